This is an optimization exercise on Yosys and OpenROAD, whose aim is small area, not a production implementation. RTL that was checked went through simulation tests only; none was proved equivalent to the original. Order is by start time. A run may have started before the one above it ended, and the first run may already hold edits. Some runs may be left out. An edit can pass the tests and still lose a function that they never use. The RTL of runs 8 to 11 was laid out without a check of its function. No driver is modelled on the clock port, so clocking that relies on it looks cheaper here than on a real chip.

File: flow/design.v
module ALUcntrl
(
input [3:0] Opcode,
input [3:0] OpcodeExt_ImmHi,
input [15:0] Reg2Data,
input [3:0] Rsrc_ImmLo,
output reg [3:0] ALUctrl,
output reg [15:0] Rsrc_Imm
);
reg [15:0] signExt, zeroExt, shiftExt;
reg [7:0] Imm;
parameter ADDI = 4'b0101;
parameter SUBI = 4'b1001;
parameter CMPI = 4'b1011;
parameter ANDI = 4'b0001;
parameter ORI = 4'b0010;
parameter XORI = 4'b0011;
parameter MOVI = 4'b1101;
parameter LSH= 4'b1000;
parameter LUI = 4'b1111;
parameter ADD = 4'b0101;
parameter SUB = 4'b1001;
parameter CMP = 4'b1011;
parameter AND = 4'b0001;
parameter OR = 4'b0010;
parameter XOR = 4'b0011;
parameter MOV = 4'b1101;
always@(*) begin
	Rsrc_Imm <= 16'b0;
	Imm <= {OpcodeExt_ImmHi[3:0], Rsrc_ImmLo[3:0]};  
	zeroExt <= {8'b00000000, Imm[7:0]};  
	signExt <= {{8{Imm[7]}}, Imm[7:0]};  
	shiftExt <= {{12{Rsrc_ImmLo[3]}}, Imm[3:0]};  
	case(Opcode) 
		ADDI: begin ALUctrl <= 4'b0101; Rsrc_Imm <= signExt; end
		SUBI: begin ALUctrl <= 4'b1001; Rsrc_Imm <= signExt; end
		CMPI: begin ALUctrl <= 4'b1011; Rsrc_Imm <= signExt; end
		ANDI: begin ALUctrl <= 4'b0001; Rsrc_Imm <= zeroExt; end
		ORI: begin ALUctrl <= 4'b0010; Rsrc_Imm <= zeroExt; end
		XORI: begin ALUctrl <= 4'b0011; Rsrc_Imm <= zeroExt; end
		MOVI: begin ALUctrl <= 4'b1101; Rsrc_Imm <= zeroExt; end
		LSH:
			if(OpcodeExt_ImmHi[2])  
			begin
				ALUctrl <= 4'b0100;
			end
		else if (OpcodeExt_ImmHi[0])
			begin
				ALUctrl <= 4'b0111;  
				Rsrc_Imm <= shiftExt;
			end
		else 
			begin
				ALUctrl <= 4'b0000;  
				Rsrc_Imm <= shiftExt;
			end
		LUI:
		begin
			ALUctrl <= 4'b1111; 
			Rsrc_Imm <= {8'b0, Imm[7:0]};
		end
		default: case(OpcodeExt_ImmHi)  
			ADD: begin ALUctrl <= 4'b0101; Rsrc_Imm <= Reg2Data; end
			SUB: begin ALUctrl <= 4'b1001; Rsrc_Imm <= Reg2Data; end
			CMP: begin ALUctrl <= 4'b1011; Rsrc_Imm <= Reg2Data; end
			AND: begin ALUctrl <= 4'b0001; Rsrc_Imm <= Reg2Data; end
			OR: begin ALUctrl <= 4'b0010; Rsrc_Imm <= Reg2Data; end
			XOR: begin ALUctrl <= 4'b0011; Rsrc_Imm <= Reg2Data; end
			MOV: begin ALUctrl <= 4'b1101; Rsrc_Imm <= Reg2Data; end
			default: begin ALUctrl <= 4'b0000; Rsrc_Imm <= Reg2Data; end 
			endcase
		endcase
	end
endmodule
module ALU (
	input clk,
	input Reset,
	input ALUen,
	input [15:0] Rdest,
	input [15:0] Rsrc,
	input [3:0] alucont,
	output reg [15:0] result,
	output reg [15:0] PSR
);
parameter ADD = 4'b0101;
parameter SUB = 4'b1001;
parameter AND = 4'b0001;
parameter OR = 4'b0010;
parameter XOR = 4'b0011;
parameter LSH = 4'b0100;
parameter LSHI = 4'b0000;
parameter RSHI = 4'b0111;
parameter CMP = 4'b1011;
parameter MOV = 4'b1101;
parameter LUI = 4'b1111;
reg [16:0] temp;   
reg [15:0] PSR_next;  
always @(posedge clk) begin
	if (~Reset) PSR <= 16'b0;
	else PSR <= PSR_next & 16'h00E5;
end
always @(*) begin
	result = 16'b0;
	temp = 17'b0;
	PSR_next = PSR;
	if (ALUen) begin
	case (alucont)
		AND: result = Rdest & Rsrc;  
		OR: result = Rdest | Rsrc;   
		XOR: result = Rdest ^ Rsrc;  
		MOV: result = Rsrc; 		 
		ADD: begin
			temp = Rdest + Rsrc;  
			result = temp[15:0];  
			PSR_next[0] = temp[16];  
			PSR_next[5] = (Rdest[15] == Rsrc[15]) && (result[15] != Rdest[15]);  
		end
		SUB: begin
			temp = Rdest + (~Rsrc + 1);  
			result = temp[15:0];  
			PSR_next[0] = temp[16];  
			PSR_next[5] = (Rdest[15] != Rsrc[15]) && (result[15] != Rdest[15]);  
		end
		LSH: begin
			if (Rsrc == 16'b1111111111111111) begin       
				 result = Rdest >> 1;          				 
			end else if (Rsrc == 16'h0001) begin			 
				 result = Rdest << 1;          				 
			end else begin
				 result = Rdest;               				 
			end
      end
		LSHI:begin
			result = Rdest << Rsrc;  
		end
		RSHI:begin
			result = Rdest >> Rsrc;  
		end
		CMP: begin
			temp = Rdest - Rsrc;	 
		   result = 16'b0;
			PSR_next[6] = (temp[15:0] == 16'b0);    
			PSR_next[7] = temp[16];                 
			PSR_next[2] = (temp[15] == 1'b1);       
		end
		LUI:
			result = (Rsrc << 8) | Rdest[7:0];  
		default: result = 16'b0;  
	endcase
	end
end
endmodule
module mux(
input [15:0] data1, data2,
input select,
output [15:0] dataout
);
assign dataout = select ? data1 : data2;
endmodule
module Controller(
input clk,
input Reset,
input [3:0] OpCode,
input [3:0] OpCodeExt_ImmHi,
input [3:0] RSource_ImmLo,     
output reg AluEn,
output reg MemMuxEn,
output reg RegFileEn,
output reg MemWriteEn,
output reg PCEn,
output reg InstrEn,
output reg PCRead,
output reg PCWrite
);
reg [3:0] state;
reg [3:0] NS;
parameter FETCH = 4'b0000;
parameter DECODE = 4'b0001;
parameter MEMEX = 4'b0010;  
parameter ALUEX = 4'b0011;  
parameter REGWB = 4'b0111;
parameter MEMWB = 4'b0100;
parameter JEX = 4'b0101;
parameter JEXWB = 4'b1000;
parameter PCUPDATE = 4'b1111;
parameter MEMTYPE = 4'b0100;
parameter BranchTYPE = 4'b1100;
always @(posedge clk) begin
	if(~Reset)
	begin
	state <= FETCH;
	end
	else state <= NS;
end
always @(*) begin
	NS <= FETCH;
	case(state)
		FETCH:NS<= DECODE;
		DECODE:begin
			case(OpCode)
				MEMTYPE:begin
					if(OpCodeExt_ImmHi == 4'b0000 || OpCodeExt_ImmHi == 4'b0100)begin
					NS <= MEMEX;  
					end
					if(OpCodeExt_ImmHi == 4'b1100 || OpCodeExt_ImmHi == 4'b1000 || OpCodeExt_ImmHi == 4'b1111)begin
					NS <= JEX;  
					end
				end
				BranchTYPE: NS <= JEX;
				default: NS <= ALUEX;
				endcase
		end
		MEMEX:NS <= MEMWB;
		ALUEX:NS <= REGWB;
		REGWB: NS <= JEX;
		MEMWB: NS <= JEX;
		JEX: NS <= JEXWB;
		JEXWB: NS <= PCUPDATE;
		PCUPDATE: NS <= FETCH;
		default:NS <= FETCH;
	endcase
		if(~Reset)
		begin
			NS <= FETCH;
		end
end
always @(*) begin
	AluEn <= 0;
	MemMuxEn <= 0;
	RegFileEn <= 0;
	PCEn <= 0;
	MemWriteEn <= 0;
	InstrEn <= 0;
	PCRead <= 0;
	PCWrite <= 0;
	case(state)
		FETCH:begin
			AluEn <= 0;
			MemMuxEn <= 0;
			RegFileEn <= 0;
			PCEn <= 0;
			MemWriteEn <= 0;
			InstrEn <= 1;
			PCRead <= 1;
			PCWrite <= 0;
		end
		DECODE:begin
		end
		MEMEX: begin
		MemMuxEn <= 1;
		end
		ALUEX:AluEn <= 1;
		MEMWB:begin
			if(OpCode == 4'b0100 && OpCodeExt_ImmHi == 4'b0100) begin
				MemWriteEn <=1;
				RegFileEn <= 0;
			end
			else if(OpCode == 4'b0100 && OpCodeExt_ImmHi == 4'b0000)begin
				MemMuxEn <= 1;
				RegFileEn <= 1;
			end
			else
			RegFileEn <=1;
		end
		REGWB: begin
		if((OpCode == 4'b0000 && OpCodeExt_ImmHi == 4'b1011)||(OpCode == 4'b1011 || (OpCode == 4'b0100 && OpCodeExt_ImmHi == 4'b0100))) RegFileEn <=0;
		else RegFileEn <=1;
		AluEn <= 1;
		end
		JEX: begin
			PCEn <= 1;
		end
		JEXWB: begin
			PCWrite <=1;
			MemWriteEn <= 1;
		end
		PCUPDATE: begin
			PCRead <= 1;
		end
		default: RegFileEn <=0;
		endcase
end
endmodule
module InstrReg(
input clk,
input En,
input [15:0] instruction,
output reg[3:0] opcode,
output reg[3:0] opcodeExt_ImmHi,
output reg[3:0] Rdest,
output reg[3:0] Rsrc_ImmLo
);
always @(posedge clk)
	if(En)begin
		opcode <= instruction[15:12];  
		Rdest <= instruction[11:8];	 
		opcodeExt_ImmHi <= instruction[7:4];	 
		Rsrc_ImmLo <= instruction[3:0];  
	end
endmodule
module PCControl(
input clk, PCen, Reset,
input [15:0] PSR,             
input [15:0] RegData,
input [3:0] dispLo,           
input [3:0] OpcodeExt_dispHi,
input [3:0] CondRlink,        
input [3:0] Opcode,           
output reg [15:0]PC           
);
reg [3:0] RlinkIndex;
reg [15:0] Rlink [7:0];
parameter JUMP = 4'b0100;
parameter BCOND = 4'b1100;
parameter EQ = 4'b0000;  
parameter NE = 4'b0001;  
parameter GE = 4'b1101;  
parameter CS = 4'b0010;  
parameter CC = 4'b0011;  
parameter HI = 4'b0100;  
parameter LS = 4'b0101;  
parameter LO = 4'b1010;  
parameter HS = 4'b1011;  
parameter GT = 4'b0110;  
parameter LE = 4'b0111;  
parameter FS = 4'b1000;  
parameter FC = 4'b1001;  
parameter LT = 4'b1100;  
parameter UC = 4'b1110;  
parameter JAL = 4'b1000;  
parameter JCOND = 4'b1100;  
parameter RET = 4'b1111;  
always @(posedge clk) begin
if(~Reset) begin
	PC <= 16'h0;
	RlinkIndex <= 4'd0;
end
else if(PCen)begin
    case (Opcode)
        JUMP: begin
            case (OpcodeExt_dispHi)
                JAL: begin
						  if (RlinkIndex < 8) begin
								Rlink[RlinkIndex] <= PC + 1'b1;
								RlinkIndex <= RlinkIndex + 1'b1;
							end
                    PC <= RegData;
                end
                JCOND: begin
                    case (CondRlink)
                        EQ: PC <= PSR[6] ? RegData : PC + 1'b1;   
                        NE: PC <= ~PSR[6] ? RegData : PC + 1'b1;  
                        GE: PC <= (PSR[7] | PSR[6]) ? RegData : PC + 1'b1;  
                        CS: PC <= PSR[0] ? RegData : PC + 1'b1;  
                        CC: PC <= ~PSR[0] ? RegData : PC + 1'b1;  
                        HI: PC <= PSR[2] ? RegData : PC + 1'b1;  
                        LS: PC <= ~PSR[2] ? RegData : PC + 1'b1;  
                        LO: PC <= (~PSR[2] & ~PSR[6]) ? RegData : PC + 1'b1;  
                        HS: PC <= (PSR[2] | PSR[6]) ? RegData : PC + 1'b1;  
                        GT: PC <= PSR[7] ? RegData : PC + 1'b1;  
                        LE: PC <= ~PSR[7] ? RegData : PC + 1'b1;  
                        FS: PC <= PSR[5] ? RegData : PC + 1'b1;  
                        FC: PC <= ~PSR[5] ? RegData : PC + 1'b1;  
                        LT: PC <= (~PSR[7] & ~PSR[6]) ? RegData : PC + 1'b1;  
                        UC: PC <= RegData;  
                        default: PC <= PC + 1'b1;  
                    endcase
                end
                RET: begin
					 if(RlinkIndex >0) begin
							RlinkIndex <= RlinkIndex - 1;
                    PC <= Rlink[RlinkIndex - 1];
                end else begin
						 PC <= PC +1;
						 end
					 end
                default: PC <= PC + 1'b1;  
            endcase
        end
        BCOND: begin
            case (CondRlink)
                EQ: PC <= PSR[6] ? PC + {{8{OpcodeExt_dispHi[3]}},OpcodeExt_dispHi[3:0], dispLo[3:0]} : PC + 1'b1;   
                NE: PC <= ~PSR[6] ? PC + {{8{OpcodeExt_dispHi[3]}},OpcodeExt_dispHi[3:0], dispLo[3:0]} : PC + 1'b1;  
                GE: PC <= (PSR[7] | PSR[6]) ? PC + {{8{OpcodeExt_dispHi[3]}},OpcodeExt_dispHi[3:0], dispLo[3:0]} : PC + 1'b1;  
                CS: PC <= PSR[0] ? PC + {{8{OpcodeExt_dispHi[3]}},OpcodeExt_dispHi[3:0], dispLo[3:0]} : PC + 1'b1;  
                CC: PC <= ~PSR[0] ? PC + {{8{OpcodeExt_dispHi[3]}},OpcodeExt_dispHi[3:0], dispLo[3:0]} : PC + 1'b1;  
                HI: PC <= PSR[2] ? PC + {{8{OpcodeExt_dispHi[3]}},OpcodeExt_dispHi[3:0], dispLo[3:0]} : PC + 1'b1;  
                LS: PC <= ~PSR[2] ? PC + {{8{OpcodeExt_dispHi[3]}},OpcodeExt_dispHi[3:0], dispLo[3:0]} : PC + 1'b1;  
                LO: PC <= (~PSR[2] & ~PSR[6]) ? PC + {{8{OpcodeExt_dispHi[3]}},OpcodeExt_dispHi[3:0], dispLo[3:0]} : PC + 1'b1;  
                HS: PC <= (PSR[2] | PSR[6]) ? PC + {{8{OpcodeExt_dispHi[3]}},OpcodeExt_dispHi[3:0], dispLo[3:0]} : PC + 1'b1;  
                GT: PC <= PSR[7] ? PC + {{8{OpcodeExt_dispHi[3]}},OpcodeExt_dispHi[3:0], dispLo[3:0]} : PC + 1'b1;  
                LE: PC <= ~PSR[7] ? PC + {{8{OpcodeExt_dispHi[3]}},OpcodeExt_dispHi[3:0], dispLo[3:0]} : PC + 1'b1;  
                FS: PC <= PSR[5] ? PC + {{8{OpcodeExt_dispHi[3]}},OpcodeExt_dispHi[3:0], dispLo[3:0]} : PC + 1'b1;  
                FC: PC <= ~PSR[5] ? PC + {{8{OpcodeExt_dispHi[3]}},OpcodeExt_dispHi[3:0], dispLo[3:0]} : PC + 1'b1;  
                LT: PC <= (~PSR[7] & ~PSR[6]) ? PC + {{8{OpcodeExt_dispHi[3]}},OpcodeExt_dispHi[3:0], dispLo[3:0]} : PC + 1'b1;  
                UC: PC <= PC + {{8{OpcodeExt_dispHi[3]}},OpcodeExt_dispHi[3:0], dispLo[3:0]};  
                default: PC <= PC + 1'b1;  
            endcase
        end
        default: PC <= PC + 1'b1;  
    endcase
	 end
end
endmodule
module RegFile (
	 input Reset,
    input clk,                     
    input En,                      
    input [3:0] read_addr,         
    input [3:0] readwrite_addr,    
    input [15:0] write_data,       
    output [15:0] read_data1,      
    output [15:0] read_data2       
);
	reg [15:0] registers [15:0];
	integer i;  
always @(posedge clk) begin
        if (!Reset) begin
            for (i = 0; i < 16; i = i + 1) begin
		    registers[i] <= 16'h0000;  
            end
        end 
	else if (En) begin  
            registers[readwrite_addr] <= write_data;  
        end
		  end
 assign read_data2 = registers[read_addr];  
 assign read_data1 = registers[readwrite_addr];  
endmodule
module CPUCore(
input clk,
input Reset,
output wire [15:0] mem_addr,
output wire        mem_we,
output wire [15:0] mem_wdata,
input  wire [15:0] mem_rdata
);
wire[3:0] OpCodeExt_ImmHi;
wire[3:0] OpCode;
wire[3:0] Rdest;
wire[3:0] Rsrc_ImmLo;
wire AluEn;
wire MemMuxEn;
wire RegFileEn;
wire MemWriteEn;
wire PCEn;
wire InstrEn;
wire PCRead;
wire PCWrite;
wire [15:0] PC;
wire[15:0] read_data1;  
wire[15:0] read_data2;
wire [15:0] MemData;
wire [15:0] Rsrc_ImmData;
wire [15:0] ALUResult;
wire [15:0] PSR;
wire [3:0]alucont;
wire [15:0] Mem_a1;
wire [15:0] MemAddr;
wire [15:0] AluMuxOut;
wire [15:0] MemDataFromMux;
assign MemData   = mem_rdata;
assign mem_addr  = MemAddr;
assign mem_we    = MemWriteEn;
assign mem_wdata = MemDataFromMux;
InstrReg InstrReg(
.clk(clk),
.En(InstrEn),
.instruction(MemData),
.opcode(OpCode),
.opcodeExt_ImmHi(OpCodeExt_ImmHi),
.Rdest(Rdest),
.Rsrc_ImmLo(Rsrc_ImmLo)
);
Controller Controller(
	.clk(clk),
	.Reset(Reset),
	.OpCode(OpCode),
	.OpCodeExt_ImmHi(OpCodeExt_ImmHi),
	.RSource_ImmLo(Rsrc_ImmLo),
	.AluEn(AluEn),
	.MemMuxEn(MemMuxEn),
	.RegFileEn(RegFileEn),
	.PCEn(PCEn),
	.PCRead(PCRead),
	.PCWrite(PCWrite),
	.MemWriteEn(MemWriteEn),
	.InstrEn(InstrEn)
);
PCControl PCControl(
	.Reset(Reset),
	.clk(clk),
	.PSR(PSR),
	.PCen(PCEn),
	.RegData(read_data2),
	.dispLo(Rsrc_ImmLo),   
	.OpcodeExt_dispHi(OpCodeExt_ImmHi),
	.CondRlink(Rdest),
	.Opcode(OpCode),  
	.PC(PC)  
);
RegFile RegFile (
	 .Reset(Reset),
    .clk(clk),                 
    .En(RegFileEn),                  
    .read_addr(Rsrc_ImmLo),  
    .readwrite_addr(Rdest),    
    .write_data(AluMuxOut),   
    .read_data1(read_data1),  
    .read_data2(read_data2)   
);
ALUcntrl ALUcntrl
(
	.Opcode(OpCode),
	.OpcodeExt_ImmHi(OpCodeExt_ImmHi),
	.Reg2Data(read_data2),
	.Rsrc_ImmLo(Rsrc_ImmLo),
	.ALUctrl(alucont),
	.Rsrc_Imm(Rsrc_ImmData)
);
ALU ALU (
	.clk(clk),
	.Reset(Reset),
	.ALUen(AluEn),
	.Rdest(read_data1),
	.Rsrc(Rsrc_ImmData),
	.alucont(alucont),
	.result(ALUResult),
	.PSR(PSR)
);
mux muxALu(
.select(MemMuxEn),
.data1(MemData),
.data2(ALUResult),
.dataout(AluMuxOut)
);
mux muxMEM1(
.select(PCWrite),
.data1(16'h8000),
.data2(read_data2),  
.dataout(Mem_a1)
);
mux muxMEM2(
.select(PCRead),
.data1(PC),
.data2(Mem_a1),
.dataout(MemAddr)
);
mux muxMEMdata(
.select(PCWrite),
.data1(PC),
.data2(read_data1),
.dataout(MemDataFromMux)
);
endmodule
File: flow/run.sh
#!/bin/bash
# synth_recipe.tcl (not shown) runs the flow's synth.tcl, then flattens the netlist and writes it again
# the make line also repeats each setting of config.mk as NAME=value (left out here)
make -C /OpenROAD-flow-scripts/flow DESIGN_CONFIG=/design/flow/config.mk WORK_HOME=/design/flow/orfs CLKGATE_MAP_FILE= SYNTH_SCRIPT=/design/flow/synth_recipe.tcl finish
File: flow/config.mk
export PLATFORM = sky130hd
export DESIGN_NAME = CPUCore
export DESIGN_NICKNAME = CPUCore
export VERILOG_FILES = /design/flow/design.v
export SDC_FILE = /design/flow/constraint.sdc
export NUM_CORES = 4
export LEC_CHECK = 0
export CAP_MARGIN = 20
export CORE_MARGIN = 2
export CORE_UTILIZATION = 40
export PLACE_DENSITY = 0.6
export SLEW_MARGIN = 20
File: flow/constraint.sdc
create_clock -name core_clock -period 10.0 [get_ports {clk}]
set_input_delay 2.0000 -clock core_clock [delete_from_list [all_inputs] [get_ports {clk}]]
set_output_delay 2.0000 -clock core_clock [all_outputs]
set_load 0.01 [all_outputs]
==> results of run 1 <==
-- cell families after synthesis --
logic type,share of synthesized area
simple gates,0.170
compound gates,0.181
flops,0.414
buf+inv,0.0456
mux,0.152
fa+ha+maj,0.0241
xor+xnor,0.0137
-- critical path: stages (launching register included) --
cell and delay (ns):
sky130_fd_sc_hd__dfxtp_4 0.78, sky130_fd_sc_hd__buf_4 0.57, sky130_fd_sc_hd__mux4_2 0.39, sky130_fd_sc_hd__mux2_2 0.32, sky130_fd_sc_hd__a32oi_1 0.53, sky130_fd_sc_hd__and2_1 0.52, sky130_fd_sc_hd__inv_1 0.39, sky130_fd_sc_hd__ha_1 0.45
sky130_fd_sc_hd__inv_1 0.09, sky130_fd_sc_hd__o21bai_1 0.16, sky130_fd_sc_hd__a2111o_1 0.45, sky130_fd_sc_hd__a31oi_1 0.29, sky130_fd_sc_hd__o21bai_1 0.13, sky130_fd_sc_hd__a21oi_1 0.40, sky130_fd_sc_hd__o2bb2ai_1 0.22, sky130_fd_sc_hd__o31ai_1 0.14
sky130_fd_sc_hd__xor2_1 0.19, sky130_fd_sc_hd__a211o_1 0.31, sky130_fd_sc_hd__o21ba_2 0.50, sky130_fd_sc_hd__nor3_1 0.11
-- routing by layer --
metal  part of all wire  track usage  vias to the layer above  wire length (µm)
li1                   -            -                    11900                 -
met1               0.39        0.488                    14300             55100
met2               0.42        0.510                     2302             59200
met3               0.13       0.0904                      445             18700
met4              0.053        0.158                        2              7450
met5           0.000093            0                        -                13
-- stage by stage --
step / utilization / setup slack [ns] / std cells / hold slack [ns] / instance area [µm²]
6_report: 0.449 / 2.73 / 4172 / 0.606 / 34100
5_1_grt: 0.449 / 2.44 / 4171 / 0.620 / 34100
4_1_cts: 0.448 / 2.88 / 4171 / 0.596 / 34100
3_5_place_dp: 0.427 / 2.91 / 4083 / 0.586 / 32500
3_3_place_gp: 0.426 / 2.98 / 4080 / 0.575 / 32400
2_1_floorplan: - / 4.08 / 3130 / 0.505 / 30800
-- placed cells by master (no fill, tap or decap), types with 16 or more instances in the layout --
cell and n:
sky130_fd_sc_hd__dfxtp_1 31, sky130_fd_sc_hd__o22ai_1 29, sky130_fd_sc_hd__nor2_1 458, sky130_fd_sc_hd__nand4_1 36, sky130_fd_sc_hd__mux2i_1 72, sky130_fd_sc_hd__clkbuf_16 48
sky130_fd_sc_hd__o211ai_1 22, sky130_fd_sc_hd__a221oi_1 41, sky130_fd_sc_hd__a22oi_1 24, sky130_fd_sc_hd__a31oi_1 41, sky130_fd_sc_hd__a211oi_1 27, sky130_fd_sc_hd__mux4_2 162
sky130_fd_sc_hd__clkdlybuf4s50_1 49, sky130_fd_sc_hd__ha_1 56, sky130_fd_sc_hd__a21oi_1 195, sky130_fd_sc_hd__mux2_2 25, sky130_fd_sc_hd__a22o_1 18, sky130_fd_sc_hd__nor4_1 24
sky130_fd_sc_hd__edfxtp_1 400, sky130_fd_sc_hd__o221ai_1 25, sky130_fd_sc_hd__o21ai_0 216, sky130_fd_sc_hd__nor2b_1 16, sky130_fd_sc_hd__buf_4 117, sky130_fd_sc_hd__nor3_1 84
sky130_fd_sc_hd__nand2b_1 27, sky130_fd_sc_hd__and3_1 23, sky130_fd_sc_hd__nand2_1 328, sky130_fd_sc_hd__nand3_1 68, sky130_fd_sc_hd__xnor2_1 34, sky130_fd_sc_hd__a21o_1 20
sky130_fd_sc_hd__and2_1 23, sky130_fd_sc_hd__inv_1 66
-- state kept, by name (all words and copies together), names as in the netlist, named ones only --
register / flops
ALU.PSR: 5
Controller.state: 4
InstrReg.Rdest: 4
InstrReg.Rsrc_ImmLo: 4
InstrReg.opcode: 4
InstrReg.opcodeExt_ImmHi: 4
PCControl.PC: 16
PCControl.Rlink: 128
PCControl.RlinkIndex: 4
RegFile.registers: 256
-- how the worst min path moves through the flow --
| stage | start | end | cells past startpoint |
|---|---|---|---|
| floorplan | InstrReg.Rsrc_ImmLo[2] | register | 1 |
| global placement | Controller.state[2] | Controller.state[1] | 1 |
| detailed placement | Controller.state[2] | Controller.state[1] | 1 |
| CTS | Controller.state[2] | Controller.state[1] | 1 |
| global route | Controller.state[2] | Controller.state[1] | 1 |
| finish | Controller.state[2] | Controller.state[1] | 1 |
-- final cells by class --
| cell class | count | area share |
|---|---|---|
| repair buffers | 170 | 0.0418 |
| flip-flops and latches | 437 | 0.374 |
| diodes | 1 | 0.0000733 |
| multi-input cells | 2373 | 0.491 |
| well taps | 1030 | 0.0378 |
| clock buffers | 60 | 0.0365 |
| inverters | 73 | 0.00803 |
| clock inverters | 28 | 0.0111 |
==> summary.md, run 1 <==
| Metric | Value |
|---|---|
| Status | `no timing/DRC/antenna violations` |
| Total iterations of the first detailed-routing run | `8` |
| Post-detailed-route via-to-cell ratio | `~7.0` |
| Hold Path Class | `reg2reg` |
| Final critical-path share of the clock period | `0.727` |
| Portion of the post-synthesis area used by sequential elements | `0.414` |
| Most used flip-flop cell after synthesis | `sky130_fd_sc_hd__edfxtp_1` |
| Final ANT Viol Nets | `0` |
| Clk buf depth | `3` |
| Maximum level of the CTS H-tree | `2` |
| Total track usage | `0.350` |
| Maximum clock frequency | `approximately 0.14 GHz` |
| Type of destination of the critical path | `register` |
| Total area of sequential cells | `between 10,000 and 15,000 µm²` |
| Worst Reg2Reg Path Length in Cells | `19` |
| Leading cell types by total area after synthesis | `sky130_fd_sc_hd__edfxtp_1, sky130_fd_sc_hd__mux4_2, sky130_fd_sc_hd__nor2_1, sky130_fd_sc_hd__nand2_1, sky130_fd_sc_hd__o21ai_0` |
| Most common cell in the netlist | `sky130_fd_sc_hd__nor2_1` |
| Fin nets | `approximately 3,200` |
| Total of endpoints with negative setup slack in the final report | `0` |
| Tightest slew margin relative to the limit | `0.213` |
| Global-route wire length before repair | `roughly 200 mm` |
| Critical R2R Capture | `RegFile.registers[1][14]` |
| Last weighted congestion value of the routability-driven placer | `about 1` |
| Routed wire length per instance | `33.7 µm` |
| Standard-cell row count | `around 100` |
| Maximum fanout along the worst path | `39` |
| Max-slew violation total from the final report | `0` |
| Clock insertion delay at the later pin of the skew report | `0.64 ns` |
| Hold Buf Count CTS | `0` |
| Reg-to-reg setup timing slack | `between 2 and 3 ns` |
| Largest net degree at the start of global routing | `~50` |
| Total of max-cap violations | `0` |
| Distinct cells, synth | `94` |
| Number of antenna violations at the first check in global routing | `5` |
| Area inside the core boundary | `approximately 76,000 µm²` |
| Sink count of the clock tree | `437` |
| Number of global-route vias before repair | `between 20,000 and 30,000` |
| CTS resizes | `0` |
| Area of the mapped netlist | `around 31,000 µm²` |
| Filler cell count in the final layout | `approximately 7,200` |
| Setup TNS | `0 ns` |
| Number of cells produced by synthesis | `around 3,100` |
| Capture point of the worst path | `RegFile.registers[1][14]` |
| Number of buffer cells added on primary ports | `50` |
| Cell type with the largest total area after synthesis | `sky130_fd_sc_hd__edfxtp_1` |
| Transition time at the pin with the least slew margin | `1.18 ns` |
| Flip-flop and latch count after synthesis | `between 400 and 500` |
| Number of flops mapped to enable cells by yosys | `400` |
| Via total after detailed routing | `around 29,000` |
| Number of buffers added by the clock tree synthesis step | `48` |
| Hold Violations, Final | `0` |
| # IOs | `between 50 and 60` |
| Final WL | `~140 mm` |
| Effective utilization at floorplan | `0.405` |
| Clock root buffer | `sky130_fd_sc_hd__clkbuf_16` |
| Detailed-route DRC error count | `0` |
| Type of element launching the critical path | `register` |
| Vertical extent of the die | `roughly 280 µm` |
| Proportion of layout cells with a drive suffix above 1 | `0.141` |
| Post-Syn Area per Cell | `approximately 10 µm²` |
| Area Growth Syn to Fin | `10.9%` |
| Post-synthesis net count | `3,206` |
| Yosys warns | `6` |
| Proportion of netlist area held by the largest area contributor | `0.390` |
| Overflow left after global routing | `0` |
| Period minus WS final | `approximately 7.3 ns` |
| Clk_skew | `0.0574 ns` |
| Area of the multi-input gates | `about 17,000 µm²` |
| Share of synthesized registers carrying an async set or reset | `0` |
| Iteration-0 DRC Markers | `approximately 4,600` |
| List of most frequent post-synthesis cells | `sky130_fd_sc_hd__nor2_1, sky130_fd_sc_hd__edfxtp_1, sky130_fd_sc_hd__nand2_1` |
| TritonCTS clock tree | `built` |
| Worst-path clk slew | `0.06 ns` |
| RSZ-0062 raised after global routing | `false` |
| Die extent in x | `roughly 280 µm` |
| Signal arrival time at the worst endpoint | `7.58 ns` |
| Area of the die | `about 80,000 µm²` |
| Detailed-placement wirelength estimate | `approximately 99 mm` |
| Number of buffers inserted to repair setup after CTS | `0` |
| Crit Path Class | `reg2reg` |
| Required time at the worst-slack endpoint | `just over 10 ns` |
Power of run 1 is not shown: the default activity estimate is doubtful for this run.
==> run 2: changes to the inputs <==
==> flow/design.v (replaced) <==
module CPUCore(
input clk,
input Reset,
output wire [15:0] mem_addr,
output wire        mem_we,
output wire [15:0] mem_wdata,
input  wire [15:0] mem_rdata
);
localparam S_INIT = 4'd0,   
           S_FTCH = 4'd1,   
           S_EXEC = 4'd2,   
           S_SH1  = 4'd3,   
           S_SH2  = 4'd4,   
           S_RSH  = 4'd5,   
           S_MSET = 4'd6,   
           S_CAP  = 4'd7,   
           S_REST = 4'd8;   
reg [3:0]   ph;
reg [3:0]   st;
reg         first;
reg [255:0] rf;
reg [127:0] sk;
reg [15:0]  A, D, IR;
reg [3:0]   idx;
reg         c, cp;
reg         fC, fL, fF, fZ, fN;
wire [3:0] op  = IR[15:12];
wire [3:0] rdi = IR[11:8];
wire [3:0] ext = IR[7:4];
wire [3:0] rsi = IR[3:0];
wire [15:0] rtap;
wire [7:0]  stap;
genvar g;
generate
  for (g = 0; g < 16; g = g + 1) begin : gr
    assign rtap[g] = rf[16*g];
  end
  for (g = 0; g < 8; g = g + 1) begin : gs
    assign stap[g] = sk[16*g];
  end
endgenerate
wire [2:0] idxm1 = idx[2:0] - 3'd1;
wire rd_t = rtap[rdi];
wire rs_t = rtap[rsi];
wire st_t = stap[idxm1];
wire isR    = (op == 4'h0) | (op == 4'h6) | (op == 4'h7) | (op == 4'hA) | (op == 4'hE);
wire [3:0] f = isR ? ext : op;
wire fADD = (f == 4'h5), fSUB = (f == 4'h9), fCMP = (f == 4'hB), fAND = (f == 4'h1),
     fOR  = (f == 4'h2), fXOR = (f == 4'h3), fMOV = (f == 4'hD), fLUI = (f == 4'hF) & ~isR;
wire knownf = fADD | fSUB | fCMP | fAND | fOR | fXOR | fMOV | fLUI;
wire isALU  = knownf & (isR | (op != 4'h4 && op != 4'h8 && op != 4'hC));
wire isSHLR = isR & ~knownf;
wire isSH   = (op == 4'h8);
wire isMEM  = (op == 4'h4);
wire isB    = (op == 4'hC);
wire iLOAD  = isMEM & (ext == 4'h0);
wire iSTOR  = isMEM & (ext == 4'h4);
wire iJAL   = isMEM & (ext == 4'h8);
wire iJC    = isMEM & (ext == 4'hC);
wire iRET   = isMEM & (ext == 4'hF);
wire alu_we = isALU & ~((op == 4'h0 && ext == 4'hB) || op == 4'hB);
reg cond;
always @(*) begin
  case (rdi)
    4'h0: cond = fZ;
    4'h1: cond = ~fZ;
    4'hD: cond = fN | fZ;
    4'h2: cond = fC;
    4'h3: cond = ~fC;
    4'h4: cond = fL;
    4'h5: cond = ~fL;
    4'hA: cond = ~fL & ~fZ;
    4'hB: cond = fL | fZ;
    4'h6: cond = fN;
    4'h7: cond = ~fN;
    4'h8: cond = fF;
    4'h9: cond = ~fF;
    4'hC: cond = ~fN & ~fZ;
    4'hE: cond = 1'b1;
    default: cond = 1'b0;
  endcase
end
wire sExec = (st == S_EXEC);
wire ph0 = (ph == 4'd0);
wire ph15 = (ph == 4'd15);
wire immraw = IR[ph[2:0]];
wire sext   = ~isR & (fADD | fSUB | fCMP);
wire immb   = ph[3] ? (sext & IR[7]) : immraw;
wire a    = rd_t;
wire b    = isR ? rs_t : immb;
wire bb   = b ^ (fSUB | fCMP);
wire cin  = ph0 ? (fSUB | fCMP) : c;
wire sum  = a ^ bb ^ cin;
wire cout = (a & bb) | (cin & (a ^ bb));
reg alu_out;
always @(*) begin
  if (fADD | fSUB)      alu_out = sum;
  else if (fAND)        alu_out = a & b;
  else if (fOR)         alu_out = a | b;
  else if (fXOR)        alu_out = a ^ b;
  else if (fMOV)        alu_out = b;
  else if (fLUI)        alu_out = ph[3] ? immraw : a;
  else                  alu_out = 1'b0;
end
wire takenB = isB & cond;
wire pb     = sExec & takenB & (ph[3] ? IR[7] : immraw);
wire pcin   = ph0 ? ~(sExec & takenB) : cp;
wire pcsum  = A[0] ^ pb ^ pcin;
wire pcout  = (A[0] & pb) | (pcin & (A[0] ^ pb));
wire [3:0] m    = IR[3:0];
wire       shr  = isSH & ext[0];
wire [3:0] sel  = shr ? m : (4'd0 - m);
wire       dsel = D[sel];
wire [4:0] phs  = {1'b0, ph} + {1'b0, sel};
wire       zero = isSHLR ? c : IR[3];
wire       mask = zero | (shr ? phs[4] : ~phs[4]);
wire       shout = ~mask & dsel;
wire       shwe  = (m != 4'd0) | zero;
reg wen, wbit;
always @(*) begin
  wen = 1'b0; wbit = 1'b0;
  case (st)
    S_EXEC: begin wen = alu_we; wbit = alu_out; end
    S_SH1:  begin wen = ~shr & shwe; wbit = shout; end
    S_SH2:  begin wen = shr & shwe; wbit = shout; end
    S_MSET: begin wen = 1'b1; wbit = pcsum; end
    S_REST: begin wen = 1'b1; wbit = D[0]; end
    default: ;
  endcase
end
wire init = (st == S_INIT);
reg a_in;
always @(*) begin
  case (st)
    S_INIT: a_in = 1'b0;
    S_EXEC: begin
      if (iJAL | (iJC & cond)) a_in = rs_t;
      else if (iRET & (idx != 4'd0)) a_in = st_t;
      else a_in = pcsum;
    end
    S_SH2:  a_in = pcsum;
    S_MSET: a_in = rs_t;
    S_REST: a_in = rd_t;
    default: a_in = A[0];
  endcase
end
reg d_in;
always @(*) begin
  case (st)
    S_SH1, S_MSET: d_in = rd_t;
    S_RSH:         d_in = rs_t;
    S_CAP:         d_in = D[0];
    default:       d_in = A[15];
  endcase
end
integer r;
always @(posedge clk) begin
  for (r = 0; r < 16; r = r + 1)
    rf[16*r +: 16] <= {(init | (wen & (rdi == r))) ? (wbit & ~init) : rf[16*r], rf[16*r+1 +: 15]};
  for (r = 0; r < 8; r = r + 1)
    sk[16*r +: 16] <= {(sExec & iJAL & ~idx[3] & (idx[2:0] == r)) ? pcsum : sk[16*r], sk[16*r+1 +: 15]};
  A <= {a_in, A[15:1]};
  if (st == S_CAP && ph == 4'd1)
    D <= {mem_rdata[1:0], mem_rdata[15:2]};
  else
    D <= {d_in, D[15:1]};
  cp <= pcout;
  if (st == S_FTCH && ph == 4'd1) IR <= mem_rdata;
  if (st == S_RSH && ph15) IR[3:0] <= D[4:1];
  if (sExec) c <= cout;
  else if (st == S_RSH) c <= (ph[3:2] != 2'b00) & (c | rs_t);
end
always @(posedge clk) begin
  if (~Reset) begin
    ph <= 4'd0; st <= S_INIT; first <= 1'b1; idx <= 4'd0;
    fC <= 1'b0; fL <= 1'b0; fF <= 1'b0; fZ <= 1'b0; fN <= 1'b0;
  end else begin
    ph <= ph + 4'd1;
    if (sExec & isALU) begin
      if (fCMP) begin
        fZ <= (ph0 | fZ) & ~sum;
        if (ph15) begin fN <= ~cout; fL <= sum; end
      end
      if ((fADD | fSUB) & ph15) begin
        fC <= fADD ? cout : ~cout;
        fF <= cin ^ cout;
      end
    end
    if (ph15) begin
      if (sExec & iJAL & ~idx[3]) idx <= idx + 4'd1;
      if (sExec & iRET & (idx != 4'd0)) idx <= idx - 4'd1;
      if (st == S_FTCH) first <= 1'b0;
      case (st)
        S_INIT: st <= S_FTCH;
        S_FTCH: begin
          if (isSHLR) st <= S_RSH;
          else if (isSH & ~ext[2]) st <= S_SH1;
          else if (iLOAD | iSTOR) st <= S_MSET;
          else st <= S_EXEC;
        end
        S_SH1:  st <= S_SH2;
        S_RSH:  st <= S_SH1;
        S_MSET: st <= iLOAD ? S_CAP : S_REST;
        S_CAP:  st <= S_REST;
        default: st <= S_FTCH;
      endcase
    end
  end
end
assign mem_we    = ((st == S_FTCH) & (ph == 4'd1) & ~first) | ((st == S_REST) & ph0 & iSTOR);
assign mem_addr  = ((st == S_FTCH) & (ph == 4'd1)) ? 16'h8000 : A;
assign mem_wdata = D;
endmodule
==> run 2 against run 1 <==
Against the previous run: still clean; first-iteration DRC count is 91% lower; synthesized area is 58% lower; critical endpoint is now mem_we; non-clock buffer count is 119 lower.
==> summary.md, run 2 <==
| Metric | Value |
|---|---|
| Final ANT Viol Nets | `0 (unchanged)` |
| TritonCTS clock tree | `built` |
| Standard-cell row count | `65 (-36%)` |
| Via total after detailed routing | `7,010 (-76%)` |
| Detailed-route DRC error count | `0 (unchanged)` |
| Beginning of the worst register-to-register path | `IR[10]` |
| Start point of the critical path | `st[0]` |
| Share of synthesized registers carrying an async set or reset | `0 (unchanged)` |
| Util after Layout | `0.482 (+0.0331)` |
| Delay-heaviest family, CP | `simple AND/OR/NAND/NOR gates` |
| Transition time at the pin with the least slew margin | `1.05 ns (-0.125 ns)` |
| Placed cell areas | `13,700 µm² (-58%)` |
| Largest net degree at the start of global routing | `22 (-55%)` |
| Post-detailed-route via-to-cell ratio | `4.77 (-31%)` |
| Biggest register | `rf` |
| Worst Reg2Reg Path Length in Cells | `13 (-6)` |
| Area of the die | `33,700 µm² (-57%)` |
| Most common library cell in the layout ignoring fill and taps | `sky130_fd_sc_hd__dfxtp_1` |
| Distinct cells, synth | `77 (-18%)` |
| Flip-flop and latch count after synthesis | `452 (+3.4%)` |
| ANT cells | `0 (-1)` |
| Last weighted congestion value of the routability-driven placer | `0.878 (-10%)` |
| # IOs | `51 (unchanged)` |
| Cell type with the largest total area after synthesis | `sky130_fd_sc_hd__dfxtp_1` |
| Largest register FFs | `256 (unchanged)` |
| Hold Buf Count CTS | `0 (unchanged)` |
| Required time at the worst-slack endpoint | `8.00 ns (-2.31 ns)` |
| Cell with the largest stage delay on the worst path | `sky130_fd_sc_hd__dfxtp_1` |
| Signal arrival time at the worst endpoint | `2.93 ns (-4.65 ns)` |
| Iteration-0 DRC Markers | `428 (-91%)` |
| Most used cells in the layout excluding fill and tap cells | `sky130_fd_sc_hd__dfxtp_1, sky130_fd_sc_hd__nand2_1, sky130_fd_sc_hd__clkdlybuf4s50_1` |
| Status | `no timing/DRC/antenna violations` |
| Final critical-path share of the clock period | `0.493 (-0.233)` |
| Routed wire length per instance | `15.2 µm (-55%)` |
| Largest registers ranked by flip-flop count | `rf: 256 flops, sk: 128 flops` |
| Leading cell types by total area after synthesis | `sky130_fd_sc_hd__dfxtp_1, sky130_fd_sc_hd__edfxtp_1, sky130_fd_sc_hd__mux2_2, sky130_fd_sc_hd__mux2i_1, sky130_fd_sc_hd__nand2_1` |
| Number of flops mapped to enable cells by yosys | `17 (-96%)` |
| Type of destination of the critical path | `output port` |
| Most common cell in the netlist | `sky130_fd_sc_hd__dfxtp_1` |
| Filler cell count in the final layout | `2,746 (-62%)` |
| Hold Violations, Final | `0 (unchanged)` |
| Number of antenna violations at the first check in global routing | `0 (-5)` |
| Total of max-cap violations | `0 (unchanged)` |
| Number of cells produced by synthesis | `982 (-69%)` |
| Area of all placed cells without fillers | `15,200 µm² (-55%)` |
| Area inside the core boundary | `31,600 µm² (-58%)` |
| Maximum fanout along the worst path | `19 (-51%)` |
| Overflow left after global routing | `0 (unchanged)` |
| Crit Path Class | `reg2out` |
| Clk_skew | `0.0225 ns (-0.0349 ns)` |
| Number of buffers added by the clock tree synthesis step | `41 (-15%)` |
| Min-Delay Startpoint | `rf[104]` |
| Number of global-route vias before repair | `6,534 (-76%)` |
| Area Growth Syn to Fin | `18.0%` |
| Period minus WS final | `4.93 ns (-2.33 ns)` |
| Worst-path clk slew | `0.06 ns (about the same)` |
| Detailed-placement wirelength estimate | `14.5 mm (-85%)` |
| Critical path, cell by cell | `nor2b_1 > nand4_1 > o22ai_1 > clkdlybuf4s50_1` |
| Area of the mapped netlist | `12,900 µm² (-58%)` |
| Tightest slew margin relative to the limit | `0.294 (+0.0811)` |
| Max-slew violation total from the final report | `0 (unchanged)` |
| Die extent in x | `184 µm (-35%)` |
| Maximum level of the CTS H-tree | `2 (unchanged)` |
| Total track usage | `0.132 (-0.218)` |
| Vertical extent of the die | `184 µm (-35%)` |
| Post-synthesis net count | `1,019 (-68%)` |
| Worst Hold Depth | `0 (-1)` |
| Setup TNS | `0 ns (unchanged)` |
| Portion of the post-synthesis area used by sequential elements | `0.714 (+0.300)` |
| Sink count of the clock tree | `452 (+3.4%)` |
| Hold Path Class | `reg2reg` |
| Effective utilization at floorplan | `0.408 (+0.00348)` |
| List of most frequent post-synthesis cells | `sky130_fd_sc_hd__dfxtp_1, sky130_fd_sc_hd__nand2_1, sky130_fd_sc_hd__nor2_1` |
| Proportion of layout cells with a drive suffix above 1 | `0.125 (-0.0168)` |
| CTS resizes | `0 (unchanged)` |
| Total of endpoints with negative setup slack in the final report | `0 (unchanged)` |
| Fin nets | `1,072 (-66%)` |
| Most used flip-flop cell after synthesis | `sky130_fd_sc_hd__dfxtp_1` |
| Levels on crit path | `4 (-15)` |
| Global-route wire length before repair | `34.9 mm (-82%)` |
| Number of buffers inserted to repair setup after CTS | `0 (unchanged)` |
| Clock root buffer | `sky130_fd_sc_hd__clkbuf_16` |
| Total iterations of the first detailed-routing run | `5 (-3)` |
| Yosys warns | `1 (-5)` |
| Worst path buffer plus inverter count | `1 (-2)` |
| Type of element launching the critical path | `register` |
| Proportion of netlist area held by the largest area contributor | `0.675 (+0.284)` |
| Biggest cell delay along the critical path | `0.61 ns (-0.17 ns)` |
| RSZ-0062 raised after global routing | `false` |
| Maximum clock frequency | `0.203 GHz (+47%)` |
| Clock insertion delay at the later pin of the skew report | `0.54 ns (-0.10 ns)` |
| Number of buffer cells added on primary ports | `50 (unchanged)` |
| Final WL | `22.3 mm (-84%)` |
| Post-Syn Area per Cell | `13.1 µm² (+34%)` |
| Clk buf depth | `3 (unchanged)` |
==> run 2: logic make-up after synthesis <==
| group | share of synthesized area |
|---|---|
| flops | 0.714 |
| simple gates | 0.100 |
| compound gates | 0.0656 |
| mux | 0.0674 |
| buf+inv | 0.0234 |
| fa+ha+maj | 0.0202 |
| xor+xnor | 0.00930 |
==> run 2: cell type report <==
cell class              count  area (µm²)  area share
repair buffers             51         508      0.0333
well taps                 402         503      0.0330
flip-flops and latches    452        9220       0.605
inverters                  28         105     0.00690
clock buffers              60        1270      0.0834
clock inverters            16         235      0.0154
multi-input cells         461        3390       0.223
==> run 2: worst reg2reg max path: stages, from the launching register on <==
cell and delay (ns):
sky130_fd_sc_hd__edfxtp_1 0.64, sky130_fd_sc_hd__nor2b_1 0.41, sky130_fd_sc_hd__a22o_1 0.21, sky130_fd_sc_hd__a221o_1 0.13
sky130_fd_sc_hd__o21ai_0 0.07, sky130_fd_sc_hd__o211a_1 0.20, sky130_fd_sc_hd__or4_1 0.56, sky130_fd_sc_hd__mux2_2 0.29
sky130_fd_sc_hd__fa_1 0.60, sky130_fd_sc_hd__nor3b_1 0.21, sky130_fd_sc_hd__a31oi_1 0.17, sky130_fd_sc_hd__nor2_1 0.07
sky130_fd_sc_hd__nor3_2 0.81, sky130_fd_sc_hd__mux2i_1 0.19
==> run 2: path summary, 6_finish.rpt <==
check / to / slack [ns]
setup / recovery: mem_we / 5.07
hold / removal: rf[103] / 0.32
setup reg to reg: rf[191] / 5.26
hold reg to reg: rf[103] / 0.32
==> run 2: through the flow <==
stage	hold slack (ns)	std cells	setup WS, ns
final	0.318	1470	5.07
after global routing	0.320	1470	4.75
after CTS	0.317	1470	4.96
after detailed placement	0.312	1394	5.22
after global placement	0.310	1394	5.42
after floorplan	0.310	982	6.36
==> run 2: routing by layer <==
| layer | wire (µm) | up-vias | share of wire | track usage |
|---|---|---|---|---|
| li1 | - | 3461 | - | - |
| met1 | 11200 | 3327 | 0.50 | 0.190 |
| met2 | 9230 | 175 | 0.41 | 0.192 |
| met3 | 1240 | 47 | 0.056 | 0.0307 |
| met4 | 644 | 0 | 0.029 | 0.0493 |
| met5 | 0 | - | 0 | 0 |
Power of run 2 is not shown: the default activity estimate is doubtful for this run.
==> run 3: changes to the inputs <==
--- a/flow/config.mk
+++ b/flow/config.mk
@@ -7,2 +7,3 @@
 export LEC_CHECK = 0
+export ABC_AREA = 1
 export CAP_MARGIN = 20
@@ -10,2 +11,3 @@
 export CORE_UTILIZATION = 40
+export CTS_BUF_LIST = sky130_fd_sc_hd__clkbuf_4
 export PLACE_DENSITY = 0.6
==> run 3 against run 2 <==
Against the previous run: still clean; flip-flop and latch count stayed put; critical path depth is 4 higher; setup slack worse by 0.13 ns; clock-buffer cell count is 98 higher; clock skew is 0.018 ns higher; design area is 2.7% lower; die area is 2.9% lower; first-iteration DRC count is 0.47% higher; utilization hardly changed; wire length is 3.6% higher; synthesized area is 3.0% lower; critical path type unchanged.
==> summary.md, run 3 <==
| Metric | Value |
|---|---|
| Status | `no timing/DRC/antenna violations` |
| Worst path buffer plus inverter count | `4 (+3)` |
| Largest register FFs | `256 (unchanged)` |
| Max-slew violation total from the final report | `0 (unchanged)` |
| # IOs | `51 (unchanged)` |
| Maximum fanout along the worst path | `20 (+1)` |
| Detailed-placement wirelength estimate | `15.5 mm (+6.9%)` |
| Clock root buffer | `sky130_fd_sc_hd__clkbuf_4` |
| Hold Violations, Final | `0 (unchanged)` |
| Proportion of layout cells with a drive suffix above 1 | `0.154 (+0.0290)` |
| Clock insertion delay at the later pin of the skew report | `0.74 ns (+0.20 ns)` |
| Tightest slew margin relative to the limit | `0.345 (+0.0504)` |
| Hold Buf Count CTS | `0 (unchanged)` |
| Proportion of netlist area held by the largest area contributor | `0.695 (+0.0207)` |
| Most common cell in the netlist | `sky130_fd_sc_hd__dfxtp_1` |
| Biggest cell delay along the critical path | `0.56 ns (-0.05 ns)` |
| Number of flops mapped to enable cells by yosys | `17 (unchanged)` |
| Maximum level of the CTS H-tree | `3 (+1)` |
| Period minus WS final | `5.06 ns (+0.134 ns)` |
| Most common library cell in the layout ignoring fill and taps | `sky130_fd_sc_hd__dfxtp_1` |
| Filler cell count in the final layout | `2,868 (+4.4%)` |
| Crit Path Class | `reg2out` |
| Detailed-route DRC error count | `0 (unchanged)` |
| Biggest register | `rf` |
| Multiplexer share of the synthesized area | `0.00619 (-0.0612)` |
| Number of buffer cells added on primary ports | `50 (unchanged)` |
| Complex-gate fraction of the synthesized area | `0.0579 (-0.00768)` |
| Final critical-path share of the clock period | `0.506 (+0.0134)` |
| Distinct cells, synth | `48 (-38%)` |
| Yosys warns | `1 (unchanged)` |
| Cell with the largest stage delay on the worst path | `sky130_fd_sc_hd__dfxtp_1` |
| Post-Syn Area per Cell | `11.1 µm² (-15%)` |
| Post-synthesis net count | `1,162 (+14%)` |
| Routed wire length per instance | `13.2 µm (-13%)` |
| Clk buf depth | `3 (unchanged)` |
| Final ANT Viol Nets | `0 (unchanged)` |
| Hold Path Class | `reg2reg` |
| RSZ-0062 raised after global routing | `false` |
| Flip-flop and latch count after synthesis | `452 (unchanged)` |
| Final WL | `23.1 mm (+3.6%)` |
| Required time at the worst-slack endpoint | `8.00 ns (about the same)` |
| Util after Layout | `0.482 (about the same)` |
| Standard-cell row count | `64 (-1.5%)` |
| Largest net degree at the start of global routing | `34 (+55%)` |
| Die extent in x | `181 µm (-1.5%)` |
| Placed cell areas | `13,500 µm² (-1.9%)` |
| Largest registers ranked by flip-flop count | `rf: 256 flops, sk: 128 flops` |
| Global-route wire length before repair | `38.1 mm (+9.1%)` |
| Largest family of logic cells by synthesized area | `simple AND/OR/NAND/NOR gates` |
| Type of element launching the critical path | `register` |
| Worst-path clk slew | `0.06 ns (about the same)` |
| Last weighted congestion value of the routability-driven placer | `0.884 (+0.68%)` |
| Share of synthesized registers carrying an async set or reset | `0 (unchanged)` |
| Number of buffers inserted to repair setup after CTS | `0 (unchanged)` |
| Fraction of the mapped netlist area in adder cells | `0.0208 (+0.000618)` |
| Post-synthesis xor/xnor area fraction | `0.00629 (-0.00301)` |
| Post-detailed-route via-to-cell ratio | `4.47 (-6.2%)` |
| Iteration-0 DRC Markers | `430 (+0.47%)` |
| Number of buffers added by the clock tree synthesis step | `105 (+160%)` |
| Overflow left after global routing | `0 (unchanged)` |
| Portion of the post-synthesis area used by sequential elements | `0.736 (+0.0219)` |
| Vertical extent of the die | `181 µm (-1.5%)` |
| Effective utilization at floorplan | `0.407 (-0.000719)` |
| Maximum clock frequency | `0.197 GHz (-2.6%)` |
| Number of cells produced by synthesis | `1,125 (+15%)` |
| Area Growth Syn to Fin | `18.3%` |
| List of most frequent post-synthesis cells | `sky130_fd_sc_hd__dfxtp_1, sky130_fd_sc_hd__nand2_1, sky130_fd_sc_hd__inv_1` |
| Simple logic cell fraction of the synthesized area | `0.132 (+0.0320)` |
| TritonCTS clock tree | `built` |
| Clk_skew | `0.0401 ns (+0.0176 ns)` |
| Leading cell types by total area after synthesis | `sky130_fd_sc_hd__dfxtp_1, sky130_fd_sc_hd__nand2_1, sky130_fd_sc_hd__edfxtp_1, sky130_fd_sc_hd__inv_1, sky130_fd_sc_hd__nor2_1` |
| Most used cells in the layout excluding fill and tap cells | `sky130_fd_sc_hd__dfxtp_1, sky130_fd_sc_hd__nand2_1, sky130_fd_sc_hd__clkbuf_4` |
| Type of destination of the critical path | `output port` |
| Area of the mapped netlist | `12,500 µm² (-3.0%)` |
| Critical path, cell by cell | `ha_1 > inv_1 > nor2_1 > nand2_1 > inv_1 > buf_4 > nor2_1 > clkdlybuf4s50_1` |
| Total track usage | `0.146 (+0.0141)` |
| Total of max-cap violations | `0 (unchanged)` |
| Sink count of the clock tree | `452 (unchanged)` |
| Cell type with the largest total area after synthesis | `sky130_fd_sc_hd__dfxtp_1` |
| Area of all placed cells without fillers | `14,800 µm² (-2.7%)` |
| Total of endpoints with negative setup slack in the final report | `0 (unchanged)` |
| Transition time at the pin with the least slew margin | `0.982 ns (-0.0710 ns)` |
| Most used flip-flop cell after synthesis | `sky130_fd_sc_hd__dfxtp_1` |
| Fin nets | `1,306 (+22%)` |
| Number of global-route vias before repair | `7,841 (+20%)` |
| Signal arrival time at the worst endpoint | `3.06 ns (+0.13 ns)` |
| Setup TNS | `0 ns (unchanged)` |
| Total iterations of the first detailed-routing run | `5 (unchanged)` |
| Via total after detailed routing | `7,812 (+11%)` |
| Delay-heaviest family, CP | `buffers and inverters` |
| Area of the die | `32,700 µm² (-2.9%)` |
| CTS resizes | `0 (unchanged)` |
| Number of antenna violations at the first check in global routing | `2 (+2)` |
| Area inside the core boundary | `30,700 µm² (-2.8%)` |
[run 3: worst paths after layout]
kind / startpoint / end / slack, ns / cells after the start
worst max register to register: IR[0] / rf[111] / 6.36 / 13
worst min-delay path: sk[83] / sk[82] / 0.29 / 0
worst max-delay path: ph[0] / mem_addr[9] / 4.94 / 8
worst min register to register: sk[83] / sk[82] / 0.29 / 0
[run 3: worst register-to-register path: stages, from the launching register on]
cell and delay, ns:
sky130_fd_sc_hd__edfxtp_1 0.90, sky130_fd_sc_hd__clkinv_1 0.46, sky130_fd_sc_hd__o21ai_0 0.26, sky130_fd_sc_hd__nand3b_1 0.13, sky130_fd_sc_hd__nand3_1 0.09, sky130_fd_sc_hd__nand2_1 0.08
sky130_fd_sc_hd__nor2_1 0.16, sky130_fd_sc_hd__fa_1 0.48, sky130_fd_sc_hd__clkinv_1 0.21, sky130_fd_sc_hd__o22ai_1 0.17, sky130_fd_sc_hd__a21oi_2 0.17, sky130_fd_sc_hd__nand2_2 0.23
sky130_fd_sc_hd__nand2_1 0.13, sky130_fd_sc_hd__nand2_1 0.05
[run 3: final cells by class]
type | instances | area, µm² | area share
Clock buffer | 158 | 1190 | 0.0800
Sequential cell | 452 | 9220 | 0.622
Multi-Input combinational cell | 542 | 2800 | 0.189
Antenna cell | 2 | 5.00 | 0.000338
Tap cell | 396 | 495 | 0.0334
Clock inverter | 28 | 166 | 0.0112
Inverter | 116 | 435 | 0.0294
Timing Repair Buffer | 52 | 515 | 0.0348
[run 3: logic make-up after synthesis]
| group | Yosys count |
|---|---|
| adder cells (fa/ha/maj) | 19 |
| XOR/XNOR | 9 |
| AO/OA/AOI/OAI | 124 |
| buffers and inverters | 131 |
| AND/OR/NAND/NOR | 383 |
| flip-flops | 452 |
| multiplexers | 7 |
[run 3: metrics by stage]
step | std cells | setup WS [ns] | hold WS, ns
after floorplan | 1125 | 6.17 | 0.310
after global placement | 1558 | 5.80 | 0.310
after detailed placement | 1558 | 5.73 | 0.312
after CTS | 1744 | 4.87 | 0.282
after global routing | 1746 | 4.67 | 0.290
final | 1746 | 4.94 | 0.294
[run 3: routing by layer]
layer | share of wire | vias to the layer above | global-route usage
met5 | 0 | - | 0
met4 | 0.020 | 0 | 0.0660
met3 | 0.068 | 32 | 0.0490
met2 | 0.44 | 230 | 0.222
met1 | 0.48 | 3586 | 0.188
li1 | - | 3964 | -
Power of run 3 is not shown: the default activity estimate is doubtful for this run.
==> run 4: changes to the inputs <==
--- a/flow/design.v
+++ b/flow/design.v
@@ -8,14 +8,12 @@
 );
-localparam S_INIT = 4'd0,   
-           S_FTCH = 4'd1,   
-           S_EXEC = 4'd2,   
-           S_SH1  = 4'd3,   
-           S_SH2  = 4'd4,   
-           S_RSH  = 4'd5,   
-           S_MSET = 4'd6,   
-           S_CAP  = 4'd7,   
-           S_REST = 4'd8;   
+localparam S_INIT = 3'd0,   
+           S_FTCH = 3'd1,   
+           S_PRE  = 3'd2,   
+           S_EXEC = 3'd3,   
+           S_SHF  = 3'd4,   
+           S_MSET = 3'd5,   
+           S_CAP  = 3'd6,   
+           S_REST = 3'd7;   
 reg [3:0]   ph;
-reg [3:0]   st;
-reg         first;
+reg [2:0]   st;
 reg [255:0] rf;
@@ -30,17 +28,13 @@
 wire [3:0] rsi = IR[3:0];
-wire [15:0] rtap;
-wire [7:0]  stap;
-genvar g;
-generate
-  for (g = 0; g < 16; g = g + 1) begin : gr
-    assign rtap[g] = rf[16*g];
-  end
-  for (g = 0; g < 8; g = g + 1) begin : gs
-    assign stap[g] = sk[16*g];
-  end
-endgenerate
-wire [2:0] idxm1 = idx[2:0] - 3'd1;
-wire rd_t = rtap[rdi];
-wire rs_t = rtap[rsi];
-wire st_t = stap[idxm1];
+wire sInit = (st == S_INIT);
+wire sFtch = (st == S_FTCH);
+wire sPre  = (st == S_PRE);
+wire sExec = (st == S_EXEC);
+wire sShf  = (st == S_SHF);
+wire sMset = (st == S_MSET);
+wire sCap  = (st == S_CAP);
+wire sRest = (st == S_REST);
+wire ph0  = (ph == 4'd0);
+wire ph1  = (ph == 4'd1);
+wire ph15 = (ph == 4'd15);
 wire isR    = (op == 4'h0) | (op == 4'h6) | (op == 4'h7) | (op == 4'hA) | (op == 4'hE);
@@ -61,2 +55,19 @@
 wire alu_we = isALU & ~((op == 4'h0 && ext == 4'hB) || op == 4'hB);
+wire shimm  = isSH & ~ext[2];
+wire shr    = isSH & ext[0];
+wire [15:0] rtap;
+wire [7:0]  stap;
+genvar g;
+generate
+  for (g = 0; g < 16; g = g + 1) begin : gr
+    assign rtap[g] = rf[16*g];
+  end
+  for (g = 0; g < 8; g = g + 1) begin : gs
+    assign stap[g] = sk[16*g];
+  end
+endgenerate
+wire [3:0] pidx = (sPre & ~isSH) ? rsi : rdi;
+wire pt   = rtap[pidx];
+wire [2:0] idxm1 = idx[2:0] - 3'd1;
+wire st_t = stap[idxm1];
 reg cond;
@@ -82,5 +93,2 @@
 end
-wire sExec = (st == S_EXEC);
-wire ph0 = (ph == 4'd0);
-wire ph15 = (ph == 4'd15);
 wire immraw = IR[ph[2:0]];
@@ -88,4 +96,4 @@
 wire immb   = ph[3] ? (sext & IR[7]) : immraw;
-wire a    = rd_t;
-wire b    = isR ? rs_t : immb;
+wire a    = pt;
+wire b    = isR ? D[0] : immb;
 wire bb   = b ^ (fSUB | fCMP);
@@ -104,16 +112,11 @@
 end
-wire takenB = isB & cond;
-wire pb     = sExec & takenB & (ph[3] ? IR[7] : immraw);
-wire pcin   = ph0 ? ~(sExec & takenB) : cp;
+wire takenB = sExec & isB & cond;
+wire pb     = takenB & (ph[3] ? IR[7] : immraw);
+wire pcin   = ph0 ? ~takenB : cp;
 wire pcsum  = A[0] ^ pb ^ pcin;
 wire pcout  = (A[0] & pb) | (pcin & (A[0] ^ pb));
-wire [3:0] m    = IR[3:0];
-wire       shr  = isSH & ext[0];
-wire [3:0] sel  = shr ? m : (4'd0 - m);
-wire       dsel = D[sel];
-wire [4:0] phs  = {1'b0, ph} + {1'b0, sel};
+wire [3:0] cnt  = IR[3:0];
 wire       zero = isSHLR ? c : IR[3];
-wire       mask = zero | (shr ? phs[4] : ~phs[4]);
-wire       shout = ~mask & dsel;
-wire       shwe  = (m != 4'd0) | zero;
+wire       cnz  = (cnt != 4'd0);
+wire       shout = ~zero & (shr ? (~ph15 & D[1]) : (~ph0 & D[15]));
 reg wen, wbit;
@@ -123,4 +126,3 @@
     S_EXEC: begin wen = alu_we; wbit = alu_out; end
-    S_SH1:  begin wen = ~shr & shwe; wbit = shout; end
-    S_SH2:  begin wen = shr & shwe; wbit = shout; end
+    S_SHF:  begin wen = zero | cnz; wbit = shout; end
     S_MSET: begin wen = 1'b1; wbit = pcsum; end
@@ -130,3 +132,2 @@
 end
-wire init = (st == S_INIT);
 reg a_in;
@@ -136,3 +137,3 @@
     S_EXEC: begin
-      if (iJAL | (iJC & cond)) a_in = rs_t;
+      if (iJAL | (iJC & cond)) a_in = D[0];
       else if (iRET & (idx != 4'd0)) a_in = st_t;
@@ -140,5 +141,4 @@
     end
-    S_SH2:  a_in = pcsum;
-    S_MSET: a_in = rs_t;
-    S_REST: a_in = rd_t;
+    S_MSET: a_in = D[0];
+    S_REST: a_in = pt;
     default: a_in = A[0];
@@ -149,4 +149,4 @@
   case (st)
-    S_SH1, S_MSET: d_in = rd_t;
-    S_RSH:         d_in = rs_t;
+    S_PRE, S_MSET: d_in = pt;
+    S_SHF:         d_in = shr ? wbit : pt;
     S_CAP:         d_in = D[0];
@@ -155,2 +155,10 @@
 end
+wire [3:0] dlo, dhi;
+generate
+  for (g = 0; g < 4; g = g + 1) begin : gd
+    assign dlo[g] = sInit | (wen & (rdi[1:0] == g));
+    assign dhi[g] = sInit | (rdi[3:2] == g);
+  end
+endgenerate
+wire wb = wbit & ~sInit;
 integer r;
@@ -158,3 +166,3 @@
   for (r = 0; r < 16; r = r + 1)
-    rf[16*r +: 16] <= {(init | (wen & (rdi == r))) ? (wbit & ~init) : rf[16*r], rf[16*r+1 +: 15]};
+    rf[16*r +: 16] <= {(dlo[r%4] & dhi[r/4]) ? wb : rf[16*r], rf[16*r+1 +: 15]};
   for (r = 0; r < 8; r = r + 1)
@@ -162,3 +170,3 @@
   A <= {a_in, A[15:1]};
-  if (st == S_CAP && ph == 4'd1)
+  if (sCap & ph1)
     D <= {mem_rdata[1:0], mem_rdata[15:2]};
@@ -167,6 +175,7 @@
   cp <= pcout;
-  if (st == S_FTCH && ph == 4'd1) IR <= mem_rdata;
-  if (st == S_RSH && ph15) IR[3:0] <= D[4:1];
+  if ((sFtch | sInit) & ph1) IR <= mem_rdata;
+  if (sPre & isSHLR & ph15) IR[3:0] <= D[4:1];
+  if (sShf & ph15 & cnz) IR[3:0] <= cnt - 4'd1;
   if (sExec) c <= cout;
-  else if (st == S_RSH) c <= (ph[3:2] != 2'b00) & (c | rs_t);
+  else if (sPre) c <= (ph[3:2] != 2'b00) & (c | pt);
 end
@@ -174,3 +183,3 @@
   if (~Reset) begin
-    ph <= 4'd0; st <= S_INIT; first <= 1'b1; idx <= 4'd0;
+    ph <= 4'd0; st <= S_INIT; idx <= 4'd0;
     fC <= 1'b0; fL <= 1'b0; fF <= 1'b0; fZ <= 1'b0; fN <= 1'b0;
@@ -191,8 +200,10 @@
       if (sExec & iRET & (idx != 4'd0)) idx <= idx - 4'd1;
-      if (st == S_FTCH) first <= 1'b0;
       case (st)
-        S_INIT: st <= S_FTCH;
-        S_FTCH: begin
-          if (isSHLR) st <= S_RSH;
-          else if (isSH & ~ext[2]) st <= S_SH1;
+        S_INIT, S_FTCH: begin
+          if (isSHLR | (shimm & shr) | iLOAD | iSTOR | iJAL | iJC | (isR & isALU)) st <= S_PRE;
+          else if (shimm) st <= S_SHF;
+          else st <= S_EXEC;
+        end
+        S_PRE: begin
+          if (isSHLR | shimm) st <= S_SHF;
           else if (iLOAD | iSTOR) st <= S_MSET;
@@ -200,4 +211,3 @@
         end
-        S_SH1:  st <= S_SH2;
-        S_RSH:  st <= S_SH1;
+        S_SHF:  if (zero | (cnt[3:1] == 3'd0)) st <= S_EXEC;
         S_MSET: st <= iLOAD ? S_CAP : S_REST;
@@ -209,4 +219,6 @@
 end
-assign mem_we    = ((st == S_FTCH) & (ph == 4'd1) & ~first) | ((st == S_REST) & ph0 & iSTOR);
-assign mem_addr  = ((st == S_FTCH) & (ph == 4'd1)) ? 16'h8000 : A;
+wire f0 = sInit & ph0;
+wire f8 = sFtch & ph1;
+assign mem_we    = f8 | (sRest & ph0 & iSTOR);
+assign mem_addr  = {f8 | (A[15] & ~f0), A[14:0] & ~{15{f0 | f8}}};
 assign mem_wdata = D;
--- a/flow/config.mk
+++ b/flow/config.mk
@@ -10,5 +10,7 @@
 export CORE_MARGIN = 2
-export CORE_UTILIZATION = 40
-export CTS_BUF_LIST = sky130_fd_sc_hd__clkbuf_4
-export PLACE_DENSITY = 0.6
+export CORE_UTILIZATION = 60
+export CTS_BUF_LIST = sky130_fd_sc_hd__clkbuf_16
+export CTS_CLUSTER_DIAMETER = 60
+export CTS_CLUSTER_SIZE = 32
+export PLACE_DENSITY = 0.7
 export SLEW_MARGIN = 20
==> run 4 against run 3 <==
Against the previous run: clock skew fell by 0.016 ns; flip-flop and latch count down 2; maximum frequency shrank 3.9%; via count shrank 13%; critical path type unchanged; synthesized area decreased by 3.2%; final cell count shrank 20%; largest cell class unchanged; register-to-register slack got worse by 0.07 ns.
==> summary.md, run 4 <==
| Metric | Value |
|---|---|
| Biggest register | `rf` |
| # IOs | `51 (unchanged)` |
| RSZ-0062 raised after global routing | `false` |
| Clk buf depth | `3 (unchanged)` |
| Max-slew violation total from the final report | `0 (unchanged)` |
| List of most frequent post-synthesis cells | `sky130_fd_sc_hd__dfxtp_1, sky130_fd_sc_hd__nand2_1, sky130_fd_sc_hd__inv_1` |
| Beginning of the worst register-to-register path | `IR[13]` |
| Number of antenna violations at the first check in global routing | `0 (-2)` |
| Die extent in x | `146 µm (-19%)` |
| Total track usage | `0.187 (+0.0413)` |
| Number of buffers added by the clock tree synthesis step | `21 (-80%)` |
| Complex-gate fraction of the synthesized area | `0.0566 (-0.00138)` |
| Hold Path Class | `reg2reg` |
| Number of cells produced by synthesis | `1,048 (-6.8%)` |
| Number of global-route vias before repair | `6,457 (-18%)` |
| DP Worst Slack | `4.86 ns (-0.875 ns)` |
| Total iterations of the first detailed-routing run | `5 (unchanged)` |
| Signal arrival time at the worst endpoint | `3.27 ns (+0.21 ns)` |
| Clk_skew | `0.0245 ns (-0.0156 ns)` |
| Number of flops mapped to enable cells by yosys | `17 (unchanged)` |
| Period minus WS final | `5.27 ns (+0.208 ns)` |
| Maximum fanout along the worst path | `15 (-25%)` |
| Via total after detailed routing | `6,761 (-13%)` |
| Maximum clock frequency | `0.190 GHz (-3.9%)` |
| Multiplexer share of the synthesized area | `0.000826 (-0.00537)` |
| Post-synthesis net count | `1,083 (-6.8%)` |
| Number of buffers inserted to repair setup after CTS | `0 (unchanged)` |
| Proportion of layout cells with a drive suffix above 1 | `0.0667 (-0.0869)` |
| Critical R2R Capture | `rf[239]` |
| Distinct cells, synth | `46 (-4.2%)` |
| Portion of the post-synthesis area used by sequential elements | `0.757 (+0.0212)` |
| Fraction of the mapped netlist area in adder cells | `0.0194 (-0.00137)` |
| Area Growth Syn to Fin | `12.4%` |
| Detailed-route DRC error count | `0 (unchanged)` |
| Largest family of logic cells by synthesized area | `simple AND/OR/NAND/NOR gates` |
| Type of destination of the critical path | `output port` |
| Iteration-0 DRC Markers | `391 (-9.1%)` |
| Post-Syn Area per Cell | `11.6 µm² (+3.9%)` |
| Overflow left after global routing | `0 (unchanged)` |
| Effective utilization at floorplan | `0.617 (+0.209)` |
| Area of the die | `21,400 µm² (-35%)` |
| Area of all placed cells without fillers | `13,600 µm² (-8.1%)` |
| Worst-path clk slew | `0.10 ns (+0.04 ns)` |
| Fin nets | `1,150 (-12%)` |
| Maximum level of the CTS H-tree | `1 (-2)` |
| Yosys warns | `1 (unchanged)` |
| Proportion of netlist area held by the largest area contributor | `0.715 (+0.0198)` |
| Total of max-cap violations | `0 (unchanged)` |
| Clock root buffer | `sky130_fd_sc_hd__clkbuf_16` |
| Cell type with the largest total area after synthesis | `sky130_fd_sc_hd__dfxtp_1` |
| Util after Layout | `0.693 (+0.211)` |
| Final critical-path share of the clock period | `0.527 (+0.0208)` |
| Capture point of the worst path | `mem_addr[1]` |
| CTS resizes | `0 (unchanged)` |
| Clock insertion delay at the later pin of the skew report | `0.53 ns (-0.21 ns)` |
| Hold Buf Count CTS | `0 (unchanged)` |
| ANT cells | `0 (-2)` |
| Flip-flop and latch count after synthesis | `450 (-0.44%)` |
| Status | `no timing/DRC/antenna violations` |
| Most common library cell in the layout ignoring fill and taps | `sky130_fd_sc_hd__dfxtp_1` |
| Filler cell count in the final layout | `1,498 (-48%)` |
| Most used cells in the layout excluding fill and tap cells | `sky130_fd_sc_hd__dfxtp_1, sky130_fd_sc_hd__nand2_1, sky130_fd_sc_hd__inv_1` |
| Final WL | `19.7 mm (-14%)` |
| Tightest slew margin relative to the limit | `0.342 (-0.00284)` |
| Post-detailed-route via-to-cell ratio | `4.86 (+8.7%)` |
| Largest register FFs | `256 (unchanged)` |
| Type of element launching the critical path | `register` |
| Required time at the worst-slack endpoint | `8.00 ns (about the same)` |
| Simple logic cell fraction of the synthesized area | `0.133 (+0.000573)` |
| Area of the mapped netlist | `12,100 µm² (-3.2%)` |
| Post-synthesis xor/xnor area fraction | `0.00361 (-0.00268)` |
| Detailed-placement wirelength estimate | `13.9 mm (-11%)` |
| Most used flip-flop cell after synthesis | `sky130_fd_sc_hd__dfxtp_1` |
| Routed wire length per instance | `14.2 µm (+7.4%)` |
| Vertical extent of the die | `146 µm (-19%)` |
| Setup TNS | `0 ns (unchanged)` |
| Reg-to-reg setup timing slack | `6.29 ns (-0.07 ns)` |
| Share of synthesized registers carrying an async set or reset | `0 (unchanged)` |
| Number of buffer cells added on primary ports | `50 (unchanged)` |
| Last weighted congestion value of the routability-driven placer | `0.899 (+1.7%)` |
| Largest net degree at the start of global routing | `34 (unchanged)` |
| Worst Slack Setup Final | `4.73 ns (-0.208 ns)` |
| Hold Violations, Final | `0 (unchanged)` |
| Final ANT Viol Nets | `0 (unchanged)` |
| Transition time at the pin with the least slew margin | `0.981 ns (-0.00124 ns)` |
| Leading cell types by total area after synthesis | `sky130_fd_sc_hd__dfxtp_1, sky130_fd_sc_hd__nand2_1, sky130_fd_sc_hd__edfxtp_1, sky130_fd_sc_hd__inv_1, sky130_fd_sc_hd__nand3_1` |
| Global-route wire length before repair | `32.3 mm (-15%)` |
| TritonCTS clock tree | `built` |
| Sink count of the clock tree | `450 (-0.44%)` |
| Crit Path Class | `reg2out` |
| Area inside the core boundary | `19,700 µm² (-36%)` |
| Total of endpoints with negative setup slack in the final report | `0 (unchanged)` |
| Start point of the critical path | `ph[0]` |
| Largest registers ranked by flip-flop count | `rf: 256 flops, sk: 128 flops` |
| Most common cell in the netlist | `sky130_fd_sc_hd__dfxtp_1` |
| Standard-cell row count | `51 (-20%)` |
| Placed cell areas | `12,900 µm² (-4.0%)` |
| Worst Reg2Reg Path Length in Cells | `17 (+4)` |
[run 4: final cells by class]
| cell class | count | area, µm² | area share |
|---|---|---|---|
| Sequential cell | 450 | 9180 | 0.674 |
| Multi-Input combinational cell | 506 | 2590 | 0.190 |
| Clock buffer | 21 | 526 | 0.0386 |
| Timing Repair Buffer | 51 | 508 | 0.0373 |
| Tap cell | 265 | 332 | 0.0243 |
| Inverter | 85 | 319 | 0.0234 |
| Clock inverter | 12 | 176 | 0.0129 |
[run 4: routing by layer]
layer | wire, µm | up-vias | track usage
met4 | 298 | 0 | 0.0398
met2 | 8010 | 163 | 0.275
li1 | - | 3478 | -
met5 | 0 | - | 0
met1 | 10300 | 3096 | 0.290
met3 | 1120 | 24 | 0.0353
[run 4: logic make-up after synthesis]
family / Yosys count
mux: 1
fa+ha+maj: 17
buf+inv: 92
xor+xnor: 5
simple gates: 372
compound gates: 111
flops: 450
[run 4: how the worst min path moves through the flow]
stage / start / end / slack [ns] / depth (start not counted)
floorplan: rf[1] / rf[0] / 0.31 / 0
global placement: sk[34] / sk[33] / 0.31 / 0
detailed placement: sk[117] / sk[116] / 0.31 / 0
CTS: rf[121] / rf[120] / 0.32 / 0
global route: rf[121] / rf[120] / 0.32 / 0
finish: rf[121] / rf[120] / 0.32 / 0
[run 4: metrics by stage]
| step | hold slack, ns | instances |
|---|---|---|
| after global placement | 0.310 | 1357 |
| after detailed placement | 0.312 | 1357 |
| final | 0.318 | 1390 |
| after floorplan | 0.310 | 1048 |
| after CTS | 0.316 | 1390 |
| after global routing | 0.315 | 1390 |
[run 4: critical path: stages (launching register included)]
cell and delay (ns):
sky130_fd_sc_hd__dfxtp_1 0.50, sky130_fd_sc_hd__ha_1 0.20, sky130_fd_sc_hd__nand2_1 0.07, sky130_fd_sc_hd__nor2_2 0.54
sky130_fd_sc_hd__nand2_1 0.23, sky130_fd_sc_hd__o21ai_1 0.59, sky130_fd_sc_hd__nor2_1 0.10, sky130_fd_sc_hd__clkdlybuf4s50_1 0.53
Power of run 4 is not shown: the default activity estimate is doubtful for this run.
==> run 5: changes to the inputs <==
--- a/flow/config.mk
+++ b/flow/config.mk
@@ -11,5 +11,5 @@
 export CORE_UTILIZATION = 60
-export CTS_BUF_LIST = sky130_fd_sc_hd__clkbuf_16
-export CTS_CLUSTER_DIAMETER = 60
-export CTS_CLUSTER_SIZE = 32
+export CTS_BUF_LIST = sky130_fd_sc_hd__clkbuf_8
+export CTS_CLUSTER_DIAMETER = 50
+export CTS_CLUSTER_SIZE = 20
 export PLACE_DENSITY = 0.7
==> run 5 against run 4 <==
Against the previous run: wire length decreased by 0.49%; global-route usage unchanged; critical path depth unchanged; critical endpoint unchanged; synthesized cell count unchanged; die area unchanged; clock-buffer cell count increased by 10; non-clock buffer count unchanged; register-to-register slack about the same.
==> summary.md, run 5 <==
| Metric | Value |
|---|---|
| Number of buffers added by the clock tree synthesis step | `31 (+48%)` |
| Signal arrival time at the worst endpoint | `3.37 ns (+0.10 ns)` |
| Setup TNS | `0 ns (unchanged)` |
| Cell type with the largest total area after synthesis | `sky130_fd_sc_hd__dfxtp_1` |
| Area of the mapped netlist | `12,100 µm² (unchanged)` |
| Period minus WS final | `5.37 ns (+0.0962 ns)` |
| Final WL | `19.7 mm (-0.49%)` |
| Cell with the largest stage delay on the worst path | `sky130_fd_sc_hd__o21ai_1` |
| Iteration-0 DRC Markers | `407 (+4.1%)` |
| Transition time at the pin with the least slew margin | `0.962 ns (-0.0191 ns)` |
| Number of antenna violations at the first check in global routing | `0 (unchanged)` |
| Flip-flop and latch count after synthesis | `450 (unchanged)` |
| Sink count of the clock tree | `450 (unchanged)` |
| List of most frequent post-synthesis cells | `sky130_fd_sc_hd__dfxtp_1, sky130_fd_sc_hd__nand2_1, sky130_fd_sc_hd__inv_1` |
| Post-detailed-route via-to-cell ratio | `4.86 (-0.18%)` |
| Post-Syn Area per Cell | `11.6 µm² (unchanged)` |
| Worst Slack Setup Final | `4.63 ns (-0.0962 ns)` |
| Tightest slew margin relative to the limit | `0.355 (+0.0128)` |
| Standard-cell row count | `51 (unchanged)` |
| Clock root buffer | `sky130_fd_sc_hd__clkbuf_8` |
| RSZ-0062 raised after global routing | `false` |
| Post-synthesis net count | `1,083 (unchanged)` |
| Via total after detailed routing | `6,812 (+0.75%)` |
| Proportion of layout cells with a drive suffix above 1 | `0.0773 (+0.0107)` |
| Placed cell areas | `12,900 µm² (unchanged)` |
| Largest registers ranked by flip-flop count | `rf: 256 flops, sk: 128 flops` |
| Portion of the post-synthesis area used by sequential elements | `0.757 (unchanged)` |
| Area inside the core boundary | `19,700 µm² (unchanged)` |
| Most used flip-flop cell after synthesis | `sky130_fd_sc_hd__dfxtp_1` |
| ANT cells | `0 (unchanged)` |
| Final ANT Viol Nets | `0 (unchanged)` |
| Detailed-route DRC error count | `0 (unchanged)` |
| Final critical-path share of the clock period | `0.537 (+0.00962)` |
| Clk buf depth | `3 (unchanged)` |
| Effective utilization at floorplan | `0.617 (unchanged)` |
| Most common library cell in the layout ignoring fill and taps | `sky130_fd_sc_hd__dfxtp_1` |
| Last weighted congestion value of the routability-driven placer | `0.899 (unchanged)` |
| Distinct cells, synth | `46 (unchanged)` |
| Number of buffers inserted to repair setup after CTS | `0 (unchanged)` |
| Crit Path Class | `reg2out` |
| Area Growth Syn to Fin | `11.6%` |
| TritonCTS clock tree | `built` |
| Met3 wirelength from detailed routing | `1.12 mm (unchanged)` |
| Most used cells in the layout excluding fill and tap cells | `sky130_fd_sc_hd__dfxtp_1, sky130_fd_sc_hd__nand2_1, sky130_fd_sc_hd__inv_1` |
| DP Worst Slack | `4.86 ns (unchanged)` |
| WHS | `0.323 ns (+0.00450 ns)` |
| Share of synthesized registers carrying an async set or reset | `0 (unchanged)` |
| Detailed-routing wirelength on met1 | `10.3 mm (about the same)` |
| Number of global-route vias before repair | `6,532 (+1.2%)` |
| Area of all placed cells without fillers | `13,500 µm² (-0.74%)` |
| Hold Violations, Final | `0 (unchanged)` |
| Total iterations of the first detailed-routing run | `5 (unchanged)` |
| Type of destination of the critical path | `output port` |
| Number of flops mapped to enable cells by yosys | `17 (unchanged)` |
| Largest register FFs | `256 (unchanged)` |
| Yosys warns | `1 (unchanged)` |
| CTS resizes | `0 (unchanged)` |
| Status | `no timing/DRC/antenna violations` |
| Global-route wire length before repair | `32.4 mm (+0.24%)` |
| Clk_skew | `0.0300 ns (+0.00545 ns)` |
| Biggest register | `rf` |
| Hold Path Class | `reg2reg` |
| Proportion of netlist area held by the largest area contributor | `0.715 (unchanged)` |
| Type of element launching the critical path | `register` |
| Overflow left after global routing | `0 (unchanged)` |
| Number of buffer cells added on primary ports | `50 (unchanged)` |
| Cell with the most instances on the worst path | `sky130_fd_sc_hd__nand2_1` |
| Maximum clock frequency | `0.186 GHz (-1.8%)` |
| Total of max-cap violations | `0 (unchanged)` |
| Detailed-placement wirelength estimate | `13.9 mm (unchanged)` |
| Clock insertion delay at the later pin of the skew report | `0.60 ns (+0.07 ns)` |
| Largest net degree at the start of global routing | `22 (-35%)` |
| Area of the die | `21,400 µm² (unchanged)` |
| Biggest cell delay along the critical path | `0.58 ns (about the same)` |
| Required time at the worst-slack endpoint | `8.00 ns (about the same)` |
| Total length of routed met2 wires | `7.82 mm (-2.4%)` |
| Number of cells produced by synthesis | `1,048 (unchanged)` |
| Total of endpoints with negative setup slack in the final report | `0 (unchanged)` |
| Routed wire length per instance | `14.0 µm (-1.4%)` |
| Most common cell in the netlist | `sky130_fd_sc_hd__dfxtp_1` |
| Maximum fanout along the worst path | `15 (unchanged)` |
| Leading cell types by total area after synthesis | `sky130_fd_sc_hd__dfxtp_1, sky130_fd_sc_hd__nand2_1, sky130_fd_sc_hd__edfxtp_1, sky130_fd_sc_hd__inv_1, sky130_fd_sc_hd__nand3_1` |
| # IOs | `51 (unchanged)` |
| Vertical extent of the die | `146 µm (unchanged)` |
| Worst-path clk slew | `0.11 ns (about the same)` |
| Max-slew violation total from the final report | `0 (unchanged)` |
| Total track usage | `0.187 (unchanged)` |
| Fin nets | `1,160 (+0.87%)` |
| Maximum level of the CTS H-tree | `1 (unchanged)` |
| Filler cell count in the final layout | `1,520 (+1.5%)` |
| Uppermost signal routing layer after detailed routing | `met4` |
| Die extent in x | `146 µm (unchanged)` |
| Hold Buf Count CTS | `0 (unchanged)` |
| Critical path, cell by cell | `ha_1 > nand2_1 > nor2_2 > nand2_1 > o21ai_1 > nor2_1 > clkdlybuf4s50_1` |
==> run 5: area by class of cell <==
class,count,area (µm²),share of cell area
Inverter,85,319,0.0236
Clock inverter,15,174,0.0129
Sequential cell,450,9180,0.679
Multi-Input combinational cell,506,2590,0.191
Tap cell,265,332,0.0245
Clock buffer,31,427,0.0315
Timing Repair Buffer,51,508,0.0376
==> run 5: critical path, delay by kind of cell (launching register included) <==
family	cells	cell delay, ns
AO/OA/AOI/OAI	1	0.58
adder cells (fa/ha/maj)	1	0.20
buffers and inverters	1	0.52
flip-flops	1	0.50
AND/OR/NAND/NOR	4	0.98
==> run 5: cell families (layout without fill, tap and decap cells) <==
kind of cell,count (synthesis),after routing,share of synthesized area
XOR/XNOR,5,5,0.00361
multiplexers,1,1,0.000826
AO/OA/AOI/OAI,111,111,0.0566
AND/OR/NAND/NOR,372,372,0.133
flip-flops,450,450,0.757
buffers and inverters,92,182,0.0297
adder cells (fa/ha/maj),17,17,0.0194
==> run 5: worst paths after layout <==
check,from,endpoint,slack (ns),depth (start not counted)
setup reg to reg,IR[8],rf[239],6.28,16
hold reg to reg,sk[122],sk[121],0.32,0
hold / removal,sk[122],sk[121],0.32,0
setup / recovery,ph[0],mem_addr[1],4.63,7
==> run 5: routing by layer <==
layer / global-route usage / vias to the layer above
met5: 0 / -
li1: - / 3496
met1: 0.291 / 3093
met3: 0.0381 / 36
met4: 0.0422 / 0
met2: 0.271 / 187
==> run 5: stage by stage <==
stage | util | cells
after floorplan | - | 1048
after global placement | 0.657 | 1357
after detailed placement | 0.657 | 1357
after CTS | 0.688 | 1403
after global routing | 0.688 | 1403
final | 0.688 | 1403
Power of run 5 is not shown: the default activity estimate is doubtful for this run.
==> run 6: changes to the inputs <==
--- a/flow/design.v
+++ b/flow/design.v
@@ -40,8 +40,2 @@
 wire isR    = (op == 4'h0) | (op == 4'h6) | (op == 4'h7) | (op == 4'hA) | (op == 4'hE);
-wire [3:0] f = isR ? ext : op;
-wire fADD = (f == 4'h5), fSUB = (f == 4'h9), fCMP = (f == 4'hB), fAND = (f == 4'h1),
-     fOR  = (f == 4'h2), fXOR = (f == 4'h3), fMOV = (f == 4'hD), fLUI = (f == 4'hF) & ~isR;
-wire knownf = fADD | fSUB | fCMP | fAND | fOR | fXOR | fMOV | fLUI;
-wire isALU  = knownf & (isR | (op != 4'h4 && op != 4'h8 && op != 4'hC));
-wire isSHLR = isR & ~knownf;
 wire isSH   = (op == 4'h8);
@@ -49,2 +43,11 @@
 wire isB    = (op == 4'hC);
+wire [3:0] f = isR ? ext : op;
+wire knownR = (f[0] & ~(f[2] & f[1])) | (f == 4'b0010);
+wire isALU  = isR ? knownR : ~(isMEM | isSH | isB);
+wire isSHLR = isR & ~knownR;
+wire fLOG  = (f[3:2] == 2'b00);
+wire fSUBC = f[3] & ~f[2];            
+wire fADDS = fSUBC | (f[3:2] == 2'b01);  
+wire fCMP  = fSUBC & f[1];
+wire fMOV  = f[3] & f[2] & ~f[1];
 wire iLOAD  = isMEM & (ext == 4'h0);
@@ -54,3 +57,3 @@
 wire iRET   = isMEM & (ext == 4'hF);
-wire alu_we = isALU & ~((op == 4'h0 && ext == 4'hB) || op == 4'hB);
+wire alu_we = isALU & ~(fCMP & ~op[2] & (op[3] ? op[0] : ~op[1]));   
 wire shimm  = isSH & ~ext[2];
@@ -72,25 +75,18 @@
 wire st_t = stap[idxm1];
-reg cond;
-always @(*) begin
-  case (rdi)
-    4'h0: cond = fZ;
-    4'h1: cond = ~fZ;
-    4'hD: cond = fN | fZ;
-    4'h2: cond = fC;
-    4'h3: cond = ~fC;
-    4'h4: cond = fL;
-    4'h5: cond = ~fL;
-    4'hA: cond = ~fL & ~fZ;
-    4'hB: cond = fL | fZ;
-    4'h6: cond = fN;
-    4'h7: cond = ~fN;
-    4'h8: cond = fF;
-    4'h9: cond = ~fF;
-    4'hC: cond = ~fN & ~fZ;
-    4'hE: cond = 1'b1;
-    default: cond = 1'b0;
-  endcase
-end
+reg cbase;
+always @(*) begin
+  case (rdi[3:1])
+    3'd0: cbase = fZ;
+    3'd1: cbase = fC;
+    3'd2: cbase = fL;
+    3'd3: cbase = fN;
+    3'd4: cbase = fF;
+    3'd5: cbase = fL | fZ;
+    3'd6: cbase = fN | fZ;
+    default: cbase = 1'b0;
+  endcase
+end
+wire cond = cbase ^ rdi[0] ^ (rdi[3] & (rdi[2] | rdi[1]));
 wire immraw = IR[ph[2:0]];
-wire sext   = ~isR & (fADD | fSUB | fCMP);
+wire sext   = ~isR & fADDS;
 wire immb   = ph[3] ? (sext & IR[7]) : immraw;
@@ -98,16 +94,14 @@
 wire b    = isR ? D[0] : immb;
-wire bb   = b ^ (fSUB | fCMP);
-wire cin  = ph0 ? (fSUB | fCMP) : c;
-wire sum  = a ^ bb ^ cin;
-wire cout = (a & bb) | (cin & (a ^ bb));
-reg alu_out;
-always @(*) begin
-  if (fADD | fSUB)      alu_out = sum;
-  else if (fAND)        alu_out = a & b;
-  else if (fOR)         alu_out = a | b;
-  else if (fXOR)        alu_out = a ^ b;
-  else if (fMOV)        alu_out = b;
-  else if (fLUI)        alu_out = ph[3] ? immraw : a;
-  else                  alu_out = 1'b0;
-end
+wire bb   = b ^ fSUBC;
+wire cin  = ph0 ? fSUBC : c;
+wire axb  = a ^ bb;
+wire sum  = axb ^ cin;
+wire cout = (a & bb) | (cin & axb);
+wire lxor = a ^ b;
+wire land = a & b;
+wire logic_out = f[1] ? (f[0] ? lxor : (lxor | land)) : land;
+wire alu_out = fLOG ? logic_out :
+               fADDS ? (sum & ~fCMP) :
+               fMOV ? b :
+               (ph[3] ? immraw : a);    
 wire takenB = sExec & isB & cond;
@@ -115,4 +109,5 @@
 wire pcin   = ph0 ? ~takenB : cp;
-wire pcsum  = A[0] ^ pb ^ pcin;
-wire pcout  = (A[0] & pb) | (pcin & (A[0] ^ pb));
+wire pxa    = A[0] ^ pb;
+wire pcsum  = pxa ^ pcin;
+wire pcout  = (A[0] & pb) | (pcin & pxa);
 wire [3:0] cnt  = IR[3:0];
@@ -149,3 +144,4 @@
   case (st)
-    S_PRE, S_MSET: d_in = pt;
+    S_PRE:         d_in = pt;
+    S_MSET:        d_in = pt & iSTOR;
     S_SHF:         d_in = shr ? wbit : pt;
@@ -163,2 +159,3 @@
 wire wb = wbit & ~sInit;
+wire push = sExec & iJAL & ~idx[3];
 integer r;
@@ -168,8 +165,5 @@
   for (r = 0; r < 8; r = r + 1)
-    sk[16*r +: 16] <= {(sExec & iJAL & ~idx[3] & (idx[2:0] == r)) ? pcsum : sk[16*r], sk[16*r+1 +: 15]};
+    sk[16*r +: 16] <= {(push & (idx[2:0] == r)) ? pcsum : sk[16*r], sk[16*r+1 +: 15]};
   A <= {a_in, A[15:1]};
-  if (sCap & ph1)
-    D <= {mem_rdata[1:0], mem_rdata[15:2]};
-  else
-    D <= {d_in, D[15:1]};
+  D <= {d_in, D[15:1]} | ({16{sCap & ph1}} & {mem_rdata[1:0], mem_rdata[15:2]});
   cp <= pcout;
@@ -187,3 +181,3 @@
     ph <= ph + 4'd1;
-    if (sExec & isALU) begin
+    if (sExec & isALU & fADDS) begin
       if (fCMP) begin
@@ -191,5 +185,4 @@
         if (ph15) begin fN <= ~cout; fL <= sum; end
-      end
-      if ((fADD | fSUB) & ph15) begin
-        fC <= fADD ? cout : ~cout;
+      end else if (ph15) begin
+        fC <= cout ^ fSUBC;
         fF <= cin ^ cout;
@@ -198,3 +191,3 @@
     if (ph15) begin
-      if (sExec & iJAL & ~idx[3]) idx <= idx + 4'd1;
+      if (push) idx <= idx + 4'd1;
       if (sExec & iRET & (idx != 4'd0)) idx <= idx - 4'd1;
==> flow/flow/run.sh (new file) <==
#!/bin/bash
# Standard layout, with the port buffers made from the smallest buffer cell
# and a clock tree of clkbuf_8 leaf clusters without dummy loads.
export BUFFER_PORTS_ARGS="-buffer_cell sky130_fd_sc_hd__buf_1"
export CTS_ARGS="-sink_clustering_enable -repair_clock_nets -buf_list sky130_fd_sc_hd__clkbuf_8 -sink_clustering_size 24 -sink_clustering_max_diameter 40 -dont_use_dummy_load"
bash standard.sh > standard.log 2>&1
==> flow/standard.sh (new file) <==
#!/bin/bash
# synth_recipe.tcl (not shown) runs the flow's synth.tcl, then flattens the netlist and writes it again
# the make line also repeats each setting of config.mk as NAME=value (left out here)
make -C /OpenROAD-flow-scripts/flow DESIGN_CONFIG=/design/flow/config.mk WORK_HOME=/design/flow/orfs CLKGATE_MAP_FILE= SYNTH_SCRIPT=/design/flow/synth_recipe.tcl "${@:-finish}"
removed: flow/run.sh
==> run 6 against run 5 <==
Against the previous run: still clean; via count down 2.0%; die area fell by 0.87%; clock skew grew 0.047 ns; global-route usage down 0.58 points; final cell count shrank 3.5%; register-to-register slack improved by 0.07 ns; utilization is 2.2 points lower; first-iteration DRC count is 6.1% higher; setup slack improved by 0.46 ns; critical endpoint is now mem_addr[13]; largest cell class unchanged; highest routed layer unchanged.
==> summary.md, run 6 <==
| Metric | Value |
|---|---|
| Status | `no timing/DRC/antenna violations` |
| Number of buffers inserted to repair setup after CTS | `0 (unchanged)` |
| Last weighted congestion value of the routability-driven placer | `0.863 (-4.0%)` |
| Met3 wirelength from detailed routing | `902 µm (-20%)` |
| Global-route wire length before repair | `30.9 mm (-4.4%)` |
| Detailed-route DRC error count | `0 (unchanged)` |
| Hold Violations, Final | `0 (unchanged)` |
| Setup TNS | `0 ns (unchanged)` |
| Critical R2R Capture | `rf[239]` |
| Clock root buffer | `sky130_fd_sc_hd__clkbuf_8` |
| Area of the die | `21,200 µm² (-0.87%)` |
| Period minus WS final | `4.91 ns (-0.459 ns)` |
| Critical path, cell by cell | `ha_1 > nand2_1 > nor2_2 > nand2_1 > o21ai_1 > clkbuf_4 > nor2_1 > buf_1` |
| Fin nets | `1,127 (-2.8%)` |
| Maximum clock frequency | `0.204 GHz (+9.3%)` |
| Clock insertion delay at the later pin of the skew report | `0.55 ns (-0.05 ns)` |
| Largest registers ranked by flip-flop count | `rf: 256 flops, sk: 128 flops` |
| Maximum fanout along the worst path | `14 (-1)` |
| Largest net degree at the start of global routing | `25 (+14%)` |
| Tightest slew margin relative to the limit | `0.545 (+0.190)` |
| Type of destination of the critical path | `output port` |
| Transition time at the pin with the least slew margin | `0.682 ns (-0.280 ns)` |
| Standard-cell row count | `51 (unchanged)` |
| Clk buf depth | `3 (unchanged)` |
| Vertical extent of the die | `146 µm (-0.43%)` |
| Worst path buffer plus inverter count | `2 (+1)` |
| Routed wire length per instance | `14.0 µm (-0.13%)` |
| Leading cell types by total area after synthesis | `sky130_fd_sc_hd__dfxtp_1, sky130_fd_sc_hd__nand2_1, sky130_fd_sc_hd__edfxtp_1, sky130_fd_sc_hd__inv_1, sky130_fd_sc_hd__nand3_1` |
| Effective utilization at floorplan | `0.615 (-0.00148)` |
| Signal arrival time at the worst endpoint | `2.91 ns (-0.46 ns)` |
| Number of antenna violations at the first check in global routing | `0 (unchanged)` |
| Hold Path Class | `reg2reg` |
| Beginning of the worst register-to-register path | `IR[12]` |
| Hold Buf Count CTS | `0 (unchanged)` |
| Post-synthesis net count | `1,046 (-3.4%)` |
| Final critical-path share of the clock period | `0.491 (-0.0459)` |
| Total track usage | `0.181 (-0.00581)` |
| Post-detailed-route via-to-cell ratio | `4.93 (+1.5%)` |
| Yosys warns | `1 (unchanged)` |
| Proportion of layout cells with a drive suffix above 1 | `0.0579 (-0.0194)` |
| Number of buffer cells added on primary ports | `50 (unchanged)` |
| Area inside the core boundary | `19,500 µm² (-0.65%)` |
| Uppermost signal routing layer after detailed routing | `met4` |
| Crit Path Class | `reg2out` |
| Number of buffers added by the clock tree synthesis step | `36 (+16%)` |
| Type of element launching the critical path | `register` |
| Total of max-cap violations | `0 (unchanged)` |
| Final ANT Viol Nets | `0 (unchanged)` |
| Maximum level of the CTS H-tree | `2 (+1)` |
| Total iterations of the first detailed-routing run | `5 (unchanged)` |
| Share of synthesized registers carrying an async set or reset | `0 (unchanged)` |
| Clk_skew | `0.0767 ns (+0.0467 ns)` |
| Number of flops mapped to enable cells by yosys | `17 (unchanged)` |
| Via total after detailed routing | `6,675 (-2.0%)` |
| Reg-to-reg setup timing slack | `6.35 ns (+0.07 ns)` |
| Largest register FFs | `256 (unchanged)` |
| Worst-path clk slew | `0.12 ns (about the same)` |
| Detailed-routing wirelength on met1 | `10.0 mm (-3.1%)` |
| Most used cells in the layout excluding fill and tap cells | `sky130_fd_sc_hd__dfxtp_1, sky130_fd_sc_hd__nand2_1, sky130_fd_sc_hd__inv_1` |
| Biggest register | `rf` |
| Terminating pin of the worst hold path | `sk[76]` |
| Overflow left after global routing | `0 (unchanged)` |
| Max-slew violation total from the final report | `0 (unchanged)` |
| Cell with the largest stage delay on the worst path | `sky130_fd_sc_hd__nor2_2` |
| Total of endpoints with negative setup slack in the final report | `0 (unchanged)` |
| Final WL | `18.9 mm (-3.6%)` |
| Worst Reg2Reg Path Length in Cells | `20 (+4)` |
| Flip-flop and latch count after synthesis | `450 (unchanged)` |
| Area Growth Syn to Fin | `8.18%` |
| # IOs | `51 (unchanged)` |
| Total length of routed met2 wires | `7.54 mm (-3.6%)` |
| Post-Syn Area per Cell | `11.9 µm² (+2.9%)` |
| Most common cell in the netlist | `sky130_fd_sc_hd__dfxtp_1` |
| Biggest cell delay along the critical path | `0.55 ns (-0.03 ns)` |
| CTS resizes | `0 (unchanged)` |
| List of most frequent post-synthesis cells | `sky130_fd_sc_hd__dfxtp_1, sky130_fd_sc_hd__nand2_1, sky130_fd_sc_hd__inv_1` |
| Most used flip-flop cell after synthesis | `sky130_fd_sc_hd__dfxtp_1` |
| Number of global-route vias before repair | `6,277 (-3.9%)` |
| Cell type with the largest total area after synthesis | `sky130_fd_sc_hd__dfxtp_1` |
| Portion of the post-synthesis area used by sequential elements | `0.764 (+0.00678)` |
| RSZ-0062 raised after global routing | `false` |
| Required time at the worst-slack endpoint | `8.00 ns (about the same)` |
| Proportion of netlist area held by the largest area contributor | `0.721 (+0.00640)` |
| Worst Hold Depth | `0 (unchanged)` |
| Detailed-placement wirelength estimate | `13.2 mm (-5.2%)` |
| Die extent in x | `146 µm (-0.43%)` |
| Distinct cells, synth | `43 (-6.5%)` |
| Number of cells produced by synthesis | `1,009 (-3.7%)` |
| Min-Delay Startpoint | `sk[77]` |
| Sink count of the clock tree | `450 (unchanged)` |
| Filler cell count in the final layout | `1,539 (+1.3%)` |
| TritonCTS clock tree | `built` |
| Delay-heaviest family, CP | `simple AND/OR/NAND/NOR gates` |
| Cell with the most instances on the worst path | `sky130_fd_sc_hd__nand2_1` |
| Area of the mapped netlist | `12,000 µm² (-0.89%)` |
| Most common library cell in the layout ignoring fill and taps | `sky130_fd_sc_hd__dfxtp_1` |
| Iteration-0 DRC Markers | `432 (+6.1%)` |
run 6: changes by cell type in the layout (fill, tap and decap cells not counted), moves of 8 or more:
cell / change
sky130_fd_sc_hd__o21ai_2: -13
sky130_fd_sc_hd__nand2_1: -68
sky130_fd_sc_hd__clkdlybuf4s50_1: -50
sky130_fd_sc_hd__a21o_1: +12
sky130_fd_sc_hd__nand3_1: +8
sky130_fd_sc_hd__buf_1: +50
run 6: layout make-up:
class | count | area (µm²) | area share
tap | 265 | 332 | 0.0255
clock buffer | 36 | 495 | 0.0381
timing repair buffer | 51 | 195 | 0.0150
antenna | 1 | 2.50 | 0.000193
multi-input combinational | 460 | 2450 | 0.189
sequential | 450 | 9180 | 0.706
inverter | 91 | 342 | 0.0263
run 6: worst reg2reg max path: cells and delay by family, from the launching register on:
kind	cells	cell delay, ns
and+or+nand+nor	10	0.96
DFF	1	0.43
adders and majority gates	2	0.79
buffers and inverters	3	0.25
xor gates and xnor gates	1	0.23
AOI/OAI and AO/OA	4	0.87
run 6: worst max-delay path by stage:
stage / from / endpoint / slack, ns / depth (start not counted)
floorplan: st[2] / mem_addr[10] / 5.88 / 8
finish: ph[0] / mem_addr[13] / 5.09 / 8
global placement: st[2] / mem_addr[3] / 5.33 / 7
CTS: ph[0] / mem_addr[1] / 4.68 / 7
global route: ph[0] / mem_addr[13] / 4.89 / 8
detailed placement: ph[0] / mem_addr[1] / 5.21 / 7
run 6: cell families (layout without fill, tap and decap cells):
family,count (synthesis),in the layout,synth area share
AO/OA/AOI/OAI,122,122,0.0605
buffers and inverters,99,178,0.0323
AND/OR/NAND/NOR,311,311,0.116
adder cells (fa/ha/maj),19,19,0.0217
flip-flops,450,450,0.764
XOR/XNOR,8,8,0.00583
other,0,1,0
run 6: through the flow:
stage,hold WS (ns),util,area (µm²),setup slack [ns],std cells
global route,0.268,0.666,13000,4.89,1353
floorplan,0.310,-,12000,5.88,1009
detailed placement,0.312,0.640,12500,5.21,1316
finish,0.265,0.666,13000,5.09,1354
global placement,0.310,0.640,12500,5.33,1316
CTS,0.262,0.665,13000,4.68,1352
run 6: routing by layer:
metal / vias to the layer above / GRT usage
met1: 3063 / 0.277
met5: - / 0
met4: 0 / 0.0627
met3: 42 / 0.0329
met2: 182 / 0.261
li1: 3388 / -
Power of run 6 is not shown: the default activity estimate is doubtful for this run.
==> run 7: changes to the inputs <==
==> flow/flow/run.sh (replaced) <==
#!/bin/bash
# Standard layout, with the port buffers made from the smallest buffer cell
# and a clock tree of clkbuf_8 leaf clusters without dummy loads.
export BUFFER_PORTS_ARGS="-buffer_cell sky130_fd_sc_hd__buf_1"
export CTS_ARGS="-sink_clustering_enable -repair_clock_nets -buf_list sky130_fd_sc_hd__clkbuf_8 -sink_clustering_size 20 -sink_clustering_max_diameter 50 -dont_use_dummy_load"
bash standard.sh > standard.log 2>&1
==> run 7 against run 6 <==
Against the previous run: sequential share of layout area increased by 0.19 points; critical path depth is 1 lower; wire length is 0.34% higher; worst hold slack better by 0.017 ns; global-route usage increased by 0.11 points; synthesized area did not move; setup slack lost 0.14 ns; die area did not move; utilization is 0.18 points lower; clock-buffer cell count fell by 2; design area is 0.27% lower; critical endpoint is now mem_addr[5].
==> summary.md, run 7 <==
| Metric | Value |
|---|---|
| Status | `no timing/DRC/antenna violations` |
| Period minus WS final | `5.05 ns (+0.136 ns)` |
| Area inside the core boundary | `19,500 µm² (unchanged)` |
| Number of buffers inserted to repair setup after CTS | `0 (unchanged)` |
| Post-Syn Area per Cell | `11.9 µm² (unchanged)` |
| RSZ-0062 raised after global routing | `false` |
| Via total after detailed routing | `6,662 (-0.19%)` |
| Detailed-route DRC error count | `0 (unchanged)` |
| Distinct cells, synth | `43 (unchanged)` |
| Clk_skew | `0.0719 ns (-0.00482 ns)` |
| Largest register FFs | `256 (unchanged)` |
| Hold Violations, Final | `0 (unchanged)` |
| Critical R2R Capture | `rf[239]` |
| Terminating pin of the worst hold path | `sk[76]` |
| Crit Path Class | `reg2out` |
| Routed wire length per instance | `14.1 µm (+0.56%)` |
| Hold Path Class | `reg2reg` |
| Total iterations of the first detailed-routing run | `5 (unchanged)` |
| Type of element launching the critical path | `register` |
| Cell type with the largest total area after synthesis | `sky130_fd_sc_hd__dfxtp_1` |
| Iteration-0 DRC Markers | `395 (-8.6%)` |
| Worst-path clk slew | `0.11 ns (about the same)` |
| Total area of sequential cells | `9180 µm² (unchanged)` |
| Most used flip-flop cell after synthesis | `sky130_fd_sc_hd__dfxtp_1` |
| Area Growth Syn to Fin | `7.89%` |
| Maximum fanout along the worst path | `15 (+1)` |
| Area of all placed cells without fillers | `13,000 µm² (-0.27%)` |
| List of most frequent post-synthesis cells | `sky130_fd_sc_hd__dfxtp_1, sky130_fd_sc_hd__nand2_1, sky130_fd_sc_hd__inv_1` |
| Largest net degree at the start of global routing | `21 (-16%)` |
| Max-slew violation total from the final report | `0 (unchanged)` |
| Total of max-cap violations | `0 (unchanged)` |
| Share of synthesized registers carrying an async set or reset | `0 (unchanged)` |
| Min-Delay Startpoint | `sk[77]` |
| Post-synthesis net count | `1,046 (unchanged)` |
| Tightest slew margin relative to the limit | `0.307 (-0.238)` |
| Area of the die | `21,200 µm² (unchanged)` |
| Die extent in x | `146 µm (unchanged)` |
| Most common cell in the netlist | `sky130_fd_sc_hd__dfxtp_1` |
| Hold Buf Count CTS | `0 (unchanged)` |
| Type of destination of the critical path | `output port` |
| Reg-to-reg setup timing slack | `6.34 ns (about the same)` |
| Fin nets | `1,124 (-0.27%)` |
| Standard-cell row count | `51 (unchanged)` |
| Leading cell types by total area after synthesis | `sky130_fd_sc_hd__dfxtp_1, sky130_fd_sc_hd__nand2_1, sky130_fd_sc_hd__edfxtp_1, sky130_fd_sc_hd__inv_1, sky130_fd_sc_hd__nand3_1` |
| Sink count of the clock tree | `450 (unchanged)` |
| Portion of the post-synthesis area used by sequential elements | `0.764 (unchanged)` |
| Post-detailed-route via-to-cell ratio | `4.93 (about the same)` |
| Filler cell count in the final layout | `1,542 (+0.19%)` |
| Worst path buffer plus inverter count | `1 (-1)` |
| Final WL | `19.0 mm (+0.34%)` |
| CTS resizes | `0 (unchanged)` |
| Flip-flop and latch count after synthesis | `450 (unchanged)` |
| Transition time at the pin with the least slew margin | `1.03 ns (+0.351 ns)` |
| Beginning of the worst register-to-register path | `IR[12]` |
| Most used cells in the layout excluding fill and tap cells | `sky130_fd_sc_hd__dfxtp_1, sky130_fd_sc_hd__nand2_1, sky130_fd_sc_hd__inv_1` |
| Cell with the largest stage delay on the worst path | `sky130_fd_sc_hd__o21ai_1` |
| Number of global-route vias before repair | `6,263 (-0.22%)` |
| Detailed-placement wirelength estimate | `13.2 mm (unchanged)` |
| Maximum clock frequency | `0.198 GHz (-2.7%)` |
| Vertical extent of the die | `146 µm (unchanged)` |
| # IOs | `51 (unchanged)` |
| Setup TNS | `0 ns (unchanged)` |
| Overflow left after global routing | `0 (unchanged)` |
| Biggest register | `rf` |
| Number of antenna violations at the first check in global routing | `0 (unchanged)` |
| Required time at the worst-slack endpoint | `8.00 ns (about the same)` |
| Delay-heaviest family, CP | `simple AND/OR/NAND/NOR gates` |
| Worst Hold Depth | `0 (unchanged)` |
| Number of flops mapped to enable cells by yosys | `17 (unchanged)` |
| Number of cells produced by synthesis | `1,009 (unchanged)` |
| Area of the multi-input gates | `2450 µm² (unchanged)` |
| Proportion of layout cells with a drive suffix above 1 | `0.0553 (-0.00260)` |
| Yosys warns | `1 (unchanged)` |
| Number of buffer cells added on primary ports | `50 (unchanged)` |
| Cell with the most instances on the worst path | `sky130_fd_sc_hd__nand2_1` |
| Global-route wire length before repair | `31.0 mm (+0.31%)` |
| Most common library cell in the layout ignoring fill and taps | `sky130_fd_sc_hd__dfxtp_1` |
| Signal arrival time at the worst endpoint | `3.05 ns (+0.14 ns)` |
| Final critical-path share of the clock period | `0.505 (+0.0136)` |
| Maximum level of the CTS H-tree | `2 (unchanged)` |
| Area of the mapped netlist | `12,000 µm² (unchanged)` |
| Effective utilization at floorplan | `0.615 (unchanged)` |
| Biggest cell delay along the critical path | `0.61 ns (+0.06 ns)` |
| Placed cell areas | `12,500 µm² (unchanged)` |
| TritonCTS clock tree | `built` |
| Final ANT Viol Nets | `0 (unchanged)` |
| Worst Reg2Reg Path Length in Cells | `20 (unchanged)` |
| Proportion of netlist area held by the largest area contributor | `0.721 (unchanged)` |
| Number of buffers added by the clock tree synthesis step | `34 (-5.6%)` |
| Total of endpoints with negative setup slack in the final report | `0 (unchanged)` |
| Largest registers ranked by flip-flop count | `rf: 256 flops, sk: 128 flops` |
| Total track usage | `0.182 (+0.00113)` |
| Last weighted congestion value of the routability-driven placer | `0.863 (unchanged)` |
| Clock root buffer | `sky130_fd_sc_hd__clkbuf_8` |
| Clk buf depth | `3 (unchanged)` |
| Critical path, cell by cell | `ha_1 > nand2_1 > nor2_2 > nand2_1 > o21ai_1 > nor2_1 > buf_1` |
| Clock insertion delay at the later pin of the skew report | `0.54 ns (about the same)` |
run 7: cell count changes in the layout (fill, tap and decap cells not counted), sizes merged:
cell    delta
clkbuf     -3
run 7: how the worst max path moves through the flow:
stage / from / endpoint / slack (ns) / cells after the start
after global routing: ph[0] / mem_addr[13] / 4.67 / 7
after floorplan: st[2] / mem_addr[10] / 5.88 / 8
after CTS: ph[0] / mem_addr[14] / 4.60 / 7
after global placement: st[2] / mem_addr[3] / 5.33 / 7
final: ph[0] / mem_addr[5] / 4.95 / 7
after detailed placement: ph[0] / mem_addr[1] / 5.21 / 7
run 7: cell type report:
class,count,area share
clock buffer,34,0.0361
antenna,1,0.000193
multi-input combinational,460,0.189
inverter,91,0.0263
sequential,450,0.708
timing repair buffer,50,0.0145
tap,265,0.0256
run 7: kinds of logic (layout without fill, tap and decap cells):
kind of cell | Yosys count | count (layout) | synth area share
fa+ha+maj | 19 | 19 | 0.0217
compound gates | 122 | 122 | 0.0605
flops | 450 | 450 | 0.764
simple gates | 311 | 311 | 0.116
buf+inv | 99 | 175 | 0.0323
xor+xnor | 8 | 8 | 0.00583
other cells | 0 | 1 | 0
run 7: metrics by stage:
stage / cells / utilization / hold WS, ns / worst slack [ns]
floorplan: 1009 / - / 0.310 / 5.88
global placement: 1316 / 0.640 / 0.310 / 5.33
detailed placement: 1316 / 0.640 / 0.312 / 5.21
CTS: 1350 / 0.664 / 0.276 / 4.60
global route: 1350 / 0.664 / 0.284 / 4.67
finish: 1351 / 0.664 / 0.282 / 4.95
run 7: metal layers:
metal | share of wire | global-route usage | up-vias
met3 | 0.052 | 0.0326 | 43
met1 | 0.52 | 0.277 | 3058
li1 | - | - | 3384
met4 | 0.025 | 0.0637 | 0
met2 | 0.40 | 0.264 | 177
met5 | 0 | 0 | -
run 7: worst reg2reg max path, cell delays in order (launching register included):
cell and delay (ns):
sky130_fd_sc_hd__edfxtp_1 0.44, sky130_fd_sc_hd__inv_1 0.10, sky130_fd_sc_hd__nand2_1 0.09, sky130_fd_sc_hd__nand3_1 0.11
sky130_fd_sc_hd__nand2_2 0.12, sky130_fd_sc_hd__nand2_1 0.08, sky130_fd_sc_hd__o21a_1 0.17, sky130_fd_sc_hd__inv_1 0.08
sky130_fd_sc_hd__ha_1 0.30, sky130_fd_sc_hd__inv_1 0.07, sky130_fd_sc_hd__a21oi_1 0.12, sky130_fd_sc_hd__nor2_1 0.06
sky130_fd_sc_hd__a22oi_1 0.38, sky130_fd_sc_hd__xor2_1 0.23, sky130_fd_sc_hd__fa_1 0.50, sky130_fd_sc_hd__a31oi_1 0.20
sky130_fd_sc_hd__nand2_1 0.08, sky130_fd_sc_hd__nand2_2 0.08, sky130_fd_sc_hd__nand2_4 0.13, sky130_fd_sc_hd__nand3_1 0.11
sky130_fd_sc_hd__nand2_1 0.10
Power of run 7 is not shown: the default activity estimate is doubtful for this run.
==> run 8: changes to the inputs <==
--- a/flow/design.v
+++ b/flow/design.v
@@ -73,4 +73,3 @@
 wire pt   = rtap[pidx];
-wire [2:0] idxm1 = idx[2:0] - 3'd1;
-wire st_t = stap[idxm1];
+wire st_t = stap[0];    
 reg cbase;
@@ -160,2 +159,3 @@
 wire push = sExec & iJAL & ~idx[3];
+wire pop  = sExec & iRET & (idx != 4'd0);
 integer r;
@@ -164,4 +164,6 @@
     rf[16*r +: 16] <= {(dlo[r%4] & dhi[r/4]) ? wb : rf[16*r], rf[16*r+1 +: 15]};
-  for (r = 0; r < 8; r = r + 1)
-    sk[16*r +: 16] <= {(push & (idx[2:0] == r)) ? pcsum : sk[16*r], sk[16*r+1 +: 15]};
+  sk[15:0] <= {push ? pcsum : pop ? sk[16] : sk[0], sk[15:1]};
+  for (r = 1; r < 7; r = r + 1)
+    sk[16*r +: 16] <= {push ? sk[16*(r-1)] : pop ? sk[16*(r+1)] : sk[16*r], sk[16*r+1 +: 15]};
+  sk[127:112] <= {push ? sk[96] : sk[112], sk[127:113]};
   A <= {a_in, A[15:1]};
@@ -192,3 +194,3 @@
       if (push) idx <= idx + 4'd1;
-      if (sExec & iRET & (idx != 4'd0)) idx <= idx - 4'd1;
+      if (pop) idx <= idx - 4'd1;
       case (st)
==> flow/flow/run.sh (replaced) <==
#!/bin/bash
# Standard layout, with the port buffers made from the smallest buffer cell
# and a clock tree of clkbuf_8 leaf clusters without dummy loads.
export BUFFER_PORTS_ARGS="-buffer_cell sky130_fd_sc_hd__buf_1"
export CTS_ARGS="-sink_clustering_enable -repair_clock_nets -buf_list sky130_fd_sc_hd__clkbuf_16 -sink_clustering_size 36 -sink_clustering_max_diameter 50 -dont_use_dummy_load"
bash standard.sh > standard.log 2>&1
==> run 8 against run 7 <==
Against the previous run: highest routed layer unchanged; design area is 1.5% higher; non-clock buffer count is 2 higher; critical endpoint is now mem_addr[14]; utilization is 0.98 points higher; critical path depth is 1 higher; synthesized cell count is 1.8% lower; largest cell class unchanged; still clean.
==> summary.md, run 8 <==
| Metric | Value |
|---|---|
| Status | `no timing/DRC/antenna violations` |
| Detailed-placement wirelength estimate | `12.9 mm (-1.9%)` |
| Final WL | `19.2 mm (+0.92%)` |
| Vertical extent of the die | `145 µm (-0.31%)` |
| Biggest register | `rf` |
| Hold Path Class | `reg2reg` |
| Multiplexer share of the synthesized area | `0 (unchanged)` |
| Hold Buf Count CTS | `0 (unchanged)` |
| Routed wire length per instance | `14.4 µm (+2.7%)` |
| Overflow left after global routing | `0 (unchanged)` |
| Delay-heaviest family, CP | `flip-flops` |
| Sink count of the clock tree | `450 (unchanged)` |
| Signal arrival time at the worst endpoint | `2.34 ns (-0.71 ns)` |
| Cell type with the largest total area after synthesis | `sky130_fd_sc_hd__dfxtp_1` |
| Number of buffers inserted to repair setup after CTS | `0 (unchanged)` |
| Final critical-path share of the clock period | `0.434 (-0.0705)` |
| List of most frequent post-synthesis cells | `sky130_fd_sc_hd__dfxtp_1, sky130_fd_sc_hd__nand2_1, sky130_fd_sc_hd__inv_1` |
| Total length of routed met2 wires | `8.02 mm (+5.9%)` |
| Yosys warns | `1 (unchanged)` |
| Total area of sequential cells | `9180 µm² (unchanged)` |
| Proportion of layout cells with a drive suffix above 1 | `0.0602 (+0.00491)` |
| Maximum fanout along the worst path | `15 (unchanged)` |
| Beginning of the worst register-to-register path | `IR[14]` |
| Share of synthesized registers carrying an async set or reset | `0 (unchanged)` |
| Most common cell in the netlist | `sky130_fd_sc_hd__dfxtp_1` |
| Most used cells in the layout excluding fill and tap cells | `sky130_fd_sc_hd__dfxtp_1, sky130_fd_sc_hd__nand2_1, sky130_fd_sc_hd__inv_1` |
| Largest net degree at the start of global routing | `30 (+43%)` |
| Most common library cell in the layout ignoring fill and taps | `sky130_fd_sc_hd__dfxtp_1` |
| Fraction of the mapped netlist area in adder cells | `0.0166 (-0.00510)` |
| Area inside the core boundary | `19,500 µm² (unchanged)` |
| Cell with the largest stage delay on the worst path | `sky130_fd_sc_hd__dfxtp_1` |
| Clk_skew | `0.0562 ns (-0.0157 ns)` |
| Setup TNS | `0 ns (unchanged)` |
| Met3 wirelength from detailed routing | `1.12 mm (+12%)` |
| Uppermost signal routing layer after detailed routing | `met4` |
| Number of buffer cells added on primary ports | `50 (unchanged)` |
| ANT cells | `0 (-1)` |
| Required time at the worst-slack endpoint | `8.00 ns (about the same)` |
| Area of the mapped netlist | `11,900 µm² (-0.64%)` |
| Clock root buffer | `sky130_fd_sc_hd__clkbuf_16` |
| Fin cells | `1,328 (-1.7%)` |
| Area of the multi-input gates | `2360 µm² (-3.7%)` |
| Detailed-route DRC error count | `0 (unchanged)` |
| Number of global-route vias before repair | `6,211 (-0.83%)` |
| Area of the die | `21,000 µm² (-0.62%)` |
| Flip-flop and latch count after synthesis | `450 (unchanged)` |
| Post-Syn Area per Cell | `12.0 µm² (+1.2%)` |
| Worst path buffer plus inverter count | `2 (+1)` |
| Proportion of netlist area held by the largest area contributor | `0.726 (+0.00461)` |
| Most used flip-flop cell after synthesis | `sky130_fd_sc_hd__dfxtp_1` |
| Maximum clock frequency | `0.230 GHz (+16%)` |
| Hold Violations, Final | `0 (unchanged)` |
| Iteration-0 DRC Markers | `489 (+24%)` |
| Global-route wire length before repair | `31.5 mm (+1.6%)` |
| Number of buffers added by the clock tree synthesis step | `29 (-15%)` |
| Clock insertion delay at the later pin of the skew report | `0.56 ns (+0.02 ns)` |
| Final ANT Viol Nets | `0 (unchanged)` |
| Simple logic cell fraction of the synthesized area | `0.117 (+0.000740)` |
| Effective utilization at floorplan | `0.611 (-0.00391)` |
| Largest registers ranked by flip-flop count | `rf: 256 flops, sk: 128 flops` |
| Maximum level of the CTS H-tree | `1 (-1)` |
| Fin nets | `1,097 (-2.4%)` |
| Die extent in x | `145 µm (-0.31%)` |
| Largest family of logic cells by synthesized area | `simple AND/OR/NAND/NOR gates` |
| Total placed cells including tap cells | `1,299 (-1.3%)` |
| Min-Delay Startpoint | `sk[104]` |
| CTS resizes | `0 (unchanged)` |
| Distinct cells, synth | `44 (+2.3%)` |
| Portion of the post-synthesis area used by sequential elements | `0.769 (+0.00488)` |
| Max-slew violation total from the final report | `0 (unchanged)` |
| Total track usage | `0.186 (+0.00359)` |
| Type of element launching the critical path | `register` |
| Post-synthesis net count | `1,023 (-2.2%)` |
| Via total after detailed routing | `6,477 (-2.8%)` |
| Largest register FFs | `256 (unchanged)` |
| Critical path, cell by cell | `ha_1 > nand2_1 > nor2_1 > buf_4 > nand2_1 > o21ai_2 > nor2_1 > buf_1` |
| Number of cells produced by synthesis | `991 (-1.8%)` |
| Post-detailed-route via-to-cell ratio | `4.88 (-1.1%)` |
| Total iterations of the first detailed-routing run | `6 (+1)` |
| Worst-path clk slew | `0.10 ns (about the same)` |
| Standard-cell row count | `51 (unchanged)` |
| Period minus WS final | `4.34 ns (-0.705 ns)` |
| Total of endpoints with negative setup slack in the final report | `0 (unchanged)` |
| Number of antenna violations at the first check in global routing | `0 (unchanged)` |
| Biggest cell delay along the critical path | `0.53 ns (-0.08 ns)` |
| Complex-gate fraction of the synthesized area | `0.0602 (-0.000347)` |
| Area Growth Syn to Fin | `10.2%` |
| Last weighted congestion value of the routability-driven placer | `0.907 (+5.0%)` |
| Total of max-cap violations | `0 (unchanged)` |
| Number of flops mapped to enable cells by yosys | `17 (unchanged)` |
| Type of destination of the critical path | `output port` |
| Transition time at the pin with the least slew margin | `0.724 ns (-0.309 ns)` |
| # IOs | `51 (unchanged)` |
| RSZ-0062 raised after global routing | `false` |
| Tightest slew margin relative to the limit | `0.514 (+0.207)` |
| Crit Path Class | `reg2out` |
| Leading cell types by total area after synthesis | `sky130_fd_sc_hd__dfxtp_1, sky130_fd_sc_hd__nand2_1, sky130_fd_sc_hd__edfxtp_1, sky130_fd_sc_hd__inv_1, sky130_fd_sc_hd__nand3_1` |
| Detailed-routing wirelength on met1 | `9.61 mm (-3.4%)` |
| TritonCTS clock tree | `built` |
| Clk buf depth | `3 (unchanged)` |
| Filler cell count in the final layout | `1,472 (-4.5%)` |
| Post-synthesis xor/xnor area fraction | `0.00440 (-0.00143)` |
| Start point of the critical path | `ph[0]` |
-- run 8: cell count changes after synthesis, moves of 3 or more --
cell / previous run / this run
sky130_fd_sc_hd__ha_1: 16 / 11
sky130_fd_sc_hd__nor2_1: 68 / 57
sky130_fd_sc_hd__a21oi_1: 32 / 18
sky130_fd_sc_hd__nand3_1: 61 / 58
sky130_fd_sc_hd__a211oi_1: 0 / 4
sky130_fd_sc_hd__nor3_1: 9 / 2
sky130_fd_sc_hd__nand3_2: 4 / 7
sky130_fd_sc_hd__a31oi_1: 5 / 2
sky130_fd_sc_hd__nand2_2: 5 / 8
sky130_fd_sc_hd__inv_1: 86 / 90
sky130_fd_sc_hd__nand2_1: 144 / 150
sky130_fd_sc_hd__o211ai_1: 4 / 13
-- run 8: metal layers --
| layer | GRT usage | vias up |
|---|---|---|
| met3 | 0.0340 | 31 |
| met4 | 0.0544 | 0 |
| li1 | - | 3300 |
| met1 | 0.278 | 2978 |
| met2 | 0.280 | 168 |
| met5 | 0 | - |
-- run 8: cell families after synthesis --
family / after synthesis
AO/OA/AOI/OAI: 116
XOR/XNOR: 6
buffers and inverters: 103
flip-flops: 450
adder cells (fa/ha/maj): 14
AND/OR/NAND/NOR: 302
-- run 8: stage by stage --
stage,instance area (µm²),utilization,setup WS (ns),hold WS [ns]
floorplan,11900,-,5.92,0.310
global placement,12400,0.636,6.01,0.309
detailed placement,12400,0.636,5.87,0.312
CTS,13200,0.674,5.33,0.284
global route,13200,0.674,5.38,0.284
finish,13200,0.674,5.66,0.280
-- run 8: worst paths after layout --
kind,depth (start not counted),to,slack [ns]
hold / removal,0,sk[103],0.28
setup / recovery,8,mem_addr[14],5.66
setup reg to reg,17,rf[15],6.39
hold reg to reg,0,sk[103],0.28
-- run 8: final cells by class --
cell class | count | area share
Clock buffer | 29 | 0.0552
Tap cell | 265 | 0.0252
Sequential cell | 450 | 0.698
Multi-Input combinational cell | 438 | 0.180
Timing Repair Buffer | 52 | 0.0154
Inverter | 94 | 0.0268
-- run 8: worst reg2reg max path: cells and delay by family (launching register included) --
family / cells / cell delay [ns]
buffers and inverters: 2 / 0.18
DFF: 1 / 0.46
AOI/OAI and AO/OA: 5 / 1.12
xor gates and xnor gates: 1 / 0.23
and+or+nand+nor: 7 / 0.70
adders and majority gates: 2 / 0.83
Power of run 8 is not shown: the default activity estimate is doubtful for this run.
==> run 9: changes to the inputs <==
==> flow/flow/run.sh (replaced) <==
#!/bin/bash
# Standard layout, with the port buffers made from the smallest buffer cell
# and a clock tree of clkbuf_8 leaf clusters without dummy loads.
export BUFFER_PORTS_ARGS="-buffer_cell sky130_fd_sc_hd__buf_1"
export CTS_ARGS="-sink_clustering_enable -repair_clock_nets -buf_list sky130_fd_sc_hd__clkbuf_16 -sink_clustering_size 36 -sink_clustering_max_diameter 100 -dont_use_dummy_load"
bash standard.sh > standard.log 2>&1
==> run 9 against run 8 <==
Against the previous run: die area unchanged; clock skew down 0.035 ns; global-route usage down 0.44 points; flip-flop and latch count unchanged; via count down 1.9%; critical path type unchanged; highest routed layer unchanged.
==> summary.md, run 9 <==
| Metric | Value |
|---|---|
| Status | `no timing/DRC/antenna violations` |
| Leading cell types by total area after synthesis | `sky130_fd_sc_hd__dfxtp_1, sky130_fd_sc_hd__nand2_1, sky130_fd_sc_hd__edfxtp_1, sky130_fd_sc_hd__inv_1, sky130_fd_sc_hd__nand3_1` |
| Type of destination of the critical path | `output port` |
| Area inside the core boundary | `19,500 µm² (unchanged)` |
| Area of all placed cells without fillers | `12,800 µm² (-2.5%)` |
| Final WL | `18.7 mm (-2.3%)` |
| Most used cells in the layout excluding fill and tap cells | `sky130_fd_sc_hd__dfxtp_1, sky130_fd_sc_hd__nand2_1, sky130_fd_sc_hd__inv_1` |
| Crit Path Class | `reg2out` |
| Number of buffers inserted to repair setup after CTS | `0 (unchanged)` |
| Cell with the largest stage delay on the worst path | `sky130_fd_sc_hd__dfxtp_1` |
| Area of the die | `21,000 µm² (unchanged)` |
| Worst path buffer plus inverter count | `2 (unchanged)` |
| Biggest register | `rf` |
| Proportion of netlist area held by the largest area contributor | `0.726 (unchanged)` |
| Routed wire length per instance | `14.3 µm (-1.3%)` |
| Delay-heaviest family, CP | `flip-flops` |
| Final ANT Viol Nets | `0 (unchanged)` |
| Most used flip-flop cell after synthesis | `sky130_fd_sc_hd__dfxtp_1` |
| Area of the mapped netlist | `11,900 µm² (unchanged)` |
| Number of cells produced by synthesis | `991 (unchanged)` |
| Number of flops mapped to enable cells by yosys | `17 (unchanged)` |
| List of most frequent post-synthesis cells | `sky130_fd_sc_hd__dfxtp_1, sky130_fd_sc_hd__nand2_1, sky130_fd_sc_hd__inv_1` |
| ANT cells | `0 (unchanged)` |
| Sink count of the clock tree | `450 (unchanged)` |
| Detailed-placement wirelength estimate | `12.9 mm (unchanged)` |
| Type of element launching the critical path | `register` |
| Total iterations of the first detailed-routing run | `6 (unchanged)` |
| Distinct cells, synth | `44 (unchanged)` |
| Number of buffers added by the clock tree synthesis step | `16 (-45%)` |
| Worst Reg2Reg Path Length in Cells | `17 (unchanged)` |
| Cell type with the largest total area after synthesis | `sky130_fd_sc_hd__dfxtp_1` |
| Number of antenna violations at the first check in global routing | `0 (unchanged)` |
| Fin nets | `1,084 (-1.2%)` |
| Placed cell areas | `12,400 µm² (unchanged)` |
| Share of synthesized registers carrying an async set or reset | `0 (unchanged)` |
| TritonCTS clock tree | `built` |
| Proportion of layout cells with a drive suffix above 1 | `0.0486 (-0.0116)` |
| Total of endpoints with negative setup slack in the final report | `0 (unchanged)` |
| Number of global-route vias before repair | `6,046 (-2.7%)` |
| Number of buffer cells added on primary ports | `50 (unchanged)` |
| Largest register FFs | `256 (unchanged)` |
| Maximum clock frequency | `0.230 GHz (about the same)` |
| Clk_skew | `0.0212 ns (-0.0350 ns)` |
| Period minus WS final | `4.34 ns (-0.000670 ns)` |
| Most common library cell in the layout ignoring fill and taps | `sky130_fd_sc_hd__dfxtp_1` |
| Clock insertion delay at the later pin of the skew report | `0.51 ns (-0.05 ns)` |
| Iteration-0 DRC Markers | `437 (-11%)` |
| Hold Path Class | `reg2reg` |
| CTS resizes | `0 (unchanged)` |
| Yosys warns | `1 (unchanged)` |
| Start point of the critical path | `ph[0]` |
| Levels on crit path | `8 (unchanged)` |
| Overflow left after global routing | `0 (unchanged)` |
| Total of max-cap violations | `0 (unchanged)` |
| Area Growth Syn to Fin | `7.46%` |
| Clk buf depth | `3 (unchanged)` |
| Critical R2R Capture | `rf[47]` |
| Beginning of the worst register-to-register path | `IR[14]` |
| Reg-to-reg setup timing slack | `6.40 ns (about the same)` |
| Via total after detailed routing | `6,351 (-1.9%)` |
| Critical path, cell by cell | `ha_1 > nand2_1 > nor2_1 > buf_4 > nand2_1 > o21ai_2 > nor2_1 > buf_1` |
| RSZ-0062 raised after global routing | `false` |
| Standard-cell row count | `51 (unchanged)` |
| Global-route wire length before repair | `30.8 mm (-2.3%)` |
| Effective utilization at floorplan | `0.611 (unchanged)` |
| Vertical extent of the die | `145 µm (unchanged)` |
| # IOs | `51 (unchanged)` |
| Largest net degree at the start of global routing | `37 (+23%)` |
| Clock root buffer | `sky130_fd_sc_hd__clkbuf_16` |
| Capture point of the worst path | `mem_addr[14]` |
| Signal arrival time at the worst endpoint | `2.34 ns (about the same)` |
| Post-detailed-route via-to-cell ratio | `4.83 (-0.98%)` |
| Tightest slew margin relative to the limit | `0.523 (+0.00926)` |
| Setup TNS | `0 ns (unchanged)` |
| Maximum level of the CTS H-tree | `1 (unchanged)` |
| Total track usage | `0.182 (-0.00442)` |
| Post-Syn Area per Cell | `12.0 µm² (unchanged)` |
| Die extent in x | `145 µm (unchanged)` |
| Post-synthesis net count | `1,023 (unchanged)` |
| Most common cell in the netlist | `sky130_fd_sc_hd__dfxtp_1` |
| Largest registers ranked by flip-flop count | `rf: 256 flops, sk: 128 flops` |
| Hold Buf Count CTS | `0 (unchanged)` |
| Hold Violations, Final | `0 (unchanged)` |
| Final critical-path share of the clock period | `0.434 (about the same)` |
| Worst-path clk slew | `0.12 ns (+0.02 ns)` |
| Required time at the worst-slack endpoint | `8.00 ns (about the same)` |
| Max-slew violation total from the final report | `0 (unchanged)` |
| Detailed-route DRC error count | `0 (unchanged)` |
| Maximum fanout along the worst path | `15 (unchanged)` |
| Portion of the post-synthesis area used by sequential elements | `0.769 (unchanged)` |
| Biggest cell delay along the critical path | `0.55 ns (+0.02 ns)` |
| Last weighted congestion value of the routability-driven placer | `0.907 (unchanged)` |
| Transition time at the pin with the least slew margin | `0.710 ns (-0.0138 ns)` |
| Flip-flop and latch count after synthesis | `450 (unchanged)` |
## run 9: worst min path at each step
stage,startpoint,end,slack [ns],depth (start not counted)
2_1_floorplan,rf[1],rf[0],0.31,0
3_3_place_gp,sk[104],sk[103],0.31,0
3_5_place_dp,rf[114],rf[113],0.31,0
4_1_cts,sk[106],sk[105],0.32,0
5_1_grt,sk[63],sk[62],0.32,0
6_report,sk[106],sk[105],0.32,0
## run 9: layer usage
metal | GRT usage | share of wire | vias to the layer above
met3 | 0.0321 | 0.043 | 28
met4 | 0.0490 | 0.023 | 0
met1 | 0.274 | 0.52 | 2919
met2 | 0.272 | 0.41 | 135
li1 | - | - | 3269
met5 | 0 | 0 | -
## run 9: through the flow
step	hold slack, ns	worst slack (ns)	util	instances
2_1_floorplan	0.310	5.92	-	991
3_3_place_gp	0.309	6.01	0.636	1299
3_5_place_dp	0.312	5.87	0.636	1299
4_1_cts	0.318	5.33	0.657	1315
5_1_grt	0.319	5.38	0.657	1315
6_report	0.324	5.66	0.657	1315
## run 9: logic make-up after synthesis
family                   after synthesis  synth area share
buffers and inverters                103            0.0335
adder cells (fa/ha/maj)               14            0.0166
flip-flops                           450             0.769
AO/OA/AOI/OAI                        116            0.0602
XOR/XNOR                               6           0.00440
AND/OR/NAND/NOR                      302             0.117
## run 9: area by class of cell
| class | instances | area (µm²) |
|---|---|---|
| Tap cell | 265 | 332 |
| Clock buffer | 16 | 400 |
| Fill cell | 1523 | 6700 |
| Multi-Input combinational cell | 438 | 2360 |
| Inverter | 94 | 353 |
| Timing Repair Buffer | 52 | 203 |
| Sequential cell | 450 | 9180 |
Power of run 9 is not shown: the default activity estimate is doubtful for this run.
==> run 10: changes to the inputs <==
==> flow/flow/run.sh (replaced) <==
#!/bin/bash
# Standard layout, with the port buffers made from the smallest buffer cell
# and a clock tree of clkbuf_8 leaf clusters without dummy loads.
export BUFFER_PORTS_ARGS="-buffer_cell sky130_fd_sc_hd__buf_1"
export CTS_ARGS="-sink_clustering_enable -repair_clock_nets -buf_list sky130_fd_sc_hd__clkbuf_8 -sink_clustering_size 22 -sink_clustering_max_diameter 65 -dont_use_dummy_load"
bash standard.sh > standard.log 2>&1
==> run 10 against run 9 <==
Against the previous run: flip-flop and latch count stayed put; register-to-register slack better by 0.02 ns; critical path depth is 1 lower; die area stayed put; sequential share of layout area is 0.32 points higher; via count is 1.5% higher; synthesized area stayed put; global-route usage hardly changed.
==> summary.md, run 10 <==
| Metric | Value |
|---|---|
| Fin nets | `1,093 (+0.83%)` |
| Total track usage | `0.182 (about the same)` |
| Final critical-path share of the clock period | `0.437 (+0.00320)` |
| Clock root buffer | `sky130_fd_sc_hd__clkbuf_8` |
| RSZ-0062 raised after global routing | `false` |
| Maximum fanout along the worst path | `15 (unchanged)` |
| Most used routing layer | `met1` |
| Worst-path clk slew | `0.11 ns (about the same)` |
| Hold Buf Count CTS | `0 (unchanged)` |
| Clk buf depth | `3 (unchanged)` |
| Number of global-route vias before repair | `6,138 (+1.5%)` |
| Most common library cell in the layout ignoring fill and taps | `sky130_fd_sc_hd__dfxtp_1` |
| Total of endpoints with negative setup slack in the final report | `0 (unchanged)` |
| Overflow left after global routing | `0 (unchanged)` |
| Number of cells produced by synthesis | `991 (unchanged)` |
| Die extent in x | `145 µm (unchanged)` |
| Clock insertion delay at the later pin of the skew report | `0.58 ns (+0.07 ns)` |
| Iteration-0 DRC Markers | `497 (+14%)` |
| Status | `no timing/DRC/antenna violations` |
| Signal arrival time at the worst endpoint | `2.37 ns (+0.03 ns)` |
| Post-detailed-route via-to-cell ratio | `4.87 (+0.82%)` |
| Area of all placed cells without fillers | `12,800 µm² (-0.44%)` |
| Period minus WS final | `4.37 ns (+0.0320 ns)` |
| Distinct cells, synth | `44 (unchanged)` |
| Proportion of netlist area held by the largest area contributor | `0.726 (unchanged)` |
| Biggest register | `rf` |
| Area of the mapped netlist | `11,900 µm² (unchanged)` |
| Placed cell areas | `12,400 µm² (unchanged)` |
| Share of synthesized registers carrying an async set or reset | `0 (unchanged)` |
| Cell with the largest stage delay on the worst path | `sky130_fd_sc_hd__o21ai_2` |
| Critical path, cell by cell | `nor2_1 > inv_1 > nor2_1 > inv_1 > o21ai_2 > nor2_1 > buf_1` |
| Crit Path Class | `reg2out` |
| ANT cells | `0 (unchanged)` |
| Area inside the core boundary | `19,500 µm² (unchanged)` |
| Largest net degree at the start of global routing | `23 (-38%)` |
| Post-Syn Area per Cell | `12.0 µm² (unchanged)` |
| Clk_skew | `0.0570 ns (+0.0358 ns)` |
| Maximum clock frequency | `0.229 GHz (-0.73%)` |
| Standard-cell row count | `51 (unchanged)` |
| CTS resizes | `0 (unchanged)` |
| DP Worst Slack | `5.87 ns (unchanged)` |
| Routed wire length per instance | `14.0 µm (-1.6%)` |
| Most common cell in the netlist | `sky130_fd_sc_hd__dfxtp_1` |
| Total of max-cap violations | `0 (unchanged)` |
| # IOs | `51 (unchanged)` |
| Leading cell types by total area after synthesis | `sky130_fd_sc_hd__dfxtp_1, sky130_fd_sc_hd__nand2_1, sky130_fd_sc_hd__edfxtp_1, sky130_fd_sc_hd__inv_1, sky130_fd_sc_hd__nand3_1` |
| Portion of the post-synthesis area used by sequential elements | `0.769 (unchanged)` |
| Maximum level of the CTS H-tree | `1 (unchanged)` |
| Largest register FFs | `256 (unchanged)` |
| Largest registers ranked by flip-flop count | `rf: 256 flops, sk: 128 flops` |
| Area of the die | `21,000 µm² (unchanged)` |
| Number of antenna violations at the first check in global routing | `0 (unchanged)` |
| Most used cells in the layout excluding fill and tap cells | `sky130_fd_sc_hd__dfxtp_1, sky130_fd_sc_hd__nand2_1, sky130_fd_sc_hd__inv_1` |
| Via total after detailed routing | `6,447 (+1.5%)` |
| Biggest cell delay along the critical path | `0.59 ns (+0.04 ns)` |
| Sink count of the clock tree | `450 (unchanged)` |
| List of most frequent post-synthesis cells | `sky130_fd_sc_hd__dfxtp_1, sky130_fd_sc_hd__nand2_1, sky130_fd_sc_hd__inv_1` |
| Area Growth Syn to Fin | `6.99%` |
| Met1 demand-to-capacity share in global routing | `0.272 (-0.00208)` |
| Type of element launching the critical path | `register` |
| TritonCTS clock tree | `built` |
| Global-route wire length before repair | `30.9 mm (+0.22%)` |
| Number of buffers added by the clock tree synthesis step | `25 (+9)` |
| Hold Path Class | `reg2reg` |
| Most used flip-flop cell after synthesis | `sky130_fd_sc_hd__dfxtp_1` |
| Post-synthesis net count | `1,023 (unchanged)` |
| Max-slew violation total from the final report | `0 (unchanged)` |
| Setup TNS | `0 ns (unchanged)` |
| Flip-flop and latch count after synthesis | `450 (unchanged)` |
| Number of buffer cells added on primary ports | `50 (unchanged)` |
| Final ANT Viol Nets | `0 (unchanged)` |
| Effective utilization at floorplan | `0.611 (unchanged)` |
| Cell type with the largest total area after synthesis | `sky130_fd_sc_hd__dfxtp_1` |
| Type of destination of the critical path | `output port` |
| Last weighted congestion value of the routability-driven placer | `0.907 (unchanged)` |
| Hold Violations, Final | `0 (unchanged)` |
| Number of buffers inserted to repair setup after CTS | `0 (unchanged)` |
| Detailed-placement wirelength estimate | `12.9 mm (unchanged)` |
| Detailed-route DRC error count | `0 (unchanged)` |
| Fraction of met3 tracks used by global routing | `0.0318 (-0.000314)` |
| Worst Slack Setup Final | `5.63 ns (-0.0320 ns)` |
| Yosys warns | `1 (unchanged)` |
| Cell with the most instances on the worst path | `sky130_fd_sc_hd__nor2_1` |
| Required time at the worst-slack endpoint | `8.00 ns (about the same)` |
| Final WL | `18.6 mm (-0.91%)` |
| Tightest slew margin relative to the limit | `0.509 (-0.0144)` |
| Transition time at the pin with the least slew margin | `0.732 ns (+0.0214 ns)` |
| Proportion of layout cells with a drive suffix above 1 | `0.0567 (+0.00809)` |
| Vertical extent of the die | `145 µm (unchanged)` |
| Number of flops mapped to enable cells by yosys | `17 (unchanged)` |
| Met2 Use GR | `0.271 (-0.00143)` |
| Total iterations of the first detailed-routing run | `5 (-1)` |
[run 10: critical path: cells and delay by family, from the launching register on]
kind | cells | cell delay [ns]
AO/OA/AOI/OAI | 1 | 0.59
buffers and inverters | 3 | 0.43
flip-flops | 1 | 0.43
AND/OR/NAND/NOR | 3 | 0.38
[run 10: layer usage]
layer | wire length, µm | up-vias | share of wire
met1 | 9410 | 2952 | 0.51
met3 | 969 | 41 | 0.052
met2 | 7670 | 167 | 0.41
met5 | 0 | - | 0
li1 | - | 3287 | -
met4 | 527 | 0 | 0.028
[run 10: final cells by class]
| type | count | area, µm² |
|---|---|---|
| flip-flops and latches | 450 | 9180 |
| fillers | 1516 | 6750 |
| multi-input cells | 438 | 2360 |
| inverters | 94 | 353 |
| clock buffers | 25 | 344 |
| well taps | 265 | 332 |
| repair buffers | 52 | 203 |
[run 10: final timing paths]
check | start | to | slack (ns) | cells past startpoint
worst min register to register | sk[125] | sk[124] | 0.27 | 0
worst min-delay path | sk[125] | sk[124] | 0.27 | 0
worst max register to register | IR[14] | rf[47] | 6.42 | 17
worst max-delay path | st[2] | mem_addr[14] | 5.63 | 7
[run 10: metrics by stage]
step | hold slack, ns | std cells | util
global route | 0.261 | 1324 | 0.654
finish | 0.266 | 1324 | 0.654
CTS | 0.264 | 1324 | 0.654
global placement | 0.309 | 1299 | 0.636
detailed placement | 0.312 | 1299 | 0.636
floorplan | 0.310 | 991 | -
[run 10: logic make-up after synthesis]
| kind of cell | synth area share |
|---|---|
| DFF | 0.769 |
| and+or+nand+nor | 0.117 |
| AOI/OAI and AO/OA | 0.0602 |
| buffers and inverters | 0.0335 |
| adders and majority gates | 0.0166 |
| xor gates and xnor gates | 0.00440 |
Power of run 10 is not shown: the default activity estimate is doubtful for this run.
==> run 11: changes to the inputs <==
==> flow/flow/run.sh (replaced) <==
#!/bin/bash
# Standard layout, with the port buffers made from the smallest buffer cell
# and a clock tree of clkbuf_8 leaf clusters without dummy loads.
export BUFFER_PORTS_ARGS="-buffer_cell sky130_fd_sc_hd__buf_1"
export CTS_ARGS="-sink_clustering_enable -repair_clock_nets -buf_list sky130_fd_sc_hd__clkbuf_8 -sink_clustering_size 23 -sink_clustering_max_diameter 70 -dont_use_dummy_load"
bash standard.sh > standard.log 2>&1
==> run 11 against run 10 <==
Against the previous run: still clean on timing, DRC and antenna; synthesized area unchanged; utilization down 0.14 points; sequential share of layout area up 0.16 points; critical endpoint unchanged; largest cell class unchanged.
==> summary.md, run 11 <==
| Metric | Value |
|---|---|
| Status | `no timing/DRC/antenna violations` |
| Proportion of netlist area held by the largest area contributor | `0.726 (unchanged)` |
| Worst Reg2Reg Path Length in Cells | `17 (unchanged)` |
| Total of max-cap violations | `0 (unchanged)` |
| Most used cells in the layout excluding fill and tap cells | `sky130_fd_sc_hd__dfxtp_1, sky130_fd_sc_hd__nand2_1, sky130_fd_sc_hd__inv_1` |
| Worst Hold Depth | `0 (unchanged)` |
| Worst Slack Setup Final | `5.60 ns (-0.0292 ns)` |
| Fin cells | `1,322 (-0.15%)` |
| Number of buffer cells added on primary ports | `50 (unchanged)` |
| Hold Buf Count CTS | `0 (unchanged)` |
| Leading cell types by total area after synthesis | `sky130_fd_sc_hd__dfxtp_1, sky130_fd_sc_hd__nand2_1, sky130_fd_sc_hd__edfxtp_1, sky130_fd_sc_hd__inv_1, sky130_fd_sc_hd__nand3_1` |
| Portion of the post-synthesis area used by sequential elements | `0.769 (unchanged)` |
| Global-route wire length before repair | `30.6 mm (-0.76%)` |
| Critical path, cell by cell | `nor2_1 > inv_1 > nor2_1 > inv_1 > o21ai_2 > nor2_1 > buf_1` |
| Area of the multi-input gates | `2360 µm² (unchanged)` |
| Cell type with the largest total area after synthesis | `sky130_fd_sc_hd__dfxtp_1` |
| Clk buf depth | `3 (unchanged)` |
| Clock root buffer | `sky130_fd_sc_hd__clkbuf_8` |
| Setup TNS | `0 ns (unchanged)` |
| Maximum fanout along the worst path | `15 (unchanged)` |
| Sink count of the clock tree | `450 (unchanged)` |
| DP Worst Slack | `5.87 ns (unchanged)` |
| Cell with the largest stage delay on the worst path | `sky130_fd_sc_hd__o21ai_2` |
| Standard-cell row count | `51 (unchanged)` |
| Area Growth Syn to Fin | `6.76%` |
| Critical R2R Capture | `rf[47]` |
| Total area of sequential cells | `9180 µm² (unchanged)` |
| Number of buffers added by the clock tree synthesis step | `23 (-8.0%)` |
| Fin nets | `1,091 (-0.18%)` |
| Area inside the core boundary | `19,500 µm² (unchanged)` |
| Most common library cell in the layout ignoring fill and taps | `sky130_fd_sc_hd__dfxtp_1` |
| Hold Path Class | `reg2reg` |
| Total of endpoints with negative setup slack in the final report | `0 (unchanged)` |
| # IOs | `51 (unchanged)` |
| Number of buffers inserted to repair setup after CTS | `0 (unchanged)` |
| Total track usage | `0.181 (-0.00102)` |
| Overflow left after global routing | `0 (unchanged)` |
| Signal arrival time at the worst endpoint | `2.40 ns (+0.03 ns)` |
| Largest registers ranked by flip-flop count | `rf: 256 flops, sk: 128 flops` |
| Max-slew violation total from the final report | `0 (unchanged)` |
| Post-Syn Area per Cell | `12.0 µm² (unchanged)` |
| Crit Path Class | `reg2out` |
| Clock insertion delay at the later pin of the skew report | `0.56 ns (-0.02 ns)` |
| Transition time at the pin with the least slew margin | `0.750 ns (+0.0179 ns)` |
| Detailed-placement wirelength estimate | `12.9 mm (unchanged)` |
| Number of cells produced by synthesis | `991 (unchanged)` |
| Share of synthesized registers carrying an async set or reset | `0 (unchanged)` |
| Biggest register | `rf` |
| Distinct cells, synth | `44 (unchanged)` |
| Final ANT Viol Nets | `0 (unchanged)` |
| Min-Delay Startpoint | `rf[188]` |
| Post-synthesis net count | `1,023 (unchanged)` |
| Most used flip-flop cell after synthesis | `sky130_fd_sc_hd__dfxtp_1` |
| Effective utilization at floorplan | `0.611 (unchanged)` |
| Area of the die | `21,000 µm² (unchanged)` |
| Worst-path clk slew | `0.12 ns (about the same)` |
| Beginning of the worst register-to-register path | `IR[14]` |
| Last weighted congestion value of the routability-driven placer | `0.907 (unchanged)` |
| Detailed-route DRC error count | `0 (unchanged)` |
| Final critical-path share of the clock period | `0.440 (+0.00292)` |
| Die extent in x | `145 µm (unchanged)` |
| Number of flops mapped to enable cells by yosys | `17 (unchanged)` |
| RSZ-0062 raised after global routing | `false` |
| Total iterations of the first detailed-routing run | `5 (unchanged)` |
| Terminating pin of the worst hold path | `rf[187]` |
| TritonCTS clock tree | `built` |
| Vertical extent of the die | `145 µm (unchanged)` |
| Util after Layout | `0.653 (-0.00141)` |
| ANT cells | `0 (unchanged)` |
| Type of element launching the critical path | `register` |
| Tightest slew margin relative to the limit | `0.497 (-0.0120)` |
| CTS resizes | `0 (unchanged)` |
| Maximum level of the CTS H-tree | `1 (unchanged)` |
| Flip-flop and latch count after synthesis | `450 (unchanged)` |
| Proportion of layout cells with a drive suffix above 1 | `0.0549 (-0.00178)` |
| Clk_skew | `0.0426 ns (-0.0143 ns)` |
| Routed wire length per instance | `14.1 µm (+0.35%)` |
| Number of global-route vias before repair | `6,098 (-0.65%)` |
| Cell with the most instances on the worst path | `sky130_fd_sc_hd__nor2_1` |
| Most common cell in the netlist | `sky130_fd_sc_hd__dfxtp_1` |
| Final WL | `18.6 mm (+0.20%)` |
| Area of the mapped netlist | `11,900 µm² (unchanged)` |
| Filler cell count in the final layout | `1,529 (+0.86%)` |
| Yosys warns | `1 (unchanged)` |
| Largest net degree at the start of global routing | `24 (+4.3%)` |
| Type of destination of the critical path | `output port` |
| Biggest cell delay along the critical path | `0.59 ns (about the same)` |
| Required time at the worst-slack endpoint | `8.00 ns (about the same)` |
| Period minus WS final | `4.40 ns (+0.0292 ns)` |
| Hold Violations, Final | `0 (unchanged)` |
| Number of antenna violations at the first check in global routing | `0 (unchanged)` |
| Maximum clock frequency | `0.227 GHz (-0.66%)` |
| Reg-to-reg setup timing slack | `6.39 ns (-0.03 ns)` |
| Largest register FFs | `256 (unchanged)` |
| Total placed cells including tap cells | `1,299 (unchanged)` |
| Via total after detailed routing | `6,439 (-0.12%)` |
| Iteration-0 DRC Markers | `504 (+1.4%)` |
| List of most frequent post-synthesis cells | `sky130_fd_sc_hd__dfxtp_1, sky130_fd_sc_hd__nand2_1, sky130_fd_sc_hd__inv_1` |
| Post-detailed-route via-to-cell ratio | `4.87 (about the same)` |
[run 11: cell counts after synthesis]
No cell type changed its count.
[run 11: how the worst max path moves through the flow]
stage / slack, ns / to / cells past startpoint / from
finish: 5.60 / mem_addr[14] / 7 / st[2]
floorplan: 5.92 / mem_addr[10] / 8 / st[2]
global placement: 6.01 / mem_addr[11] / 8 / ph[0]
CTS: 5.24 / mem_addr[14] / 7 / st[2]
global route: 5.33 / mem_addr[14] / 8 / ph[0]
detailed placement: 5.87 / mem_addr[14] / 7 / st[2]
[run 11: area by class of cell]
| type | instances | share of cell area |
|---|---|---|
| clock buffers | 23 | 0.0248 |
| inverters | 94 | 0.0277 |
| multi-input cells | 438 | 0.185 |
| flip-flops and latches | 450 | 0.720 |
| well taps | 265 | 0.0260 |
| repair buffers | 52 | 0.0159 |
[run 11: kinds of logic (layout without fill, tap and decap cells)]
logic type      count (synthesis)  count (layout)  synth area share
simple gates                  302             302             0.117
buf+inv                       103             169            0.0335
compound gates                116             116            0.0602
fa+ha+maj                      14              14            0.0166
xor+xnor                        6               6           0.00440
flops                         450             450             0.769
[run 11: layer usage]
layer,vias to the layer above,track usage,share of wire
met1,2963,0.271,0.51
met2,160,0.271,0.41
met5,-,0,0
li1,3285,-,-
met4,0,0.0534,0.025
met3,31,0.0308,0.048
[run 11: stage by stage]
step                      cell area [µm²]  hold WS, ns
after global routing                12700        0.303
after global placement              12400        0.309
after CTS                           12700        0.306
final                               12700        0.308
after detailed placement            12400        0.312
after floorplan                     11900        0.310
[run 11: worst max-delay path, delay by kind of cell, from the launching register on]
kind | cells | cell delay (ns)
buffers and inverters | 3 | 0.44
and+or+nand+nor | 3 | 0.39
DFF | 1 | 0.43
AOI/OAI and AO/OA | 1 | 0.59
Power of run 11 is not shown: the default activity estimate is doubtful for this run.
==> run 12: changes to the inputs <==
--- a/flow/design.v
+++ b/flow/design.v
@@ -71,4 +71,4 @@
 endgenerate
-wire [3:0] pidx = (sPre & ~isSH) ? rsi : rdi;
-wire pt   = rtap[pidx];
+wire pa   = rtap[rdi];
+wire ps   = rtap[rsi];
 wire st_t = stap[0];    
@@ -91,4 +91,4 @@
 wire immb   = ph[3] ? (sext & IR[7]) : immraw;
-wire a    = pt;
-wire b    = isR ? D[0] : immb;
+wire a    = pa;
+wire b    = isR ? ps : immb;
 wire bb   = b ^ fSUBC;
@@ -131,3 +131,3 @@
     S_EXEC: begin
-      if (iJAL | (iJC & cond)) a_in = D[0];
+      if (iJAL | (iJC & cond)) a_in = ps;
       else if (iRET & (idx != 4'd0)) a_in = st_t;
@@ -135,4 +135,4 @@
     end
-    S_MSET: a_in = D[0];
-    S_REST: a_in = pt;
+    S_MSET: a_in = ps;
+    S_REST: a_in = pa;
     default: a_in = A[0];
@@ -143,5 +143,5 @@
   case (st)
-    S_PRE:         d_in = pt;
-    S_MSET:        d_in = pt & iSTOR;
-    S_SHF:         d_in = shr ? wbit : pt;
+    S_PRE:         d_in = isSH ? pa : ps;
+    S_MSET:        d_in = pa & iSTOR;
+    S_SHF:         d_in = shr ? wbit : pa;
     S_CAP:         d_in = D[0];
@@ -175,3 +175,3 @@
   if (sExec) c <= cout;
-  else if (sPre) c <= (ph[3:2] != 2'b00) & (c | pt);
+  else if (sPre) c <= (ph[3:2] != 2'b00) & (c | ps);
 end
@@ -197,8 +197,4 @@
         S_INIT, S_FTCH: begin
-          if (isSHLR | (shimm & shr) | iLOAD | iSTOR | iJAL | iJC | (isR & isALU)) st <= S_PRE;
+          if (isSHLR | (shimm & shr)) st <= S_PRE;
           else if (shimm) st <= S_SHF;
-          else st <= S_EXEC;
-        end
-        S_PRE: begin
-          if (isSHLR | shimm) st <= S_SHF;
           else if (iLOAD | iSTOR) st <= S_MSET;
@@ -206,2 +202,3 @@
         end
+        S_PRE:  st <= S_SHF;
         S_SHF:  if (zero | (cnt[3:1] == 3'd0)) st <= S_EXEC;
==> flow/flow/run.sh (replaced) <==
#!/bin/bash
# Standard layout, with the port buffers made from the smallest buffer cell
# and a clock tree of clkbuf_8 leaf clusters without dummy loads.
export BUFFER_PORTS_ARGS="-buffer_cell sky130_fd_sc_hd__buf_1"
export CTS_ARGS="-sink_clustering_enable -repair_clock_nets -buf_list sky130_fd_sc_hd__clkbuf_8 -sink_clustering_size 22 -sink_clustering_max_diameter 65 -dont_use_dummy_load"
bash standard.sh > standard.log 2>&1
--- a/flow/config.mk
+++ b/flow/config.mk
@@ -12,4 +12,5 @@
 export CTS_BUF_LIST = sky130_fd_sc_hd__clkbuf_8
-export CTS_CLUSTER_DIAMETER = 50
-export CTS_CLUSTER_SIZE = 20
+export CTS_CLUSTER_DIAMETER = 65
+export CTS_CLUSTER_SIZE = 22
+export GPL_TIMING_DRIVEN = 0
 export PLACE_DENSITY = 0.7
==> run 12 against run 11 <==
Against the previous run: worst hold slack lost 0.018 ns; die area shrank 0.24%; highest routed layer is now met5; non-clock buffer count grew 11.
==> summary.md, run 12 <==
| Metric | Value |
|---|---|
| Clock insertion delay at the later pin of the skew report | `0.57 ns (about the same)` |
| Number of antenna violations at the first check in global routing | `1 (+1)` |
| Flip-flop and latch count after synthesis | `450 (unchanged)` |
| Filler cell count in the final layout | `1,516 (-0.85%)` |
| Proportion of layout cells with a drive suffix above 1 | `0.0441 (-0.0108)` |
| Hold Buf Count CTS | `0 (unchanged)` |
| Max-slew violation total from the final report | `0 (unchanged)` |
| # IOs | `51 (unchanged)` |
| Most used flip-flop cell after synthesis | `sky130_fd_sc_hd__dfxtp_1` |
| Via total after detailed routing | `6,583 (+2.2%)` |
| Cell type with the largest total area after synthesis | `sky130_fd_sc_hd__dfxtp_1` |
| Number of flops mapped to enable cells by yosys | `17 (unchanged)` |
| List of most frequent post-synthesis cells | `sky130_fd_sc_hd__dfxtp_1, sky130_fd_sc_hd__nand2_1, sky130_fd_sc_hd__inv_1` |
| Detailed-route DRC error count | `0 (unchanged)` |
| Last weighted congestion value of the routability-driven placer | `0.909 (+0.29%)` |
| Status | `no timing/DRC/antenna violations` |
| Number of global-route vias before repair | `6,177 (+1.3%)` |
| Sink count of the clock tree | `450 (unchanged)` |
| Total of max-cap violations | `0 (unchanged)` |
| Worst-path clk slew | `0.11 ns (about the same)` |
| Type of destination of the critical path | `output port` |
| Final WL | `18.6 mm (about the same)` |
| Number of buffers inserted to repair setup after CTS | `0 (unchanged)` |
| Setup TNS | `0 ns (unchanged)` |
| Fin nets | `1,122 (+2.8%)` |
| Area of all placed cells without fillers | `12,800 µm² (+0.23%)` |
| Most common library cell in the layout ignoring fill and taps | `sky130_fd_sc_hd__dfxtp_1` |
| Post-detailed-route via-to-cell ratio | `4.87 (-0.11%)` |
| Largest net degree at the start of global routing | `23 (-4.2%)` |
| Largest register FFs | `256 (unchanged)` |
| Total of endpoints with negative setup slack in the final report | `0 (unchanged)` |
| Total track usage | `0.182 (+0.00149)` |
| Worst Slack Setup Final | `5.07 ns (-0.526 ns)` |
| Share of synthesized registers carrying an async set or reset | `0 (unchanged)` |
| Total area of sequential cells | `9180 µm² (unchanged)` |
| Yosys warns | `1 (unchanged)` |
| Maximum level of the CTS H-tree | `1 (unchanged)` |
| Area of the multi-input gates | `2310 µm² (-2.2%)` |
| Final ANT Viol Nets | `0 (unchanged)` |
| Routed wire length per instance | `13.8 µm (-2.2%)` |
| Largest registers ranked by flip-flop count | `rf: 256 flops, sk: 128 flops` |
| Area of the mapped netlist | `11,900 µm² (-0.25%)` |
| Leading cell types by total area after synthesis | `sky130_fd_sc_hd__dfxtp_1, sky130_fd_sc_hd__nand2_1, sky130_fd_sc_hd__edfxtp_1, sky130_fd_sc_hd__inv_1, sky130_fd_sc_hd__o21ai_0` |
| Biggest register | `rf` |
| Most used cells in the layout excluding fill and tap cells | `sky130_fd_sc_hd__dfxtp_1, sky130_fd_sc_hd__nand2_1, sky130_fd_sc_hd__inv_1` |
| Total iterations of the first detailed-routing run | `5 (unchanged)` |
| DP Worst Slack | `5.28 ns (-0.590 ns)` |
| Most common cell in the netlist | `sky130_fd_sc_hd__dfxtp_1` |
| Final critical-path share of the clock period | `0.493 (+0.0526)` |
| Hold Violations, Final | `0 (unchanged)` |
| Number of buffer cells added on primary ports | `50 (unchanged)` |
| Hold Path Class | `reg2reg` |
| Portion of the post-synthesis area used by sequential elements | `0.771 (+0.00194)` |
| Period minus WS final | `4.93 ns (+0.526 ns)` |
| Area of the die | `21,000 µm² (-0.24%)` |
| Distinct cells, synth | `39 (-11%)` |
| Post-Syn Area per Cell | `11.8 µm² (-2.4%)` |
| Iteration-0 DRC Markers | `303 (-40%)` |
| Post-synthesis net count | `1,045 (+2.2%)` |
| ANT cells | `0 (unchanged)` |
| Effective utilization at floorplan | `0.612 (about the same)` |
| Crit Path Class | `reg2out` |
| Detailed-placement wirelength estimate | `13.0 mm (+0.64%)` |
| Type of element launching the critical path | `register` |
| Maximum clock frequency | `0.203 GHz (-11%)` |
| Tightest slew margin relative to the limit | `0.525 (+0.0282)` |
| WHS | `0.290 ns (-0.0184 ns)` |
| Signal arrival time at the worst endpoint | `2.93 ns (+0.53 ns)` |
| Proportion of netlist area held by the largest area contributor | `0.728 (+0.00183)` |
| Number of cells produced by synthesis | `1,013 (+2.2%)` |
| Area Growth Syn to Fin | `7.27%` |
| Transition time at the pin with the least slew margin | `0.712 ns (-0.0380 ns)` |
| TritonCTS clock tree | `built` |
| Placed cell areas | `12,400 µm² (about the same)` |
| RSZ-0062 raised after global routing | `false` |
| Clk_skew | `0.0492 ns (+0.00657 ns)` |
| Clk buf depth | `3 (unchanged)` |
| Area inside the core boundary | `19,500 µm² (-0.33%)` |
| Overflow left after global routing | `0 (unchanged)` |
| Number of buffers added by the clock tree synthesis step | `25 (+8.7%)` |
| Required time at the worst-slack endpoint | `8.00 ns (about the same)` |
| Standard-cell row count | `51 (unchanged)` |
| Vertical extent of the die | `145 µm (-0.12%)` |
| CTS resizes | `0 (unchanged)` |
| Maximum fanout along the worst path | `14 (-1)` |
| Clock root buffer | `sky130_fd_sc_hd__clkbuf_8` |
| Die extent in x | `145 µm (-0.12%)` |
| Global-route wire length before repair | `29.8 mm (-2.6%)` |
run 12: cell count changes in the layout (fill, tap and decap cells not counted), sizes merged, moves of 3 or more:
cell,previous run,this run
o211ai,13,7
a211oi,4,1
clkbuf,23,34
o21ai,54,63
nand3,65,50
nand4,5,8
inv,93,96
nor3,2,7
a21oi,18,35
nor2,59,70
run 12: worst max-delay path: stages, from the launching register on:
cell	delay [ns]
sky130_fd_sc_hd__dfxtp_1	0.38
sky130_fd_sc_hd__nor2_1	0.23
sky130_fd_sc_hd__nand2_1	0.16
sky130_fd_sc_hd__nor2_2	0.58
sky130_fd_sc_hd__nand2_1	0.18
sky130_fd_sc_hd__o21ai_1	0.29
sky130_fd_sc_hd__clkbuf_1	0.35
sky130_fd_sc_hd__nor2_1	0.08
sky130_fd_sc_hd__buf_1	0.13
run 12: final cells by class:
type | instances | area share
buffer | 13 | 0.00470
clock buffer | 25 | 0.0269
inverter | 96 | 0.0282
multi-input combinational | 454 | 0.181
sequential | 450 | 0.719
tap | 265 | 0.0260
timing repair buffer | 50 | 0.0147
run 12: final timing paths:
check | start | endpoint | depth (start not counted) | slack (ns)
max | ph[2] | mem_addr[9] | 8 | 5.07
min | rf[115] | rf[114] | 0 | 0.29
max reg2reg | IR[15] | rf[47] | 17 | 6.10
min reg2reg | rf[115] | rf[114] | 0 | 0.29
run 12: cells by family after synthesis:
logic type | synth area share
buffers and inverters | 0.0353
and+or+nand+nor | 0.111
DFF | 0.771
adders and majority gates | 0.0166
AOI/OAI and AO/OA | 0.0601
xor gates and xnor gates | 0.00588
run 12: routing by layer:
metal,share of wire,track usage
met5,0.00048,0
met4,0.034,0.0772
met3,0.042,0.0352
met2,0.44,0.284
met1,0.49,0.250
run 12: metrics by stage:
step,instances,utilization
floorplan,1013,-
global placement,1328,0.639
detailed placement,1328,0.639
CTS,1353,0.656
global route,1353,0.656
finish,1353,0.656
Power of run 12 is not shown: the default activity estimate is doubtful for this run.
==> run 13: changes to the inputs <==
--- a/flow/design.v
+++ b/flow/design.v
@@ -60,2 +60,3 @@
 wire shr    = isSH & ext[0];
+wire fast   = (isALU & ~fADDS) | (isSH & ext[2]);   
 wire [15:0] rtap;
@@ -106,4 +107,6 @@
 wire takenB = sExec & isB & cond;
-wire pb     = takenB & (ph[3] ? IR[7] : immraw);
-wire pcin   = ph0 ? ~takenB : cp;
+wire offk   = ph[3] ? IR[7] : immraw;
+wire brw    = ph0 | c;
+wire pb     = takenB & (offk ^ brw);
+wire pcin   = ph0 ? sFtch : cp;
 wire pxa    = A[0] ^ pb;
@@ -119,5 +122,6 @@
   case (st)
-    S_EXEC: begin wen = alu_we; wbit = alu_out; end
+    S_FTCH: begin wen = alu_we & ~fADDS; wbit = alu_out; end
+    S_EXEC: begin wen = alu_we & (fADDS | ~(ph0 | ph1)); wbit = alu_out; end
     S_SHF:  begin wen = zero | cnz; wbit = shout; end
-    S_MSET: begin wen = 1'b1; wbit = pcsum; end
+    S_MSET: begin wen = 1'b1; wbit = A[0]; end
     S_REST: begin wen = 1'b1; wbit = D[0]; end
@@ -129,3 +133,3 @@
   case (st)
-    S_INIT: a_in = 1'b0;
+    S_INIT: a_in = ph0;
     S_EXEC: begin
@@ -137,3 +141,3 @@
     S_REST: a_in = pa;
-    default: a_in = A[0];
+    default: a_in = pcsum;
   endcase
@@ -164,3 +168,3 @@
     rf[16*r +: 16] <= {(dlo[r%4] & dhi[r/4]) ? wb : rf[16*r], rf[16*r+1 +: 15]};
-  sk[15:0] <= {push ? pcsum : pop ? sk[16] : sk[0], sk[15:1]};
+  sk[15:0] <= {push ? A[0] : pop ? sk[16] : sk[0], sk[15:1]};
   for (r = 1; r < 7; r = r + 1)
@@ -174,3 +178,3 @@
   if (sShf & ph15 & cnz) IR[3:0] <= cnt - 4'd1;
-  if (sExec) c <= cout;
+  if (sExec) c <= isB ? (brw & ~offk) : cout;
   else if (sPre) c <= (ph[3:2] != 2'b00) & (c | ps);
@@ -197,3 +201,4 @@
         S_INIT, S_FTCH: begin
-          if (isSHLR | (shimm & shr)) st <= S_PRE;
+          if (fast) st <= sInit ? S_EXEC : S_FTCH;
+          else if (isSHLR | (shimm & shr)) st <= S_PRE;
           else if (shimm) st <= S_SHF;
==> run 13 against run 12 <==
Against the previous run: synthesized area grew 2.1%; global-route usage grew 0.13 points; maximum frequency shrank 8.8%; flip-flop and latch count is the same; setup slack lost 0.48 ns; highest routed layer unchanged; still clean; sequential share of layout area shrank 1.5 points.
==> summary.md, run 13 <==
| Metric | Value |
|---|---|
| Area Growth Syn to Fin | `7.25% (about the same)` |
| Proportion of layout cells with a drive suffix above 1 | `0.0645 (+0.0203)` |
| Number of buffer cells added on primary ports | `49 (-2.0%)` |
| List of most frequent post-synthesis cells | `sky130_fd_sc_hd__dfxtp_1, sky130_fd_sc_hd__nand2_1, sky130_fd_sc_hd__inv_1` |
| Detailed-route DRC error count | `0 (unchanged)` |
| Reg-to-reg setup timing slack | `6.18 ns (+0.08 ns)` |
| Global-route wire length before repair | `31.5 mm (+5.6%)` |
| Start point of the critical path | `ph[0]` |
| Status | `no timing/DRC/antenna violations` |
| Area inside the core boundary | `20,000 µm² (+3.0%)` |
| Vertical extent of the die | `146 µm (+1.0%)` |
| TritonCTS clock tree | `built` |
| Most used cells in the layout excluding fill and tap cells | `sky130_fd_sc_hd__dfxtp_1, sky130_fd_sc_hd__nand2_1, sky130_fd_sc_hd__inv_1` |
| Clk_skew | `0.0387 ns (-0.0105 ns)` |
| Delay-heaviest family, CP | `simple AND/OR/NAND/NOR gates` |
| Hold Path Class | `reg2reg` |
| Transition time at the pin with the least slew margin | `0.690 ns (-0.0214 ns)` |
| Placed cell areas | `12,700 µm² (+2.1%)` |
| Capture point of the worst path | `mem_addr[12]` |
| Number of buffers added by the clock tree synthesis step | `26 (+4.0%)` |
| Flip-flop and latch count after synthesis | `450 (unchanged)` |
| Area of the die | `21,400 µm² (+2.1%)` |
| Clock insertion delay at the later pin of the skew report | `0.57 ns (about the same)` |
| Tightest slew margin relative to the limit | `0.539 (+0.0143)` |
| Worst Reg2Reg Path Length in Cells | `19 (+2)` |
| Worst-path clk slew | `0.12 ns (about the same)` |
| Most common library cell in the layout ignoring fill and taps | `sky130_fd_sc_hd__dfxtp_1` |
| Cell with the largest stage delay on the worst path | `sky130_fd_sc_hd__nor2_2` |
| Area of the mapped netlist | `12,200 µm² (+2.1%)` |
| Number of global-route vias before repair | `6,468 (+4.7%)` |
| Post-synthesis net count | `1,106 (+5.8%)` |
| Iteration-0 DRC Markers | `410 (+35%)` |
| Final critical-path share of the clock period | `0.540 (+0.0477)` |
| Biggest register | `rf` |
| Total iterations of the first detailed-routing run | `6 (+1)` |
| Cell type with the largest total area after synthesis | `sky130_fd_sc_hd__dfxtp_1` |
| Maximum level of the CTS H-tree | `1 (unchanged)` |
| Routed wire length per instance | `13.7 µm (-0.76%)` |
| Worst path buffer plus inverter count | `4 (+2)` |
| RSZ-0062 raised after global routing | `false` |
| Overflow left after global routing | `0 (unchanged)` |
| ANT cells | `0 (unchanged)` |
| Largest net degree at the start of global routing | `23 (unchanged)` |
| Last weighted congestion value of the routability-driven placer | `0.928 (+2.1%)` |
| Number of cells produced by synthesis | `1,073 (+5.9%)` |
| Period minus WS final | `5.40 ns (+0.477 ns)` |
| Type of destination of the critical path | `output port` |
| Total of endpoints with negative setup slack in the final report | `0 (unchanged)` |
| Max-slew violation total from the final report | `0 (unchanged)` |
| # IOs | `51 (unchanged)` |
| Area of all placed cells without fillers | `13,000 µm² (+2.1%)` |
| Total area of sequential cells | `9180 µm² (unchanged)` |
| Total of max-cap violations | `0 (unchanged)` |
| Signal arrival time at the worst endpoint | `3.40 ns (+0.47 ns)` |
| Leading cell types by total area after synthesis | `sky130_fd_sc_hd__dfxtp_1, sky130_fd_sc_hd__nand2_1, sky130_fd_sc_hd__edfxtp_1, sky130_fd_sc_hd__inv_1, sky130_fd_sc_hd__nand3_1` |
| Via total after detailed routing | `6,770 (+2.8%)` |
| Distinct cells, synth | `40 (+2.6%)` |
| Portion of the post-synthesis area used by sequential elements | `0.755 (-0.0160)` |
| Type of element launching the critical path | `register` |
| Clock root buffer | `sky130_fd_sc_hd__clkbuf_8` |
| Sink count of the clock tree | `450 (unchanged)` |
| Filler cell count in the final layout | `1,651 (+8.9%)` |
| Number of flops mapped to enable cells by yosys | `17 (unchanged)` |
| Largest register FFs | `256 (unchanged)` |
| Effective utilization at floorplan | `0.607 (-0.00500)` |
| Hold Violations, Final | `0 (unchanged)` |
| Required time at the worst-slack endpoint | `8.00 ns (about the same)` |
| Biggest cell delay along the critical path | `0.56 ns (-0.02 ns)` |
| Post-Syn Area per Cell | `11.3 µm² (-3.6%)` |
| Number of antenna violations at the first check in global routing | `1 (unchanged)` |
| Largest registers ranked by flip-flop count | `rf: 256 flops, sk: 128 flops` |
| Fin nets | `1,183 (+5.4%)` |
| Crit Path Class | `reg2out` |
| Share of synthesized registers carrying an async set or reset | `0 (unchanged)` |
| Maximum fanout along the worst path | `14 (unchanged)` |
| Final ANT Viol Nets | `0 (unchanged)` |
| Setup TNS | `0 ns (unchanged)` |
| Total track usage | `0.183 (+0.00129)` |
| Final WL | `19.4 mm (+4.0%)` |
| Number of buffers inserted to repair setup after CTS | `0 (unchanged)` |
| Post-detailed-route via-to-cell ratio | `4.77 (-1.9%)` |
| Proportion of netlist area held by the largest area contributor | `0.713 (-0.0151)` |
| Standard-cell row count | `52 (+2.0%)` |
| Area of the multi-input gates | `2500 µm² (+8.1%)` |
| Hold Buf Count CTS | `0 (unchanged)` |
| Clk buf depth | `3 (unchanged)` |
| Critical R2R Capture | `rf[143]` |
| Most common cell in the netlist | `sky130_fd_sc_hd__dfxtp_1` |
| Yosys warns | `1 (unchanged)` |
| Beginning of the worst register-to-register path | `IR[14]` |
| Detailed-placement wirelength estimate | `13.5 mm (+3.9%)` |
| Maximum clock frequency | `0.185 GHz (-8.8%)` |
| CTS resizes | `0 (unchanged)` |
| Die extent in x | `146 µm (+1.0%)` |
| Levels on crit path | `10 (+2)` |
| Most used flip-flop cell after synthesis | `sky130_fd_sc_hd__dfxtp_1` |
| Critical path, cell by cell | `ha_1 > inv_1 > nor2_1 > inv_1 > nor2_2 > nand2_1 > nand2_1 > clkbuf_1 > nor2_1 > buf_1` |
-- run 13: cell type report --
| class | count | area share |
|---|---|---|
| buffer | 15 | 0.00585 |
| sequential | 450 | 0.704 |
| clock buffer | 26 | 0.0274 |
| inverter | 109 | 0.0314 |
| multi-input combinational | 499 | 0.192 |
| timing repair buffer | 49 | 0.0141 |
| tap | 270 | 0.0259 |
-- run 13: kinds of logic after synthesis --
group / count (synthesis) / share of synthesized area
compound gates: 101 / 0.0508
xor+xnor: 9 / 0.00648
flops: 450 / 0.755
fa+ha+maj: 15 / 0.0173
buf+inv: 124 / 0.0399
simple gates: 374 / 0.131
-- run 13: metal layers --
layer	global-route usage	wire length, µm	up-vias
met2	0.280	8160	135
met4	0.0602	601	2
met1	0.270	9840	3085
met3	0.0313	751	36
met5	0	13	-
li1	-	-	3512
-- run 13: worst register-to-register path, cell delays in order, from the launching register on --
cell and delay, ns:
sky130_fd_sc_hd__edfxtp_1 0.48, sky130_fd_sc_hd__o21ai_1 0.33, sky130_fd_sc_hd__nand2_2 0.14, sky130_fd_sc_hd__o21ai_0 0.33
sky130_fd_sc_hd__ha_1 0.37, sky130_fd_sc_hd__nor3_1 0.20, sky130_fd_sc_hd__nor2_1 0.07, sky130_fd_sc_hd__nand2_1 0.08
sky130_fd_sc_hd__nand2_1 0.13, sky130_fd_sc_hd__xnor2_1 0.17, sky130_fd_sc_hd__fa_1 0.57, sky130_fd_sc_hd__nand2_1 0.07
sky130_fd_sc_hd__a21oi_1 0.13, sky130_fd_sc_hd__nand2_1 0.06, sky130_fd_sc_hd__nand2_1 0.05, sky130_fd_sc_hd__nand2_1 0.09
sky130_fd_sc_hd__nand2_4 0.15, sky130_fd_sc_hd__buf_6 0.16, sky130_fd_sc_hd__nand3_1 0.08, sky130_fd_sc_hd__nand2_1 0.13
-- run 13: stage by stage --
stage | hold WS [ns] | setup WS [ns] | util | cells
final | 0.287 | 4.60 | 0.651 | 1418
after detailed placement | 0.312 | 4.79 | 0.633 | 1392
after CTS | 0.267 | 4.13 | 0.651 | 1418
after floorplan | 0.310 | 5.76 | - | 1073
after global placement | 0.310 | 4.91 | 0.633 | 1392
after global routing | 0.274 | 4.25 | 0.651 | 1418
-- run 13: worst min path at each step --
stage,depth (start not counted),startpoint,to
global route,0,sk[7],sk[6]
global placement,0,rf[250],rf[249]
detailed placement,0,rf[1],rf[0]
finish,0,sk[7],sk[6]
floorplan,0,rf[1],rf[0]
CTS,0,sk[7],sk[6]
Power of run 13 is not shown: the default activity estimate is doubtful for this run.
==> run 14: changes to the inputs <==
--- a/flow/design.v
+++ b/flow/design.v
@@ -60,3 +60,2 @@
 wire shr    = isSH & ext[0];
-wire fast   = (isALU & ~fADDS) | (isSH & ext[2]);   
 wire [15:0] rtap;
@@ -107,6 +106,4 @@
 wire takenB = sExec & isB & cond;
-wire offk   = ph[3] ? IR[7] : immraw;
-wire brw    = ph0 | c;
-wire pb     = takenB & (offk ^ brw);
-wire pcin   = ph0 ? sFtch : cp;
+wire pb     = takenB & (ph[3] ? IR[7] : immraw);
+wire pcin   = ph0 ? ~takenB : cp;
 wire pxa    = A[0] ^ pb;
@@ -122,6 +119,5 @@
   case (st)
-    S_FTCH: begin wen = alu_we & ~fADDS; wbit = alu_out; end
-    S_EXEC: begin wen = alu_we & (fADDS | ~(ph0 | ph1)); wbit = alu_out; end
+    S_EXEC: begin wen = alu_we; wbit = alu_out; end
     S_SHF:  begin wen = zero | cnz; wbit = shout; end
-    S_MSET: begin wen = 1'b1; wbit = A[0]; end
+    S_MSET: begin wen = 1'b1; wbit = pcsum; end
     S_REST: begin wen = 1'b1; wbit = D[0]; end
@@ -133,3 +129,3 @@
   case (st)
-    S_INIT: a_in = ph0;
+    S_INIT: a_in = 1'b0;
     S_EXEC: begin
@@ -141,3 +137,3 @@
     S_REST: a_in = pa;
-    default: a_in = pcsum;
+    default: a_in = A[0];
   endcase
@@ -168,3 +164,3 @@
     rf[16*r +: 16] <= {(dlo[r%4] & dhi[r/4]) ? wb : rf[16*r], rf[16*r+1 +: 15]};
-  sk[15:0] <= {push ? A[0] : pop ? sk[16] : sk[0], sk[15:1]};
+  sk[15:0] <= {push ? pcsum : pop ? sk[16] : sk[0], sk[15:1]};
   for (r = 1; r < 7; r = r + 1)
@@ -178,3 +174,3 @@
   if (sShf & ph15 & cnz) IR[3:0] <= cnt - 4'd1;
-  if (sExec) c <= isB ? (brw & ~offk) : cout;
+  if (sExec) c <= cout;
   else if (sPre) c <= (ph[3:2] != 2'b00) & (c | ps);
@@ -201,4 +197,3 @@
         S_INIT, S_FTCH: begin
-          if (fast) st <= sInit ? S_EXEC : S_FTCH;
-          else if (isSHLR | (shimm & shr)) st <= S_PRE;
+          if (isSHLR | (shimm & shr)) st <= S_PRE;
           else if (shimm) st <= S_SHF;
==> flow/flow/run.sh (replaced) <==
#!/bin/bash
# Standard layout, with the port buffers made from the smallest buffer cell
# and a clock tree of clkbuf_8 leaf clusters without dummy loads.
export BUFFER_PORTS_ARGS="-buffer_cell sky130_fd_sc_hd__buf_1"
export CTS_ARGS="-sink_clustering_enable -repair_clock_nets -buf_list sky130_fd_sc_hd__clkbuf_4 -sink_clustering_size 12 -sink_clustering_max_diameter 40 -dont_use_dummy_load"
bash standard.sh > standard.log 2>&1
--- a/flow/config.mk
+++ b/flow/config.mk
@@ -10,8 +10,8 @@
 export CORE_MARGIN = 2
-export CORE_UTILIZATION = 60
-export CTS_BUF_LIST = sky130_fd_sc_hd__clkbuf_8
-export CTS_CLUSTER_DIAMETER = 65
-export CTS_CLUSTER_SIZE = 22
+export CORE_UTILIZATION = 70
+export CTS_BUF_LIST = sky130_fd_sc_hd__clkbuf_4
+export CTS_CLUSTER_DIAMETER = 40
+export CTS_CLUSTER_SIZE = 12
 export GPL_TIMING_DRIVEN = 0
-export PLACE_DENSITY = 0.7
+export PLACE_DENSITY = 0.8
 export SLEW_MARGIN = 20
==> run 14 against run 13 <==
Against the previous run: synthesized area down 2.1%; maximum frequency up 8.3%; global-route usage up 4.5 points; sequential share of layout area up 1.8 points; wire length up 2.4%; critical path depth down 1; setup slack better by 0.41 ns.
==> summary.md, run 14 <==
| Metric | Value |
|---|---|
| Status | `no timing/DRC/antenna violations` |
| Worst Slack Setup Final | `5.01 ns (+0.412 ns)` |
| Leading cell types by total area after synthesis | `sky130_fd_sc_hd__dfxtp_1, sky130_fd_sc_hd__nand2_1, sky130_fd_sc_hd__edfxtp_1, sky130_fd_sc_hd__inv_1, sky130_fd_sc_hd__o21ai_0` |
| Sink count of the clock tree | `450 (unchanged)` |
| Terminating pin of the worst hold path | `sk[94]` |
| Total iterations of the first detailed-routing run | `5 (-1)` |
| Proportion of netlist area held by the largest area contributor | `0.728 (+0.0151)` |
| Final ANT Viol Nets | `0 (unchanged)` |
| Area of the die | `18,100 µm² (-16%)` |
| Distinct cells, synth | `39 (-2.5%)` |
| Hold Path Class | `reg2reg` |
| Tightest slew margin relative to the limit | `0.548 (+0.00831)` |
| TritonCTS clock tree | `built` |
| Most common library cell in the layout ignoring fill and taps | `sky130_fd_sc_hd__dfxtp_1` |
| List of most frequent post-synthesis cells | `sky130_fd_sc_hd__dfxtp_1, sky130_fd_sc_hd__nand2_1, sky130_fd_sc_hd__inv_1` |
| Area Growth Syn to Fin | `6.77%` |
| Iteration-0 DRC Markers | `447 (+9.0%)` |
| Worst Reg2Reg Path Length in Cells | `17 (-2)` |
| Beginning of the worst register-to-register path | `IR[15]` |
| Number of buffers added by the clock tree synthesis step | `45 (+73%)` |
| Hold Buf Count CTS | `0 (unchanged)` |
| Number of buffers inserted to repair setup after CTS | `0 (unchanged)` |
| Number of flops mapped to enable cells by yosys | `17 (unchanged)` |
| Area of the mapped netlist | `11,900 µm² (-2.1%)` |
| Setup TNS | `0 ns (unchanged)` |
| Clock insertion delay at the later pin of the skew report | `0.67 ns (+0.10 ns)` |
| Maximum clock frequency | `0.200 GHz (+8.3%)` |
| Fin cells | `1,329 (-6.3%)` |
| Area inside the core boundary | `16,600 µm² (-17%)` |
| CTS resizes | `0 (unchanged)` |
| Largest register FFs | `256 (unchanged)` |
| Vertical extent of the die | `134 µm (-8.2%)` |
| Worst Hold Depth | `0 (unchanged)` |
| Crit Path Class | `reg2out` |
| Global-route wire length before repair | `32.5 mm (+3.2%)` |
| Via total after detailed routing | `6,757 (-0.19%)` |
| Maximum fanout along the worst path | `14 (unchanged)` |
| Period minus WS final | `4.99 ns (-0.412 ns)` |
| Biggest register | `rf` |
| Detailed-placement wirelength estimate | `13.6 mm (+0.92%)` |
| Critical R2R Capture | `rf[111]` |
| Total of endpoints with negative setup slack in the final report | `0 (unchanged)` |
| Number of global-route vias before repair | `6,760 (+4.5%)` |
| Clock root buffer | `sky130_fd_sc_hd__clkbuf_4` |
| Largest net degree at the start of global routing | `15 (-35%)` |
| Biggest cell delay along the critical path | `0.54 ns (-0.02 ns)` |
| Filler cell count in the final layout | `1,090 (-34%)` |
| Standard-cell row count | `47 (-9.6%)` |
| RSZ-0062 raised after global routing | `false` |
| Post-Syn Area per Cell | `11.8 µm² (+3.7%)` |
| Share of synthesized registers carrying an async set or reset | `0 (unchanged)` |
| Routed wire length per instance | `14.9 µm (+9.2%)` |
| Number of buffer cells added on primary ports | `50 (+2.0%)` |
| Clk_skew | `0.105 ns (+0.0667 ns)` |
| Die extent in x | `134 µm (-8.2%)` |
| Min-Delay Startpoint | `sk[95]` |
| DP Worst Slack | `5.30 ns (+0.508 ns)` |
| Proportion of layout cells with a drive suffix above 1 | `0.0614 (-0.00309)` |
| Hold Violations, Final | `0 (unchanged)` |
| Clk buf depth | `3 (unchanged)` |
| Fin nets | `1,142 (-3.5%)` |
| Transition time at the pin with the least slew margin | `0.674 ns (-0.0162 ns)` |
| Required time at the worst-slack endpoint | `8.00 ns (about the same)` |
| Max-slew violation total from the final report | `0 (unchanged)` |
| Number of cells produced by synthesis | `1,013 (-5.6%)` |
| Signal arrival time at the worst endpoint | `2.99 ns (-0.41 ns)` |
| Worst-path clk slew | `0.11 ns (about the same)` |
| Cell type with the largest total area after synthesis | `sky130_fd_sc_hd__dfxtp_1` |
| Total placed cells including tap cells | `1,283 (-7.8%)` |
| Total track usage | `0.229 (+0.0453)` |
| Largest registers ranked by flip-flop count | `rf: 256 flops, sk: 128 flops` |
| Util after Layout | `0.767 (+0.116)` |
| Portion of the post-synthesis area used by sequential elements | `0.771 (+0.0160)` |
| Reg-to-reg setup timing slack | `6.28 ns (+0.10 ns)` |
| Final WL | `19.8 mm (+2.4%)` |
| Maximum level of the CTS H-tree | `2 (+1)` |
| Critical path, cell by cell | `clkbuf_1 > nor2_1 > inv_1 > nor2_2 > nand2_1 > o21ai_1 > clkbuf_1 > nor2_1 > buf_1` |
| Total of max-cap violations | `0 (unchanged)` |
| Overflow left after global routing | `0 (unchanged)` |
| Last weighted congestion value of the routability-driven placer | `0.871 (-6.2%)` |
| Most used flip-flop cell after synthesis | `sky130_fd_sc_hd__dfxtp_1` |
| Post-synthesis net count | `1,045 (-5.5%)` |
| Effective utilization at floorplan | `0.718 (+0.111)` |
| Most common cell in the netlist | `sky130_fd_sc_hd__dfxtp_1` |
| Final critical-path share of the clock period | `0.499 (-0.0412)` |
| Number of antenna violations at the first check in global routing | `1 (unchanged)` |
| Detailed-route DRC error count | `0 (unchanged)` |
| Post-detailed-route via-to-cell ratio | `5.08 (+6.5%)` |
| Flip-flop and latch count after synthesis | `450 (unchanged)` |
| Type of destination of the critical path | `output port` |
| Most used cells in the layout excluding fill and tap cells | `sky130_fd_sc_hd__dfxtp_1, sky130_fd_sc_hd__nand2_1, sky130_fd_sc_hd__inv_1` |
| Type of element launching the critical path | `register` |
| Cell with the largest stage delay on the worst path | `sky130_fd_sc_hd__nor2_2` |
| Yosys warns | `1 (unchanged)` |
| # IOs | `51 (unchanged)` |
==> run 14: cell types whose count changed after synthesis, sizes merged, moves of 4 or more <==
cell | previous run | this run
a31o | 12 | 0
a21oi | 22 | 35
nor2 | 74 | 70
nor4 | 0 | 4
nand3 | 59 | 50
o211ai | 13 | 7
inv | 107 | 96
o21ai | 42 | 63
nand2 | 222 | 162
a21o | 0 | 11
==> run 14: how the worst max path moves through the flow <==
| stage | startpoint | end | depth (start not counted) |
|---|---|---|---|
| CTS | st[2] | mem_addr[7] | 9 |
| finish | st[2] | mem_addr[7] | 9 |
| global route | st[2] | mem_addr[5] | 9 |
| floorplan | st[2] | mem_addr[10] | 8 |
| global placement | st[2] | mem_addr[6] | 9 |
| detailed placement | st[2] | mem_addr[7] | 9 |
==> run 14: layer usage <==
metal  vias up  GRT usage  share of wire
met5         -          0              0
met4         0      0.100          0.030
met3        54     0.0385          0.043
met2       173      0.383           0.48
met1      3122      0.295           0.45
li1       3408          -              -
==> run 14: worst max-delay path, delay by kind of cell, from the launching register on <==
kind                   cells  cell delay (ns)
buffers and inverters      4             0.79
AND/OR/NAND/NOR            4             1.01
AO/OA/AOI/OAI              1             0.29
flip-flops                 1             0.30
==> run 14: cell families after synthesis <==
logic type / share of synthesized area
and+or+nand+nor: 0.111
xor gates and xnor gates: 0.00588
adders and majority gates: 0.0166
DFF: 0.771
AOI/OAI and AO/OA: 0.0601
buffers and inverters: 0.0353
==> run 14: through the flow <==
stage,hold slack [ns],cell area (µm²)
finish,0.302,12700
global route,0.303,12700
CTS,0.305,12700
detailed placement,0.312,12400
global placement,0.310,12400
floorplan,0.310,11900
==> run 14: layout make-up <==
cell class | count | area [µm²] | share of cell area
Inverter | 96 | 360 | 0.0283
Multi-Input combinational cell | 454 | 2310 | 0.182
Sequential cell | 450 | 9180 | 0.722
Clock buffer | 45 | 338 | 0.0266
Buffer | 13 | 60.1 | 0.00472
Timing Repair Buffer | 50 | 188 | 0.0148
Tap cell | 220 | 275 | 0.0216
Antenna cell | 1 | 2.50 | 0.000197
Power of run 14 is not shown: the default activity estimate is doubtful for this run.

-- separate check: timing with driven ports --
How much do the figures lean on ideal ports? The routed layouts below were timed once more, with nothing changed but the port constraints.
Step 1 (the two cells are an assumption about what drives the block):
set clk [get_ports {clk}]
set_driving_cell -lib_cell sky130_fd_sc_hd__clkbuf_16 $clk
set_driving_cell -lib_cell sky130_fd_sc_hd__buf_2 [delete_from_list [all_inputs] $clk]
Step 2 also shifts input and output timing later by t, the mid clock arrival at the registers, as if the neighbouring blocks saw the same clock.
a / b / c = no drivers / after step 1 / after step 2; a / b = the first two.
run | shift t [ns] | setup WS [ns] | worst hold slack (ns) | pins driven straight from the clock port
run 1 | 0.679 | 2.735 / 2.735 / 2.735 | 0.606 / 0.606 / 0.606 | 1
run 2 | 0.583 | 5.069 / 5.019 / 5.265 | 0.318 / 0.318 / 0.318 | 1
run 3 | 0.758 | 4.935 / 4.889 / 5.647 | 0.294 / 0.294 / 0.294 | 1
run 4 | 0.572 | 4.727 / 4.679 / 5.251 | 0.318 / 0.318 / 0.318 | 1
run 5 | 0.630 | 4.631 / 4.590 / 5.220 | 0.323 / 0.323 / 0.323 | 1
run 6 | 0.549 | 5.090 / 5.051 / 5.601 | 0.265 / 0.265 / 0.265 | 1
run 7 | 0.551 | 4.954 / 4.912 / 5.463 | 0.282 / 0.282 / 0.282 | 1
run 8 | 0.575 | 5.659 / 5.614 / 6.188 | 0.280 / 0.280 / 0.280 | 1
run 9 | 0.544 | 5.660 / 5.615 / 6.159 | 0.324 / 0.324 / 0.324 | 1
run 10 | 0.590 | 5.628 / 5.587 / 6.177 | 0.266 / 0.266 / 0.266 | 1
run 11 | 0.578 | 5.599 / 5.561 / 6.138 | 0.308 / 0.308 / 0.308 | 1
run 12 | 0.586 | 5.073 / 5.032 / 5.618 | 0.290 / 0.290 / 0.290 | 1
run 13 | 0.595 | 4.596 / 4.556 / 5.150 | 0.287 / 0.287 / 0.287 | 1
run 14 | 0.659 | 5.008 / 4.969 / 5.628 | 0.302 / 0.302 / 0.302 | 1
After both steps setup and hold are still met in every run listed.
